What follows belongs to an exercise in optimizing a design on an open flow for a short achievable clock period and few clock cycles; a production flow would make more cautious choices.
At most, simulation tests tie the RTL to the original design; equivalence was not proved.
Runs are listed by start time; runs that overlapped did not see each other's results, and the first one shown may already differ from the original design.
Some runs may be left out. An edit can pass the tests and still lose a function that they never use.
Function not checked in runs 1 to 8, 11 to 15, 18 to 20 and 25: the RTL went through the layout flow alone.
No activity file was given, so power comes from the tool's default toggle rates.

[flow/design.v]
module mult_harris (input  [15:0] A,
		    input  [15:0] B,
		    output [31:0] S,
		    output [31:0] C);
	wire [31:0] asx = {{16{A[15]}}, A};
	wire [16:0] bb  = {B, 1'b0};
	reg  [31:0] pp [0:8];
	reg  [2:0]  g;
	reg  [31:0] sel;
	integer i;
	always @(*) begin
		pp[8] = 32'b0;
		for (i = 0; i < 8; i = i + 1) begin
			g = bb[2*i +: 3];
			case (g)
				3'b001, 3'b010, 3'b101, 3'b110: sel = asx;
				3'b011, 3'b100:                 sel = asx << 1;
				default:                        sel = 32'b0;
			endcase
			if (g[2]) sel = ~sel;
			pp[i] = sel << (2*i);
			pp[8][2*i] = g[2];
		end
	end
	function [63:0] csa;
		input [31:0] x, y, z;
		reg [31:0] s, c;
		begin
			s = x ^ y ^ z;
			c = (x & y) | (x & z) | (y & z);
			csa = {s, c << 1};
		end
	endfunction
	wire [63:0] l1a = csa(pp[0], pp[1], pp[2]);
	wire [63:0] l1b = csa(pp[3], pp[4], pp[5]);
	wire [63:0] l1c = csa(pp[6], pp[7], pp[8]);
	wire [63:0] l2a = csa(l1a[63:32], l1a[31:0], l1b[63:32]);
	wire [63:0] l2b = csa(l1b[31:0], l1c[63:32], l1c[31:0]);
	wire [63:0] l3a = csa(l2a[63:32], l2a[31:0], l2b[63:32]);
	wire [63:0] l4a = csa(l3a[63:32], l3a[31:0], l2b[31:0]);
	assign S = l4a[63:32];
	assign C = l4a[31:0];
endmodule
module MIPS	(input		clk, reset_n,
		 output	[31:0]	imem_addr,
		 input	[31:0]	imem_data,
		 output	[31:0]	dmem_addr, dmem_wdata,
		 output		dmem_we,
		 input	[31:0]	dmem_rdata);
	reg  [31:0]	pc_f;
	reg		v_d;
	reg  [31:0]	ir_d, pcp1_d;
	reg  [31:0]	a_e, b_e, sd_e, tgt_e, pcp1_e;
	reg		fa_e, fb_e, fs_e;
	reg		wen_e, ld_e, st_e, mul_e, beq_e, bne_e, pred_e;
	reg  [4:0]	wdst_e;
	reg  [1:0]	sel_e;		 
	reg		sub_e;
	reg  [1:0]	lop_e;		 
	reg  [31:0]	res_m, sd_m, ms_m, mc_m;
	reg		wen_m, ld_m, st_m, mul_m;
	reg  [4:0]	wdst_m;
	reg  [31:0]	rf [1:31];
	wire [31:0]	mprod = ms_m + mc_m;
	wire [31:0]	wres  = ld_m ? dmem_rdata : (mul_m ? mprod : res_m);
	assign imem_addr  = pc_f;
	assign dmem_addr  = res_m;
	assign dmem_wdata = sd_m;
	assign dmem_we    = st_m;
	always @(posedge clk)
		if (wen_m)
			rf[wdst_m] <= wres;
	wire [5:0]	op    = ir_d[31:26];
	wire [5:0]	funct = ir_d[5:0];
	wire [4:0]	rs    = ir_d[25:21];
	wire [4:0]	rt    = ir_d[20:16];
	wire [4:0]	rd    = ir_d[15:11];
	wire [15:0]	imm   = ir_d[15:0];
	wire		is_r    = (op == 6'h00);
	wire		is_mul  = (op == 6'h3F);
	wire		is_addi = (op == 6'h08);
	wire		is_slti = (op == 6'h0A);
	wire		is_andi = (op == 6'h0C);
	wire		is_ori  = (op == 6'h0D);
	wire		is_xori = (op == 6'h0E);
	wire		is_lw   = (op == 6'h23);
	wire		is_sw   = (op == 6'h2B);
	wire		is_beq  = (op == 6'h04);
	wire		is_bne  = (op == 6'h05);
	wire		is_j    = (op == 6'h02);
	wire		sext    = is_addi | is_slti | is_lw | is_sw;
	wire		use_imm = sext | is_andi | is_ori | is_xori;
	wire		use_rs  = is_r | is_mul | use_imm | is_beq | is_bne;
	wire		use_rtb = is_r | is_mul | is_beq | is_bne;
	wire		wr      = is_r | is_mul | is_addi | is_slti | is_andi | is_ori | is_xori | is_lw;
	wire [4:0]	wdst    = (is_r | is_mul) ? rd : rt;
	wire		wen_d   = v_d & wr & (wdst != 5'd0);
	reg  [1:0]	sel_d, lop_d;
	reg		sub_d;
	always @(*) begin
		sel_d = 2'd0; sub_d = 1'b0; lop_d = 2'd0;
		if (is_r)
			case (funct)
				6'h22: sub_d = 1'b1;
				6'h24: begin sel_d = 2'd2; lop_d = 2'd0; end
				6'h25: begin sel_d = 2'd2; lop_d = 2'd1; end
				6'h27: begin sel_d = 2'd2; lop_d = 2'd2; end
				6'h26: begin sel_d = 2'd2; lop_d = 2'd3; end
				6'h2A: begin sel_d = 2'd1; sub_d = 1'b1; end
				default: ;
			endcase
		else if (is_slti) begin sel_d = 2'd1; sub_d = 1'b1; end
		else if (is_andi) begin sel_d = 2'd2; lop_d = 2'd0; end
		else if (is_ori)  begin sel_d = 2'd2; lop_d = 2'd1; end
		else if (is_xori) begin sel_d = 2'd2; lop_d = 2'd3; end
	end
	wire		fm_s = wen_m & (wdst_m == rs);
	wire		fm_t = wen_m & (wdst_m == rt);
	wire [31:0]	rs_val = (rs == 5'd0) ? 32'b0 : (fm_s ? wres : rf[rs]);
	wire [31:0]	rt_val = (rt == 5'd0) ? 32'b0 : (fm_t ? wres : rf[rt]);
	wire [31:0]	immx   = {(sext & imm[15]) ? 16'hFFFF : 16'h0000, imm};
	wire		fe_s = wen_e & (wdst_e == rs);
	wire		fe_t = wen_e & (wdst_e == rt);
	wire		stall = v_d & (ld_e | mul_e) & ((use_rs & fe_s) | (use_rtb & fe_t));
	wire [31:0]	btgt = pcp1_d + {{16{imm[15]}}, imm};
	wire [31:0]	jtgt = {pcp1_d[31:26], ir_d[25:0]};
	wire		same = (rs == rt);
	wire		pred = is_j | (is_beq & (same | imm[15])) | (is_bne & ~same);
	wire [31:0]	A = fa_e ? res_m : a_e;
	wire [31:0]	B = fb_e ? res_m : b_e;
	wire [31:0]	Bx = sub_e ? ~B : B;
	wire [32:0]	sum = {1'b0, A} + {1'b0, Bx} + {32'b0, sub_e};
	wire		slt = sum[31] ^ ~sum[32];
	reg  [31:0]	logic_r;
	always @(*)
		case (lop_e)
			2'd0: logic_r = A & B;
			2'd1: logic_r = A | B;
			2'd2: logic_r = ~(A | B);
			default: logic_r = A ^ B;
		endcase
	wire [31:0]	res_e = (sel_e == 2'd2) ? logic_r :
				(sel_e == 2'd1) ? {31'b0, slt} : sum[31:0];
	wire		eq    = (A == B);
	wire		taken = (beq_e & eq) | (bne_e & ~eq);
	wire		mispredict = (beq_e | bne_e) & (taken ^ pred_e);
	wire [31:0]	fix_pc = taken ? tgt_e : pcp1_e;
	wire [31:0]	ms_e, mc_e;
	mult_harris mult (.A(A[15:0]), .B(B[15:0]), .S(ms_e), .C(mc_e));
	wire		redirect_d = v_d & pred & ~stall;
	always @(posedge clk, negedge reset_n)
		if (!reset_n) begin
			pc_f   <= 32'b0;
			v_d    <= 1'b0;
			wen_e  <= 1'b0; ld_e <= 1'b0; st_e <= 1'b0; mul_e <= 1'b0;
			beq_e  <= 1'b0; bne_e <= 1'b0;
			wen_m  <= 1'b0; ld_m <= 1'b0; st_m <= 1'b0; mul_m <= 1'b0;
		end else begin
			if (mispredict)
				pc_f <= fix_pc;
			else if (stall)
				pc_f <= pc_f;
			else if (redirect_d)
				pc_f <= is_j ? jtgt : btgt;
			else
				pc_f <= pc_f + 32'd1;
			if (mispredict | redirect_d)
				v_d <= 1'b0;
			else if (!stall)
				v_d <= 1'b1;
			if (mispredict | stall | ~v_d) begin
				wen_e <= 1'b0; ld_e <= 1'b0; st_e <= 1'b0; mul_e <= 1'b0;
				beq_e <= 1'b0; bne_e <= 1'b0;
			end else begin
				wen_e <= wen_d; ld_e <= is_lw; st_e <= is_sw; mul_e <= is_mul;
				beq_e <= is_beq; bne_e <= is_bne;
			end
			wen_m <= wen_e; ld_m <= ld_e; st_m <= st_e; mul_m <= mul_e;
		end
	always @(posedge clk) begin
		if (!stall && !mispredict) begin
			ir_d   <= imem_data;
			pcp1_d <= pc_f + 32'd1;
		end
		a_e    <= rs_val;
		b_e    <= use_imm ? immx : rt_val;
		sd_e   <= rt_val;
		fa_e   <= fe_s;
		fb_e   <= fe_t & ~use_imm;
		fs_e   <= fe_t;
		wdst_e <= wdst;
		sel_e  <= sel_d;
		sub_e  <= sub_d;
		lop_e  <= lop_d;
		pred_e <= pred;
		tgt_e  <= btgt;
		pcp1_e <= pcp1_d;
		res_m  <= res_e;
		sd_m   <= fs_e ? wres : sd_e;
		ms_m   <= ms_e;
		mc_m   <= mc_e;
		wdst_m <= wdst_e;
	end
endmodule
[flow/run.sh]
#!/bin/bash
# synth_recipe.tcl (not shown) runs the flow's synth.tcl, then flattens the netlist and writes it again
# the make line also repeats each setting of config.mk as NAME=value (left out here)
make -C /OpenROAD-flow-scripts/flow DESIGN_CONFIG=/design/flow/config.mk WORK_HOME=/design/flow/orfs CLKGATE_MAP_FILE= SYNTH_SCRIPT=/design/flow/synth_recipe.tcl finish
[flow/config.mk]
export PLATFORM = sky130hd
export DESIGN_NAME = MIPS
export DESIGN_NICKNAME = MIPS
export VERILOG_FILES = /design/flow/design.v
export SDC_FILE = /design/flow/constraint.sdc
export NUM_CORES = 4
export LEC_CHECK = 0
export ABC_CLOCK_PERIOD_IN_PS = 3000
export CAP_MARGIN = 20
export CORE_MARGIN = 2
export CORE_UTILIZATION = 40
export SETUP_SLACK_MARGIN = 5
export SLEW_MARGIN = 20
[flow/constraint.sdc]
create_clock -name core_clock -period 11.5 [get_ports {clk}]
set_input_delay 2.3000 -clock core_clock [delete_from_list [all_inputs] [get_ports {clk}]]
set_output_delay 2.3000 -clock core_clock [all_outputs]
set_load 0.01 [all_outputs]
==> impl_results.md, run 1 <==
- Status: finished clean
- Measured slew at the worst slew-check pin: 1.15 ns
- Routed len/inst: 29.3 microns
- Via density: 6.03
- Io pins: 163
- Max reg flops: 992
- Reg2Reg Depth: 15
- Min Tclk post-route: 6.04 ns
- Placed Cells: 7762
- Filler cell count: 16400
- Synth top area share: 0.425
- Total setup buffers inserted after CTS: 0
- Hold buffers post-CTS: 0
- Relative slew margins: 0.230
- Final slew viol count: 0
- Post-Syn Area: 74500 sq um
- Clock Sinks: 1407
- Post-synthesis mux area share: 0.210
- Critical Path Stages: 15
- Largest net degree at the start of global routing: 95
- Worst Setup End Kind: register
- Tot Pwr: 19.8 mW
- Leak: 29.6 nW
- Post-DRT Antenna Nets: 0
- Drt drc: 0
- Max incr delay on CP: 0.58 ns
- Top Family by Delay on Critical Path: simple AND/OR/NAND/NOR gates
- Synth warn: 3
- Layout cell share with drive strength beyond 1: 0.195
- Total track usage: 0.244
- Root buffer cell: clkbuf_16
- Critical path destination: pc_f[31]$_DFFE_PN0P_
- Initial DRT Pass Iterations: 6
- Antenna violations before repair: 14
- Async set or reset register ratio after synthesis: 0.0306
- Grt total ovfl: 0
- First-pass GRT wire length: 340 mm
- Worst vdd ir: 241 uV
- Initial core utilization: 0.402
- H-Tree Depth: 4
- Post-synth EDFFs: 1056
- FMAX: 0.165 GHz
- Crit Reg-Reg Startpoint: fb_e$_DFF_P_
- Crit path top cell by count: buf_4
- Startpoint type of the worst setup path: register
- Cells resized by post-CTS repair: 1
- FP Rows: 158
- Finished Cell Area: 84100 sq um
- Fin crit share: 0.526
- Core Footprint: 185000 sq um
- Largest cells by area after synthesis: edfxtp_1 43%, mux4_2 15%, dfxtp_1 8.3%, mux2i_1 4.1%, ha_1 3.6%
- Kind of critical path: register to register
- Max clock buf depth: 3
- Vias: 48500
- Final Hold Viols: 0
- Seq/Total Area, Yosys: 0.523
- Non-Filler Instances: 8043
- Compound-cell area share of the yosys netlist: 0.0829
- Die height: 436 microns
- CP bufs+invs: 4
- Placed cell areas: 79200 sq um
- Setup Viol. Count Final: 0
- Post-Synth Simple-Gate Area: 0.0477
- RSZ-0062 raised after global routing: no
- DIE WIDTH: 436 microns
- Arr. time, crit path: 6.73 ns
- Routability cong.: 0.927
- Clock Latency Late Sink: 0.82 ns
- Vias in the first global route: 48300
- Worst Hold Class: register to register
- Post-synthesis adder-cell area fraction: 0.0652
- Slowest stage cell, crit path: buf_4
- CP Launch Point: fb_e$_DFF_P_
- Xor/xnor share of the synthesized area: 0.0365
- Clock transition at path regs: 0.07 ns
- Fin nets: 5823
- Area Overhead vs Synth: 12.8%
- CP cell instances: buf_4 > mux2i_1 > ha_1 > nor4_1 > nand4_1 > nor2_2 > o21ai_0 > a22o_2 > buf_4 > nand2b_1 > clkinv_2 > buf_6 > nand2_1 > a211oi_1 > nor3_1
- Port Buffers: 162
- Most common flop cell mapped by yosys: edfxtp_1
- Final HPWL DP: 151 mm
- CTS tree: done
- Total negative slack: 0 ns
- CTS buffer count: 152
- Synth cell types: 94
- Routed Wire Length: 236 mm
- CP max FO: 59
- Flops & latches, synth: 1407
- R2r endpoint: pc_f[31]$_DFFE_PN0P_
- Syn avg cell area: 13.9 sq um
- Max cap viols: 0
- Cells after Synth: 5361
- FF-to-FF setup slack: 5.46 ns
- Reg with most FFs: rf
- Initial DRC Count: 5689
- Clock skew: 0.0419 ns
- Largest area contributor in the netlist: edfxtp_1
- Die ar.: 190000 sq um
- Power Density: 236 nW/um^2
- Required time worst endpoint: 12.18 ns
- Combinational family with the most area after synthesis: multiplexers
worst min-delay path by stage:
| stage | cells past startpoint | startpoint | end |
|---|---|---|---|
| 6_report | 0 | mul_e$_DFF_PN0_ | mul_m$_DFF_PN0_ |
| 5_1_grt | 0 | pcp1_d[19]$_DFFE_PN_ | pcp1_e[19]$_DFF_P_ |
| 4_1_cts | 0 | pcp1_d[19]$_DFFE_PN_ | pcp1_e[19]$_DFF_P_ |
| 3_5_place_dp | 0 | mul_e$_DFF_PN0_ | mul_m$_DFF_PN0_ |
| 3_3_place_gp | 0 | ld_e$_DFF_PN0_ | ld_m$_DFF_PN0_ |
| 2_1_floorplan | 0 | st_e$_DFF_PN0_ | st_m$_DFF_PN0_ |
layout make-up:
type	instances	area (sq um)	area share
Antenna cell	7	17.5	0.000208
Clock buffer	198	4170	0.0496
Clock inverter	76	658	0.00783
Inverter	290	1090	0.0130
Multi-Input combinational cell	3297	33400	0.398
Sequential cell	1407	39000	0.464
Tap cell	2480	3100	0.0369
Timing Repair Buffer	288	2630	0.0313
cells by family after synthesis:
logic type | after synthesis
flops | 1407
compound gates | 960
mux | 918
simple gates | 783
buf+inv | 657
fa+ha+maj | 325
xor+xnor | 311
cells in the mapped netlist (all sizes together), types with 53 or more instances:
cell and number:
mux2 104, mux2i 308, a21o 60, nand2 221, clkbuf 234, o21ai 207
mux4 506, nor2 282, nand3 53, fa 107, inv 288, dfxtp 308
edfxtp 1056, a211oi 74, buf 133, nor3 73, a21oi 267, ha 214
a22oi 108, xor2 63, xnor2 248
per-stage QoR:
stage,util,hold WS (ns),worst slack (ns)
3_5_place_dp,0.428,0.361,4.99
2_1_floorplan,-,0.331,6.49
3_3_place_gp,0.428,0.357,5.06
6_report,0.454,0.375,5.46
5_1_grt,0.454,0.373,5.10
4_1_cts,0.454,0.374,5.19
per-layer routing:
metal | GRT usage | up-vias | share of wire
met5 | 0 | - | 0.000030
met1 | 0.324 | 25100 | 0.40
met4 | 0.0910 | 2 | 0.039
li1 | - | 20800 | -
met2 | 0.401 | 2251 | 0.48
met3 | 0.0429 | 430 | 0.079
power by group:
part	internal, mW	switching [mW]	total (mW)
Combinational	3.12	4.80	7.92
Clock	2.75	2.07	4.81
Sequential	6.68	0.414	7.09
Total	12.5	7.28	19.8
cells in the final DEF, fill, tap and decap left out, drive strengths merged, types with 11 or more instances in the layout:
master / instances
o21ai: 207
a21o: 60
inv: 295
a311oi: 11
and2: 13
nor4: 18
o21a: 18
nor2b: 20
a221oi: 34
a31oi: 38
and3: 27
buf: 127
clkinv: 61
mux2: 104
clkdlybuf4s50: 161
mux2i: 308
clkbuf: 198
nor3: 73
o211ai: 16
a21oi: 267
mux4: 506
xor2: 63
a22oi: 108
nor2: 282
ha: 214
dfxtp: 308
xnor2: 248
a211oi: 74
fa: 107
nand2: 221
nand3: 53
o22ai: 22
nand4: 16
dfrtp: 43
edfxtp: 1056
nand2b: 13
or3: 13
==> run 2: changes to the inputs <==
--- a/flow/design.v
+++ b/flow/design.v
@@ -50,5 +50,6 @@
 	reg  [31:0]	pc_f;
 	reg		v_d;
-	reg  [31:0]	ir_d, pcp1_d;
+	reg  [31:0]	ir_d, pcp1_d, tgt_d;
+	reg		pred_d;
 	reg  [31:0]	a_e, b_e, sd_e, tgt_e, pcp1_e;
 	reg		fa_e, fb_e, fs_e;
@@ -123,8 +124,13 @@
 	wire		fe_t = wen_e & (wdst_e == rt);
 	wire		stall = v_d & (ld_e | mul_e) & ((use_rs & fe_s) | (use_rtb & fe_t));
-	wire [31:0]	btgt = pcp1_d + {{16{imm[15]}}, imm};
-	wire [31:0]	jtgt = {pcp1_d[31:26], ir_d[25:0]};
-	wire		same = (rs == rt);
-	wire		pred = is_j | (is_beq & (same | imm[15])) | (is_bne & ~same);
+	wire [31:0]	pcp1_f = pc_f + 32'd1;
+	wire [5:0]	op_f   = imem_data[31:26];
+	wire		j_f    = (op_f == 6'h02);
+	wire		beq_f  = (op_f == 6'h04);
+	wire		bne_f  = (op_f == 6'h05);
+	wire		same_f = (imem_data[25:21] == imem_data[20:16]);
+	wire		pred_f = j_f | (beq_f & (same_f | imem_data[15])) | (bne_f & ~same_f);
+	wire [31:0]	btgt_f = pcp1_f + {{16{imem_data[15]}}, imem_data[15:0]};
+	wire [31:0]	tgt_f  = j_f ? {pcp1_f[31:26], imem_data[25:0]} : btgt_f;
 	wire [31:0]	A = fa_e ? res_m : a_e;
 	wire [31:0]	B = fb_e ? res_m : b_e;
@@ -148,5 +154,4 @@
 	wire [31:0]	ms_e, mc_e;
 	mult_harris mult (.A(A[15:0]), .B(B[15:0]), .S(ms_e), .C(mc_e));
-	wire		redirect_d = v_d & pred & ~stall;
 	always @(posedge clk, negedge reset_n)
 		if (!reset_n) begin
@@ -161,9 +166,9 @@
 			else if (stall)
 				pc_f <= pc_f;
-			else if (redirect_d)
-				pc_f <= is_j ? jtgt : btgt;
+			else if (pred_f)
+				pc_f <= tgt_f;
 			else
-				pc_f <= pc_f + 32'd1;
-			if (mispredict | redirect_d)
+				pc_f <= pcp1_f;
+			if (mispredict)
 				v_d <= 1'b0;
 			else if (!stall)
@@ -181,5 +186,7 @@
 		if (!stall && !mispredict) begin
 			ir_d   <= imem_data;
-			pcp1_d <= pc_f + 32'd1;
+			pcp1_d <= pcp1_f;
+			tgt_d  <= btgt_f;
+			pred_d <= pred_f;
 		end
 		a_e    <= rs_val;
@@ -193,6 +200,6 @@
 		sub_e  <= sub_d;
 		lop_e  <= lop_d;
-		pred_e <= pred;
-		tgt_e  <= btgt;
+		pred_e <= pred_d;
+		tgt_e  <= tgt_d;
 		pcp1_e <= pcp1_d;
 		res_m  <= res_e;
==> flow/flow/run.sh (new file) <==
#!/bin/bash
set -euo pipefail
bash standard.sh SETUP_SLACK_MARGIN=8 finish > standard_flow.log 2>&1
==> flow/standard.sh (new file) <==
#!/bin/bash
# synth_recipe.tcl (not shown) runs the flow's synth.tcl, then flattens the netlist and writes it again
# the make line also repeats each setting of config.mk as NAME=value (left out here)
make -C /OpenROAD-flow-scripts/flow DESIGN_CONFIG=/design/flow/config.mk WORK_HOME=/design/flow/orfs CLKGATE_MAP_FILE= SYNTH_SCRIPT=/design/flow/synth_recipe.tcl "${@:-finish}"
--- a/flow/config.mk
+++ b/flow/config.mk
@@ -10,4 +10,4 @@
 export CORE_MARGIN = 2
 export CORE_UTILIZATION = 40
-export SETUP_SLACK_MARGIN = 5
 export SLEW_MARGIN = 20
+export TNS_END_PERCENT = 10
removed: flow/run.sh
==> run 2 against run 1 <==
  * Non-clock buffer count increased by 221
  * Sequential share of layout area decreased by 2.1 points
  * Register-to-register slack improved by 1.9 ns
  * Wire length increased by 5.6%
  * Die area increased by 1.1%
  * Worst setup slack improved by 1.9 ns
  * Clock skew decreased by 0.012 ns
  * Sequential power increased by 4.2%
  * Critical path depth increased by 17
  * Global-route usage increased by 0.55 points
  * Combinational power increased by 15%
  * Largest power group unchanged
==> impl_results.md, run 2 <==
- Status: finished clean (unchanged)
- Startpoint type of the worst setup path: register (unchanged)
- Initial DRC Count: 5773 (was 5689)
- Grt total ovfl: 0 (unchanged)
- Seq/Total Area, Yosys: 0.530 (was 0.523)
- Most common cell after layout, fill and taps aside: edfxtp_1 (unchanged)
- Max reg flops: 992 (unchanged)
- Final Hold Viols: 0 (unchanged)
- Max cap viols: 0 (unchanged)
- Largest area contributor in the netlist: edfxtp_1 (unchanged)
- Synth top area share: 0.434 (was 0.425)
- Initial core utilization: 0.402 (about the same)
- Hold buffers post-CTS: 0 (unchanged)
- Via density: 6.11 (was 6.03)
- Slowest stage cell, crit path: dfxtp_4 (was buf_4)
- Power Density: 238 nW/um^2 (was 236 nW/um^2)
- Post-synth EDFFs: 1089 (was 1056)
- Antenna violations before repair: 4 (was 14)
- CP max FO: 5 (was 59)
- Async set or reset register ratio after synthesis: 0.0299 (was 0.0306)
- GR Layer Usage met2: 0.412 (was 0.401)
- Initial DRT Pass Iterations: 9 (was 6)
- Final slew viol count: 0 (unchanged)
- CTS tree: done (unchanged)
- Cells after Synth: 5326 (was 5361)
- Post-DRT Antenna Nets: 0 (unchanged)
- Final HPWL DP: 152 mm (was 151 mm)
- Relative slew margins: 0.244 (was 0.230)
- DIE WIDTH: 438 microns (was 436 microns)
- Worst Setup End Kind: register (unchanged)
- Kind of critical path: register to register (unchanged)
- FMAX: 0.239 GHz (was 0.165 GHz)
- Largest net degree at the start of global routing: 110 (was 95)
- Clock skew: 0.0303 ns (was 0.0419 ns)
- Worst Hold Class: register to register (unchanged)
- Layout cell share with drive strength beyond 1: 0.300 (was 0.195)
- Die height: 438 microns (was 436 microns)
- Utilization after layout: 0.483 (was 0.454)
- Setup Viol. Count Final: 0 (unchanged)
- Reg with most FFs: rf (unchanged)
- Routed Wire Length: 249 mm (was 236 mm)
- H-Tree Depth: 4 (unchanged)
- Total track usage: 0.250 (was 0.244)
- Most common flop cell mapped by yosys: edfxtp_1 (unchanged)
- Max incr delay on CP: 0.41 ns (was 0.58 ns)
- Synth cell types: 100 (was 94)
- Synth warn: 3 (unchanged)
- FP Rows: 159 (was 158)
- Clock Sinks: 1440 (was 1407)
- Required time worst endpoint: 12.18 ns (about the same)
- Total negative slack: 0 ns (unchanged)
- Max clock buf depth: 3 (unchanged)
- Post-Syn Area: 75400 sq um (was 74500 sq um)
- Met3 Use GR: 0.0396 (was 0.0429)
- Leak: 32.0 nW (was 29.6 nW)
- Routed len/inst: 30.1 microns (was 29.3 microns)
- RSZ-0062 raised after global routing: yes (was no)
- Most frequent cells after synthesis: 1089 x edfxtp_1, 503 x mux4_2, 308 x dfxtp_1 (was 1056 x edfxtp_1, 506 x mux4_2, 308 x dfxtp_1)
- Grt peak-use layer: met2 (unchanged)
- Area Overhead vs Synth: 20.0% (was 12.8%)
- Vias in the first global route: 49600 (was 48300)
- Die ar.: 192000 sq um (was 190000 sq um)
- Fin crit share: 0.365 (was 0.526)
- Fin nets: 6051 (was 5823)
- Core Footprint: 187000 sq um (was 185000 sq um)
- Vias: 50600 (was 48500)
- Root buffer cell: clkbuf_16 (unchanged)
- Routability cong.: 0.913 (was 0.927)
- Port Buffers: 162 (unchanged)
- Crit path top cell by count: buf_6 (was buf_4)
- Worst vdd ir: 287 uV (was 241 uV)
- Most common cell in the synthesized netlist: edfxtp_1 (unchanged)
- Min Tclk post-route: 4.19 ns (was 6.04 ns)
- Arr. time, crit path: 4.87 ns (was 6.73 ns)
- Grt met1 use: 0.327 (was 0.324)
- CTS buffer count: 154 (was 152)
- Drt drc: 0 (unchanged)
- Io pins: 163 (unchanged)
- WHS: 0.329 ns (was 0.375 ns)
- Measured slew at the worst slew-check pin: 1.13 ns (was 1.15 ns)
- Most frequent cells in the layout: 1089 x edfxtp_1, 503 x mux4_2, 265 x inv_1, 264 x dfxtp_1, 257 x mux2i_1 (was 1056 x edfxtp_1, 506 x mux4_2, 301 x mux2i_1, 296 x dfxtp_1, 281 x inv_1)
- Clock transition at path regs: 0.06 ns (was 0.07 ns)
- Clock Latency Late Sink: 0.82 ns (about the same)
- First-pass GRT wire length: 349 mm (was 340 mm)
- Syn avg cell area: 14.1 sq um (was 13.9 sq um)
- Flops & latches, synth: 1440 (was 1407)
- Largest cells by area after synthesis: edfxtp_1 43%, mux4_2 15%, dfxtp_1 8.2%, mux2i_1 3.9%, ha_1 3.7% (was edfxtp_1 43%, mux4_2 15%, dfxtp_1 8.3%, mux2i_1 4.1%, ha_1 3.6%)
- FF-to-FF setup slack: 7.31 ns (was 5.46 ns)
-- run 2: cell types whose count changed in the layout (fill, tap and decap cells not counted), sizes merged, moves of 19 or more --
cell | previous run | this run
clkbuf | 198 | 220
o22ai | 22 | 44
buf | 127 | 346
dlygate4sd2 | 0 | 35
a31oi | 38 | 14
clkdlybuf4s50 | 161 | 104
edfxtp | 1056 | 1089
o21ai | 207 | 226
nor2 | 282 | 238
-- run 2: logic make-up (layout without fill, tap and decap cells) --
family / after synthesis / count (layout) / synth area share
DFF: 1440 / 1440 / 0.530
AOI/OAI and AO/OA: 967 / 967 / 0.0824
muxes: 914 / 918 / 0.207
and+or+nand+nor: 713 / 713 / 0.0443
buffers and inverters: 641 / 1100 / 0.0332
adders and majority gates: 332 / 332 / 0.0657
xor gates and xnor gates: 319 / 319 / 0.0374
other: 0 / 2 / 0
-- run 2: area by class of cell --
type / instances / area [sq um]
timing repair buffer: 509 / 4960
clock inverter: 84 / 830
antenna: 2 / 5.00
timing repair inverter: 12 / 138
inverter: 291 / 1200
multi-input combinational: 3249 / 35900
sequential: 1440 / 40100
fill: 15900 / 97000
clock buffer: 204 / 4270
tap: 2495 / 3120
-- run 2: per-layer routing --
layer | wire [microns] | up-vias | part of all wire
met5 | 0 | - | 0
met4 | 11800 | 0 | 0.047
met3 | 19100 | 549 | 0.077
met2 | 120000 | 2572 | 0.48
met1 | 97700 | 26300 | 0.39
li1 | - | 21300 | -
-- run 2: worst max-delay path, delay by kind of cell, from the launching register on --
kind,cells,cell delay (ns)
buf+inv,25,2.71
flops,1,0.41
fa+ha+maj,1,0.15
mux,2,0.33
compound gates,3,0.30
simple gates,1,0.14
-- run 2: metrics by stage --
step | cell area, sq um | worst slack [ns] | total power [mW] | std cells
floorplan | 75600 | 6.77 | 12.7 | 5326
global placement | 80300 | 5.39 | 15.3 | 7761
detailed placement | 80300 | 5.32 | 15.5 | 7761
CTS | 87700 | 7.35 | 21.0 | 8169
global route | 90400 | 7.21 | 22.9 | 8285
finish | 90400 | 7.31 | 21.5 | 8286
-- run 2: power breakdown --
part | switching (mW) | internal (mW) | total (mW) | leakage, nW
clock | 2.16 | 2.89 | 5.05 | 2.50
combinational | 5.33 | 3.78 | 9.11 | 16.4
sequential | 0.463 | 6.93 | 7.39 | 13.1
total | 7.96 | 13.6 | 21.5 | 32.0
-- run 2: repair_timing --
action | CTS | global route
setup endpoints to repair | 783 | 816
pin swaps | 55 | 115
cloned | 14 | 14
resized for setup | 356 | 402
setup buffers | 106 | 101
-- run 2: final timing paths --
path,to,start,depth (start not counted)
min,pcp1_e[27]$_DFF_P_,pcp1_d[27]$_DFFE_PP_,0
max reg2reg,res_m[2]$_DFF_P_,fb_e$_DFF_P_,32
max,res_m[2]$_DFF_P_,fb_e$_DFF_P_,32
min in group asynchronous,pc_f[8]$_DFFE_PN0P_,reset_n,2
min reg2reg,pcp1_e[27]$_DFF_P_,pcp1_d[27]$_DFFE_PP_,0
max in group asynchronous,ld_m$_DFF_PN0_,reset_n,2
==> run 3: changes to the inputs <==
--- a/flow/design.v
+++ b/flow/design.v
@@ -53,5 +53,5 @@
 	reg		pred_d;
 	reg  [31:0]	a_e, b_e, sd_e, tgt_e, pcp1_e;
-	reg		fa_e, fb_e, fs_e;
+	reg		fs_e;
 	reg		wen_e, ld_e, st_e, mul_e, beq_e, bne_e, pred_e;
 	reg  [4:0]	wdst_e;
@@ -133,6 +133,6 @@
 	wire [31:0]	btgt_f = pcp1_f + {{16{imem_data[15]}}, imem_data[15:0]};
 	wire [31:0]	tgt_f  = j_f ? {pcp1_f[31:26], imem_data[25:0]} : btgt_f;
-	wire [31:0]	A = fa_e ? res_m : a_e;
-	wire [31:0]	B = fb_e ? res_m : b_e;
+	wire [31:0]	A = a_e;
+	wire [31:0]	B = b_e;
 	wire [31:0]	Bx = sub_e ? ~B : B;
 	wire [32:0]	sum = {1'b0, A} + {1'b0, Bx} + {32'b0, sub_e};
@@ -190,9 +190,7 @@
 			pred_d <= pred_f;
 		end
-		a_e    <= rs_val;
-		b_e    <= use_imm ? immx : rt_val;
+		a_e    <= fe_s ? res_e : rs_val;
+		b_e    <= (fe_t & ~use_imm) ? res_e : (use_imm ? immx : rt_val);
 		sd_e   <= rt_val;
-		fa_e   <= fe_s;
-		fb_e   <= fe_t & ~use_imm;
 		fs_e   <= fe_t;
 		wdst_e <= wdst;
==> flow/flow/run.sh (replaced) <==
#!/bin/bash
set -euo pipefail
bash standard.sh SETUP_SLACK_MARGIN=8 SETUP_MOVE_SEQUENCE=unbuffer,sizeup,swap,split finish > standard_flow.log 2>&1
==> run 3 against run 2 <==
  * Still clean on timing, DRC and antenna
  * Synthesized cell count rose by 3.4%
  * Register-to-register slack improved by 0.11 ns
  * Critical path depth shrank 19
  * Total power shrank 3.9%
  * Worst hold slack better by 0.010 ns
  * Wire length increased by 5.2%
  * Via count up 3.2%
  * Critical path type is now primary input to register
  * Highest routed layer is now met5
==> impl_results.md, run 3 <==
- WHS: 0.339 ns (was 0.329 ns)
- Total track usage: 0.255 (was 0.250)
- Hold Path Depth: 0 (unchanged)
- Tot Pwr: 20.7 mW (was 21.5 mW)
- Final slew viol count: 0 (unchanged)
- Power Density: 229 nW/um^2 (was 238 nW/um^2)
- Hold buffers post-CTS: 0 (unchanged)
- CTS tree: done (unchanged)
- Via density: 6.28 (was 6.11)
- Placed cell areas: 80800 sq um (was 80300 sq um)
- Clock Sinks: 1443 (was 1440)
- Core Footprint: 190000 sq um (was 187000 sq um)
- Post-Syn Area: 76000 sq um (was 75400 sq um)
- Seq/Total Area, Yosys: 0.526 (was 0.530)
- Non-Filler Instances: 8322 (was 8286)
- Die ar.: 194000 sq um (was 192000 sq um)
- Layout cell share with drive strength beyond 1: 0.270 (was 0.300)
- Arr. time, crit path: 4.84 ns (was 4.87 ns)
- Worst vdd ir: 203 uV (was 287 uV)
- Port Buffers: 162 (unchanged)
- FMAX: 0.243 GHz (was 0.239 GHz)
- CP max FO: 3 (was 5)
- H-Tree Depth: 4 (unchanged)
- Max incr delay on CP: 0.37 ns (was 0.41 ns)
- Area Overhead vs Synth: 19.0% (was 20.0%)
- Post-Synth Simple-Gate Area: 0.0531 (was 0.0443)
- Slowest stage cell, crit path: a2111oi_4 (was dfxtp_4)
- FP Rows: 160 (was 159)
- Initial DRT Pass Iterations: 6 (was 9)
- CTS buffer count: 157 (was 154)
- Measured slew at the worst slew-check pin: 1.22 ns (was 1.13 ns)
- Worst Setup End Kind: register (unchanged)
- Initial DRC Count: 6763 (was 5773)
- Final Hold Viols: 0 (unchanged)
- Final worst setup slack: 7.39 ns (was 7.31 ns)
- Reg with most FFs: rf (unchanged)
- Total negative slack: 0 ns (unchanged)
- Hold Startpoint: tgt_d[20]$_DFFE_PP_ (was pcp1_d[27]$_DFFE_PP_)
- Post-DRT Antenna Nets: 0 (unchanged)
- Largest cells by area after synthesis: edfxtp_1 43%, mux4_2 17%, dfxtp_1 8.2%, ha_1 3.5%, mux2i_1 3.3% (was edfxtp_1 43%, mux4_2 15%, dfxtp_1 8.2%, mux2i_1 3.9%, ha_1 3.7%)
- Async set or reset register ratio after synthesis: 0.0298 (was 0.0299)
- Relative slew margins: 0.185 (was 0.244)
- Synth warn: 3 (unchanged)
- Clock Latency Late Sink: 0.84 ns (was 0.82 ns)
- Post-synthesis adder-cell area fraction: 0.0638 (was 0.0657)
- Area of the multi-input gates: 35900 sq um (about the same)
- Crit Reg-Reg Startpoint: b_e[1]$_DFF_P_ (was fb_e$_DFF_P_)
- R2r endpoint: ms_m[25]$_DFF_P_ (was res_m[2]$_DFF_P_)
- Routed len/inst: 31.5 microns (was 30.1 microns)
- Root buffer cell: clkbuf_16 (unchanged)
- Syn avg cell area: 13.8 sq um (was 14.1 sq um)
- Min Tclk post-route: 4.11 ns (was 4.19 ns)
- Die height: 440 microns (was 438 microns)
- Combinational family with the most area after synthesis: multiplexers (unchanged)
- Clock skew: 0.0497 ns (was 0.0303 ns)
- Cells after Synth: 5508 (was 5326)
- Flops & latches, synth: 1443 (was 1440)
- Drt drc: 0 (unchanged)
- Placed Cells: 7916 (was 7761)
- Grt total ovfl: 0 (unchanged)
- Status: finished clean (unchanged)
- Vias: 52300 (was 50600)
- Io pins: 163 (unchanged)
- Synth top area share: 0.430 (was 0.434)
- Finished Cell Area: 90400 sq um (about the same)
- Post-synthesis mux area share: 0.206 (was 0.207)
- Routability cong.: 0.903 (was 0.913)
- Leak: 32.0 nW (about the same)
- Worst Hold Class: register to register (unchanged)
- Max reg flops: 992 (unchanged)
- Post-synth EDFFs: 1089 (unchanged)
- Initial core utilization: 0.401 (was 0.402)
- Fin nets: 6068 (was 6051)
- Largest area contributor in the netlist: edfxtp_1 (unchanged)
- Routed Wire Length: 262 mm (was 249 mm)
- FF-to-FF setup slack: 7.42 ns (was 7.31 ns)
- Clock transition at path regs: 0.06 ns (about the same)
- Crit path top cell by count: a21o_1 (was buf_6)
- Compound-cell area share of the yosys netlist: 0.0907 (was 0.0824)
- Worst hold path endpoint: tgt_e[20]$_DFF_P_ (was pcp1_e[27]$_DFF_P_)
- Synth cell types: 90 (was 100)
- Antenna violations before repair: 10 (was 4)
- Most common cell in the synthesized netlist: edfxtp_1 (unchanged)
- RSZ-0062 raised after global routing: yes (unchanged)
- CP cell instances: buf_8 > ha_4 > fa_2 > a21o_1 > a21oi_2 > nand3b_1 > a21o_1 > a21oi_4 > a2111oi_4 > o31ai_2 > xor2_1 > a21oi_1 > a211oi_1
- First-pass GRT wire length: 357 mm (was 349 mm)
- DIE WIDTH: 440 microns (was 438 microns)
- Most common cell after layout, fill and taps aside: edfxtp_1 (unchanged)
- Utilization after layout: 0.477 (was 0.483)
- Max clock buf depth: 3 (unchanged)
- Largest net degree at the start of global routing: 126 (was 110)
- Setup Viol. Count Final: 0 (unchanged)
- Most frequent cells in the layout: 1089 x edfxtp_1, 563 x mux4_2, 363 x nor2_1, 273 x a21oi_1, 260 x inv_1 (was 1089 x edfxtp_1, 503 x mux4_2, 265 x inv_1, 264 x dfxtp_1, 257 x mux2i_1)
- Required time worst endpoint: 12.23 ns (was 12.18 ns)
- Startpoint type of the worst setup path: primary input (was register)
- Vias in the first global route: 50000 (was 49600)
- Fin crit share: 0.357 (was 0.365)
- Register area: 40100 sq um (about the same)
- Xor/xnor share of the synthesized area: 0.0253 (was 0.0374)
- Pre-CTS setup slack: 5.14 ns (was 5.32 ns)
- Kind of critical path: primary input to register (was register to register)
- Max cap viols: 0 (unchanged)
- Most frequent cells after synthesis: 1089 x edfxtp_1, 563 x mux4_2, 407 x nor2_1 (was 1089 x edfxtp_1, 503 x mux4_2, 308 x dfxtp_1)
- Most common flop cell mapped by yosys: edfxtp_1 (unchanged)
- Final HPWL DP: 151 mm (was 152 mm)
- Reg2Reg Depth: 14 (was 32)
- Filler cell count: 16200 (was 15900)
run 3: layout make-up:
| class | instances | area share |
|---|---|---|
| Timing Repair Buffer | 423 | 0.0557 |
| Antenna cell | 4 | 0.000111 |
| Inverter | 277 | 0.0122 |
| Clock inverter | 77 | 0.00852 |
| Tap cell | 2511 | 0.0347 |
| Multi-Input combinational cell | 3378 | 0.397 |
| Sequential cell | 1443 | 0.444 |
| Clock buffer | 209 | 0.0477 |
run 3: worst max-delay path by stage:
stage                   start                    to  depth (start not counted)
2_1_floorplan    imem_data[0]  pc_f[24]$_DFFE_PN0P_                         12
3_3_place_gp   b_e[5]$_DFF_P_        st_e$_DFF_PN0_                         19
3_5_place_dp   b_e[5]$_DFF_P_        st_e$_DFF_PN0_                         19
4_1_cts          imem_data[0]  pc_f[24]$_DFFE_PN0P_                         13
5_1_grt          imem_data[0]  pc_f[24]$_DFFE_PN0P_                         13
6_report         imem_data[0]  pc_f[24]$_DFFE_PN0P_                         13
run 3: report_power, final:
group	internal, mW	switching (mW)	leakage [nW]
clock	2.83	2.21	2.48
sequential	6.87	0.418	13.1
combinational	3.30	5.07	16.4
total	13.0	7.70	32.0
run 3: what timing repair did:
| action | in CTS | in global routing |
|---|---|---|
| endpoints found under the setup margin | 719 | 839 |
| setup buffers | 60 | 56 |
| resized for setup | 495 | 366 |
| pin swaps | 58 | 142 |
run 3: per-layer routing:
layer	vias to the layer above	GRT usage	share of wire
li1	21700	-	-
met1	27000	0.348	0.39
met2	3065	0.402	0.46
met3	558	0.0485	0.10
met4	2	0.105	0.046
met5	-	0	0.00073
run 3: critical path, delay by kind of cell:
kind	cells	cell delay (ns)
AO/OA/AOI/OAI	8	1.49
buffers and inverters	1	0.11
adder cells (fa/ha/maj)	2	0.52
AND/OR/NAND/NOR	1	0.19
XOR/XNOR	1	0.21
run 3: logic make-up after synthesis:
group           Yosys count
mux                     854
buf+inv                 687
flops                  1443
xor+xnor                220
fa+ha+maj               322
simple gates            911
compound gates         1071
==> run 4: changes to the inputs <==
--- a/flow/config.mk
+++ b/flow/config.mk
@@ -9,5 +9,5 @@
 export CAP_MARGIN = 20
 export CORE_MARGIN = 2
-export CORE_UTILIZATION = 40
+export CORE_UTILIZATION = 65
 export SLEW_MARGIN = 20
 export TNS_END_PERCENT = 10
==> run 4 against run 3 <==
  * First-iteration DRC count up 28%
  * Core utilization up 28 points
  * Non-clock buffer count down 21
  * Design area down 2.7%
  * Flip-flop and latch count unchanged
  * Clock skew down 0.0049 ns
  * Sequential power about the same
  * Global-route usage up 14 points
  * Die area down 38%
  * Via count up 2.1%
  * Area after synthesis unchanged
  * Fmax down 1.5%
  * Critical endpoint is now b_e[4]$_DFF_P_
  * Highest routed layer unchanged
==> impl_results.md, run 4 <==
- Status: finished clean (unchanged)
- CTS buffer count: 148 (was 157)
- Clock transition at path regs: 0.06 ns (about the same)
- Clk pwr share: 0.234 (was 0.243)
- Drt drc: 0 (unchanged)
- Utilization after layout: 0.759 (was 0.477)
- CP max FO: 34 (was 3)
- Die ar.: 120000 sq um (was 194000 sq um)
- Port Buffers: 162 (unchanged)
- Largest area contributor in the netlist: edfxtp_1 (unchanged)
- Antenna violations before repair: 8 (was 10)
- Clock Latency Late Sink: 0.79 ns (was 0.84 ns)
- Measured slew at the worst slew-check pin: 1.23 ns (was 1.22 ns)
- Post-synth EDFFs: 1089 (unchanged)
- Power Density: 232 nW/um^2 (was 229 nW/um^2)
- Worst Setup End Kind: register (unchanged)
- Io pins: 163 (unchanged)
- Most common flop cell mapped by yosys: edfxtp_1 (unchanged)
- DIE WIDTH: 346 microns (was 440 microns)
- Most common cell after layout, fill and taps aside: edfxtp_1 (unchanged)
- H-Tree Depth: 4 (unchanged)
- Max incr delay on CP: 0.80 ns (was 0.37 ns)
- Final slew viol count: 0 (unchanged)
- Placed Cells: 6918 (was 7916)
- CP cell instances: clkdlybuf4s50_1 > nand2_1 > o21ai_2 > buf_4 > nor2_1 > a211oi_1 > mux2i_1 > o21ai_0 (was buf_8 > ha_4 > fa_2 > a21o_1 > a21oi_2 > nand3b_1 > a21o_1 > a21oi_4 > a2111oi_4 > o31ai_2 > xor2_1 > a21oi_1 > a211oi_1)
- Largest net degree at the start of global routing: 139 (was 126)
- Synth warn: 3 (unchanged)
- CTS tree: done (unchanged)
- Worst vdd ir: 193 uV (was 203 uV)
- Vias in the first global route: 50700 (was 50000)
- Post-Syn Area: 76000 sq um (unchanged)
- Fin crit share: 0.363 (was 0.357)
- FP Rows: 125 (was 160)
- Reg with most FFs: rf (unchanged)
- Cell-internal power: 12.9 mW (was 13.0 mW)
- Filler cell count: 6995 (was 16200)
- Switching share of power: 0.368 (was 0.372)
- Clock skew: 0.0448 ns (was 0.0497 ns)
- First-pass GRT wire length: 345 mm (was 357 mm)
- Grt total ovfl: 0 (unchanged)
- Synth cell types: 90 (unchanged)
- Startpoint type of the worst setup path: primary input (unchanged)
- Root buffer cell: clkbuf_16 (unchanged)
- Net Switching: 7.53 mW (was 7.70 mW)
- Total track usage: 0.399 (was 0.255)
- Die height: 346 microns (was 440 microns)
- Tot Pwr: 20.4 mW (was 20.7 mW)
- Synth top area share: 0.430 (unchanged)
- Initial DRC Count: 8677 (was 6763)
- Total negative slack: 0 ns (unchanged)
- Largest cells by area after synthesis: edfxtp_1 43%, mux4_2 17%, dfxtp_1 8.2%, ha_1 3.5%, mux2i_1 3.3% (unchanged)
- Layout cell share with drive strength beyond 1: 0.252 (was 0.270)
- Leak: 31.5 nW (was 32.0 nW)
- Vias: 53400 (was 52300)
- Routability cong.: 0.976 (was 0.903)
- Routed Wire Length: 252 mm (was 262 mm)
- Initial core utilization: 0.655 (was 0.401)
- Flops & latches, synth: 1443 (unchanged)
- Final HPWL DP: 142 mm (was 151 mm)
- Max reg flops: 992 (unchanged)
- Most common cell in the synthesized netlist: edfxtp_1 (unchanged)
- Slowest stage cell, crit path: a211oi_1 (was a2111oi_4)
- Clock Sinks: 1443 (unchanged)
- Seq/Total Area, Yosys: 0.526 (unchanged)
- Arr. time, crit path: 4.80 ns (was 4.84 ns)
- Non-Filler Instances: 7298 (was 8322)
- Sequential Power Share: 0.357 (was 0.352)
- Required time worst endpoint: 12.13 ns (was 12.23 ns)
- Worst Hold Class: register to register (unchanged)
- Via density: 7.32 (was 6.28)
- Async set or reset register ratio after synthesis: 0.0298 (unchanged)
- RSZ-0062 raised after global routing: yes (unchanged)
- Setup Viol. Count Final: 0 (unchanged)
- Max cap viols: 0 (unchanged)
- Relative slew margins: 0.181 (was 0.185)
- FMAX: 0.240 GHz (was 0.243 GHz)
- Min Tclk post-route: 4.17 ns (was 4.11 ns)
- Fin nets: 6038 (was 6068)
- Routed len/inst: 34.6 microns (was 31.5 microns)
- Post-DRT Antenna Nets: 0 (unchanged)
- Most frequent cells in the layout: 1089 x edfxtp_1, 563 x mux4_2, 363 x nor2_1, 284 x a21oi_1, 263 x dfxtp_1 (was 1089 x edfxtp_1, 563 x mux4_2, 363 x nor2_1, 273 x a21oi_1, 260 x inv_1)
- Comb pwr share: 0.409 (was 0.405)
- Area Overhead vs Synth: 15.8% (was 19.0%)
- Max clock buf depth: 3 (unchanged)
- Initial DRT Pass Iterations: 9 (was 6)
- Final Hold Viols: 0 (unchanged)
- Kind of critical path: primary input to register (unchanged)
- Core Footprint: 116000 sq um (was 190000 sq um)
- Cells after Synth: 5508 (unchanged)
- Most frequent cells after synthesis: 1089 x edfxtp_1, 563 x mux4_2, 407 x nor2_1 (unchanged)
- Syn avg cell area: 13.8 sq um (unchanged)
## run 4: cell counts after synthesis
No cell type changed its count.
## run 4: layout make-up
| cell class | count | area [sq um] | area share |
|---|---|---|---|
| Sequential cell | 1443 | 40100 | 0.456 |
| Multi-Input combinational cell | 3378 | 35400 | 0.403 |
| Timing Repair Buffer | 402 | 4670 | 0.0530 |
| Clock buffer | 203 | 4160 | 0.0472 |
| Tap cell | 1524 | 1910 | 0.0217 |
| Inverter | 277 | 1110 | 0.0126 |
| Clock inverter | 69 | 611 | 0.00694 |
| Antenna cell | 2 | 5.00 | 0.0000568 |
## run 4: kinds of logic (layout without fill, tap and decap cells)
kind of cell / after synthesis / in the layout / synth area share
fa+ha+maj: 322 / 322 / 0.0638
xor+xnor: 220 / 220 / 0.0253
flops: 1443 / 1443 / 0.526
compound gates: 1071 / 1071 / 0.0907
simple gates: 911 / 911 / 0.0531
buf+inv: 687 / 951 / 0.0350
mux: 854 / 854 / 0.206
other cells: 0 / 2 / 0
## run 4: metal layers
| metal | up-vias | routed length (microns) | global-route usage |
|---|---|---|---|
| li1 | 21600 | - | - |
| met1 | 26800 | 89500 | 0.552 |
| met2 | 4261 | 114000 | 0.603 |
| met3 | 735 | 35500 | 0.106 |
| met4 | 6 | 14000 | 0.175 |
| met5 | - | 45 | 0 |
## run 4: power groups by stage
stage	registers, mW	logic [mW]	clock network [mW]
after floorplan	7.25	4.68	0
after global placement	7.35	7.02	0
after detailed placement	7.36	7.21	0
after CTS	7.26	7.56	4.79
after global routing	7.34	9.13	4.99
final	7.30	8.35	4.79
## run 4: what timing repair did
| action | 4_1_cts | 5_1_grt |
|---|---|---|
| hold endpoints to repair | 0 | 0 |
| resized for setup | 334 | 326 |
| hold buffers | 0 | 0 |
| buffers inserted | 47 | 58 |
| setup endpoints to repair | 695 | 804 |
| pin swaps | 47 | 96 |
## run 4: metrics by stage
| step | setup WS, ns | hold WS, ns | cell area [sq um] |
|---|---|---|---|
| after floorplan | 6.99 | 0.323 | 76100 |
| after global placement | 5.46 | 0.324 | 79400 |
| after detailed placement | 5.36 | 0.327 | 79500 |
| after CTS | 7.38 | 0.335 | 85800 |
| after global routing | 7.29 | 0.335 | 88000 |
| final | 7.33 | 0.333 | 88000 |
## run 4: path summary, 6_finish.rpt
check                               startpoint              endpoint  slack (ns)  depth (start not counted)
setup / recovery                 dmem_rdata[4]        b_e[4]$_DFF_P_        7.33                          8
hold / removal             tgt_d[13]$_DFFE_PP_     tgt_e[13]$_DFF_P_        0.33                          0
setup reg to reg               mul_m$_DFF_PN0_        b_e[4]$_DFF_P_        7.40                         10
hold reg to reg            tgt_d[13]$_DFFE_PP_     tgt_e[13]$_DFF_P_        0.33                          0
max in group asynchronous              reset_n  pc_f[24]$_DFFE_PN0P_        9.33                          2
min in group asynchronous              reset_n   pc_f[7]$_DFFE_PN0P_        1.66                          2
## run 4: worst max-delay path, delay by kind of cell
| family | cells | cell delay [ns] |
|---|---|---|
| buf+inv | 2 | 0.81 |
| simple gates | 2 | 0.15 |
| mux | 1 | 0.22 |
| compound gates | 3 | 1.31 |
==> run 5: changes to the inputs <==
--- a/flow/design.v
+++ b/flow/design.v
@@ -49,8 +49,9 @@
 		 input	[31:0]	dmem_rdata);
 	reg  [31:0]	pc_f;
+	reg  [31:0]	ia_f;		 
 	reg		v_d;
-	reg  [31:0]	ir_d, pcp1_d, tgt_d;
+	reg  [31:0]	ir_d, alt_d;	 
 	reg		pred_d;
-	reg  [31:0]	a_e, b_e, sd_e, tgt_e, pcp1_e;
+	reg  [31:0]	a_e, b_e, sd_e, alt_e;
 	reg		fs_e;
 	reg		wen_e, ld_e, st_e, mul_e, beq_e, bne_e, pred_e;
@@ -65,5 +66,5 @@
 	wire [31:0]	mprod = ms_m + mc_m;
 	wire [31:0]	wres  = ld_m ? dmem_rdata : (mul_m ? mprod : res_m);
-	assign imem_addr  = pc_f;
+	assign imem_addr  = ia_f;
 	assign dmem_addr  = res_m;
 	assign dmem_wdata = sd_m;
@@ -131,5 +132,10 @@
 	wire		same_f = (imem_data[25:21] == imem_data[20:16]);
 	wire		pred_f = j_f | (beq_f & (same_f | imem_data[15])) | (bne_f & ~same_f);
-	wire [31:0]	btgt_f = pcp1_f + {{16{imem_data[15]}}, imem_data[15:0]};
+	wire [15:0]	imm_f  = imem_data[15:0];
+	wire [16:0]	lo_f   = {1'b0, pcp1_f[15:0]} + {1'b0, imm_f};
+	wire [15:0]	hip_f  = pcp1_f[31:16] + 16'd1;
+	wire [15:0]	him_f  = pcp1_f[31:16] - 16'd1;
+	wire [15:0]	hi_f   = (lo_f[16] == imm_f[15]) ? pcp1_f[31:16] : (lo_f[16] ? hip_f : him_f);
+	wire [31:0]	btgt_f = {hi_f, lo_f[15:0]};
 	wire [31:0]	tgt_f  = j_f ? {pcp1_f[31:26], imem_data[25:0]} : btgt_f;
 	wire [31:0]	A = a_e;
@@ -151,7 +157,11 @@
 	wire		taken = (beq_e & eq) | (bne_e & ~eq);
 	wire		mispredict = (beq_e | bne_e) & (taken ^ pred_e);
-	wire [31:0]	fix_pc = taken ? tgt_e : pcp1_e;
 	wire [31:0]	ms_e, mc_e;
 	mult_harris mult (.A(A[15:0]), .B(B[15:0]), .S(ms_e), .C(mc_e));
+	wire		take_tgt = pred_f & ~mispredict & ~stall;
+	wire [31:0]	pc_other = mispredict ? alt_e : (stall ? pc_f : pcp1_f);
+	wire [31:0]	pc_next  = take_tgt ? tgt_f : pc_other;
+	always @(posedge clk)
+		ia_f <= reset_n ? pc_next : 32'b0;
 	always @(posedge clk, negedge reset_n)
 		if (!reset_n) begin
@@ -162,12 +172,5 @@
 			wen_m  <= 1'b0; ld_m <= 1'b0; st_m <= 1'b0; mul_m <= 1'b0;
 		end else begin
-			if (mispredict)
-				pc_f <= fix_pc;
-			else if (stall)
-				pc_f <= pc_f;
-			else if (pred_f)
-				pc_f <= tgt_f;
-			else
-				pc_f <= pcp1_f;
+			pc_f <= pc_next;
 			if (mispredict)
 				v_d <= 1'b0;
@@ -186,6 +189,5 @@
 		if (!stall && !mispredict) begin
 			ir_d   <= imem_data;
-			pcp1_d <= pcp1_f;
-			tgt_d  <= btgt_f;
+			alt_d  <= pred_f ? pcp1_f : btgt_f;
 			pred_d <= pred_f;
 		end
@@ -199,6 +201,5 @@
 		lop_e  <= lop_d;
 		pred_e <= pred_d;
-		tgt_e  <= tgt_d;
-		pcp1_e <= pcp1_d;
+		alt_e  <= alt_d;
 		res_m  <= res_e;
 		sd_m   <= fs_e ? wres : sd_e;
==> flow/flow/run.sh (replaced) <==
#!/bin/bash
# Layout of the design: the standard flow (standard.sh) with different
# effort settings; the constraints (clock period, I/O delays, loads) are
# the standard flow's, unchanged.
#  - ports are buffered with buf_4 instead of the weakest buffer.
set -euo pipefail
bash standard.sh \
  SETUP_SLACK_MARGIN=8.3 \
  SETUP_MOVE_SEQUENCE=unbuffer,sizeup,swap,buffer,split \
  "BUFFER_PORTS_ARGS=-buffer_cell sky130_fd_sc_hd__buf_4" \
  finish > standard_flow.log 2>&1
--- a/flow/config.mk
+++ b/flow/config.mk
@@ -9,5 +9,5 @@
 export CAP_MARGIN = 20
 export CORE_MARGIN = 2
-export CORE_UTILIZATION = 65
+export CORE_UTILIZATION = 50
 export SLEW_MARGIN = 20
-export TNS_END_PERCENT = 10
+export TNS_END_PERCENT = 100
==> run 5 against run 4 <==
  * Wire length up 7.2%
  * Final cell count up 13%
  * Area after synthesis down 0.32%
  * Synthesized cell count up 2.2%
  * Worst hold slack worse by 0.0025 ns
  * Critical path depth up 12
==> impl_results.md, run 5 <==
- Seq/Total Area, Yosys: 0.515 (was 0.526)
- Max incr delay on CP: 0.40 ns (was 0.80 ns)
- Routed Wire Length: 271 mm (was 252 mm)
- Required time worst endpoint: 12.19 ns (was 12.13 ns)
- Most common flop cell mapped by yosys: edfxtp_1 (unchanged)
- Final HPWL DP: 149 mm (was 142 mm)
- Final worst setup slack: 6.30 ns (was 7.33 ns)
- Setup Viol. Count Final: 0 (unchanged)
- Initial core utilization: 0.505 (was 0.655)
- Io pins: 163 (unchanged)
- CTS tree: done (unchanged)
- Most frequent cells in the layout: 1057 x edfxtp_1, 572 x mux4_2, 415 x nor2_1, 349 x buf_4, 260 x a21oi_1 (was 1089 x edfxtp_1, 563 x mux4_2, 363 x nor2_1, 284 x a21oi_1, 263 x dfxtp_1)
- Drt drc: 0 (unchanged)
- Clock skew: 0.0645 ns (was 0.0448 ns)
- FP Rows: 142 (was 125)
- Initial DRT Pass Iterations: 6 (was 9)
- Async set or reset register ratio after synthesis: 0.0305 (was 0.0298)
- H-Tree Depth: 4 (unchanged)
- Routability cong.: 0.901 (was 0.976)
- Relative slew margins: 0.0841 (was 0.181)
- Max clock buf depth: 3 (unchanged)
- Grt total ovfl: 0 (unchanged)
- Final slew viol count: 0 (unchanged)
- Total track usage: 0.344 (was 0.399)
- Most frequent cells after synthesis: 1057 x edfxtp_1, 572 x mux4_2, 476 x nor2_1 (was 1089 x edfxtp_1, 563 x mux4_2, 407 x nor2_1)
- Post-Syn Area: 75800 sq um (was 76000 sq um)
- Synth warn: 3 (unchanged)
- Final Hold Viols: 0 (unchanged)
- Most common cell in the synthesized netlist: edfxtp_1 (unchanged)
- Initial DRC Count: 7377 (was 8677)
- Port Buffers: 162 (unchanged)
- Core Footprint: 150000 sq um (was 116000 sq um)
- Root buffer cell: clkbuf_16 (unchanged)
- Slowest stage cell, crit path: o41a_1 (was a211oi_1)
- CP cell instances: buf_8 > ha_4 > inv_2 > fa_2 > nand2b_4 > a21oi_4 > o41a_1 > a211oi_4 > o21ai_4 > inv_8 > ha_4 > a21o_1 > a21oi_2 > nand2_1 > a31oi_2 > a21oi_2 > a2111oi_4 > mux2i_1 > mux2i_1 > a21oi_1 (was clkdlybuf4s50_1 > nand2_1 > o21ai_2 > buf_4 > nor2_1 > a211oi_1 > mux2i_1 > o21ai_0)
- Largest net degree at the start of global routing: 65 (was 139)
- Fin nets: 6463 (was 6038)
- Metal2 WL: 123 mm (was 114 mm)
- Kind of critical path: primary input to register (unchanged)
- First-pass GRT wire length: 378 mm (was 345 mm)
- CP max FO: 8 (was 34)
- Worst Hold Class: register to register (unchanged)
- Status: finished clean (unchanged)
- Fin crit share: 0.452 (was 0.363)
- WHS: 0.331 ns (was 0.333 ns)
- Die height: 393 microns (was 346 microns)
- Hold Path Depth: 0 (unchanged)
- RSZ-0062 raised after global routing: yes (unchanged)
- Worst vdd ir: 173 uV (was 193 uV)
- Placed Cells: 7516 (was 6918)
- Layout cell share with drive strength beyond 1: 0.381 (was 0.252)
- Max layer used: met5 (unchanged)
- CTS buffer count: 152 (was 148)
- Clock Sinks: 1411 (was 1443)
- Power Density: 247 nW/um^2 (was 232 nW/um^2)
- Reg with most FFs: rf (unchanged)
- Flops & latches, synth: 1411 (was 1443)
- Leak: 33.8 nW (was 31.5 nW)
- Synth top area share: 0.419 (was 0.430)
- Clock Latency Late Sink: 0.81 ns (was 0.79 ns)
- Routed len/inst: 32.9 microns (was 34.6 microns)
- Via density: 6.69 (was 7.32)
- Max cap viols: 0 (unchanged)
- Wl on met1: 105 mm (was 89.5 mm)
- Vias in the first global route: 52800 (was 50700)
- Largest area contributor in the netlist: edfxtp_1 (unchanged)
- Arr. time, crit path: 5.89 ns (was 4.80 ns)
- Min Tclk post-route: 5.20 ns (was 4.17 ns)
- FMAX: 0.192 GHz (was 0.240 GHz)
- Non-Filler Instances: 8226 (was 7298)
- Cells after Synth: 5630 (was 5508)
- DIE WIDTH: 393 microns (was 346 microns)
- Post-synth EDFFs: 1057 (was 1089)
- Most common cell after layout, fill and taps aside: edfxtp_1 (unchanged)
- Total negative slack: 0 ns (unchanged)
- Antenna violations before repair: 7 (was 8)
- Hold buffers post-CTS: 0 (unchanged)
- Area Overhead vs Synth: 24.7% (was 15.8%)
- Synth cell types: 91 (was 90)
- Die ar.: 155000 sq um (was 120000 sq um)
- Measured slew at the worst slew-check pin: 1.37 ns (was 1.23 ns)
- Met3 wire length: 30.1 mm (was 35.5 mm)
- Reg2Reg Depth: 22 (was 10)
- Pre-CTS setup slack: 5.02 ns (was 5.36 ns)
- Post-DRT Antenna Nets: 0 (unchanged)
- Startpoint type of the worst setup path: primary input (unchanged)
- Largest cells by area after synthesis: edfxtp_1 42%, mux4_2 17%, dfxtp_1 8.2%, ha_1 3.2%, fa_1 3.1% (was edfxtp_1 43%, mux4_2 17%, dfxtp_1 8.2%, ha_1 3.5%, mux2i_1 3.3%)
- Syn avg cell area: 13.5 sq um (was 13.8 sq um)
- Clock transition at path regs: 0.06 ns (about the same)
- Vias: 55000 (was 53400)
- Max reg flops: 992 (unchanged)
- Worst Setup End Kind: register (unchanged)
run 5: stage by stage:
step / power (mW) / utilization / cell area, sq um
CTS: 22.2 / 0.613 / 92000
global placement: 15.5 / 0.535 / 80300
detailed placement: 15.6 / 0.535 / 80300
global route: 24.5 / 0.629 / 94500
floorplan: 12.8 / - / 77200
finish: 23.3 / 0.630 / 94500
run 5: cells by family (layout without fill, tap and decap cells):
family | after synthesis | in the layout | share of synthesized area
compound gates | 1082 | 1082 | 0.0898
xor+xnor | 233 | 233 | 0.0270
simple gates | 1042 | 1042 | 0.0615
mux | 860 | 860 | 0.209
other cells | 0 | 2 | 0
buf+inv | 690 | 1268 | 0.0343
fa+ha+maj | 312 | 312 | 0.0632
flops | 1411 | 1411 | 0.515
run 5: cell type report:
| class | instances | area, sq um |
|---|---|---|
| tap | 2016 | 2520 |
| timing repair buffer | 720 | 8440 |
| clock inverter | 77 | 832 |
| antenna | 2 | 5.00 |
| clock buffer | 200 | 4120 |
| sequential | 1411 | 39300 |
| inverter | 271 | 1110 |
| fill | 11000 | 55600 |
| multi-input combinational | 3529 | 38100 |
run 5: critical path: cells and delay by family:
family / cells / cell delay [ns]
muxes: 2 / 0.51
and+or+nand+nor: 2 / 0.23
adders and majority gates: 3 / 0.55
buffers and inverters: 3 / 0.27
AOI/OAI and AO/OA: 10 / 2.04
run 5: repair_timing:
action / in CTS / in global routing
buffers inserted: 312 / 119
pin swaps: 202 / 213
endpoints found under the hold margin: 0 / 0
resized for setup: 805 / 340
endpoints found under the setup margin: 1027 / 813
run 5: path summary, 6_finish.rpt:
path | start | end | slack (ns)
max in group asynchronous | reset_n | ld_m$_DFF_PN0_ | 9.07
worst min register to register | alt_d[17]$_DFFE_PP_ | alt_e[17]$_DFF_P_ | 0.33
min in group asynchronous | reset_n | pc_f[15]$_DFF_PN0_ | 1.41
worst max-delay path | imem_data[0] | ia_f[29]$_SDFF_PN0_ | 6.30
worst max register to register | pc_f[0]$_DFF_PN0_ | ia_f[29]$_SDFF_PN0_ | 6.45
worst min-delay path | alt_d[17]$_DFFE_PP_ | alt_e[17]$_DFF_P_ | 0.33
run 5: routing by layer:
metal  track usage  vias to the layer above
met5       0.00319                        -
met2         0.523                     3492
met3        0.0697                      631
met1         0.488                    28300
li1              -                    22600
met4         0.133                        8
run 5: power by group:
part           switching [mW]  internal [mW]  leakage (nW)  total [mW]
Combinational            6.38           4.95          18.6        11.3
Sequential              0.418           6.70          12.8        7.12
Clock                    2.17           2.70          2.40        4.88
==> run 6: changes to the inputs <==
--- a/flow/flow/run.sh
+++ b/flow/flow/run.sh
@@ -7,5 +7,5 @@
 bash standard.sh \
   SETUP_SLACK_MARGIN=8.3 \
-  SETUP_MOVE_SEQUENCE=unbuffer,sizeup,swap,buffer,split \
+  SETUP_MOVE_SEQUENCE=unbuffer,sizeup,swap,split \
   "BUFFER_PORTS_ARGS=-buffer_cell sky130_fd_sc_hd__buf_4" \
   finish > standard_flow.log 2>&1
==> run 6 against run 5 <==
  * Fmax fell by 3.1%
  * Register-to-register slack got worse by 0.17 ns
  * Synthesized cell count stayed put
  * Design area decreased by 2.5%
  * Count of clock-buffer cells in the layout unchanged
  * Total power decreased by 2.9%
  * Clock power barely moved
  * Critical path depth is the same
  * Core utilization fell by 1.6 points
  * Largest power group unchanged
  * Worst hold slack worse by 0.00066 ns
  * Still clean
  * Clock skew increased by 0.0026 ns
  * First-iteration DRC count up 1.7%
==> impl_results.md, run 6 <==
- Measured slew at the worst slew-check pin: 1.33 ns (was 1.37 ns)
- CP max FO: 7 (was 8)
- CTS buffer count: 152 (unchanged)
- Most frequent cells in the layout: 1057 x edfxtp_1, 572 x mux4_2, 417 x nor2_1, 274 x a21oi_1, 246 x inv_1 (was 1057 x edfxtp_1, 572 x mux4_2, 415 x nor2_1, 349 x buf_4, 260 x a21oi_1)
- Core Footprint: 150000 sq um (unchanged)
- Routability cong.: 0.901 (unchanged)
- H-Tree Depth: 4 (unchanged)
- Seq/Total Area, Yosys: 0.515 (unchanged)
- Max clock buf depth: 3 (unchanged)
- CTS tree: done (unchanged)
- Via density: 6.77 (was 6.69)
- Die ar.: 155000 sq um (unchanged)
- Synth cell types: 91 (unchanged)
- Kind of critical path: primary input to register (unchanged)
- WHS: 0.330 ns (was 0.331 ns)
- Antenna violations before repair: 6 (was 7)
- Worst Setup End Kind: register (unchanged)
- Layout cell share with drive strength beyond 1: 0.343 (was 0.381)
- Initial DRC Count: 7505 (was 7377)
- Routed Wire Length: 277 mm (was 271 mm)
- Most common cell after layout, fill and taps aside: edfxtp_1 (unchanged)
- Startpoint type of the worst setup path: primary input (unchanged)
- Vias: 54000 (was 55000)
- Final slew viol count: 0 (unchanged)
- Syn avg cell area: 13.5 sq um (unchanged)
- Io pins: 163 (unchanged)
- Clock Latency Late Sink: 0.82 ns (was 0.81 ns)
- Total negative slack: 0 ns (unchanged)
- Leak: 32.5 nW (was 33.8 nW)
- Largest area contributor in the netlist: edfxtp_1 (unchanged)
- Area Overhead vs Synth: 21.6% (was 24.7%)
- Vias in the first global route: 51900 (was 52800)
- Worst vdd ir: 184 uV (was 173 uV)
- Grt total ovfl: 0 (unchanged)
- Final HPWL DP: 149 mm (unchanged)
- Clock transition at path regs: 0.06 ns (about the same)
- Synth top area share: 0.419 (unchanged)
- Async set or reset register ratio after synthesis: 0.0305 (unchanged)
- Relative slew margins: 0.111 (was 0.0841)
- R2r endpoint: ia_f[29]$_SDFF_PN0_ (unchanged)
- Total track usage: 0.352 (was 0.344)
- Post-DRT Antenna Nets: 0 (unchanged)
- Initial core utilization: 0.505 (unchanged)
- Most frequent cells after synthesis: 1057 x edfxtp_1, 572 x mux4_2, 476 x nor2_1 (unchanged)
- Cells after Synth: 5630 (unchanged)
- Max reg flops: 992 (unchanged)
- Fin nets: 6213 (was 6463)
- Die height: 393 microns (unchanged)
- Final Hold Viols: 0 (unchanged)
- Fin crit share: 0.467 (was 0.452)
- Largest cells by area after synthesis: edfxtp_1 42%, mux4_2 17%, dfxtp_1 8.2%, ha_1 3.2%, fa_1 3.1% (unchanged)
- Root buffer cell: clkbuf_16 (unchanged)
- Status: finished clean (unchanged)
- Setup Viol. Count Final: 0 (unchanged)
- Flops & latches, synth: 1411 (unchanged)
- Worst Hold Class: register to register (unchanged)
- FMAX: 0.186 GHz (was 0.192 GHz)
- FP Rows: 142 (unchanged)
- Synth warn: 3 (unchanged)
- Hold buffers post-CTS: 0 (unchanged)
- First-pass GRT wire length: 383 mm (was 378 mm)
- RSZ-0062 raised after global routing: yes (unchanged)
- Power Density: 246 nW/um^2 (was 247 nW/um^2)
- Hold Startpoint: alt_d[17]$_DFFE_PP_ (unchanged)
- Crit Reg-Reg Startpoint: pc_f[0]$_DFF_PN0_ (unchanged)
- Clock Sinks: 1411 (unchanged)
- Largest net degree at the start of global routing: 65 (unchanged)
- FF-to-FF setup slack: 6.28 ns (was 6.45 ns)
- Initial DRT Pass Iterations: 6 (unchanged)
- Most common flop cell mapped by yosys: edfxtp_1 (unchanged)
- Min Tclk post-route: 5.37 ns (was 5.20 ns)
- Post-Syn Area: 75800 sq um (unchanged)
- Most common cell in the synthesized netlist: edfxtp_1 (unchanged)
- Routed len/inst: 34.7 microns (was 32.9 microns)
- Reg with most FFs: rf (unchanged)
- Port Buffers: 162 (unchanged)
- Worst hold path endpoint: alt_e[17]$_DFF_P_ (unchanged)
- Arr. time, crit path: 6.06 ns (was 5.89 ns)
- Max cap viols: 0 (unchanged)
- Required time worst endpoint: 12.19 ns (about the same)
- DIE WIDTH: 393 microns (unchanged)
- Clock skew: 0.0671 ns (was 0.0645 ns)
- Reg2Reg Depth: 21 (was 22)
- Hold Path Depth: 0 (unchanged)
- Drt drc: 0 (unchanged)
- Post-synth EDFFs: 1057 (unchanged)
-- run 6: cell counts after synthesis --
Identical to the previous run, type by type.
-- run 6: stage by stage --
| stage | setup WS (ns) | instance area (sq um) | utilization | cells | total power [mW] |
|---|---|---|---|---|---|
| after global routing | 6.00 | 92100 | 0.614 | 7975 | 23.8 |
| final | 6.13 | 92100 | 0.614 | 7975 | 22.7 |
| after CTS | 6.14 | 90500 | 0.603 | 7951 | 22.1 |
| after global placement | 5.01 | 80300 | 0.535 | 7516 | 15.5 |
| after detailed placement | 5.02 | 80300 | 0.535 | 7516 | 15.6 |
| after floorplan | 5.68 | 77200 | - | 5630 | 12.8 |
-- run 6: cells by family (layout without fill, tap and decap cells) --
kind of cell | after synthesis | in the layout | synth area share
muxes | 860 | 860 | 0.209
buffers and inverters | 690 | 1018 | 0.0343
other | 0 | 1 | 0
adders and majority gates | 312 | 312 | 0.0632
DFF | 1411 | 1411 | 0.515
and+or+nand+nor | 1042 | 1042 | 0.0615
AOI/OAI and AO/OA | 1082 | 1082 | 0.0898
xor gates and xnor gates | 233 | 233 | 0.0270
-- run 6: final cells by class --
type	count	area, sq um
diodes	1	2.50
clock buffers	200	4120
clock inverters	77	832
fillers	11300	58000
inverters	271	1120
multi-input cells	3529	38100
flip-flops and latches	1411	39300
well taps	2016	2520
repair buffers	470	6140
-- run 6: routing by layer --
metal / track usage / routed length [microns] / up-vias
met1: 0.497 / 107000 / 27900
met5: 0.00319 / 94 / -
met4: 0.153 / 14300 / 8
met3: 0.0747 / 30800 / 617
li1: - / - / 22100
met2: 0.529 / 124000 / 3475
-- run 6: worst max-delay path by stage --
stage                  from  cells after the start             endpoint  slack, ns
2_1_floorplan  imem_data[0]                     20  alt_d[31]$_DFFE_PP_       5.68
3_3_place_gp   imem_data[0]                     20  ia_f[29]$_SDFF_PN0_       5.01
3_5_place_dp   imem_data[0]                     19  ia_f[30]$_SDFF_PN0_       5.02
4_1_cts        imem_data[0]                     20  ia_f[29]$_SDFF_PN0_       6.14
5_1_grt        imem_data[0]                     20  ia_f[29]$_SDFF_PN0_       6.00
6_report       imem_data[0]                     20  ia_f[29]$_SDFF_PN0_       6.13
-- run 6: critical path, cell delays in order --
cell	delay, ns
buf_8	0.08
ha_4	0.12
inv_2	0.03
fa_2	0.35
nand2b_4	0.17
a21oi_4	0.14
o41a_1	0.32
a211oi_4	0.14
o21ai_4	0.35
inv_8	0.12
ha_4	0.26
a21o_1	0.17
a21oi_2	0.18
nand2_1	0.08
a31oi_2	0.23
a21oi_2	0.09
a2111oi_4	0.32
mux2i_1	0.26
mux2i_1	0.24
a21oi_1	0.09
-- run 6: timing repair --
| action | 4_1_cts | 5_1_grt |
|---|---|---|
| resized for setup | 782 | 260 |
| pin swaps | 168 | 143 |
| hold endpoints to repair | 0 | 0 |
| setup buffers | 158 | 23 |
| endpoints found under the setup margin | 1027 | 663 |
-- run 6: power breakdown --
part	internal [mW]	total, mW	switching, mW
registers	6.70	7.13	0.432
clock network	2.70	4.89	2.19
logic	4.37	10.6	6.26
==> run 7: changes to the inputs <==
--- a/flow/design.v
+++ b/flow/design.v
@@ -1,10 +1,51 @@
+module ks_add #(parameter W = 32)
+	(input  [W-1:0] a, b,
+	 input          cin,
+	 output [W-1:0] s,
+	 output         cout);
+	localparam L = $clog2(W + 1);	 
+	wire [W-1:0] p = a ^ b;
+	wire [W:0]   g0 = {a & b, 1'b0} | {{W{1'b0}}, cin};	 
+	wire [W:0]   p0 = {p, 1'b0};
+	wire [W:0] G [0:L];
+	wire [W:0] P [0:L];
+	assign G[0] = g0;
+	assign P[0] = p0;
+	genvar k, i;
+	generate
+		for (k = 0; k < L; k = k + 1) begin : lv
+			for (i = 0; i <= W; i = i + 1) begin : bt
+				if (i >= (1 << k)) begin : op
+					assign G[k+1][i] = G[k][i] | (P[k][i] & G[k][i - (1 << k)]);
+					assign P[k+1][i] = P[k][i] & P[k][i - (1 << k)];
+				end else begin : pass
+					assign G[k+1][i] = G[k][i];
+					assign P[k+1][i] = P[k][i];
+				end
+			end
+		end
+	endgenerate
+	assign s    = p ^ G[L][W-1:0];
+	assign cout = G[L][W];
+endmodule
+module booth_enc (input  [15:0] B,
+		  output [7:0]  neg, one, two);
+	wire [16:0] bb = {B, 1'b0};
+	genvar i;
+	generate
+		for (i = 0; i < 8; i = i + 1) begin : g
+			wire [2:0] d = bb[2*i +: 3];
+			assign neg[i] = d[2];
+			assign one[i] = d[1] ^ d[0];
+			assign two[i] = (d == 3'b011) | (d == 3'b100);
+		end
+	endgenerate
+endmodule
 module mult_harris (input  [15:0] A,
-		    input  [15:0] B,
+		    input  [7:0]  neg, one, two,
 		    output [31:0] S,
 		    output [31:0] C);
 	wire [31:0] asx = {{16{A[15]}}, A};
-	wire [16:0] bb  = {B, 1'b0};
 	reg  [31:0] pp [0:8];
-	reg  [2:0]  g;
 	reg  [31:0] sel;
 	integer i;
@@ -12,13 +53,8 @@
 		pp[8] = 32'b0;
 		for (i = 0; i < 8; i = i + 1) begin
-			g = bb[2*i +: 3];
-			case (g)
-				3'b001, 3'b010, 3'b101, 3'b110: sel = asx;
-				3'b011, 3'b100:                 sel = asx << 1;
-				default:                        sel = 32'b0;
-			endcase
-			if (g[2]) sel = ~sel;
+			sel = ({32{one[i]}} & asx) | ({32{two[i]}} & (asx << 1));
+			if (neg[i]) sel = ~sel;
 			pp[i] = sel << (2*i);
-			pp[8][2*i] = g[2];
+			pp[8][2*i] = neg[i];
 		end
 	end
@@ -55,4 +91,5 @@
 	reg  [31:0]	a_e, b_e, sd_e, alt_e;
 	reg		fs_e;
+	reg  [7:0]	bneg_e, bone_e, btwo_e;	 
 	reg		wen_e, ld_e, st_e, mul_e, beq_e, bne_e, pred_e;
 	reg  [4:0]	wdst_e;
@@ -64,5 +101,7 @@
 	reg  [4:0]	wdst_m;
 	reg  [31:0]	rf [1:31];
-	wire [31:0]	mprod = ms_m + mc_m;
+	wire [31:0]	mprod;
+	wire		mprod_co;
+	ks_add #(32) madd (.a(ms_m), .b(mc_m), .cin(1'b0), .s(mprod), .cout(mprod_co));
 	wire [31:0]	wres  = ld_m ? dmem_rdata : (mul_m ? mprod : res_m);
 	assign imem_addr  = ia_f;
@@ -124,4 +163,7 @@
 	wire		fe_s = wen_e & (wdst_e == rs);
 	wire		fe_t = wen_e & (wdst_e == rt);
+	wire [15:0]	bm_d = fe_t ? res_e[15:0] : rt_val[15:0];
+	wire [7:0]	bneg_d, bone_d, btwo_d;
+	booth_enc benc (.B(bm_d), .neg(bneg_d), .one(bone_d), .two(btwo_d));
 	wire		stall = v_d & (ld_e | mul_e) & ((use_rs & fe_s) | (use_rtb & fe_t));
 	wire [31:0]	pcp1_f = pc_f + 32'd1;
@@ -132,15 +174,13 @@
 	wire		same_f = (imem_data[25:21] == imem_data[20:16]);
 	wire		pred_f = j_f | (beq_f & (same_f | imem_data[15])) | (bne_f & ~same_f);
-	wire [15:0]	imm_f  = imem_data[15:0];
-	wire [16:0]	lo_f   = {1'b0, pcp1_f[15:0]} + {1'b0, imm_f};
-	wire [15:0]	hip_f  = pcp1_f[31:16] + 16'd1;
-	wire [15:0]	him_f  = pcp1_f[31:16] - 16'd1;
-	wire [15:0]	hi_f   = (lo_f[16] == imm_f[15]) ? pcp1_f[31:16] : (lo_f[16] ? hip_f : him_f);
-	wire [31:0]	btgt_f = {hi_f, lo_f[15:0]};
+	wire [31:0]	btgt_f;
+	wire		btgt_co;
+	ks_add #(32) tadd (.a(pc_f), .b({{16{imem_data[15]}}, imem_data[15:0]}), .cin(1'b1), .s(btgt_f), .cout(btgt_co));
 	wire [31:0]	tgt_f  = j_f ? {pcp1_f[31:26], imem_data[25:0]} : btgt_f;
 	wire [31:0]	A = a_e;
 	wire [31:0]	B = b_e;
 	wire [31:0]	Bx = sub_e ? ~B : B;
-	wire [32:0]	sum = {1'b0, A} + {1'b0, Bx} + {32'b0, sub_e};
+	wire [32:0]	sum;
+	ks_add #(32) aadd (.a(A), .b(Bx), .cin(sub_e), .s(sum[31:0]), .cout(sum[32]));
 	wire		slt = sum[31] ^ ~sum[32];
 	reg  [31:0]	logic_r;
@@ -158,5 +198,5 @@
 	wire		mispredict = (beq_e | bne_e) & (taken ^ pred_e);
 	wire [31:0]	ms_e, mc_e;
-	mult_harris mult (.A(A[15:0]), .B(B[15:0]), .S(ms_e), .C(mc_e));
+	mult_harris mult (.A(A[15:0]), .neg(bneg_e), .one(bone_e), .two(btwo_e), .S(ms_e), .C(mc_e));
 	wire		take_tgt = pred_f & ~mispredict & ~stall;
 	wire [31:0]	pc_other = mispredict ? alt_e : (stall ? pc_f : pcp1_f);
@@ -196,4 +236,7 @@
 		sd_e   <= rt_val;
 		fs_e   <= fe_t;
+		bneg_e <= bneg_d;
+		bone_e <= bone_d;
+		btwo_e <= btwo_d;
 		wdst_e <= wdst;
 		sel_e  <= sel_d;
==> run 7 against run 6 <==
  * Worst setup slack improved by 1.2 ns
  * Area after synthesis about the same
  * Sequential power increased by 3.2%
  * Fmax increased by 30%
  * Sequential share of layout area about the same
  * Combinational power decreased by 5%
  * Still clean
  * Clock power increased by 3%
  * Final cell count decreased by 1.6%
  * Worst hold slack got worse by 0.0051 ns
  * Global-route usage decreased by 0.12 points
  * Core utilization increased by 0.90 points
==> impl_results.md, run 7 <==
- Die height: 393 microns (about the same)
- Synth top area share: 0.419 (about the same)
- Vias: 53000 (was 54000)
- Max reg flops: 992 (unchanged)
- Initial DRC Count: 7259 (was 7505)
- Grt peak-use layer: met2 (unchanged)
- Routed Wire Length: 280 mm (was 277 mm)
- Filler cell count: 11100 (was 11300)
- Most frequent cells after synthesis: 1057 x edfxtp_1, 567 x mux4_2, 385 x nor2_1 (was 1057 x edfxtp_1, 572 x mux4_2, 476 x nor2_1)
- CP max FO: 8 (was 7)
- DIE WIDTH: 393 microns (about the same)
- Max incr delay on CP: 0.58 ns (was 0.35 ns)
- Routed len/inst: 35.7 microns (was 34.7 microns)
- Routability cong.: 0.916 (was 0.901)
- WHS: 0.325 ns (was 0.330 ns)
- Leak: 33.2 nW (was 32.5 nW)
- Core Footprint: 150000 sq um (unchanged)
- Seq/Total Area, Yosys: 0.522 (was 0.515)
- Most frequent cells in the layout: 1057 x edfxtp_1, 567 x mux4_2, 326 x nor2_1, 282 x inv_1, 181 x a21oi_1 (was 1057 x edfxtp_1, 572 x mux4_2, 417 x nor2_1, 274 x a21oi_1, 246 x inv_1)
- Largest area contributor in the netlist: edfxtp_1 (unchanged)
- Critical path destination: ia_f[31]$_SDFF_PN0_ (was ia_f[29]$_SDFF_PN0_)
- Synth warn: 4 (was 3)
- Setup Viol. Count Final: 0 (unchanged)
- Reg with most FFs: rf (unchanged)
- Post-synth EDFFs: 1057 (unchanged)
- RSZ-0062 raised after global routing: yes (unchanged)
- Fin nets: 6107 (was 6213)
- Fin crit share: 0.359 (was 0.467)
- FF-to-FF setup slack: 7.85 ns (was 6.28 ns)
- Met3 Use GR: 0.0754 (was 0.0747)
- Clock transition at path regs: 0.06 ns (about the same)
- Largest cells by area after synthesis: edfxtp_1 42%, mux4_2 17%, dfxtp_1 8.9%, ha_1 3.5%, fa_1 3.1% (was edfxtp_1 42%, mux4_2 17%, dfxtp_1 8.2%, ha_1 3.2%, fa_1 3.1%)
- Die ar.: 155000 sq um (about the same)
- Kind of critical path: primary input to register (unchanged)
- Total track usage: 0.351 (was 0.352)
- Most common cell in the synthesized netlist: edfxtp_1 (unchanged)
- Reg2Reg Depth: 15 (was 21)
- Measured slew at the worst slew-check pin: 1.13 ns (was 1.33 ns)
- Antenna violations before repair: 8 (was 6)
- Max cap viols: 0 (unchanged)
- Clock Latency Late Sink: 0.84 ns (was 0.82 ns)
- Min Tclk post-route: 4.13 ns (was 5.37 ns)
- CP Launch Point: imem_data[17] (was imem_data[0])
- Syn avg cell area: 13.9 sq um (was 13.5 sq um)
- Area of the multi-input gates: 38100 sq um (about the same)
- Grt total ovfl: 0 (unchanged)
- Vias in the first global route: 51300 (was 51900)
- Most common flop cell mapped by yosys: edfxtp_1 (unchanged)
- Io pins: 163 (unchanged)
- Root buffer cell: clkbuf_16 (unchanged)
- FMAX: 0.242 GHz (was 0.186 GHz)
- Grt met1 use: 0.485 (was 0.497)
- Initial DRT Pass Iterations: 6 (unchanged)
- Worst vdd ir: 180 uV (was 184 uV)
- Status: finished clean (unchanged)
- Port Buffers: 162 (unchanged)
- Clock Sinks: 1435 (was 1411)
- Arr. time, crit path: 4.82 ns (was 6.06 ns)
- Max clock buf depth: 3 (unchanged)
- Final slew viol count: 0 (unchanged)
- First-pass GRT wire length: 380 mm (was 383 mm)
- CP cell instances: buf_8 > xnor2_4 > a21oi_2 > a311o_1 > o21ai_4 > clkinv_8 > or3_4 > a31oi_4 > nor4bb_4 > nor4_2 (was buf_8 > ha_4 > inv_2 > fa_2 > nand2b_4 > a21oi_4 > o41a_1 > a211oi_4 > o21ai_4 > inv_8 > ha_4 > a21o_1 > a21oi_2 > nand2_1 > a31oi_2 > a21oi_2 > a2111oi_4 > mux2i_1 > mux2i_1 > a21oi_1)
- Startpoint type of the worst setup path: primary input (unchanged)
- Via density: 6.76 (was 6.77)
- Relative slew margins: 0.249 (was 0.111)
- Placed cell areas: 80300 sq um (about the same)
- Synth cell types: 106 (was 91)
- R2r endpoint: btwo_e[6]$_DFF_P_ (was ia_f[29]$_SDFF_PN0_)
- CTS tree: done (unchanged)
- Layout cell share with drive strength beyond 1: 0.375 (was 0.343)
- Total negative slack: 0 ns (unchanged)
- Required time worst endpoint: 12.20 ns (was 12.19 ns)
- Final Hold Viols: 0 (unchanged)
- Post-DRT Antenna Nets: 0 (unchanged)
- Final HPWL DP: 147 mm (was 149 mm)
- Worst Setup End Kind: register (unchanged)
- Initial core utilization: 0.505 (about the same)
- Async set or reset register ratio after synthesis: 0.0300 (was 0.0305)
- GR Layer Usage met2: 0.537 (was 0.529)
- Hold buffers post-CTS: 0 (unchanged)
- H-Tree Depth: 4 (unchanged)
- Area Overhead vs Synth: 23.4% (was 21.6%)
- Most common cell after layout, fill and taps aside: edfxtp_1 (unchanged)
- Power Density: 240 nW/um^2 (was 246 nW/um^2)
- Cells after Synth: 5431 (was 5630)
- Finished Cell Area: 93500 sq um (was 92100 sq um)
- Largest net degree at the start of global routing: 71 (was 65)
- Diodes inserted: 0 (was 1)
- Register area: 39900 sq um (was 39300 sq um)
- Flops & latches, synth: 1435 (was 1411)
- Worst Hold Class: register to register (unchanged)
- Drt drc: 0 (unchanged)
- FP Rows: 142 (unchanged)
- Clock skew: 0.0488 ns (was 0.0671 ns)
- Hold Path Depth: 0 (unchanged)
- Crit Reg-Reg Startpoint: sub_e$_DFF_P_ (was pc_f[0]$_DFF_PN0_)
- Post-Syn Area: 75700 sq um (was 75800 sq um)
- CTS buffer count: 155 (was 152)
- Slowest stage cell, crit path: o21ai_4 (was fa_2)
==> run 7: worst min-delay path by stage <==
stage / slack, ns / startpoint / endpoint
6_report: 0.32 / alt_d[13]$_DFFE_PP_ / alt_e[13]$_DFF_P_
5_1_grt: 0.34 / alt_d[3]$_DFFE_PP_ / alt_e[3]$_DFF_P_
4_1_cts: 0.33 / alt_d[15]$_DFFE_PP_ / alt_e[15]$_DFF_P_
3_5_place_dp: 0.33 / alt_d[15]$_DFFE_PP_ / alt_e[15]$_DFF_P_
3_3_place_gp: 0.32 / alt_d[8]$_DFFE_PP_ / alt_e[8]$_DFF_P_
2_1_floorplan: 0.32 / alt_d[0]$_DFFE_PP_ / alt_e[0]$_DFF_P_
==> run 7: through the flow <==
stage,setup WS (ns),cells,power [mW],utilization
CTS,7.42,7809,21.8,0.608
global placement,5.86,7350,15.3,0.535
finish,7.37,7851,22.5,0.623
detailed placement,5.83,7350,15.4,0.535
floorplan,6.96,5431,12.8,-
global route,7.29,7851,23.7,0.623
==> run 7: final cells by class <==
| cell class | count | share of cell area |
|---|---|---|
| sequential | 1435 | 0.426 |
| multi-input combinational | 3310 | 0.408 |
| timing repair buffer | 495 | 0.0712 |
| clock buffer | 200 | 0.0442 |
| tap | 2016 | 0.0270 |
| inverter | 315 | 0.0135 |
| clock inverter | 80 | 0.0100 |
==> run 7: critical path: cells and delay by family <==
| kind | cells | cell delay, ns |
|---|---|---|
| AO/OA/AOI/OAI | 4 | 1.20 |
| XOR/XNOR | 1 | 0.18 |
| buffers and inverters | 2 | 0.35 |
| AND/OR/NAND/NOR | 3 | 0.78 |
==> run 7: repair_timing <==
| item | 4_1_cts | 5_1_grt |
|---|---|---|
| gates resized for setup | 875 | 370 |
| pin swaps | 199 | 192 |
| buffers inserted | 179 | 42 |
| setup endpoints to repair | 923 | 697 |
==> run 7: power by group <==
group | switching [mW] | internal, mW | total, mW
registers | 0.529 | 6.83 | 7.36
clock network | 2.24 | 2.78 | 5.03
logic | 5.85 | 4.24 | 10.1
==> run 7: layer usage <==
layer	vias to the layer above	routed length [microns]
li1	21500	-
met1	27600	107000
met2	3387	125000
met3	616	31900
met4	6	15900
met5	-	35
==> run 7: kinds of logic (layout without fill, tap and decap cells) <==
kind of cell,count (synthesis),in the layout,share of synthesized area
flip-flops,1435,1435,0.522
XOR/XNOR,299,299,0.0346
adder cells (fa/ha/maj),329,329,0.0658
buffers and inverters,686,1090,0.0372
AND/OR/NAND/NOR,906,906,0.0548
multiplexers,804,804,0.201
AO/OA/AOI/OAI,972,972,0.0845
==> run 8: changes to the inputs <==
--- a/flow/design.v
+++ b/flow/design.v
@@ -87,5 +87,5 @@
 	reg  [31:0]	ia_f;		 
 	reg		v_d;
-	reg  [31:0]	ir_d, alt_d;	 
+	reg  [31:0]	ir_d, pcp1_d;
 	reg		pred_d;
 	reg  [31:0]	a_e, b_e, sd_e, alt_e;
@@ -166,6 +166,12 @@
 	wire [7:0]	bneg_d, bone_d, btwo_d;
 	booth_enc benc (.B(bm_d), .neg(bneg_d), .one(bone_d), .two(btwo_d));
+	wire [31:0]	btgt_d;
+	wire		btgt_co;
+	ks_add #(32) dadd (.a(pcp1_d), .b({{16{imm[15]}}, imm}), .cin(1'b0), .s(btgt_d), .cout(btgt_co));
+	wire [31:0]	alt_d = pred_d ? pcp1_d : btgt_d;
 	wire		stall = v_d & (ld_e | mul_e) & ((use_rs & fe_s) | (use_rtb & fe_t));
-	wire [31:0]	pcp1_f = pc_f + 32'd1;
+	wire [31:0]	pcp1_f;
+	wire		pcp1_co;
+	ks_add #(32) inc (.a(pc_f), .b(32'b0), .cin(1'b1), .s(pcp1_f), .cout(pcp1_co));
 	wire [5:0]	op_f   = imem_data[31:26];
 	wire		j_f    = (op_f == 6'h02);
@@ -174,7 +180,15 @@
 	wire		same_f = (imem_data[25:21] == imem_data[20:16]);
 	wire		pred_f = j_f | (beq_f & (same_f | imem_data[15])) | (bne_f & ~same_f);
-	wire [31:0]	btgt_f;
-	wire		btgt_co;
-	ks_add #(32) tadd (.a(pc_f), .b({{16{imem_data[15]}}, imem_data[15:0]}), .cin(1'b1), .s(btgt_f), .cout(btgt_co));
+	wire [15:0]	imm_f = imem_data[15:0];
+	wire [15:0]	lo_f;
+	wire		lo_co;
+	ks_add #(16) tadd (.a(pc_f[15:0]), .b(imm_f), .cin(1'b1), .s(lo_f), .cout(lo_co));
+	wire [15:0]	hi0_f = pc_f[31:16];
+	wire [15:0]	hip_f, him_f;
+	wire		hip_co, him_co;
+	ks_add #(16) hinc (.a(pc_f[31:16]), .b(16'h0000), .cin(1'b1), .s(hip_f), .cout(hip_co));
+	ks_add #(16) hdec (.a(pc_f[31:16]), .b(16'hFFFF), .cin(1'b0), .s(him_f), .cout(him_co));
+	wire [15:0]	hi_f  = (lo_co ^ imm_f[15]) ? (lo_co ? hip_f : him_f) : hi0_f;
+	wire [31:0]	btgt_f = {hi_f, lo_f};
 	wire [31:0]	tgt_f  = j_f ? {pcp1_f[31:26], imem_data[25:0]} : btgt_f;
 	wire [31:0]	A = a_e;
@@ -202,6 +216,8 @@
 	wire [31:0]	pc_other = mispredict ? alt_e : (stall ? pc_f : pcp1_f);
 	wire [31:0]	pc_next  = take_tgt ? tgt_f : pc_other;
+	wire		take_tgt_r = take_tgt & reset_n;
+	wire [31:0]	pc_other_r = reset_n ? pc_other : 32'b0;
 	always @(posedge clk)
-		ia_f <= reset_n ? pc_next : 32'b0;
+		ia_f <= take_tgt_r ? tgt_f : pc_other_r;
 	always @(posedge clk, negedge reset_n)
 		if (!reset_n) begin
@@ -227,7 +243,7 @@
 		end
 	always @(posedge clk) begin
-		if (!stall && !mispredict) begin
+		if (!stall) begin
 			ir_d   <= imem_data;
-			alt_d  <= pred_f ? pcp1_f : btgt_f;
+			pcp1_d <= pcp1_f;
 			pred_d <= pred_f;
 		end
--- a/flow/config.mk
+++ b/flow/config.mk
@@ -6,5 +6,5 @@
 export NUM_CORES = 4
 export LEC_CHECK = 0
-export ABC_CLOCK_PERIOD_IN_PS = 3000
+export ABC_CLOCK_PERIOD_IN_PS = 1000
 export CAP_MARGIN = 20
 export CORE_MARGIN = 2
==> run 8 against run 7 <==
  * Global-route usage decreased by 1.3 points
  * Critical path type unchanged
  * Critical endpoint is now ia_f[31]$_DFF_P_
  * Sequential share of layout area increased by 0.47 points
  * Worst setup slack got worse by 0.075 ns
  * Critical path depth increased by 3
  * Fmax decreased by 1.8%
  * Highest routed layer unchanged
  * First-iteration DRC count decreased by 4.9%
  * Still clean
  * Final cell count increased by 1.7%
  * Total power decreased by 4.9%
  * Synthesized cell count increased by 3.5%
  * Sequential power about the same
==> impl_results.md, run 8 <==
- Status: finished clean (unchanged)
- Die height: 397 microns (was 393 microns)
- Most frequent cells in the layout: 1057 x edfxtp_1, 564 x mux4_2, 305 x nor2_1, 251 x inv_1, 249 x a21oi_1 (was 1057 x edfxtp_1, 567 x mux4_2, 326 x nor2_1, 282 x inv_1, 181 x a21oi_1)
- Clock skew: 0.0454 ns (was 0.0488 ns)
- Port Buffers: 162 (unchanged)
- Flops & latches, synth: 1435 (unchanged)
- Largest area contributor in the netlist: edfxtp_1 (unchanged)
- Root buffer cell: clkbuf_16 (unchanged)
- Setup Viol. Count Final: 0 (unchanged)
- Via density: 6.74 (was 6.76)
- Leak: 32.7 nW (was 33.2 nW)
- RSZ-0062 raised after global routing: yes (unchanged)
- Placed Cells: 7569 (was 7350)
- Hold buffers post-CTS: 0 (unchanged)
- CP Launch Point: imem_data[0] (was imem_data[17])
- Most common cell after layout, fill and taps aside: edfxtp_1 (unchanged)
- CTS buffer count: 158 (was 155)
- First-pass GRT wire length: 379 mm (was 380 mm)
- Clock Sinks: 1435 (unchanged)
- Synth cell types: 95 (was 106)
- CP bufs+invs: 3 (was 2)
- Initial core utilization: 0.502 (was 0.505)
- Max cap viols: 0 (unchanged)
- Async set or reset register ratio after synthesis: 0.0300 (unchanged)
- Routability cong.: 0.927 (was 0.916)
- Clock transition at path regs: 0.06 ns (about the same)
- Crit Reg-Reg Startpoint: b_e[29]$_DFF_P_ (was sub_e$_DFF_P_)
- Routed len/inst: 34.3 microns (was 35.7 microns)
- CP cell instances: buf_12 > inv_8 > ha_4 > o211ai_1 > a21o_1 > a311oi_2 > o31a_1 > o21ai_4 > buf_6 > nand2_1 > a31oi_1 > xnor2_1 > a211oi_1 (was buf_8 > xnor2_4 > a21oi_2 > a311o_1 > o21ai_4 > clkinv_8 > or3_4 > a31oi_4 > nor4bb_4 > nor4_2)
- Combinational family with the most area after synthesis: multiplexers (unchanged)
- Max clock buf depth: 3 (unchanged)
- Antenna violations before repair: 11 (was 8)
- Layout cell share with drive strength beyond 1: 0.315 (was 0.375)
- Measured slew at the worst slew-check pin: 1.08 ns (was 1.13 ns)
- Vias in the first global route: 52500 (was 51300)
- Required time worst endpoint: 12.20 ns (about the same)
- Most common flop cell mapped by yosys: edfxtp_1 (unchanged)
- Core Footprint: 154000 sq um (was 150000 sq um)
- H-Tree Depth: 4 (unchanged)
- Post-DRT Antenna Nets: 0 (unchanged)
- Synth warn: 5 (was 4)
- Post-synthesis mux area share: 0.198 (was 0.201)
- Pre-CTS setup slack: 6.17 ns (was 5.83 ns)
- Syn avg cell area: 13.7 sq um (was 13.9 sq um)
- Io pins: 163 (unchanged)
- Slowest stage cell, crit path: o31a_1 (was o21ai_4)
- Synth top area share: 0.411 (was 0.419)
- Final slew viol count: 0 (unchanged)
- Reg with most FFs: rf (unchanged)
- Fin nets: 6227 (was 6107)
- Initial DRC Count: 6905 (was 7259)
- Total track usage: 0.338 (was 0.351)
- Max incr delay on CP: 0.43 ns (was 0.58 ns)
- Total negative slack: 0 ns (unchanged)
- Compound-cell area share of the yosys netlist: 0.0920 (was 0.0845)
- Worst Setup End Kind: register (unchanged)
- Area of the multi-input gates: 38200 sq um (was 38100 sq um)
- Non-Filler Instances: 7987 (was 7851)
- Largest cells by area after synthesis: edfxtp_1 41%, mux4_2 16%, dfxtp_1 8.7%, ha_1 3.7%, fa_1 3.0% (was edfxtp_1 42%, mux4_2 17%, dfxtp_1 8.9%, ha_1 3.5%, fa_1 3.1%)
- Post-synthesis adder-cell area fraction: 0.0678 (was 0.0658)
- Fin crit share: 0.365 (was 0.359)
- CP max FO: 6 (was 8)
- Post-synth EDFFs: 1057 (unchanged)
- Routed Wire Length: 274 mm (was 280 mm)
- Xor/xnor share of the synthesized area: 0.0346 (about the same)
- Arr. time, crit path: 4.90 ns (was 4.82 ns)
- FP Rows: 144 (was 142)
- Min Tclk post-route: 4.20 ns (was 4.13 ns)
- Largest net degree at the start of global routing: 73 (was 71)
- Final HPWL DP: 151 mm (was 147 mm)
- Seq/Total Area, Yosys: 0.512 (was 0.522)
- FMAX: 0.238 GHz (was 0.242 GHz)
- Most common cell in the synthesized netlist: edfxtp_1 (unchanged)
- Worst Hold Class: register to register (unchanged)
- Drt drc: 0 (unchanged)
- Post-Synth Simple-Gate Area: 0.0592 (was 0.0548)
- Vias: 53800 (was 53000)
- Top Family by Delay on Critical Path: compound AO/OA/AOI/OAI gates (unchanged)
- Worst vdd ir: 202 uV (was 180 uV)
- Startpoint type of the worst setup path: primary input (unchanged)
- Die ar.: 157000 sq um (was 155000 sq um)
- Area Overhead vs Synth: 19.7% (was 23.4%)
- Filler cell count: 11700 (was 11100)
- Kind of critical path: primary input to register (unchanged)
- Most frequent cells after synthesis: 1057 x edfxtp_1, 564 x mux4_2, 351 x nor2_1 (was 1057 x edfxtp_1, 567 x mux4_2, 385 x nor2_1)
- Final Hold Viols: 0 (unchanged)
- Cells after Synth: 5621 (was 5431)
- Post-Syn Area: 77200 sq um (was 75700 sq um)
- Final worst setup slack: 7.30 ns (was 7.37 ns)
- Initial DRT Pass Iterations: 6 (unchanged)
- Max reg flops: 992 (unchanged)
- Grt total ovfl: 0 (unchanged)
- Register area: 39800 sq um (was 39900 sq um)
- Hold Startpoint: st_e$_DFF_PN0_ (was alt_d[13]$_DFFE_PP_)
- Clock Latency Late Sink: 0.82 ns (was 0.84 ns)
- DIE WIDTH: 397 microns (was 393 microns)
- CTS tree: done (unchanged)
- Power Density: 231 nW/um^2 (was 240 nW/um^2)
- Relative slew margins: 0.275 (was 0.249)
==> run 8: changes by cell type in the layout (fill, tap and decap cells not counted), sizes merged, moves of 18 or more <==
cell	previous run	this run
ha	213	231
nor2	388	351
nand2	206	263
a21oi	270	290
inv	317	275
a211oi	79	108
xnor2	182	148
xor2	117	157
buf	492	416
==> run 8: through the flow <==
step | power, mW | util | hold WS, ns | cell area [sq um]
floorplan | 12.4 | - | 0.331 | 78100
finish | 21.4 | 0.601 | 0.344 | 92300
global route | 22.6 | 0.601 | 0.342 | 92300
global placement | 14.9 | 0.530 | 0.333 | 81400
detailed placement | 15.0 | 0.530 | 0.345 | 81400
CTS | 20.9 | 0.592 | 0.344 | 90900
==> run 8: path summary, 6_finish.rpt <==
| path | to | slack (ns) | cells after the start |
|---|---|---|---|
| worst min register to register | st_m$_DFF_PN0_ | 0.34 | 0 |
| worst max register to register | ia_f[23]$_DFF_P_ | 7.68 | 12 |
| worst max-delay path | ia_f[31]$_DFF_P_ | 7.30 | 13 |
| max in group asynchronous | ld_m$_DFF_PN0_ | 9.24 | 1 |
| worst min-delay path | st_m$_DFF_PN0_ | 0.34 | 0 |
| min in group asynchronous | pc_f[30]$_DFF_PN0_ | 1.59 | 1 |
==> run 8: worst register-to-register path, stage by stage (launching register included) <==
cell     delay [ns]
dfxtp_1        0.41
inv_1          0.07
ha_1           0.34
nor4_4         0.56
nand4_1        0.26
nor2_4         0.23
mux2i_1        0.10
a22o_1         0.29
buf_8          0.21
nor3_4         0.49
nand2_1        0.28
o221a_2        0.33
and2_1         0.15
==> run 8: logic make-up (layout without fill, tap and decap cells) <==
family / Yosys count / after routing
and+or+nand+nor: 983 / 983
other: 0 / 3
adders and majority gates: 348 / 348
xor gates and xnor gates: 305 / 305
buffers and inverters: 665 / 984
muxes: 813 / 813
DFF: 1435 / 1435
AOI/OAI and AO/OA: 1072 / 1072
==> run 8: cell type report <==
| class | count | area share |
|---|---|---|
| timing repair buffer | 421 | 0.0609 |
| sequential | 1435 | 0.431 |
| clock inverter | 81 | 0.00810 |
| multi-input combinational | 3521 | 0.414 |
| clock buffer | 206 | 0.0462 |
| tap | 2044 | 0.0277 |
| antenna | 3 | 0.0000813 |
| inverter | 276 | 0.0121 |
==> run 8: power breakdown <==
group | internal, mW | switching, mW
logic | 3.76 | 5.30
registers | 6.77 | 0.554
clock network | 2.83 | 2.15
==> run 8: metal layers <==
metal  global-route usage  wire length [microns]  share of wire
met5                    0                     41        0.00015
met2                0.527                 127000           0.46
met3               0.0649                  28100           0.10
met1                0.464                 105000           0.38
met4                0.147                  13500          0.049
==> run 8: repair_timing <==
item	4_1_cts	5_1_grt
gates resized for setup	718	218
setup buffers	99	29
endpoints found under the setup margin	866	442
pin swaps	132	136
==> run 9: changes to the inputs <==
--- a/flow/design.v
+++ b/flow/design.v
@@ -4,5 +4,5 @@
 	 output [W-1:0] s,
 	 output         cout);
-	localparam L = $clog2(W + 1);	 
+	localparam L = (W >= 64) ? 7 : (W >= 32) ? 6 : (W >= 16) ? 5 : (W >= 8) ? 4 : (W >= 4) ? 3 : 2;	 
 	wire [W-1:0] p = a ^ b;
 	wire [W:0]   g0 = {a & b, 1'b0} | {{W{1'b0}}, cin};	 
@@ -87,5 +87,5 @@
 	reg  [31:0]	ia_f;		 
 	reg		v_d;
-	reg  [31:0]	ir_d, pcp1_d;
+	reg  [31:0]	ir_d, alt_d;	 
 	reg		pred_d;
 	reg  [31:0]	a_e, b_e, sd_e, alt_e;
@@ -166,12 +166,6 @@
 	wire [7:0]	bneg_d, bone_d, btwo_d;
 	booth_enc benc (.B(bm_d), .neg(bneg_d), .one(bone_d), .two(btwo_d));
-	wire [31:0]	btgt_d;
-	wire		btgt_co;
-	ks_add #(32) dadd (.a(pcp1_d), .b({{16{imm[15]}}, imm}), .cin(1'b0), .s(btgt_d), .cout(btgt_co));
-	wire [31:0]	alt_d = pred_d ? pcp1_d : btgt_d;
 	wire		stall = v_d & (ld_e | mul_e) & ((use_rs & fe_s) | (use_rtb & fe_t));
-	wire [31:0]	pcp1_f;
-	wire		pcp1_co;
-	ks_add #(32) inc (.a(pc_f), .b(32'b0), .cin(1'b1), .s(pcp1_f), .cout(pcp1_co));
+	wire [31:0]	pcp1_f = pc_f + 32'd1;
 	wire [5:0]	op_f   = imem_data[31:26];
 	wire		j_f    = (op_f == 6'h02);
@@ -180,15 +174,7 @@
 	wire		same_f = (imem_data[25:21] == imem_data[20:16]);
 	wire		pred_f = j_f | (beq_f & (same_f | imem_data[15])) | (bne_f & ~same_f);
-	wire [15:0]	imm_f = imem_data[15:0];
-	wire [15:0]	lo_f;
-	wire		lo_co;
-	ks_add #(16) tadd (.a(pc_f[15:0]), .b(imm_f), .cin(1'b1), .s(lo_f), .cout(lo_co));
-	wire [15:0]	hi0_f = pc_f[31:16];
-	wire [15:0]	hip_f, him_f;
-	wire		hip_co, him_co;
-	ks_add #(16) hinc (.a(pc_f[31:16]), .b(16'h0000), .cin(1'b1), .s(hip_f), .cout(hip_co));
-	ks_add #(16) hdec (.a(pc_f[31:16]), .b(16'hFFFF), .cin(1'b0), .s(him_f), .cout(him_co));
-	wire [15:0]	hi_f  = (lo_co ^ imm_f[15]) ? (lo_co ? hip_f : him_f) : hi0_f;
-	wire [31:0]	btgt_f = {hi_f, lo_f};
+	wire [31:0]	btgt_f;
+	wire		btgt_co;
+	ks_add #(32) tadd (.a(pc_f), .b({{16{imem_data[15]}}, imem_data[15:0]}), .cin(1'b1), .s(btgt_f), .cout(btgt_co));
 	wire [31:0]	tgt_f  = j_f ? {pcp1_f[31:26], imem_data[25:0]} : btgt_f;
 	wire [31:0]	A = a_e;
@@ -216,8 +202,6 @@
 	wire [31:0]	pc_other = mispredict ? alt_e : (stall ? pc_f : pcp1_f);
 	wire [31:0]	pc_next  = take_tgt ? tgt_f : pc_other;
-	wire		take_tgt_r = take_tgt & reset_n;
-	wire [31:0]	pc_other_r = reset_n ? pc_other : 32'b0;
 	always @(posedge clk)
-		ia_f <= take_tgt_r ? tgt_f : pc_other_r;
+		ia_f <= reset_n ? pc_next : 32'b0;
 	always @(posedge clk, negedge reset_n)
 		if (!reset_n) begin
@@ -243,7 +227,7 @@
 		end
 	always @(posedge clk) begin
-		if (!stall) begin
+		if (!stall && !mispredict) begin
 			ir_d   <= imem_data;
-			pcp1_d <= pcp1_f;
+			alt_d  <= pred_f ? pcp1_f : btgt_f;
 			pred_d <= pred_f;
 		end
--- a/flow/config.mk
+++ b/flow/config.mk
@@ -6,5 +6,5 @@
 export NUM_CORES = 4
 export LEC_CHECK = 0
-export ABC_CLOCK_PERIOD_IN_PS = 1000
+export ABC_CLOCK_PERIOD_IN_PS = 3000
 export CAP_MARGIN = 20
 export CORE_MARGIN = 2
==> run 9 against run 8 <==
  * Still clean
  * Non-clock buffer count is 74 higher
  * Combinational power is 11% higher
  * Sequential power hardly changed
  * Fmax is 1.8% higher
  * Die area is 1.8% lower
  * Count of clock-buffer cells in the layout is 6 lower
  * Clock power is 1% higher
  * Flip-flop and latch count stayed put
  * Largest cell class unchanged
==> impl_results.md, run 9 <==
- Most common cell in the synthesized netlist: edfxtp_1 (unchanged)
- Synth warn: 4 (was 5)
- Most frequent cells after synthesis: 1057 x edfxtp_1, 567 x mux4_2, 385 x nor2_1 (was 1057 x edfxtp_1, 564 x mux4_2, 351 x nor2_1)
- Setup Viol. Count Final: 0 (unchanged)
- Arr. time, crit path: 4.82 ns (was 4.90 ns)
- Hold buffers post-CTS: 0 (unchanged)
- Total negative slack: 0 ns (unchanged)
- Status: finished clean (unchanged)
- Initial core utilization: 0.505 (was 0.502)
- Most common cell after layout, fill and taps aside: edfxtp_1 (unchanged)
- Post-synth EDFFs: 1057 (unchanged)
- CTS buffer count: 155 (was 158)
- Layout cell share with drive strength beyond 1: 0.375 (was 0.315)
- Final worst setup slack: 7.37 ns (was 7.30 ns)
- Utilization after layout: 0.623 (was 0.601)
- Leak: 33.2 nW (was 32.7 nW)
- FF-to-FF setup slack: 7.85 ns (was 7.68 ns)
- Worst Setup End Kind: register (unchanged)
- Worst hold path endpoint: alt_e[13]$_DFF_P_ (was st_m$_DFF_PN0_)
- Cells after Synth: 5431 (was 5621)
- Final HPWL DP: 147 mm (was 151 mm)
- Largest net degree at the start of global routing: 71 (was 73)
- Drt drc: 0 (unchanged)
- FMAX: 0.242 GHz (was 0.238 GHz)
- Seq/Total Area, Yosys: 0.522 (was 0.512)
- Area Overhead vs Synth: 23.4% (was 19.7%)
- Die height: 393 microns (was 397 microns)
- Hold Startpoint: alt_d[13]$_DFFE_PP_ (was st_e$_DFF_PN0_)
- H-Tree Depth: 4 (unchanged)
- Reg2Reg Depth: 15 (was 12)
- CTS tree: done (unchanged)
- Flops & latches, synth: 1435 (unchanged)
- Required time worst endpoint: 12.20 ns (about the same)
- WHS: 0.325 ns (was 0.344 ns)
- Largest cells by area after synthesis: edfxtp_1 42%, mux4_2 17%, dfxtp_1 8.9%, ha_1 3.5%, fa_1 3.1% (was edfxtp_1 41%, mux4_2 16%, dfxtp_1 8.7%, ha_1 3.7%, fa_1 3.0%)
- Max cap viols: 0 (unchanged)
- Root buffer cell: clkbuf_16 (unchanged)
- Routed Wire Length: 280 mm (was 274 mm)
- FP Rows: 142 (was 144)
- Fin nets: 6107 (was 6227)
- Routed len/inst: 35.7 microns (was 34.3 microns)
- Kind of critical path: primary input to register (unchanged)
- Reg with most FFs: rf (unchanged)
- Io pins: 163 (unchanged)
- Startpoint type of the worst setup path: primary input (unchanged)
- Relative slew margins: 0.249 (was 0.275)
- Most frequent cells in the layout: 1057 x edfxtp_1, 567 x mux4_2, 326 x nor2_1, 282 x inv_1, 181 x a21oi_1 (was 1057 x edfxtp_1, 564 x mux4_2, 305 x nor2_1, 251 x inv_1, 249 x a21oi_1)
- Total track usage: 0.351 (was 0.338)
- Most common flop cell mapped by yosys: edfxtp_1 (unchanged)
- Core Footprint: 150000 sq um (was 154000 sq um)
- Clock Latency Late Sink: 0.84 ns (was 0.82 ns)
- Initial DRC Count: 7259 (was 6905)
- Max reg flops: 992 (unchanged)
- Post-Syn Area: 75700 sq um (was 77200 sq um)
- DIE WIDTH: 393 microns (was 397 microns)
- RSZ-0062 raised after global routing: yes (unchanged)
- Syn avg cell area: 13.9 sq um (was 13.7 sq um)
- First-pass GRT wire length: 380 mm (was 379 mm)
- Min Tclk post-route: 4.13 ns (was 4.20 ns)
- Tot Pwr: 22.5 mW (was 21.4 mW)
- Routability cong.: 0.916 (was 0.927)
- Largest area contributor in the netlist: edfxtp_1 (unchanged)
- CP max FO: 8 (was 6)
- Max clock buf depth: 3 (unchanged)
- Synth cell types: 106 (was 95)
- Antenna violations before repair: 8 (was 11)
- Vias: 53000 (was 53800)
- Async set or reset register ratio after synthesis: 0.0300 (unchanged)
- Clock skew: 0.0488 ns (was 0.0454 ns)
- Port Buffers: 162 (unchanged)
- Initial DRT Pass Iterations: 6 (unchanged)
- Measured slew at the worst slew-check pin: 1.13 ns (was 1.08 ns)
- R2r endpoint: btwo_e[6]$_DFF_P_ (was ia_f[23]$_DFF_P_)
- Via density: 6.76 (was 6.74)
- Vias in the first global route: 51300 (was 52500)
- Power Density: 240 nW/um^2 (was 231 nW/um^2)
- Clock transition at path regs: 0.06 ns (about the same)
- Hold Path Depth: 0 (unchanged)
- Die ar.: 155000 sq um (was 157000 sq um)
- Crit Reg-Reg Startpoint: sub_e$_DFF_P_ (was b_e[29]$_DFF_P_)
- Worst vdd ir: 180 uV (was 202 uV)
- Final Hold Viols: 0 (unchanged)
- Pre-CTS setup slack: 5.83 ns (was 6.17 ns)
- Synth top area share: 0.419 (was 0.411)
- Worst Hold Class: register to register (unchanged)
- Post-DRT Antenna Nets: 0 (unchanged)
- Diodes inserted: 0 (was 3)
- Grt total ovfl: 0 (unchanged)
- Clock Sinks: 1435 (unchanged)
- Fin crit share: 0.359 (was 0.365)
- Final slew viol count: 0 (unchanged)
run 9: cell count changes in the layout (fill, tap and decap cells not counted), sizes merged, moves of 14 or more:
cell | previous run | this run
a211oi | 108 | 79
a21o | 54 | 38
a21oi | 290 | 270
a221oi | 14 | 29
buf | 416 | 492
ha | 231 | 213
inv | 275 | 317
mux2i | 186 | 170
nand2 | 263 | 206
nor2 | 351 | 388
o211ai | 29 | 15
xnor2 | 148 | 182
xor2 | 157 | 117
run 9: layout make-up:
cell class / instances / area (sq um)
fill: 11100 / 56700
sequential: 1435 / 39900
multi-input combinational: 3310 / 38100
timing repair buffer: 495 / 6660
clock buffer: 200 / 4130
tap: 2016 / 2520
inverter: 315 / 1270
clock inverter: 80 / 938
run 9: metrics by stage:
step	cell area (sq um)	instances
2_1_floorplan	77200	5431
3_3_place_gp	80300	7350
3_5_place_dp	80300	7350
4_1_cts	91300	7809
5_1_grt	93500	7851
6_report	93500	7851
run 9: critical path, stage by stage:
cell and delay (ns):
buf_8 0.11, xnor2_4 0.18, a21oi_2 0.07, a311o_1 0.31, o21ai_4 0.58, clkinv_8 0.24
or3_4 0.40, a31oi_4 0.24, nor4bb_4 0.09, nor4_2 0.29
run 9: cell families (layout without fill, tap and decap cells):
logic type | Yosys count | in the layout | share of synthesized area
multiplexers | 804 | 804 | 0.201
buffers and inverters | 686 | 1090 | 0.0372
AND/OR/NAND/NOR | 906 | 906 | 0.0548
adder cells (fa/ha/maj) | 329 | 329 | 0.0658
flip-flops | 1435 | 1435 | 0.522
AO/OA/AOI/OAI | 972 | 972 | 0.0845
XOR/XNOR | 299 | 299 | 0.0346
run 9: where the power goes:
part	leakage, nW	switching, mW	internal [mW]
Clock	2.47	2.24	2.78
Combinational	17.8	5.85	4.24
Sequential	13.0	0.529	6.83
Total	33.2	8.62	13.8
run 9: layer usage:
metal	up-vias	routed length [microns]	GRT usage
li1	21500	-	-
met1	27600	107000	0.485
met2	3387	125000	0.537
met3	616	31900	0.0754
met4	6	15900	0.154
met5	-	35	0
run 9: timing repair:
action	in CTS	in global routing
pin swaps	199	192
gates resized for setup	875	370
buffers inserted	179	42
setup endpoints to repair	923	697
run 9: worst max-delay path by stage:
stage,endpoint,startpoint,slack (ns),depth (start not counted)
4_1_cts,ia_f[28]$_SDFF_PN0_,imem_data[4],7.42,12
3_3_place_gp,ia_f[6]$_SDFF_PN0_,imem_data[24],5.86,11
5_1_grt,ia_f[31]$_SDFF_PN0_,imem_data[1],7.29,11
6_report,ia_f[31]$_SDFF_PN0_,imem_data[17],7.37,10
2_1_floorplan,ia_f[28]$_SDFF_PN0_,imem_data[4],6.96,11
3_5_place_dp,ia_f[6]$_SDFF_PN0_,imem_data[19],5.83,11
Testbench counts for the RTL of run 9, summed over its fixed seeds: cycles 28,736.
==> run 10: changes to the inputs <==
--- a/flow/design.v
+++ b/flow/design.v
@@ -87,6 +87,16 @@
 	reg  [31:0]	ia_f;		 
 	reg		v_d;
-	reg  [31:0]	ir_d, alt_d;	 
-	reg		pred_d;
+	reg  [31:0]	ir_d, pc_d, pcp1_d;
+	reg		bt_d;		 
+	reg  [31:0]	bw_d;		 
+	reg  [2:0]	bi_d;		 
+	reg  [31:0]	bt_tag [0:7];
+	reg  [31:0]	bt_tgt [0:7];
+	reg  [31:0]	bt_word [0:7];
+	reg  [7:0]	bt_v;
+	reg  [2:0]	bt_rr;		 
+	reg		wq_v, kq_v;	 
+	reg  [31:0]	wq_pc, wq_tgt, wq_word;
+	reg  [2:0]	kq_idx;
 	reg  [31:0]	a_e, b_e, sd_e, alt_e;
 	reg		fs_e;
@@ -163,19 +173,37 @@
 	wire		fe_s = wen_e & (wdst_e == rs);
 	wire		fe_t = wen_e & (wdst_e == rt);
-	wire [15:0]	bm_d = fe_t ? res_e[15:0] : rt_val[15:0];
 	wire [7:0]	bneg_d, bone_d, btwo_d;
-	booth_enc benc (.B(bm_d), .neg(bneg_d), .one(bone_d), .two(btwo_d));
-	wire		stall = v_d & (ld_e | mul_e) & ((use_rs & fe_s) | (use_rtb & fe_t));
-	wire [31:0]	pcp1_f = pc_f + 32'd1;
-	wire [5:0]	op_f   = imem_data[31:26];
-	wire		j_f    = (op_f == 6'h02);
-	wire		beq_f  = (op_f == 6'h04);
-	wire		bne_f  = (op_f == 6'h05);
-	wire		same_f = (imem_data[25:21] == imem_data[20:16]);
-	wire		pred_f = j_f | (beq_f & (same_f | imem_data[15])) | (bne_f & ~same_f);
-	wire [31:0]	btgt_f;
+	booth_enc benc (.B(rt_val[15:0]), .neg(bneg_d), .one(bone_d), .two(btwo_d));
+	wire		stall = v_d & (((ld_e | mul_e) & ((use_rs & fe_s) | (use_rtb & fe_t))) | (is_mul & fe_t));
+	wire [31:0]	pcp1_f;
+	wire		pcp1_co;
+	ks_add #(32) inc (.a(pc_f), .b(32'b0), .cin(1'b1), .s(pcp1_f), .cout(pcp1_co));
+	wire		j_f    = (imem_data[31:26] == 6'h02);
+	wire [31:0]	jtgt_f = {pcp1_f[31:26], imem_data[25:0]};
+	reg  [7:0]	hitv;
+	reg  [31:0]	hit_tgt, hit_word;
+	reg  [2:0]	hit_idx;
+	integer		bi;
+	always @(*) begin
+		hit_tgt = 32'b0; hit_word = 32'b0; hit_idx = 3'd0;
+		for (bi = 0; bi < 8; bi = bi + 1) begin
+			hitv[bi] = bt_v[bi] & (bt_tag[bi] == pc_f);
+			hit_tgt  = hit_tgt  | ({32{hitv[bi]}} & bt_tgt[bi]);
+			hit_word = hit_word | ({32{hitv[bi]}} & bt_word[bi]);
+			hit_idx  = hit_idx  | ({3{hitv[bi]}} & bi[2:0]);
+		end
+	end
+	wire		bhit = |hitv;
+	wire		same   = (rs == rt);
+	wire		pred_s = (is_beq & (same | imm[15])) | (is_bne & ~same);
+	wire [31:0]	btgt_d;
 	wire		btgt_co;
-	ks_add #(32) tadd (.a(pc_f), .b({{16{imem_data[15]}}, imem_data[15:0]}), .cin(1'b1), .s(btgt_f), .cout(btgt_co));
-	wire [31:0]	tgt_f  = j_f ? {pcp1_f[31:26], imem_data[25:0]} : btgt_f;
+	ks_add #(32) dadd (.a(pcp1_d), .b({{16{imm[15]}}, imm}), .cin(1'b0), .s(btgt_d), .cout(btgt_co));
+	wire		word_ok = (bw_d == ir_d);
+	wire		redirect_d = v_d & ~stall & ~is_j & (bt_d ? ~word_ok : pred_s);
+	wire [31:0]	rtgt_d = pred_s ? btgt_d : pcp1_d;
+	wire [31:0]	alt_d  = pred_s ? pcp1_d : btgt_d;
+	wire		bt_ins = v_d & ~stall & ~is_j & pred_s & ~(bt_d & word_ok);
+	wire		bt_kill = v_d & ~stall & bt_d & ~word_ok;
 	wire [31:0]	A = a_e;
 	wire [31:0]	B = b_e;
@@ -199,9 +227,37 @@
 	wire [31:0]	ms_e, mc_e;
 	mult_harris mult (.A(A[15:0]), .neg(bneg_e), .one(bone_e), .two(btwo_e), .S(ms_e), .C(mc_e));
-	wire		take_tgt = pred_f & ~mispredict & ~stall;
-	wire [31:0]	pc_other = mispredict ? alt_e : (stall ? pc_f : pcp1_f);
-	wire [31:0]	pc_next  = take_tgt ? tgt_f : pc_other;
+	wire		take_j  = j_f & ~mispredict & ~redirect_d & ~stall;
+	wire [31:0]	pc_rest = mispredict ? alt_e : (redirect_d ? rtgt_d :
+				  (stall ? pc_f : (bhit ? hit_tgt : pcp1_f)));
+	wire [31:0]	pc_next = take_j ? jtgt_f : pc_rest;
 	always @(posedge clk)
 		ia_f <= reset_n ? pc_next : 32'b0;
+	always @(posedge clk, negedge reset_n)
+		if (!reset_n) begin
+			bt_v  <= 8'b0;
+			bt_rr <= 3'd0;
+			wq_v  <= 1'b0;
+			kq_v  <= 1'b0;
+		end else begin
+			wq_v <= bt_ins;
+			kq_v <= bt_kill;
+			if (kq_v)
+				bt_v[kq_idx] <= 1'b0;
+			if (wq_v) begin
+				bt_v[bt_rr] <= 1'b1;
+				bt_rr <= bt_rr + 3'd1;
+			end
+		end
+	always @(posedge clk) begin
+		wq_pc   <= pc_d;
+		wq_tgt  <= btgt_d;
+		wq_word <= ir_d;
+		kq_idx  <= bi_d;
+		if (wq_v) begin
+			bt_tag[bt_rr]  <= wq_pc;
+			bt_tgt[bt_rr]  <= wq_tgt;
+			bt_word[bt_rr] <= wq_word;
+		end
+	end
 	always @(posedge clk, negedge reset_n)
 		if (!reset_n) begin
@@ -213,5 +269,5 @@
 		end else begin
 			pc_f <= pc_next;
-			if (mispredict)
+			if (mispredict | redirect_d)
 				v_d <= 1'b0;
 			else if (!stall)
@@ -227,8 +283,11 @@
 		end
 	always @(posedge clk) begin
-		if (!stall && !mispredict) begin
+		if (!stall) begin
 			ir_d   <= imem_data;
-			alt_d  <= pred_f ? pcp1_f : btgt_f;
-			pred_d <= pred_f;
+			pc_d   <= pc_f;
+			pcp1_d <= pcp1_f;
+			bt_d   <= bhit & ~j_f;
+			bw_d   <= hit_word;
+			bi_d   <= hit_idx;
 		end
 		a_e    <= fe_s ? res_e : rs_val;
@@ -243,5 +302,5 @@
 		sub_e  <= sub_d;
 		lop_e  <= lop_d;
-		pred_e <= pred_d;
+		pred_e <= pred_s;
 		alt_e  <= alt_d;
 		res_m  <= res_e;
==> run 10 against run 9 <==
  * Critical path depth is the same
  * Flip-flop and latch count grew 938
  * Clock skew grew 0.041 ns
  * Global-route usage shrank 1.1 points
  * Worst hold slack gained 0.012 ns
  * Fmax grew 7.2%
  * Area after synthesis grew 45%
  * Total power grew 33%
  * Count of clock-buffer cells in the layout grew 127
  * Critical endpoint is now ia_f[27]$_SDFF_PN0_
==> impl_results.md, run 10 <==
- Status: finished clean (unchanged)
- Total track usage: 0.340 (was 0.351)
- Seq/Total Area, Yosys: 0.609 (was 0.522)
- Initial DRC Count: 10600 (was 7259)
- Startpoint type of the worst setup path: primary input (unchanged)
- Leak: 45.4 nW (was 33.2 nW)
- Cell-internal power: 19.4 mW (was 13.8 mW)
- Kind of critical path: primary input to register (unchanged)
- Min Tclk post-route: 3.85 ns (was 4.13 ns)
- Worst Setup End Kind: register (unchanged)
- Fin nets: 7963 (was 6107)
- Final slew viol count: 0 (unchanged)
- Synth top area share: 0.519 (was 0.419)
- Largest net degree at the start of global routing: 80 (was 71)
- H-Tree Depth: 4 (unchanged)
- Area Overhead vs Synth: 19.5% (was 23.4%)
- Comb pwr share: 0.337 (was 0.449)
- Largest area contributor in the netlist: edfxtp_1 (unchanged)
- Tot Pwr: 30.0 mW (was 22.5 mW)
- Hold Path Depth: 0 (unchanged)
- Setup Viol. Count Final: 0 (unchanged)
- First-pass GRT wire length: 531 mm (was 380 mm)
- Final HPWL DP: 210 mm (was 147 mm)
- Routed Wire Length: 390 mm (was 280 mm)
- Post-synth EDFFs: 1892 (was 1057)
- Syn avg cell area: 15.0 sq um (was 13.9 sq um)
- Worst hold path endpoint: wq_pc[1]$_DFF_P_ (was alt_e[13]$_DFF_P_)
- Flops & latches, synth: 2373 (was 1435)
- Largest cells by area after synthesis: edfxtp_1 52%, mux4_2 12%, dfxtp_1 7.8%, xor2_1 2.7%, ha_1 2.5% (was edfxtp_1 42%, mux4_2 17%, dfxtp_1 8.9%, ha_1 3.5%, fa_1 3.1%)
- Clock transition at path regs: 0.06 ns (about the same)
- Initial core utilization: 0.504 (was 0.505)
- Reg with most FFs: rf (unchanged)
- Die height: 472 microns (was 393 microns)
- Placed cell areas: 115000 sq um (was 80300 sq um)
- Grt total ovfl: 0 (unchanged)
- Max clock buf depth: 3 (unchanged)
- Most common cell after layout, fill and taps aside: edfxtp_1 (unchanged)
- Relative slew margins: 0.235 (was 0.249)
- Power Density: 229 nW/um^2 (was 240 nW/um^2)
- Port Buffers: 162 (unchanged)
- RSZ-0062 raised after global routing: yes (unchanged)
- Via density: 6.71 (was 6.76)
- Clock skew: 0.0900 ns (was 0.0488 ns)
- Reg2Reg Depth: 12 (was 15)
- Most common flop cell mapped by yosys: edfxtp_1 (unchanged)
- Most frequent cells in the layout: 1892 x edfxtp_1, 570 x mux4_2, 317 x xor2_1, 316 x nand2_1, 279 x dfxtp_1 (was 1057 x edfxtp_1, 567 x mux4_2, 326 x nor2_1, 282 x inv_1, 181 x a21oi_1)
- CP max FO: 6 (was 8)
- CTS tree: done (unchanged)
- CTS buffer count: 240 (was 155)
- Layout cell share with drive strength beyond 1: 0.293 (was 0.375)
- Crit Reg-Reg Startpoint: ms_m[2]$_DFF_P_ (was sub_e$_DFF_P_)
- Initial DRT Pass Iterations: 8 (was 6)
- Max cap viols: 0 (unchanged)
- Drt drc: 0 (unchanged)
- FP Rows: 171 (was 142)
- Die ar.: 223000 sq um (was 155000 sq um)
- Clk pwr share: 0.263 (was 0.224)
- Post-DRT Antenna Nets: 0 (unchanged)
- Post-Syn Area: 110000 sq um (was 75700 sq um)
- Finished Cell Area: 131000 sq um (was 93500 sq um)
- Clock Sinks: 2373 (was 1435)
- Most common cell in the synthesized netlist: edfxtp_1 (unchanged)
- Max reg flops: 992 (unchanged)
- Cells after Synth: 7286 (was 5431)
- Fin crit share: 0.335 (was 0.359)
- R2r endpoint: rf[2][28]$_DFFE_PP_ (was btwo_e[6]$_DFF_P_)
- Sequential Power Share: 0.400 (was 0.328)
- Routability cong.: 0.956 (was 0.916)
- Arr. time, crit path: 4.64 ns (was 4.82 ns)
- Synth warn: 4 (unchanged)
- Core Footprint: 217000 sq um (was 150000 sq um)
- Antenna violations before repair: 27 (was 8)
- Clock Latency Late Sink: 0.92 ns (was 0.84 ns)
- Root buffer cell: clkbuf_16 (unchanged)
- Worst vdd ir: 183 uV (was 180 uV)
- Async set or reset register ratio after synthesis: 0.0236 (was 0.0300)
- Io pins: 163 (unchanged)
- Worst Hold Class: register to register (unchanged)
- FMAX: 0.260 GHz (was 0.242 GHz)
- Hold buffers post-CTS: 0 (unchanged)
- Routed len/inst: 36.6 microns (was 35.7 microns)
- Required time worst endpoint: 12.29 ns (was 12.20 ns)
- FF-to-FF setup slack: 7.71 ns (was 7.85 ns)
- Measured slew at the worst slew-check pin: 1.15 ns (was 1.13 ns)
- Vias: 71400 (was 53000)
- Most frequent cells after synthesis: 1892 x edfxtp_1, 570 x mux4_2, 425 x dfxtp_1 (was 1057 x edfxtp_1, 567 x mux4_2, 385 x nor2_1)
- DIE WIDTH: 472 microns (was 393 microns)
- Synth cell types: 90 (was 106)
- Net Switching: 10.6 mW (was 8.62 mW)
- Hold Startpoint: pc_d[1]$_DFFE_PN_ (was alt_d[13]$_DFFE_PP_)
- Vias in the first global route: 68400 (was 51300)
- Final Hold Viols: 0 (unchanged)
- Switching share of power: 0.354 (was 0.384)
- Total negative slack: 0 ns (unchanged)
==> run 10: changes by cell type in the layout (fill, tap and decap cells not counted), moves of 38 or more <==
cell / before / now
dfxtp_1: 166 / 279
nor2_1: 326 / 273
clkbuf_16: 155 / 245
nand2_1: 170 / 316
mux2i_1: 125 / 171
a22oi_1: 105 / 243
a221oi_1: 20 / 69
xnor2_1: 163 / 235
xor2_1: 102 / 317
dfxtp_2: 120 / 82
nand3_1: 46 / 100
edfxtp_1: 1057 / 1892
a22o_1: 6 / 73
==> run 10: through the flow <==
stage	setup slack [ns]	util	hold slack [ns]	std cells
after detailed placement	6.13	0.528	0.327	10000
final	7.65	0.602	0.337	10600
after CTS	7.60	0.592	0.339	10600
after global placement	6.18	0.528	0.323	10000
after floorplan	7.47	-	0.323	7286
after global routing	7.62	0.602	0.344	10600
==> run 10: power groups by stage <==
stage | logic [mW] | clock network, mW | registers [mW]
2_1_floorplan | 5.50 | 0 | 11.5
3_3_place_gp | 7.95 | 0 | 12.0
3_5_place_dp | 8.07 | 0 | 12.0
4_1_cts | 9.40 | 7.94 | 11.9
5_1_grt | 10.9 | 8.28 | 12.0
6_report | 10.1 | 7.89 | 12.0
==> run 10: cells by family after synthesis <==
family                   count (synthesis)  synth area share
flip-flops                            2373             0.609
AO/OA/AOI/OAI                         1237            0.0781
AND/OR/NAND/NOR                       1142            0.0489
multiplexers                           831             0.142
buffers and inverters                  777            0.0286
XOR/XNOR                               590            0.0472
adder cells (fa/ha/maj)                336            0.0464
==> run 10: worst max-delay path by stage <==
| stage | from | end | slack (ns) | depth (start not counted) |
|---|---|---|---|---|
| after CTS | st_m$_DFF_PN0_ | dmem_we | 7.60 | 1 |
| final | imem_data[29] | ia_f[27]$_SDFF_PN0_ | 7.65 | 10 |
| after global placement | imem_data[29] | ia_f[2]$_SDFF_PN0_ | 6.18 | 10 |
| after detailed placement | imem_data[29] | ia_f[2]$_SDFF_PN0_ | 6.13 | 10 |
| after global routing | imem_data[29] | ia_f[27]$_SDFF_PN0_ | 7.62 | 10 |
| after floorplan | imem_data[29] | ia_f[27]$_SDFF_PN0_ | 7.47 | 10 |
==> run 10: layer usage <==
layer  vias to the layer above  GRT usage  wire (microns)
li1                      28800          -               -
met1                     37300      0.471          149000
met2                      4496      0.518          175000
met3                       862     0.0829           46500
met4                        16      0.142           19400
met5                         -          0              98
==> run 10: cell type report <==
class | instances | area (sq um)
Clock buffer | 327 | 6620
Antenna cell | 9 | 22.5
Tap cell | 2854 | 3570
Timing Repair Buffer | 515 | 6950
Fill cell | 16100 | 86500
Clock inverter | 131 | 1340
Sequential cell | 2373 | 67100
Multi-Input combinational cell | 4136 | 44100
Inverter | 295 | 1190
==> run 10: critical path, cell delays in order <==
cell	delay (ns)
buf_8	0.10
nor4_4	0.24
nand3b_1	0.38
o21bai_4	0.33
o22ai_4	0.27
or3_4	0.30
a2bb2oi_2	0.17
o21ai_1	0.07
a221o_1	0.31
and2_1	0.16
==> run 10: timing repair <==
action | CTS | global route
setup endpoints to repair | 1053 | 593
resized for setup | 904 | 363
pin swaps | 145 | 177
endpoints found under the hold margin | 0 | 0
buffers inserted | 139 | 32
Testbench counts for the RTL of run 10, summed over its fixed seeds: cycles 29,524.
==> run 11: changes to the inputs <==
--- a/flow/design.v
+++ b/flow/design.v
@@ -78,4 +78,18 @@
 	assign C = l4a[31:0];
 endmodule
+module next_pc	(input	[5:0]	op,		 
+		 input	[25:0]	target,		 
+		 input	[5:0]	pcp1_hi,	 
+		 input		hold,		 
+		 input	[31:0]	pc_rest,
+		 input		reset_n,
+		 output		take_j,
+		 output	[31:0]	pc_next, ia_next);
+	assign take_j = (op == 6'h02) & ~hold;
+	wire   take_r = take_j & reset_n;
+	wire [31:0] jtgt = {pcp1_hi, target};
+	assign pc_next = take_j ? jtgt : pc_rest;
+	assign ia_next = take_r ? jtgt : (reset_n ? pc_rest : 32'b0);
+endmodule
 module MIPS	(input		clk, reset_n,
 		 output	[31:0]	imem_addr,
@@ -180,5 +194,4 @@
 	ks_add #(32) inc (.a(pc_f), .b(32'b0), .cin(1'b1), .s(pcp1_f), .cout(pcp1_co));
 	wire		j_f    = (imem_data[31:26] == 6'h02);
-	wire [31:0]	jtgt_f = {pcp1_f[31:26], imem_data[25:0]};
 	reg  [7:0]	hitv;
 	reg  [31:0]	hit_tgt, hit_word;
@@ -227,10 +240,13 @@
 	wire [31:0]	ms_e, mc_e;
 	mult_harris mult (.A(A[15:0]), .neg(bneg_e), .one(bone_e), .two(btwo_e), .S(ms_e), .C(mc_e));
-	wire		take_j  = j_f & ~mispredict & ~redirect_d & ~stall;
 	wire [31:0]	pc_rest = mispredict ? alt_e : (redirect_d ? rtgt_d :
 				  (stall ? pc_f : (bhit ? hit_tgt : pcp1_f)));
-	wire [31:0]	pc_next = take_j ? jtgt_f : pc_rest;
+	wire		take_j;
+	wire [31:0]	pc_next, ia_next;
+	next_pc npc (.op(imem_data[31:26]), .target(imem_data[25:0]), .pcp1_hi(pcp1_f[31:26]),
+		     .hold(mispredict | redirect_d | stall), .pc_rest(pc_rest), .reset_n(reset_n),
+		     .take_j(take_j), .pc_next(pc_next), .ia_next(ia_next));
 	always @(posedge clk)
-		ia_f <= reset_n ? pc_next : 32'b0;
+		ia_f <= ia_next;
 	always @(posedge clk, negedge reset_n)
 		if (!reset_n) begin
--- a/flow/config.mk
+++ b/flow/config.mk
@@ -11,3 +11,5 @@
 export CORE_UTILIZATION = 50
 export SLEW_MARGIN = 20
+export SYNTH_HIERARCHICAL = 1
+export SYNTH_MINIMUM_KEEP_SIZE = 0
 export TNS_END_PERCENT = 100
==> run 11 against run 10 <==
  * Still clean
  * Non-clock buffer count rose by 107
  * Sequential power barely moved
  * Critical path depth rose by 8
  * Total power rose by 13%
  * Area after synthesis rose by 3.0%
  * Largest cell class unchanged
  * Global-route usage rose by 0.53 points
==> impl_results.md, run 11 <==
- FP Rows: 174 (was 171)
- Finished Cell Area: 137000 sq um (was 131000 sq um)
- Measured slew at the worst slew-check pin: 1.19 ns (was 1.15 ns)
- Relative slew margins: 0.206 (was 0.235)
- Power Density: 248 nW/um^2 (was 229 nW/um^2)
- Routed len/inst: 36.9 microns (was 36.6 microns)
- Worst Hold Class: register to register (unchanged)
- Largest net degree at the start of global routing: 68 (was 80)
- Placed Cells: 10400 (was 10000)
- Die height: 479 microns (was 472 microns)
- First-pass GRT wire length: 557 mm (was 531 mm)
- Setup Viol. Count Final: 0 (unchanged)
- Syn avg cell area: 14.9 sq um (was 15.0 sq um)
- Grt total ovfl: 0 (unchanged)
- Filler cell count: 16400 (was 16100)
- Status: finished clean (unchanged)
- Post-Syn Area: 113000 sq um (was 110000 sq um)
- Final HPWL DP: 218 mm (was 210 mm)
- DIE WIDTH: 479 microns (was 472 microns)
- Max incr delay on CP: 0.49 ns (was 0.38 ns)
- Required time worst endpoint: 12.29 ns (about the same)
- Hold buffers post-CTS: 0 (unchanged)
- Area Overhead vs Synth: 21.5% (was 19.5%)
- Utilization after layout: 0.610 (was 0.602)
- Via density: 6.68 (was 6.71)
- Kind of critical path: register to register (was primary input to register)
- Non-Filler Instances: 11200 (was 10600)
- RSZ-0062 raised after global routing: yes (unchanged)
- Max clock buf depth: 4 (was 3)
- Io pins: 163 (unchanged)
- Initial DRC Count: 10900 (was 10600)
- Max reg flops: 992 (unchanged)
- Hold Path Depth: 0 (unchanged)
- Synth warn: 10 (was 4)
- Antenna violations before repair: 33 (was 27)
- Fin crit share: 0.369 (was 0.335)
- Reg with most FFs: rf (unchanged)
- FMAX: 0.236 GHz (was 0.260 GHz)
- Initial core utilization: 0.502 (was 0.504)
- CTS tree: done (unchanged)
- Clock skew: 0.0891 ns (was 0.0900 ns)
- Initial DRT Pass Iterations: 6 (was 8)
- Final Hold Viols: 0 (unchanged)
- Clock transition at path regs: 0.06 ns (about the same)
- Top Family by Delay on Critical Path: simple AND/OR/NAND/NOR gates (was compound AO/OA/AOI/OAI gates)
- Layout cell share with drive strength beyond 1: 0.321 (was 0.293)
- Fin nets: 8383 (was 7963)
- CTS buffer count: 276 (was 240)
- Cells after Synth: 7559 (was 7286)
- Min Tclk post-route: 4.24 ns (was 3.85 ns)
- Worst Setup End Kind: register (unchanged)
- Final slew viol count: 0 (unchanged)
- Clock Sinks: 2386 (was 2373)
- Worst vdd ir: 190 uV (was 183 uV)
- Max cap viols: 0 (unchanged)
- Leak: 48.2 nW (was 45.4 nW)
- Most common cell after layout, fill and taps aside: edfxtp_1 (unchanged)
- Critical Path Stages: 18 (was 10)
- FF-to-FF setup slack: 7.26 ns (was 7.71 ns)
- CP max FO: 7 (was 6)
- Vias in the first global route: 71100 (was 68400)
- Routability cong.: 0.925 (was 0.956)
- Total track usage: 0.346 (was 0.340)
- Drt drc: 0 (unchanged)
- Routed Wire Length: 412 mm (was 390 mm)
- Clock Latency Late Sink: 0.95 ns (was 0.92 ns)
- Reg2Reg Depth: 18 (was 12)
- CP bufs+invs: 7 (was 1)
- Core Footprint: 224000 sq um (was 217000 sq um)
- Post-DRT Antenna Nets: 0 (unchanged)
- Most frequent cells in the layout: 1892 x edfxtp_1, 546 x mux4_2, 320 x inv_1, 308 x xor2_1, 286 x dfxtp_1 (was 1892 x edfxtp_1, 570 x mux4_2, 317 x xor2_1, 316 x nand2_1, 279 x dfxtp_1)
- Root buffer cell: clkbuf_16 (unchanged)
- Die ar.: 229000 sq um (was 223000 sq um)
- Port Buffers: 162 (unchanged)
- Slowest stage cell, crit path: or4b_4 (was nand3b_1)
- Placed cell areas: 118000 sq um (was 115000 sq um)
- Vias: 74500 (was 71400)
- CP cell instances: inv_1 > ha_1 > nor4_1 > nand4_1 > nor2_4 > mux2i_1 > a22o_1 > buf_12 > nand2b_4 > buf_12 > clkinv_4 > nand2_2 > or4b_4 > nor4_4 > buf_12 > buf_12 > buf_12 > mux2_4 (was buf_8 > nor4_4 > nand3b_1 > o21bai_4 > o22ai_4 > or3_4 > a2bb2oi_2 > o21ai_1 > a221o_1 > and2_1)
- Arr. time, crit path: 5.03 ns (was 4.64 ns)
- H-Tree Depth: 5 (was 4)
- Startpoint type of the worst setup path: register (was primary input)
- Crit path top cell by count: buf_12
- Total negative slack: 0 ns (unchanged)
[run 11: changes by cell type in the layout (fill, tap and decap cells not counted), sizes merged, moves of 33 or more]
cell / change
nor2: -38
nand2: -44
a211oi: +77
mux2: +122
ha: +39
buf: +96
clkbuf: +45
conb: +43
inv: +45
o31ai: +33
[run 11: layer usage]
metal,track usage,up-vias,share of wire
met3,0.0825,946,0.13
met5,0,-,0.00022
met1,0.497,38600,0.39
met4,0.135,16,0.049
li1,-,30000,-
met2,0.510,4897,0.44
[run 11: what timing repair did]
action / CTS / global route
pin swaps: 173 / 154
gates resized for setup: 1194 / 402
gates cloned: 0 / 0
buffers inserted: 220 / 56
setup endpoints to repair: 1324 / 1144
[run 11: power by group]
part | switching (mW) | internal (mW)
sequential | 1.04 | 11.1
combinational | 7.88 | 5.43
clock | 3.52 | 5.03
total | 12.4 | 21.6
[run 11: final timing paths]
| kind | start | end |
|---|---|---|
| setup / recovery | a_e[6]$_DFF_P_ | pc_f[13]$_DFF_PN0_ |
| max in group asynchronous | reset_n | ld_m$_DFF_PN0_ |
| hold / removal | pc_d[6]$_DFFE_PN_ | wq_pc[6]$_DFF_P_ |
| hold reg to reg | pc_d[6]$_DFFE_PN_ | wq_pc[6]$_DFF_P_ |
| setup reg to reg | a_e[6]$_DFF_P_ | pc_f[13]$_DFF_PN0_ |
| min in group asynchronous | reset_n | pc_f[29]$_DFF_PN0_ |
[run 11: final cells by class]
class / count / area (sq um) / area share
well taps: 2992 / 3740 / 0.0273
flip-flops and latches: 2386 / 67400 / 0.492
diodes: 8 / 20.0 / 0.000146
clock buffers: 363 / 7460 / 0.0544
repair buffers: 622 / 8270 / 0.0604
multi-input cells: 4325 / 47700 / 0.348
inverters: 338 / 1300 / 0.00948
clock inverters: 118 / 1130 / 0.00828
[run 11: worst reg2reg max path: cells and delay by family, from the launching register on]
family          cells  cell delay [ns]
compound gates      1             0.25
fa+ha+maj           1             0.30
buf+inv             7             0.95
flops               1             0.41
mux                 2             0.41
simple gates        7             1.85
[run 11: stage by stage]
stage / setup WS [ns] / hold slack [ns] / power [mW]
6_report: 7.26 / 0.311 / 34.0
5_1_grt: 7.21 / 0.322 / 35.4
4_1_cts: 7.15 / 0.300 / 33.0
3_5_place_dp: 5.61 / 0.327 / 22.0
3_3_place_gp: 5.65 / 0.323 / 21.8
2_1_floorplan: 7.68 / 0.323 / 18.2
==> run 12: changes to the inputs <==
--- a/flow/design.v
+++ b/flow/design.v
@@ -78,17 +78,28 @@
 	assign C = l4a[31:0];
 endmodule
-module next_pc	(input	[5:0]	op,		 
-		 input	[25:0]	target,		 
-		 input	[5:0]	pcp1_hi,	 
+module next_pc	(input	[31:0]	word,		 
+		 input	[31:0]	pcp1,		 
+		 input	[23:0]	up, dn,		 
 		 input		hold,		 
 		 input	[31:0]	pc_rest,
 		 input		reset_n,
-		 output		take_j,
+		 output		short_br,	 
 		 output	[31:0]	pc_next, ia_next);
-	assign take_j = (op == 6'h02) & ~hold;
-	wire   take_r = take_j & reset_n;
-	wire [31:0] jtgt = {pcp1_hi, target};
-	assign pc_next = take_j ? jtgt : pc_rest;
-	assign ia_next = take_r ? jtgt : (reset_n ? pc_rest : 32'b0);
+	wire [5:0]  op   = word[31:26];
+	wire        same = (word[25:21] == word[20:16]);
+	wire [15:0] imm  = word[15:0];
+	wire        is_j = (op == 6'h02);
+	wire        pred = ((op == 6'h04) & (same | imm[15])) | ((op == 6'h05) & ~same);
+	wire        short = (imm[15:7] == {9{imm[7]}});
+	assign short_br = pred & short;
+	wire [7:0]  lo;
+	wire        lo_co;
+	ks_add #(8) badd (.a(pcp1[7:0]), .b(imm[7:0]), .cin(1'b0), .s(lo), .cout(lo_co));
+	wire [23:0] hi = (lo_co == imm[7]) ? pcp1[31:8] : (lo_co ? up : dn);
+	wire [31:0] btgt = {hi, lo};
+	wire        take = (is_j | short_br) & ~hold;
+	wire [31:0] tgt  = is_j ? {pcp1[31:26], word[25:0]} : btgt;
+	assign pc_next = take ? tgt : pc_rest;
+	assign ia_next = (take & reset_n) ? tgt : (reset_n ? pc_rest : 32'b0);
 endmodule
 module MIPS	(input		clk, reset_n,
@@ -101,16 +112,5 @@
 	reg  [31:0]	ia_f;		 
 	reg		v_d;
-	reg  [31:0]	ir_d, pc_d, pcp1_d;
-	reg		bt_d;		 
-	reg  [31:0]	bw_d;		 
-	reg  [2:0]	bi_d;		 
-	reg  [31:0]	bt_tag [0:7];
-	reg  [31:0]	bt_tgt [0:7];
-	reg  [31:0]	bt_word [0:7];
-	reg  [7:0]	bt_v;
-	reg  [2:0]	bt_rr;		 
-	reg		wq_v, kq_v;	 
-	reg  [31:0]	wq_pc, wq_tgt, wq_word;
-	reg  [2:0]	kq_idx;
+	reg  [31:0]	ir_d, pcp1_d;
 	reg  [31:0]	a_e, b_e, sd_e, alt_e;
 	reg		fs_e;
@@ -193,30 +193,16 @@
 	wire		pcp1_co;
 	ks_add #(32) inc (.a(pc_f), .b(32'b0), .cin(1'b1), .s(pcp1_f), .cout(pcp1_co));
-	wire		j_f    = (imem_data[31:26] == 6'h02);
-	reg  [7:0]	hitv;
-	reg  [31:0]	hit_tgt, hit_word;
-	reg  [2:0]	hit_idx;
-	integer		bi;
-	always @(*) begin
-		hit_tgt = 32'b0; hit_word = 32'b0; hit_idx = 3'd0;
-		for (bi = 0; bi < 8; bi = bi + 1) begin
-			hitv[bi] = bt_v[bi] & (bt_tag[bi] == pc_f);
-			hit_tgt  = hit_tgt  | ({32{hitv[bi]}} & bt_tgt[bi]);
-			hit_word = hit_word | ({32{hitv[bi]}} & bt_word[bi]);
-			hit_idx  = hit_idx  | ({3{hitv[bi]}} & bi[2:0]);
-		end
-	end
-	wire		bhit = |hitv;
+	wire [23:0]	up_f, dn_f;
+	wire		up_co, dn_co;
+	ks_add #(24) hinc (.a(pcp1_f[31:8]), .b(24'h000000), .cin(1'b1), .s(up_f), .cout(up_co));
+	ks_add #(24) hdec (.a(pcp1_f[31:8]), .b(24'hFFFFFF), .cin(1'b0), .s(dn_f), .cout(dn_co));
 	wire		same   = (rs == rt);
 	wire		pred_s = (is_beq & (same | imm[15])) | (is_bne & ~same);
+	wire		short_d = (imm[15:7] == {9{imm[7]}});
 	wire [31:0]	btgt_d;
 	wire		btgt_co;
 	ks_add #(32) dadd (.a(pcp1_d), .b({{16{imm[15]}}, imm}), .cin(1'b0), .s(btgt_d), .cout(btgt_co));
-	wire		word_ok = (bw_d == ir_d);
-	wire		redirect_d = v_d & ~stall & ~is_j & (bt_d ? ~word_ok : pred_s);
-	wire [31:0]	rtgt_d = pred_s ? btgt_d : pcp1_d;
+	wire		redirect_d = v_d & ~stall & pred_s & ~short_d;
 	wire [31:0]	alt_d  = pred_s ? pcp1_d : btgt_d;
-	wire		bt_ins = v_d & ~stall & ~is_j & pred_s & ~(bt_d & word_ok);
-	wire		bt_kill = v_d & ~stall & bt_d & ~word_ok;
 	wire [31:0]	A = a_e;
 	wire [31:0]	B = b_e;
@@ -240,42 +226,14 @@
 	wire [31:0]	ms_e, mc_e;
 	mult_harris mult (.A(A[15:0]), .neg(bneg_e), .one(bone_e), .two(btwo_e), .S(ms_e), .C(mc_e));
-	wire [31:0]	pc_rest = mispredict ? alt_e : (redirect_d ? rtgt_d :
-				  (stall ? pc_f : (bhit ? hit_tgt : pcp1_f)));
-	wire		take_j;
+	wire [31:0]	pc_rest = mispredict ? alt_e : (redirect_d ? btgt_d : (stall ? pc_f : pcp1_f));
+	wire		short_br;
 	wire [31:0]	pc_next, ia_next;
-	next_pc npc (.op(imem_data[31:26]), .target(imem_data[25:0]), .pcp1_hi(pcp1_f[31:26]),
+	next_pc npc (.word(imem_data), .pcp1(pcp1_f), .up(up_f), .dn(dn_f),
 		     .hold(mispredict | redirect_d | stall), .pc_rest(pc_rest), .reset_n(reset_n),
-		     .take_j(take_j), .pc_next(pc_next), .ia_next(ia_next));
+		     .short_br(short_br), .pc_next(pc_next), .ia_next(ia_next));
 	always @(posedge clk)
 		ia_f <= ia_next;
 	always @(posedge clk, negedge reset_n)
 		if (!reset_n) begin
-			bt_v  <= 8'b0;
-			bt_rr <= 3'd0;
-			wq_v  <= 1'b0;
-			kq_v  <= 1'b0;
-		end else begin
-			wq_v <= bt_ins;
-			kq_v <= bt_kill;
-			if (kq_v)
-				bt_v[kq_idx] <= 1'b0;
-			if (wq_v) begin
-				bt_v[bt_rr] <= 1'b1;
-				bt_rr <= bt_rr + 3'd1;
-			end
-		end
-	always @(posedge clk) begin
-		wq_pc   <= pc_d;
-		wq_tgt  <= btgt_d;
-		wq_word <= ir_d;
-		kq_idx  <= bi_d;
-		if (wq_v) begin
-			bt_tag[bt_rr]  <= wq_pc;
-			bt_tgt[bt_rr]  <= wq_tgt;
-			bt_word[bt_rr] <= wq_word;
-		end
-	end
-	always @(posedge clk, negedge reset_n)
-		if (!reset_n) begin
 			pc_f   <= 32'b0;
 			v_d    <= 1'b0;
@@ -301,9 +259,5 @@
 		if (!stall) begin
 			ir_d   <= imem_data;
-			pc_d   <= pc_f;
 			pcp1_d <= pcp1_f;
-			bt_d   <= bhit & ~j_f;
-			bw_d   <= hit_word;
-			bi_d   <= hit_idx;
 		end
 		a_e    <= fe_s ? res_e : rs_val;
--- a/flow/config.mk
+++ b/flow/config.mk
@@ -11,5 +11,3 @@
 export CORE_UTILIZATION = 50
 export SLEW_MARGIN = 20
-export SYNTH_HIERARCHICAL = 1
-export SYNTH_MINIMUM_KEEP_SIZE = 0
 export TNS_END_PERCENT = 100
==> run 12 against run 11 <==
  * Combinational power is 26% lower
  * Largest power group unchanged
  * Die area down 32%
  * Total power down 35%
  * Sequential share of layout area fell by 6.8 points
  * Clock skew fell by 0.048 ns
  * Design area down 32%
  * Largest cell class unchanged
  * Clock power fell by 41%
  * Global-route usage down 0.69 points
  * Worst setup slack worse by 0.35 ns
  * Fmax is 7.7% lower
  * Sequential power decreased by about 40%
  * Critical endpoint is now ia_f[25]$_DFF_P_
  * Final cell count down 28%
==> impl_results.md, run 12 <==
- Via density: 6.73 (was 6.68)
- Cells after Synth: 5589 (was 7559)
- Fin nets: 6242 (was 8383)
- Total track usage: 0.339 (was 0.346)
- Max cap viols: 0 (unchanged)
- Largest cells by area after synthesis: edfxtp_1 41%, mux4_2 17%, dfxtp_1 8.5%, ha_1 3.6%, mux2i_1 3.2%
- Comb pwr share: 0.442 (was 0.391)
- Max incr delay on CP: 0.39 ns (was 0.49 ns)
- Initial core utilization: 0.505 (was 0.502)
- Leak: 33.2 nW (was 48.2 nW)
- First-pass GRT wire length: 378 mm (was 557 mm)
- CP max FO: 7 (unchanged)
- Initial DRT Pass Iterations: 8 (was 6)
- Measured slew at the worst slew-check pin: 1.18 ns (was 1.19 ns)
- Utilization after layout: 0.613 (was 0.610)
- Clock Sinks: 1425 (was 2386)
- Port Buffers: 162 (unchanged)
- Most frequent cells in the layout: 1056 x edfxtp_1, 571 x mux4_2, 279 x nor2_1, 270 x inv_1, 242 x nand2_1 (was 1892 x edfxtp_1, 546 x mux4_2, 320 x inv_1, 308 x xor2_1, 286 x dfxtp_1)
- Final Hold Viols: 0 (unchanged)
- Startpoint type of the worst setup path: primary input (was register)
- Slowest stage cell, crit path: or3b_4 (was or4b_4)
- Seq/Total Area, Yosys: 0.511
- Arr. time, crit path: 5.30 ns (was 5.03 ns)
- Antenna violations before repair: 2 (was 33)
- Grt total ovfl: 0 (unchanged)
- Clk pwr share: 0.228 (was 0.251)
- Worst vdd ir: 185 uV (was 190 uV)
- Reg with most FFs: rf (unchanged)
- Kind of critical path: primary input to register (was register to register)
- FMAX: 0.218 GHz (was 0.236 GHz)
- Worst Hold Class: register to register (unchanged)
- Syn avg cell area: 13.8 sq um (was 14.9 sq um)
- Power Density: 237 nW/um^2 (was 248 nW/um^2)
- Synth warn: 6 (was 10)
- Largest area contributor in the netlist: edfxtp_1
- Core Footprint: 152000 sq um (was 224000 sq um)
- Die height: 396 microns (was 479 microns)
- Sequential Power Share: 0.331 (was 0.358)
- Post-synth EDFFs: 1056
- Drt drc: 0 (unchanged)
- Async set or reset register ratio after synthesis: 0.0302
- Synth cell types: 90
- DIE WIDTH: 396 microns (was 479 microns)
- Final HPWL DP: 155 mm (was 218 mm)
- Layout cell share with drive strength beyond 1: 0.343 (was 0.321)
- Io pins: 163 (unchanged)
- Net Switching: 8.49 mW (was 12.4 mW)
- Largest net degree at the start of global routing: 65 (was 68)
- Top Family by Delay on Critical Path: simple AND/OR/NAND/NOR gates (unchanged)
- Min Tclk post-route: 4.60 ns (was 4.24 ns)
- Routed Wire Length: 281 mm (was 412 mm)
- Fin crit share: 0.400 (was 0.369)
- Vias: 53800 (was 74500)
- Cell-internal power: 13.7 mW (was 21.6 mW)
- Switching share of power: 0.383 (was 0.366)
- Worst Setup End Kind: register (unchanged)
- FP Rows: 143 (was 174)
- Routability cong.: 0.913 (was 0.925)
- Max clock buf depth: 3 (was 4)
- Setup Viol. Count Final: 0 (unchanged)
- Post-DRT Antenna Nets: 0 (unchanged)
- Total negative slack: 0 ns (unchanged)
- Status: finished clean (unchanged)
- Flops & latches, synth: 1425
- Routed len/inst: 35.2 microns (was 36.9 microns)
- H-Tree Depth: 4 (was 5)
- Clock Latency Late Sink: 0.82 ns (was 0.95 ns)
- Most common cell after layout, fill and taps aside: edfxtp_1 (unchanged)
- Max reg flops: 992 (unchanged)
- CTS tree: done (unchanged)
- Most frequent cells after synthesis: 1056 x edfxtp_1, 571 x mux4_2, 335 x nor2_1
- Post-Syn Area: 76900 sq um (was 113000 sq um)
- CP cell instances: buf_8 > ha_4 > fa_2 > a21o_1 > a41oi_2 > nand3_4 > nand2_8 > nand4_1 > nor4_4 > a31oi_1 > xor2_1 > nor2_1 > or3b_4 > and2_1 (was inv_1 > ha_1 > nor4_1 > nand4_1 > nor2_4 > mux2i_1 > a22o_1 > buf_12 > nand2b_4 > buf_12 > clkinv_4 > nand2_2 > or4b_4 > nor4_4 > buf_12 > buf_12 > buf_12 > mux2_4)
- Relative slew margins: 0.212 (was 0.206)
- Vias in the first global route: 52200 (was 71100)
- Clock transition at path regs: 0.06 ns (about the same)
- CTS buffer count: 157 (was 276)
- CP bufs+invs: 1 (was 7)
- RSZ-0062 raised after global routing: yes (unchanged)
- Die ar.: 157000 sq um (was 229000 sq um)
- Required time worst endpoint: 12.20 ns (was 12.29 ns)
- Most common cell in the synthesized netlist: edfxtp_1
- Root buffer cell: clkbuf_16 (unchanged)
- Hold buffers post-CTS: 0 (unchanged)
- Clock skew: 0.0411 ns (was 0.0891 ns)
- Final slew viol count: 0 (unchanged)
- Synth top area share: 0.412
- Area Overhead vs Synth: 21.5% (about the same)
- Initial DRC Count: 7391 (was 10900)
- Most common flop cell mapped by yosys: edfxtp_1
-- run 12: changes by cell type in the layout (fill, tap and decap cells not counted), sizes merged, moves of 46 or more --
| cell | delta |
|---|---|
| edfxtp | -836 |
| mux2 | -97 |
| a22oi | -118 |
| buf | -139 |
| inv | -46 |
| xor2 | -192 |
| dfxtp | -112 |
| nor4 | -51 |
| nand4 | -60 |
| a22o | -55 |
| clkbuf | -161 |
| xnor2 | -52 |
| a211oi | -85 |
-- run 12: per-layer routing --
metal / track usage / wire length [microns] / vias to the layer above
met5: 0 / 0 / -
met4: 0.163 / 17900 / 0
met3: 0.0642 / 30400 / 667
met2: 0.525 / 127000 / 3340
met1: 0.463 / 106000 / 27900
li1: - / - / 21900
-- run 12: final cells by class --
cell class	count	area [sq um]
flip-flops and latches	1425	39700
repair buffers	476	6240
clock inverters	81	847
diodes	4	10.0
well taps	2030	2540
multi-input cells	3478	38700
fillers	11500	59000
inverters	297	1160
clock buffers	207	4260
-- run 12: logic make-up after synthesis --
group | after synthesis | share of synthesized area
flip-flops | 1425 | 0.511
AO/OA/AOI/OAI | 948 | 0.0788
AND/OR/NAND/NOR | 932 | 0.0569
multiplexers | 886 | 0.209
buffers and inverters | 686 | 0.0348
XOR/XNOR | 371 | 0.0422
adder cells (fa/ha/maj) | 341 | 0.0670
-- run 12: worst paths after layout --
check / startpoint / to / slack, ns / cells past startpoint
max in group asynchronous: reset_n / ld_m$_DFF_PN0_ / 9.15 / 2
max reg2reg: pc_f[0]$_DFF_PN0_ / ia_f[26]$_DFF_P_ / 7.13 / 12
min reg2reg: ld_e$_DFF_PN0_ / ld_m$_DFF_PN0_ / 0.36 / 0
min: ld_e$_DFF_PN0_ / ld_m$_DFF_PN0_ / 0.36 / 0
max: imem_data[0] / ia_f[25]$_DFF_P_ / 6.90 / 14
min in group asynchronous: reset_n / pc_f[27]$_DFF_PN0_ / 1.41 / 1
-- run 12: power by group through the flow --
stage	logic [mW]	registers (mW)	clock network, mW
after global placement	7.75	7.37	0
after CTS	9.00	7.33	5.08
after global routing	10.7	7.37	5.29
after floorplan	5.59	7.06	0
final	9.79	7.33	5.05
after detailed placement	7.85	7.36	0
-- run 12: metrics by stage --
stage | cells | hold slack (ns) | setup slack (ns) | power (mW) | cell area (sq um)
5_1_grt | 7994 | 0.366 | 6.77 | 23.4 | 93400
3_3_place_gp | 7516 | 0.343 | 5.90 | 15.1 | 81300
3_5_place_dp | 7516 | 0.344 | 5.88 | 15.2 | 81300
2_1_floorplan | 5589 | 0.331 | 6.57 | 12.6 | 78000
6_report | 7998 | 0.360 | 6.90 | 22.2 | 93500
4_1_cts | 7917 | 0.361 | 6.99 | 21.4 | 90900
-- run 12: timing repair --
action	CTS	global route
gates resized for setup	736	374
endpoints found under the hold margin	0	0
setup buffers	113	77
pin swaps	167	208
endpoints found under the setup margin	1046	718
==> run 13: changes to the inputs <==
--- a/flow/config.mk
+++ b/flow/config.mk
@@ -11,3 +11,5 @@
 export CORE_UTILIZATION = 50
 export SLEW_MARGIN = 20
+export SYNTH_HIERARCHICAL = 1
+export SYNTH_MINIMUM_KEEP_SIZE = 0
 export TNS_END_PERCENT = 100
==> run 13 against run 12 <==
  * Still clean
  * Synthesized cell count is 17% higher
  * Non-clock buffer count is 57 higher
  * Final cell count is 14% higher
  * Worst setup slack worse by 0.33 ns
  * Flip-flop and latch count is 13 higher
  * Fmax is 6.8% lower
  * Worst hold slack worse by 0.0098 ns
  * Sequential share of layout area is 3.6 points lower
  * Total power is 36% higher
  * Design area is 10% higher
  * First-iteration DRC count is 29% higher
  * Largest power group unchanged
  * Highest routed layer is now met5
==> impl_results.md, run 13 <==
- CP max FO: 6 (was 7)
- Initial DRT Pass Iterations: 8 (unchanged)
- FF-to-FF setup slack: 6.57 ns (was 7.13 ns)
- Cells after Synth: 6513 (was 5589)
- Clock skew: 0.0620 ns (was 0.0411 ns)
- WHS: 0.350 ns (was 0.360 ns)
- Clock transition at path regs: 0.05 ns (was 0.06 ns)
- Routed Wire Length: 333 mm (was 281 mm)
- Die ar.: 170000 sq um (was 157000 sq um)
- Relative slew margins: 0.179 (was 0.212)
- Status: finished clean (unchanged)
- Max cap viols: 0 (unchanged)
- Total track usage: 0.369 (was 0.339)
- Initial DRC Count: 9504 (was 7391)
- FMAX: 0.203 GHz (was 0.218 GHz)
- Min Tclk post-route: 4.93 ns (was 4.60 ns)
- Grt total ovfl: 0 (unchanged)
- Largest net degree at the start of global routing: 84 (was 65)
- Port Buffers: 162 (unchanged)
- Routability cong.: 0.970 (was 0.913)
- Kind of critical path: register to register (was primary input to register)
- Area Overhead vs Synth: 23.3% (was 21.5%)
- Syn avg cell area: 12.8 sq um (was 13.8 sq um)
- Reg with most FFs: rf (unchanged)
- Required time worst endpoint: 12.21 ns (was 12.20 ns)
- Max incr delay on CP: 0.50 ns (was 0.39 ns)
- Routed len/inst: 36.4 microns (was 35.2 microns)
- Setup Viol. Count Final: 0 (unchanged)
- FP Rows: 149 (was 143)
- Hold Path Depth: 0 (unchanged)
- Hold Startpoint: st_e$_DFF_PN0_ (was ld_e$_DFF_PN0_)
- R2r endpoint: pc_f[26]$_DFF_PN0_ (was ia_f[26]$_DFF_P_)
- CP bufs+invs: 0 (was 1)
- CP cell instances: fa_2 > a21o_1 > a221oi_4 > o21ai_4 > a31oi_4 > o21ai_4 > xor2_4 > ha_4 > a211o_1 > o211ai_2 > a21oi_2 > a311o_2 > a2111o_1 > o211a_1 > nand3b_1 > a22o_1 > nand3_2 > a22o_1 (was buf_8 > ha_4 > fa_2 > a21o_1 > a41oi_2 > nand3_4 > nand2_8 > nand4_1 > nor4_4 > a31oi_1 > xor2_1 > nor2_1 > or3b_4 > and2_1)
- Synth warn: 12 (was 6)
- Startpoint type of the worst setup path: register (was primary input)
- Max reg flops: 992 (unchanged)
- Io pins: 163 (unchanged)
- CTS tree: done (unchanged)
- Measured slew at the worst slew-check pin: 1.23 ns (was 1.18 ns)
- Root buffer cell: clkbuf_16 (unchanged)
- Drt drc: 0 (unchanged)
- Vias: 62900 (was 53800)
- Crit Reg-Reg Startpoint: pc_f[0]$_DFF_PN0_ (unchanged)
- DIE WIDTH: 412 microns (was 396 microns)
- Most frequent cells in the layout: 1056 x edfxtp_1, 492 x mux4_2, 327 x inv_1, 275 x nor2_1, 257 x nand2_1 (was 1056 x edfxtp_1, 571 x mux4_2, 279 x nor2_1, 270 x inv_1, 242 x nand2_1)
- Post-Syn Area: 83400 sq um (was 76900 sq um)
- Layout cell share with drive strength beyond 1: 0.346 (was 0.343)
- Die height: 412 microns (was 396 microns)
- First-pass GRT wire length: 443 mm (was 378 mm)
- Fin crit share: 0.429 (was 0.400)
- Reg2Reg Depth: 18 (was 12)
- Final Hold Viols: 0 (unchanged)
- Power Density: 293 nW/um^2 (was 237 nW/um^2)
- Clock Latency Late Sink: 0.86 ns (was 0.82 ns)
- Leak: 37.3 nW (was 33.2 nW)
- Worst Hold Class: register to register (unchanged)
- Worst vdd ir: 256 uV (was 185 uV)
- Worst hold path endpoint: st_m$_DFF_PN0_ (was ld_m$_DFF_PN0_)
- Post-DRT Antenna Nets: 0 (unchanged)
- Core Footprint: 165000 sq um (was 152000 sq um)
- Worst Setup End Kind: register (unchanged)
- CTS buffer count: 161 (was 157)
- Total negative slack: 0 ns (unchanged)
- Fin nets: 7290 (was 6242)
- H-Tree Depth: 4 (unchanged)
- RSZ-0062 raised after global routing: yes (unchanged)
- Final slew viol count: 0 (unchanged)
- Antenna violations before repair: 27 (was 2)
- Initial core utilization: 0.504 (was 0.505)
- Slowest stage cell, crit path: a31oi_4 (was or3b_4)
- Clock Sinks: 1438 (was 1425)
- Top Family by Delay on Critical Path: compound AO/OA/AOI/OAI gates (was simple AND/OR/NAND/NOR gates)
- Most common cell after layout, fill and taps aside: edfxtp_1 (unchanged)
- Vias in the first global route: 59600 (was 52200)
- Max clock buf depth: 3 (unchanged)
- Via density: 6.88 (was 6.73)
- Final HPWL DP: 177 mm (was 155 mm)
- Arr. time, crit path: 5.64 ns (was 5.30 ns)
[run 13: worst register-to-register path: stages, from the launching register on]
cell,delay (ns)
dfrtp_1,0.40
fa_2,0.37
a21o_1,0.21
a221oi_4,0.33
o21ai_4,0.12
a31oi_4,0.50
o21ai_4,0.12
xor2_4,0.45
ha_4,0.31
a211o_1,0.27
o211ai_2,0.08
a21oi_2,0.08
a311o_2,0.43
a2111o_1,0.39
o211a_1,0.14
nand3b_1,0.13
a22o_1,0.21
nand3_2,0.10
a22o_1,0.19
[run 13: what timing repair did]
action | in CTS | in global routing
resized for setup | 1003 | 436
pin swaps | 200 | 216
setup endpoints to repair | 1199 | 802
hold buffers | 0 | 0
hold endpoints to repair | 0 | 0
setup buffers | 167 | 56
[run 13: cell type report]
type                       count  area, sq um
antenna                       25         62.6
clock buffer                 205         4400
clock inverter                93         1130
fill                       12300        62500
inverter                     346         1310
multi-input combinational   4324        46000
sequential                  1438        39900
tap                         2189         2740
timing repair buffer         533         7280
[run 13: metal layers]
layer / vias to the layer above / part of all wire / global-route usage
met1: 32200 / 0.37 / 0.496
met4: 12 / 0.050 / 0.146
met3: 854 / 0.15 / 0.131
met5: - / 0.0016 / 0
met2: 4293 / 0.43 / 0.547
li1: 25600 / - / -
[run 13: through the flow]
stage	total power [mW]	worst slack [ns]	instance area, sq um	instances	utilization
finish	30.2	6.57	103000	9153	0.622
global route	31.5	6.44	103000	9129	0.622
CTS	28.4	6.73	100000	9068	0.605
global placement	20.2	6.07	87800	8603	0.531
detailed placement	20.3	6.08	87800	8603	0.531
floorplan	16.2	7.37	84800	6608	-
[run 13: worst max path at each step]
stage / start / to / slack [ns] / cells after the start
finish: pc_f[0]$_DFF_PN0_ / pc_f[26]$_DFF_PN0_ / 6.57 / 18
global route: pc_f[0]$_DFF_PN0_ / ia_f[25]$_DFF_P_ / 6.44 / 17
CTS: pc_f[0]$_DFF_PN0_ / pc_f[26]$_DFF_PN0_ / 6.73 / 18
detailed placement: imem_data[7] / pc_f[28]$_DFF_PN0_ / 6.08 / 6
global placement: imem_data[7] / pc_f[29]$_DFF_PN0_ / 6.07 / 6
floorplan: imem_data[2] / ia_f[16]$_DFF_P_ / 7.37 / 13
[run 13: report_power, final]
group | total [mW] | internal [mW] | switching (mW) | leakage (nW)
Sequential | 7.40 | 6.86 | 0.541 | 13.0
Clock | 5.40 | 3.13 | 2.27 | 2.70
Combinational | 17.4 | 7.11 | 10.3 | 21.6
==> run 14: changes to the inputs <==
--- a/flow/design.v
+++ b/flow/design.v
@@ -79,8 +79,11 @@
 endmodule
 module next_pc	(input	[31:0]	word,		 
+		 input	[31:0]	pc,		 
 		 input	[31:0]	pcp1,		 
 		 input	[23:0]	up, dn,		 
 		 input		hold,		 
 		 input	[31:0]	pc_rest,
+		 input		mispredict,	 
+		 input	[31:0]	alt,		 
 		 input		reset_n,
 		 output		short_br,	 
@@ -95,11 +98,12 @@
 	wire [7:0]  lo;
 	wire        lo_co;
-	ks_add #(8) badd (.a(pcp1[7:0]), .b(imm[7:0]), .cin(1'b0), .s(lo), .cout(lo_co));
-	wire [23:0] hi = (lo_co == imm[7]) ? pcp1[31:8] : (lo_co ? up : dn);
+	ks_add #(8) badd (.a(pc[7:0]), .b(imm[7:0]), .cin(1'b1), .s(lo), .cout(lo_co));
+	wire [23:0] hi = (lo_co == imm[7]) ? pc[31:8] : (lo_co ? up : dn);
 	wire [31:0] btgt = {hi, lo};
 	wire        take = (is_j | short_br) & ~hold;
 	wire [31:0] tgt  = is_j ? {pcp1[31:26], word[25:0]} : btgt;
-	assign pc_next = take ? tgt : pc_rest;
-	assign ia_next = (take & reset_n) ? tgt : (reset_n ? pc_rest : 32'b0);
+	wire [31:0] pc_f_next = take ? tgt : pc_rest;
+	assign pc_next = mispredict ? alt : pc_f_next;
+	assign ia_next = ~reset_n ? 32'b0 : pc_next;
 endmodule
 module MIPS	(input		clk, reset_n,
@@ -195,6 +199,6 @@
 	wire [23:0]	up_f, dn_f;
 	wire		up_co, dn_co;
-	ks_add #(24) hinc (.a(pcp1_f[31:8]), .b(24'h000000), .cin(1'b1), .s(up_f), .cout(up_co));
-	ks_add #(24) hdec (.a(pcp1_f[31:8]), .b(24'hFFFFFF), .cin(1'b0), .s(dn_f), .cout(dn_co));
+	ks_add #(24) hinc (.a(pc_f[31:8]), .b(24'h000000), .cin(1'b1), .s(up_f), .cout(up_co));
+	ks_add #(24) hdec (.a(pc_f[31:8]), .b(24'hFFFFFF), .cin(1'b0), .s(dn_f), .cout(dn_co));
 	wire		same   = (rs == rt);
 	wire		pred_s = (is_beq & (same | imm[15])) | (is_bne & ~same);
@@ -226,9 +230,9 @@
 	wire [31:0]	ms_e, mc_e;
 	mult_harris mult (.A(A[15:0]), .neg(bneg_e), .one(bone_e), .two(btwo_e), .S(ms_e), .C(mc_e));
-	wire [31:0]	pc_rest = mispredict ? alt_e : (redirect_d ? btgt_d : (stall ? pc_f : pcp1_f));
+	wire [31:0]	pc_rest = redirect_d ? btgt_d : (stall ? pc_f : pcp1_f);
 	wire		short_br;
 	wire [31:0]	pc_next, ia_next;
-	next_pc npc (.word(imem_data), .pcp1(pcp1_f), .up(up_f), .dn(dn_f),
-		     .hold(mispredict | redirect_d | stall), .pc_rest(pc_rest), .reset_n(reset_n),
+	next_pc npc (.word(imem_data), .pc(pc_f), .pcp1(pcp1_f), .up(up_f), .dn(dn_f),
+		     .hold(redirect_d | stall), .pc_rest(pc_rest), .mispredict(mispredict), .alt(alt_e), .reset_n(reset_n),
 		     .short_br(short_br), .pc_next(pc_next), .ia_next(ia_next));
 	always @(posedge clk)
==> run 14 against run 13 <==
  * Largest power group unchanged
  * Global-route usage is 0.50 points lower
  * Core utilization shrank 1.3 points
  * Wire length is 3.9% lower
  * Area after synthesis fell by 0.52%
  * Count of clock-buffer cells in the layout up 5
  * Still clean
  * Design area down 2.4%
  * Sequential share of layout area increased by 0.88 points
  * Highest routed layer unchanged
==> impl_results.md, run 14 <==
- Area Overhead vs Synth: 21.0% (was 23.3%)
- Sequential Power Share: 0.295 (was 0.245)
- Largest net degree at the start of global routing: 73 (was 84)
- Arr. time, crit path: 4.74 ns (was 5.64 ns)
- Synth warn: 12 (unchanged)
- CP max FO: 12 (was 6)
- FP Rows: 149 (unchanged)
- Clock skew: 0.0448 ns (was 0.0620 ns)
- Vias in the first global route: 61000 (was 59600)
- Total track usage: 0.364 (was 0.369)
- Via density: 6.76 (was 6.88)
- Tot Pwr: 25.3 mW (was 30.2 mW)
- Max reg flops: 992 (unchanged)
- Final slew viol count: 0 (unchanged)
- Initial DRC Count: 7953 (was 9504)
- CTS tree: done (unchanged)
- Placed Cells: 8745 (was 8603)
- Most common cell after layout, fill and taps aside: edfxtp_1 (unchanged)
- Most frequent cells in the layout: 1056 x edfxtp_1, 425 x mux4_2, 376 x nand2_1, 319 x inv_1, 290 x mux2i_1 (was 1056 x edfxtp_1, 492 x mux4_2, 327 x inv_1, 275 x nor2_1, 257 x nand2_1)
- Comb pwr share: 0.500 (was 0.576)
- Max cap viols: 0 (unchanged)
- Grt total ovfl: 0 (unchanged)
- Clock Latency Late Sink: 0.83 ns (was 0.86 ns)
- Clock Sinks: 1438 (unchanged)
- Final HPWL DP: 181 mm (was 177 mm)
- Measured slew at the worst slew-check pin: 1.25 ns (was 1.23 ns)
- Final worst setup slack: 7.45 ns (was 6.57 ns)
- Fin nets: 7376 (was 7290)
- Post-DRT Antenna Nets: 0 (unchanged)
- Reg with most FFs: rf (unchanged)
- Routability cong.: 0.928 (was 0.970)
- Root buffer cell: clkbuf_16 (unchanged)
- Worst Setup End Kind: register (unchanged)
- DIE WIDTH: 411 microns (was 412 microns)
- Clock transition at path regs: 0.06 ns (was 0.05 ns)
- WHS: 0.362 ns (was 0.350 ns)
- Kind of critical path: primary input to register (was register to register)
- Initial core utilization: 0.504 (about the same)
- RSZ-0062 raised after global routing: yes (unchanged)
- Finished Cell Area: 100000 sq um (was 103000 sq um)
- Required time worst endpoint: 12.19 ns (was 12.21 ns)
- Cell-internal power: 15.0 mW (was 17.1 mW)
- Non-Filler Instances: 9214 (was 9153)
- Relative slew margins: 0.164 (was 0.179)
- Io pins: 163 (unchanged)
- Worst Hold Class: register to register (unchanged)
- Pre-CTS setup slack: 6.36 ns (was 6.08 ns)
- Min Tclk post-route: 4.05 ns (was 4.93 ns)
- Switching share of power: 0.406 (was 0.433)
- FMAX: 0.247 GHz (was 0.203 GHz)
- Leak: 36.4 nW (was 37.3 nW)
- Utilization after layout: 0.609 (was 0.622)
- Routed Wire Length: 320 mm (was 333 mm)
- Die ar.: 169000 sq um (was 170000 sq um)
- First-pass GRT wire length: 441 mm (was 443 mm)
- Drt drc: 0 (unchanged)
- H-Tree Depth: 4 (unchanged)
- Core Footprint: 165000 sq um (about the same)
- Power Density: 252 nW/um^2 (was 293 nW/um^2)
- Cells after Synth: 6657 (was 6513)
- CTS buffer count: 156 (was 161)
- Net Switching: 10.3 mW (was 13.1 mW)
- Worst vdd ir: 320 uV (was 256 uV)
- Layout cell share with drive strength beyond 1: 0.307 (was 0.346)
- Post-Syn Area: 83000 sq um (was 83400 sq um)
- Die height: 411 microns (was 412 microns)
- Final Hold Viols: 0 (unchanged)
- Vias: 62300 (was 62900)
- Initial DRT Pass Iterations: 12 (was 8)
- Syn avg cell area: 12.5 sq um (was 12.8 sq um)
- Antenna violations before repair: 8 (was 27)
- Setup Viol. Count Final: 0 (unchanged)
- Max clock buf depth: 3 (unchanged)
- Clk pwr share: 0.204 (was 0.179)
- Fin crit share: 0.352 (was 0.429)
- Startpoint type of the worst setup path: primary input (was register)
- Placed cell areas: 87300 sq um (was 87800 sq um)
- Status: finished clean (unchanged)
- Total negative slack: 0 ns (unchanged)
- Routed len/inst: 34.7 microns (was 36.4 microns)
- Port Buffers: 162 (unchanged)
- FF-to-FF setup slack: 7.52 ns (was 6.57 ns)
-- run 14: changes by cell type in the layout (fill, tap and decap cells not counted), moves of 34 or more --
cell	before	now
nand3_1	83	122
o21ai_0	145	181
buf_12	132	87
a21oi_1	176	221
mux2i_1	170	290
nor2_1	275	233
a22o_1	57	0
a22oi_1	119	162
mux4_2	492	425
a211oi_2	46	4
a211oi_1	168	101
and3_1	54	20
nand2_1	257	376
-- run 14: power groups by stage --
| stage | logic [mW] | clock network (mW) | registers (mW) |
|---|---|---|---|
| floorplan | 6.89 | 0 | 7.19 |
| detailed placement | 9.79 | 0 | 7.46 |
| global placement | 9.69 | 0 | 7.45 |
| CTS | 11.7 | 5.19 | 7.42 |
| global route | 13.6 | 5.39 | 7.50 |
| finish | 12.7 | 5.17 | 7.47 |
-- run 14: area by class of cell --
| cell class | instances | area, sq um |
|---|---|---|
| Inverter | 339 | 1290 |
| Timing Repair Buffer | 498 | 6410 |
| Clock buffer | 210 | 4280 |
| Clock inverter | 78 | 948 |
| Tap cell | 2189 | 2740 |
| Sequential cell | 1438 | 39900 |
| Multi-Input combinational cell | 4457 | 44800 |
| Fill cell | 12700 | 64400 |
| Antenna cell | 5 | 12.5 |
-- run 14: final timing paths --
check | startpoint | to | cells past startpoint
worst min register to register | st_e$_DFF_PN0_ | st_m$_DFF_PN0_ | 0
worst max-delay path | imem_data[0] | pc_f[9]$_DFF_PN0_ | 15
max in group asynchronous | reset_n | ld_m$_DFF_PN0_ | 1
min in group asynchronous | reset_n | pc_f[17]$_DFF_PN0_ | 1
worst min-delay path | st_e$_DFF_PN0_ | st_m$_DFF_PN0_ | 0
worst max register to register | sub_e$_DFF_P_ | b_e[0]$_DFF_P_ | 14
-- run 14: critical path, stage by stage --
cell and delay [ns]:
buf_8 0.11, ha_4 0.25, a21o_1 0.12, nand4_1 0.14, nand2_2 0.14, a21oi_4 0.07
o21ai_4 0.16, buf_12 0.19, buf_16 0.17, buf_16 0.19, mux2i_1 0.21, mux2_2 0.17
o211ai_1 0.09, o31ai_2 0.28, o31ai_1 0.12
-- run 14: per-layer routing --
layer  routed length, microns  global-route usage  up-vias
met3                    31500              0.0789      878
met1                   117000               0.459    31700
li1                         -                   -    26000
met2                   143000               0.556     3713
met4                    28400               0.265       10
met5                       61                   0        -
-- run 14: what timing repair did --
action / CTS / global route
gates resized for setup: 907 / 365
setup buffers: 144 / 32
hold endpoints to repair: 0 / 0
hold buffers: 0 / 0
endpoints found under the setup margin: 1088 / 608
pin swaps: 166 / 158
==> run 15: changes to the inputs <==
--- a/flow/design.v
+++ b/flow/design.v
@@ -78,8 +78,7 @@
 	assign C = l4a[31:0];
 endmodule
-module next_pc	(input	[31:0]	word,		 
-		 input	[31:0]	pc,		 
-		 input	[31:0]	pcp1,		 
-		 input	[23:0]	up, dn,		 
+module next_pc	(input	[5:0]	op,		 
+		 input	[25:0]	target,		 
+		 input	[5:0]	pcp1_hi,	 
 		 input		hold,		 
 		 input	[31:0]	pc_rest,
@@ -87,21 +86,9 @@
 		 input	[31:0]	alt,		 
 		 input		reset_n,
-		 output		short_br,	 
+		 output		take_j,
 		 output	[31:0]	pc_next, ia_next);
-	wire [5:0]  op   = word[31:26];
-	wire        same = (word[25:21] == word[20:16]);
-	wire [15:0] imm  = word[15:0];
-	wire        is_j = (op == 6'h02);
-	wire        pred = ((op == 6'h04) & (same | imm[15])) | ((op == 6'h05) & ~same);
-	wire        short = (imm[15:7] == {9{imm[7]}});
-	assign short_br = pred & short;
-	wire [7:0]  lo;
-	wire        lo_co;
-	ks_add #(8) badd (.a(pc[7:0]), .b(imm[7:0]), .cin(1'b1), .s(lo), .cout(lo_co));
-	wire [23:0] hi = (lo_co == imm[7]) ? pc[31:8] : (lo_co ? up : dn);
-	wire [31:0] btgt = {hi, lo};
-	wire        take = (is_j | short_br) & ~hold;
-	wire [31:0] tgt  = is_j ? {pcp1[31:26], word[25:0]} : btgt;
-	wire [31:0] pc_f_next = take ? tgt : pc_rest;
+	assign take_j = (op == 6'h02) & ~hold;
+	wire [31:0] jtgt = {pcp1_hi, target};
+	wire [31:0] pc_f_next = take_j ? jtgt : pc_rest;
 	assign pc_next = mispredict ? alt : pc_f_next;
 	assign ia_next = ~reset_n ? 32'b0 : pc_next;
@@ -116,5 +103,16 @@
 	reg  [31:0]	ia_f;		 
 	reg		v_d;
-	reg  [31:0]	ir_d, pcp1_d;
+	reg  [31:0]	ir_d, pc_d, pcp1_d;
+	reg		bt_d;		 
+	reg  [31:0]	bw_d;		 
+	reg  [2:0]	bi_d;		 
+	reg  [31:0]	bt_tag [0:7];
+	reg  [31:0]	bt_tgt [0:7];
+	reg  [31:0]	bt_word [0:7];
+	reg  [7:0]	bt_v;
+	reg  [2:0]	bt_rr;		 
+	reg		wq_v, kq_v;	 
+	reg  [31:0]	wq_pc, wq_tgt, wq_word;
+	reg  [2:0]	kq_idx;
 	reg  [31:0]	a_e, b_e, sd_e, alt_e;
 	reg		fs_e;
@@ -197,16 +195,30 @@
 	wire		pcp1_co;
 	ks_add #(32) inc (.a(pc_f), .b(32'b0), .cin(1'b1), .s(pcp1_f), .cout(pcp1_co));
-	wire [23:0]	up_f, dn_f;
-	wire		up_co, dn_co;
-	ks_add #(24) hinc (.a(pc_f[31:8]), .b(24'h000000), .cin(1'b1), .s(up_f), .cout(up_co));
-	ks_add #(24) hdec (.a(pc_f[31:8]), .b(24'hFFFFFF), .cin(1'b0), .s(dn_f), .cout(dn_co));
+	wire		j_f    = (imem_data[31:26] == 6'h02);
+	reg  [7:0]	hitv;
+	reg  [31:0]	hit_tgt, hit_word;
+	reg  [2:0]	hit_idx;
+	integer		bi;
+	always @(*) begin
+		hit_tgt = 32'b0; hit_word = 32'b0; hit_idx = 3'd0;
+		for (bi = 0; bi < 8; bi = bi + 1) begin
+			hitv[bi] = bt_v[bi] & (bt_tag[bi] == pc_f);
+			hit_tgt  = hit_tgt  | ({32{hitv[bi]}} & bt_tgt[bi]);
+			hit_word = hit_word | ({32{hitv[bi]}} & bt_word[bi]);
+			hit_idx  = hit_idx  | ({3{hitv[bi]}} & bi[2:0]);
+		end
+	end
+	wire		bhit = |hitv;
 	wire		same   = (rs == rt);
 	wire		pred_s = (is_beq & (same | imm[15])) | (is_bne & ~same);
-	wire		short_d = (imm[15:7] == {9{imm[7]}});
 	wire [31:0]	btgt_d;
 	wire		btgt_co;
 	ks_add #(32) dadd (.a(pcp1_d), .b({{16{imm[15]}}, imm}), .cin(1'b0), .s(btgt_d), .cout(btgt_co));
-	wire		redirect_d = v_d & ~stall & pred_s & ~short_d;
+	wire		word_ok = (bw_d == ir_d);
+	wire		redirect_d = v_d & ~stall & ~is_j & (bt_d ? ~word_ok : pred_s);
+	wire [31:0]	rtgt_d = pred_s ? btgt_d : pcp1_d;
 	wire [31:0]	alt_d  = pred_s ? pcp1_d : btgt_d;
+	wire		bt_ins = v_d & ~stall & ~is_j & pred_s & ~(bt_d & word_ok);
+	wire		bt_kill = v_d & ~stall & bt_d & ~word_ok;
 	wire [31:0]	A = a_e;
 	wire [31:0]	B = b_e;
@@ -230,14 +242,41 @@
 	wire [31:0]	ms_e, mc_e;
 	mult_harris mult (.A(A[15:0]), .neg(bneg_e), .one(bone_e), .two(btwo_e), .S(ms_e), .C(mc_e));
-	wire [31:0]	pc_rest = redirect_d ? btgt_d : (stall ? pc_f : pcp1_f);
-	wire		short_br;
+	wire [31:0]	pc_rest = redirect_d ? rtgt_d : (stall ? pc_f : (bhit ? hit_tgt : pcp1_f));
+	wire		take_j;
 	wire [31:0]	pc_next, ia_next;
-	next_pc npc (.word(imem_data), .pc(pc_f), .pcp1(pcp1_f), .up(up_f), .dn(dn_f),
+	next_pc npc (.op(imem_data[31:26]), .target(imem_data[25:0]), .pcp1_hi(pcp1_f[31:26]),
 		     .hold(redirect_d | stall), .pc_rest(pc_rest), .mispredict(mispredict), .alt(alt_e), .reset_n(reset_n),
-		     .short_br(short_br), .pc_next(pc_next), .ia_next(ia_next));
+		     .take_j(take_j), .pc_next(pc_next), .ia_next(ia_next));
 	always @(posedge clk)
 		ia_f <= ia_next;
 	always @(posedge clk, negedge reset_n)
 		if (!reset_n) begin
+			bt_v  <= 8'b0;
+			bt_rr <= 3'd0;
+			wq_v  <= 1'b0;
+			kq_v  <= 1'b0;
+		end else begin
+			wq_v <= bt_ins;
+			kq_v <= bt_kill;
+			if (kq_v)
+				bt_v[kq_idx] <= 1'b0;
+			if (wq_v) begin
+				bt_v[bt_rr] <= 1'b1;
+				bt_rr <= bt_rr + 3'd1;
+			end
+		end
+	always @(posedge clk) begin
+		wq_pc   <= pc_d;
+		wq_tgt  <= btgt_d;
+		wq_word <= ir_d;
+		kq_idx  <= bi_d;
+		if (wq_v) begin
+			bt_tag[bt_rr]  <= wq_pc;
+			bt_tgt[bt_rr]  <= wq_tgt;
+			bt_word[bt_rr] <= wq_word;
+		end
+	end
+	always @(posedge clk, negedge reset_n)
+		if (!reset_n) begin
 			pc_f   <= 32'b0;
 			v_d    <= 1'b0;
@@ -263,5 +302,9 @@
 		if (!stall) begin
 			ir_d   <= imem_data;
+			pc_d   <= pc_f;
 			pcp1_d <= pcp1_f;
+			bt_d   <= bhit & ~j_f;
+			bw_d   <= hit_word;
+			bi_d   <= hit_idx;
 		end
 		a_e    <= fe_s ? res_e : rs_val;
==> run 15 against run 14 <==
  * Synthesized cell count rose by 21%
  * Highest routed layer unchanged
  * Wire length increased by 37%
  * Critical path depth grew 1
  * Total power grew 36%
  * Via count rose by 29%
  * Largest cell class is now sequential cells
  * Final cell count increased by 26%
  * Still clean
  * Combinational power increased by 6%
  * Sequential share of layout area increased by 8.4 points
  * Core utilization about the same
  * Area after synthesis grew 39%
==> impl_results.md, run 15 <==
- Status: finished clean (unchanged)
- Post-Syn Area: 116000 sq um (was 83000 sq um)
- Met3 wire length: 59.3 mm (was 31.5 mm)
- Routed Wire Length: 438 mm (was 320 mm)
- Max layer used: met5 (unchanged)
- Syn avg cell area: 14.3 sq um (was 12.5 sq um)
- CP max FO: 6 (was 12)
- Placed cell areas: 121000 sq um (was 87300 sq um)
- Kind of critical path: register to register (was primary input to register)
- Die ar.: 235000 sq um (was 169000 sq um)
- Clock skew: 0.0645 ns (was 0.0448 ns)
- Metal2 WL: 185 mm (was 143 mm)
- CTS tree: done (unchanged)
- Vias in the first global route: 76600 (was 61000)
- RSZ-0062 raised after global routing: yes (unchanged)
- Io pins: 163 (unchanged)
- Grt total ovfl: 0 (unchanged)
- Die height: 485 microns (was 411 microns)
- Post-DRT Antenna Nets: 0 (unchanged)
- Final HPWL DP: 242 mm (was 181 mm)
- Total track usage: 0.353 (was 0.364)
- Vias: 80200 (was 62300)
- Core Footprint: 230000 sq um (was 165000 sq um)
- Initial core utilization: 0.503 (was 0.504)
- Routability cong.: 0.952 (was 0.928)
- Clock transition at path regs: 0.07 ns (was 0.06 ns)
- FP Rows: 176 (was 149)
- Cells after Synth: 8067 (was 6657)
- Worst Setup End Kind: register (unchanged)
- Power Density: 245 nW/um^2 (was 252 nW/um^2)
- Final slew viol count: 0 (unchanged)
- Via density: 6.90 (was 6.76)
- Total negative slack: 0 ns (unchanged)
- Largest net degree at the start of global routing: 100 (was 73)
- Max clock buf depth: 4 (was 3)
- Antenna violations before repair: 33 (was 8)
- Root buffer cell: clkbuf_16 (unchanged)
- Most frequent cells in the layout: 1892 x edfxtp_1, 506 x mux4_2, 370 x xnor2_1, 341 x inv_1, 311 x nand4_1 (was 1056 x edfxtp_1, 425 x mux4_2, 376 x nand2_1, 319 x inv_1, 290 x mux2i_1)
- Area Overhead vs Synth: 21.2% (was 21.0%)
- Finished Cell Area: 140000 sq um (was 100000 sq um)
- Wl on met1: 170 mm (was 117 mm)
- Most common cell after layout, fill and taps aside: edfxtp_1 (unchanged)
- Fin crit share: 0.338 (was 0.352)
- Relative slew margins: 0.219 (was 0.164)
- Worst Hold Class: register to register (unchanged)
- Min Tclk post-route: 3.89 ns (was 4.05 ns)
- Max reg flops: 992 (unchanged)
- Routed len/inst: 37.6 microns (was 34.7 microns)
- Final Hold Viols: 0 (unchanged)
- Arr. time, crit path: 4.70 ns (was 4.74 ns)
- Setup Viol. Count Final: 0 (unchanged)
- Drt drc: 0 (unchanged)
- CTS buffer count: 276 (was 156)
- Worst vdd ir: 183 uV (was 320 uV)
- Layout cell share with drive strength beyond 1: 0.311 (was 0.307)
- Initial DRC Count: 11700 (was 7953)
- DIE WIDTH: 485 microns (was 411 microns)
- FMAX: 0.257 GHz (was 0.247 GHz)
- Required time worst endpoint: 12.32 ns (was 12.19 ns)
- Startpoint type of the worst setup path: register (was primary input)
- Max cap viols: 0 (unchanged)
- Leak: 48.6 nW (was 36.4 nW)
- Initial DRT Pass Iterations: 6 (was 12)
- Clock Sinks: 2386 (was 1438)
- Clock Latency Late Sink: 0.95 ns (was 0.83 ns)
- Synth warn: 10 (was 12)
- First-pass GRT wire length: 587 mm (was 441 mm)
- H-Tree Depth: 5 (was 4)
- Fin nets: 8820 (was 7376)
- Reg with most FFs: rf (unchanged)
- Measured slew at the worst slew-check pin: 1.17 ns (was 1.25 ns)
- Filler cell count: 17000 (was 12700)
- Port Buffers: 162 (unchanged)
## run 15: through the flow
stage               cells  setup WS [ns]  utilization  hold WS [ns]  total power, mW
CTS                 11500           7.58        0.594         0.331             33.0
global route        11600           7.52        0.609         0.346             35.7
floorplan            8107           7.88            -         0.323             18.4
global placement    10900           6.45        0.526         0.324             22.4
finish              11600           7.61        0.609         0.328             34.4
detailed placement  10900           6.34        0.526         0.327             22.4
## run 15: power by group
group	internal, mW	switching, mW
sequential	11.1	1.20
clock	5.05	3.57
combinational	5.37	8.08
## run 15: worst paths after layout
check                                   from  slack, ns  cells after the start            endpoint
min                        pc_d[4]$_DFFE_PN_       0.33                      0    wq_pc[4]$_DFF_P_
max                            sub_e$_DFF_P_       7.61                     16      b_e[0]$_DFF_P_
max in group asynchronous            reset_n       9.11                      2   pc_f[3]$_DFF_PN0_
min reg2reg                pc_d[4]$_DFFE_PN_       0.33                      0    wq_pc[4]$_DFF_P_
min in group asynchronous            reset_n       1.23                      1  pc_f[24]$_DFF_PN0_
max reg2reg                    sub_e$_DFF_P_       7.61                     16      b_e[0]$_DFF_P_
## run 15: what timing repair did
action	4_1_cts	5_1_grt
pin swaps	251	217
hold buffers	0	0
setup endpoints to repair	1495	810
buffers inserted	173	68
resized for setup	1079	476
## run 15: layout make-up
| cell class | count | area (sq um) | share of cell area |
|---|---|---|---|
| Timing Repair Buffer | 618 | 8060 | 0.0575 |
| Clock inverter | 113 | 1050 | 0.00751 |
| Tap cell | 3026 | 3790 | 0.0270 |
| Antenna cell | 13 | 32.5 | 0.000232 |
| Inverter | 362 | 1370 | 0.00976 |
| Clock buffer | 365 | 7610 | 0.0543 |
| Sequential cell | 2386 | 67400 | 0.481 |
| Multi-Input combinational cell | 4742 | 50800 | 0.362 |
## run 15: metal layers
metal	global-route usage	up-vias
met5	0	-
met4	0.153	14
met3	0.0956	1019
met2	0.507	5543
met1	0.505	41500
li1	-	32100
## run 15: critical path, stage by stage (launching register included)
cell      delay, ns
dfxtp_2        0.33
buf_12         0.14
buf_12         0.15
xor2_4         0.16
fa_2           0.39
a21o_1         0.21
a221oi_4       0.31
o21ai_4        0.14
a31oi_4        0.34
o41a_4         0.29
o31ai_4        0.08
xor2_2         0.21
xnor2_2        0.31
a211oi_2       0.13
a21oi_2        0.29
a21oi_2        0.10
a21oi_2        0.15
==> run 16: changes to the inputs <==
--- a/flow/design.v
+++ b/flow/design.v
@@ -3,4 +3,5 @@
 	 input          cin,
 	 output [W-1:0] s,
+	 output [W-1:0] c,	 
 	 output         cout);
 	localparam L = (W >= 64) ? 7 : (W >= 32) ? 6 : (W >= 16) ? 5 : (W >= 8) ? 4 : (W >= 4) ? 3 : 2;	 
@@ -26,5 +27,6 @@
 		end
 	endgenerate
-	assign s    = p ^ G[L][W-1:0];
+	assign c    = G[L][W-1:0];
+	assign s    = p ^ c;
 	assign cout = G[L][W];
 endmodule
@@ -106,13 +108,13 @@
 	reg		bt_d;		 
 	reg  [31:0]	bw_d;		 
-	reg  [2:0]	bi_d;		 
-	reg  [31:0]	bt_tag [0:7];
-	reg  [31:0]	bt_tgt [0:7];
-	reg  [31:0]	bt_word [0:7];
-	reg  [7:0]	bt_v;
-	reg  [2:0]	bt_rr;		 
+	reg  [1:0]	bi_d;		 
+	reg  [31:0]	bt_tag [0:3];
+	reg  [31:0]	bt_tgt [0:3];
+	reg  [31:0]	bt_word [0:3];
+	reg  [3:0]	bt_v;
+	reg  [1:0]	bt_rr;		 
 	reg		wq_v, kq_v;	 
 	reg  [31:0]	wq_pc, wq_tgt, wq_word;
-	reg  [2:0]	kq_idx;
+	reg  [1:0]	kq_idx;
 	reg  [31:0]	a_e, b_e, sd_e, alt_e;
 	reg		fs_e;
@@ -196,15 +198,15 @@
 	ks_add #(32) inc (.a(pc_f), .b(32'b0), .cin(1'b1), .s(pcp1_f), .cout(pcp1_co));
 	wire		j_f    = (imem_data[31:26] == 6'h02);
-	reg  [7:0]	hitv;
+	reg  [3:0]	hitv;
 	reg  [31:0]	hit_tgt, hit_word;
-	reg  [2:0]	hit_idx;
+	reg  [1:0]	hit_idx;
 	integer		bi;
 	always @(*) begin
-		hit_tgt = 32'b0; hit_word = 32'b0; hit_idx = 3'd0;
-		for (bi = 0; bi < 8; bi = bi + 1) begin
+		hit_tgt = 32'b0; hit_word = 32'b0; hit_idx = 2'd0;
+		for (bi = 0; bi < 4; bi = bi + 1) begin
 			hitv[bi] = bt_v[bi] & (bt_tag[bi] == pc_f);
 			hit_tgt  = hit_tgt  | ({32{hitv[bi]}} & bt_tgt[bi]);
 			hit_word = hit_word | ({32{hitv[bi]}} & bt_word[bi]);
-			hit_idx  = hit_idx  | ({3{hitv[bi]}} & bi[2:0]);
+			hit_idx  = hit_idx  | ({2{hitv[bi]}} & bi[1:0]);
 		end
 	end
@@ -225,6 +227,9 @@
 	wire [31:0]	Bx = sub_e ? ~B : B;
 	wire [32:0]	sum;
-	ks_add #(32) aadd (.a(A), .b(Bx), .cin(sub_e), .s(sum[31:0]), .cout(sum[32]));
-	wire		slt = sum[31] ^ ~sum[32];
+	wire [31:0]	carry;
+	ks_add #(32) aadd (.a(A), .b(Bx), .cin(sub_e), .s(sum[31:0]), .c(carry), .cout(sum[32]));
+	wire		p31 = A[31] ^ Bx[31];
+	wire		g31 = A[31] & Bx[31];
+	wire		slt = carry[31] ? (p31 ^ (g31 | p31)) : (p31 ^ ~g31);
 	reg  [31:0]	logic_r;
 	always @(*)
@@ -252,6 +257,6 @@
 	always @(posedge clk, negedge reset_n)
 		if (!reset_n) begin
-			bt_v  <= 8'b0;
-			bt_rr <= 3'd0;
+			bt_v  <= 4'b0;
+			bt_rr <= 2'd0;
 			wq_v  <= 1'b0;
 			kq_v  <= 1'b0;
@@ -263,5 +268,5 @@
 			if (wq_v) begin
 				bt_v[bt_rr] <= 1'b1;
-				bt_rr <= bt_rr + 3'd1;
+				bt_rr <= bt_rr + 2'd1;
 			end
 		end
--- a/flow/config.mk
+++ b/flow/config.mk
@@ -9,5 +9,5 @@
 export CAP_MARGIN = 20
 export CORE_MARGIN = 2
-export CORE_UTILIZATION = 50
+export CORE_UTILIZATION = 62
 export SLEW_MARGIN = 20
 export SYNTH_HIERARCHICAL = 1
==> run 16 against run 15 <==
  * Largest cell class unchanged
  * Clock power decreased by 21%
  * Highest routed layer unchanged
  * Still clean on timing, DRC and antenna
  * Die area decreased by 31%
  * Count of clock-buffer cells in the layout decreased by 95
==> impl_results.md, run 16 <==
- Status: finished clean (unchanged)
- Max clock buf depth: 3 (was 4)
- CTS buffer count: 200 (was 276)
- Worst vdd ir: 288 uV (was 183 uV)
- CTS tree: done (unchanged)
- Final Hold Viols: 0 (unchanged)
- Max cap viols: 0 (unchanged)
- Initial core utilization: 0.622 (was 0.503)
- Cell-internal power: 18.5 mW (was 21.5 mW)
- Antenna violations before repair: 9 (was 33)
- Non-Filler Instances: 9268 (was 11600)
- Worst Setup End Kind: register (unchanged)
- Max reg flops: 992 (unchanged)
- Placed Cells: 8685 (was 10900)
- Comb pwr share: 0.422 (was 0.391)
- CP max FO: 27 (was 6)
- H-Tree Depth: 4 (was 5)
- Placed cell areas: 102000 sq um (was 121000 sq um)
- Grt total ovfl: 0 (unchanged)
- CP cell instances: xor2_1 > nor4_1 > nand4_1 > o21ai_1 > a221oi_2 > a21o_1 > buf_12 > or4_4 > nor2_4 > buf_12 > buf_16 > a211oi_2 (was buf_12 > buf_12 > xor2_4 > fa_2 > a21o_1 > a221oi_4 > o21ai_4 > a31oi_4 > o41a_4 > o31ai_4 > xor2_2 > xnor2_2 > a211oi_2 > a21oi_2 > a21oi_2 > a21oi_2)
- Required time worst endpoint: 12.19 ns (was 12.32 ns)
- Total track usage: 0.406 (was 0.353)
- Clock Latency Late Sink: 0.87 ns (was 0.95 ns)
- Total negative slack: 0 ns (unchanged)
- Root buffer cell: clkbuf_16 (unchanged)
- Die ar.: 162000 sq um (was 235000 sq um)
- Relative slew margins: 0.169 (was 0.219)
- FP Rows: 146 (was 176)
- Synth warn: 10 (unchanged)
- Finished Cell Area: 117000 sq um (was 140000 sq um)
- Hold buffers post-CTS: 0 (unchanged)
- Routed len/inst: 37.1 microns (was 37.6 microns)
- Setup Viol. Count Final: 0 (unchanged)
- Initial DRC Count: 9516 (was 11700)
- RSZ-0062 raised after global routing: yes (unchanged)
- Kind of critical path: register to register (unchanged)
- Drt drc: 0 (unchanged)
- Area of the multi-input gates: 43700 sq um (was 50800 sq um)
- Largest net degree at the start of global routing: 97 (was 100)
- Final slew viol count: 0 (unchanged)
- Power Density: 254 nW/um^2 (was 245 nW/um^2)
- First-pass GRT wire length: 464 mm (was 587 mm)
- Measured slew at the worst slew-check pin: 1.21 ns (was 1.17 ns)
- Grt met1 use: 0.554 (was 0.505)
- GR Layer Usage met2: 0.601 (was 0.507)
- Startpoint type of the worst setup path: register (unchanged)
- Die height: 402 microns (was 485 microns)
- Port Buffers: 162 (unchanged)
- Vias in the first global route: 63800 (was 76600)
- Post-DRT Antenna Nets: 0 (unchanged)
- Reg with most FFs: rf (unchanged)
- Tot Pwr: 29.6 mW (was 34.4 mW)
- Grt peak-use layer: met2 (unchanged)
- Max incr delay on CP: 0.65 ns (was 0.39 ns)
- Syn avg cell area: 14.5 sq um (was 14.3 sq um)
- Clk pwr share: 0.229 (was 0.251)
- Min Tclk post-route: 3.88 ns (was 3.89 ns)
- Register area: 55600 sq um (was 67400 sq um)
- DIE WIDTH: 402 microns (was 485 microns)
- Io pins: 163 (unchanged)
- Net Switching: 11.1 mW (was 12.8 mW)
- Via density: 7.14 (was 6.90)
- Filler cell count: 9708 (was 17000)
- Core Footprint: 158000 sq um (was 230000 sq um)
- Leak: 41.8 nW (was 48.6 nW)
- Initial DRT Pass Iterations: 6 (unchanged)
- Area Overhead vs Synth: 18.7% (was 21.2%)
- Vias: 66100 (was 80200)
- Cells after Synth: 6763 (was 8067)
- Layout cell share with drive strength beyond 1: 0.320 (was 0.311)
- Clock skew: 0.0708 ns (was 0.0645 ns)
- Sequential Power Share: 0.349 (was 0.358)
- Crit path top cell by count: buf_12 (was a21oi_2)
- Most common cell after layout, fill and taps aside: edfxtp_1 (unchanged)
- Post-Syn Area: 98300 sq um (was 116000 sq um)
- Most frequent cells in the layout: 1507 x edfxtp_1, 543 x mux4_2, 296 x inv_1, 293 x dfxtp_1, 268 x nand2_1 (was 1892 x edfxtp_1, 506 x mux4_2, 370 x xnor2_1, 341 x inv_1, 311 x nand4_1)
- Utilization after layout: 0.738 (was 0.609)
- Fin crit share: 0.337 (was 0.338)
- Worst Hold Class: register to register (unchanged)
- Clock Sinks: 1995 (was 2386)
- Fin nets: 7456 (was 8820)
- Switching share of power: 0.375 (was 0.374)
- Routability cong.: 0.945 (was 0.952)
- Routed Wire Length: 344 mm (was 438 mm)
- Final HPWL DP: 184 mm (was 242 mm)
- Met3 Use GR: 0.108 (was 0.0956)
- FMAX: 0.258 GHz (was 0.257 GHz)
- Slowest stage cell, crit path: edfxtp_1 (was fa_2)
- Arr. time, crit path: 4.57 ns (was 4.70 ns)
- Clock transition at path regs: 0.06 ns (was 0.07 ns)
run 16: power by group through the flow:
| stage | clock network (mW) | registers (mW) | logic (mW) |
|---|---|---|---|
| 2_1_floorplan | 0 | 9.87 | 6.34 |
| 3_3_place_gp | 0 | 10.3 | 9.35 |
| 3_5_place_dp | 0 | 10.3 | 9.30 |
| 4_1_cts | 6.78 | 10.3 | 11.1 |
| 5_1_grt | 7.06 | 10.4 | 13.4 |
| 6_report | 6.77 | 10.3 | 12.5 |
run 16: critical path, delay by kind of cell (launching register included):
kind	cells	cell delay (ns)
and+or+nand+nor	4	1.50
buffers and inverters	3	0.58
DFF	1	0.65
AOI/OAI and AO/OA	4	0.71
xor gates and xnor gates	1	0.26
run 16: cell type report:
class                      count  share of cell area
sequential                  1995               0.477
multi-input combinational   3973               0.374
timing repair buffer         514              0.0574
clock buffer                 270              0.0473
tap                         2072              0.0222
inverter                     335              0.0112
clock inverter               107              0.0108
antenna                        2           0.0000429
run 16: metrics by stage:
step | hold WS [ns] | worst slack, ns
after detailed placement | 0.327 | 6.33
after floorplan | 0.323 | 7.96
after CTS | 0.340 | 7.67
after global placement | 0.324 | 6.38
final | 0.340 | 7.62
after global routing | 0.346 | 7.51
run 16: final timing paths:
path | cells past startpoint | to | slack [ns] | start
setup / recovery | 12 | ia_f[7]$_DFF_P_ | 7.62 | ir_d[14]$_DFFE_PN_
hold / removal | 0 | wq_pc[23]$_DFF_P_ | 0.34 | pc_d[23]$_DFFE_PN_
setup reg to reg | 12 | ia_f[7]$_DFF_P_ | 7.62 | ir_d[14]$_DFFE_PN_
hold reg to reg | 0 | wq_pc[23]$_DFF_P_ | 0.34 | pc_d[23]$_DFFE_PN_
max in group asynchronous | 1 | ld_m$_DFF_PN0_ | 9.14 | reset_n
min in group asynchronous | 1 | kq_v$_DFF_PN0_ | 1.57 | reset_n
run 16: metal layers:
metal  vias up  share of wire
met1     33500           0.36
li1      26600              -
met2      4940           0.43
met3      1137           0.14
met5         -        0.00093
met4        10          0.071
run 16: timing repair:
action	4_1_cts	5_1_grt
endpoints found under the setup margin	1240	836
pin swaps	159	199
buffers inserted	140	63
gates resized for setup	860	365
Testbench counts for the RTL of run 16, summed over its fixed seeds: cycles 29,524.
==> run 17: changes to the inputs <==
--- a/flow/config.mk
+++ b/flow/config.mk
@@ -9,5 +9,5 @@
 export CAP_MARGIN = 20
 export CORE_MARGIN = 2
-export CORE_UTILIZATION = 62
+export CORE_UTILIZATION = 50
 export SLEW_MARGIN = 20
 export SYNTH_HIERARCHICAL = 1
==> run 17 against run 16 <==
  * Design area rose by 1.7%
  * Wire length rose by 5.6%
  * First-iteration DRC count fell by 11%
  * Critical endpoint is now pc_f[16]$_DFF_PN0_
==> impl_results.md, run 17 <==
- Total track usage: 0.349 (was 0.406)
- Crit Reg-Reg Startpoint: ir_d[26]$_DFFE_PN_ (was ir_d[14]$_DFFE_PN_)
- Die height: 447 microns (was 402 microns)
- Register area: 55600 sq um (about the same)
- Die ar.: 200000 sq um (was 162000 sq um)
- Layout cell share with drive strength beyond 1: 0.331 (was 0.320)
- Total negative slack: 0 ns (unchanged)
- CP Launch Point: ir_d[26]$_DFFE_PN_ (was ir_d[14]$_DFFE_PN_)
- Filler cell count: 14400 (was 9708)
- Measured slew at the worst slew-check pin: 1.12 ns (was 1.21 ns)
- Initial DRC Count: 8499 (was 9516)
- Reg with most FFs: rf (unchanged)
- Relative slew margins: 0.254 (was 0.169)
- CTS tree: done (unchanged)
- Clock Latency Late Sink: 0.86 ns (was 0.87 ns)
- Root buffer cell: clkbuf_16 (unchanged)
- Final HPWL DP: 196 mm (was 184 mm)
- Most common cell after layout, fill and taps aside: edfxtp_1 (unchanged)
- Reg2Reg Depth: 15 (was 12)
- Max cap viols: 0 (unchanged)
- Post-DRT Antenna Nets: 0 (unchanged)
- Fin crit share: 0.326 (was 0.337)
- Hold buffers post-CTS: 0 (unchanged)
- Syn avg cell area: 14.5 sq um (unchanged)
- Placed Cells: 9242 (was 8685)
- Antenna violations before repair: 23 (was 9)
- Post-Syn Area: 98300 sq um (unchanged)
- Setup Viol. Count Final: 0 (unchanged)
- Final worst setup slack: 7.75 ns (was 7.62 ns)
- Initial DRT Pass Iterations: 5 (was 6)
- Kind of critical path: register to register (unchanged)
- Grt total ovfl: 0 (unchanged)
- Critical path destination: pc_f[16]$_DFF_PN0_ (was ia_f[7]$_DFF_P_)
- Final Hold Viols: 0 (unchanged)
- Routability cong.: 0.923 (was 0.945)
- Required time worst endpoint: 12.20 ns (was 12.19 ns)
- Via density: 6.68 (was 7.14)
- Status: finished clean (unchanged)
- Min Tclk post-route: 3.75 ns (was 3.88 ns)
- Max reg flops: 992 (unchanged)
- Tot Pwr: 30.0 mW (was 29.6 mW)
- Startpoint type of the worst setup path: register (unchanged)
- Routed Wire Length: 363 mm (was 344 mm)
- Non-Filler Instances: 9845 (was 9268)
- FP Rows: 162 (was 146)
- CTS buffer count: 210 (was 200)
- Vias in the first global route: 63700 (was 63800)
- Core Footprint: 195000 sq um (was 158000 sq um)
- Clock transition at path regs: 0.06 ns (about the same)
- Port Buffers: 162 (unchanged)
- Placed cell areas: 103000 sq um (was 102000 sq um)
- Pre-CTS setup slack: 6.61 ns (was 6.33 ns)
- Initial core utilization: 0.504 (was 0.622)
- Worst Setup End Kind: register (unchanged)
- Finished Cell Area: 119000 sq um (was 117000 sq um)
- RSZ-0062 raised after global routing: yes (unchanged)
- Arr. time, crit path: 4.45 ns (was 4.57 ns)
- Max clock buf depth: 3 (unchanged)
- Clock skew: 0.0349 ns (was 0.0708 ns)
- DIE WIDTH: 447 microns (was 402 microns)
- H-Tree Depth: 4 (unchanged)
- Leak: 42.2 nW (was 41.8 nW)
- Area of the multi-input gates: 44300 sq um (was 43700 sq um)
- Fin nets: 7466 (was 7456)
- Drt drc: 0 (unchanged)
- FMAX: 0.267 GHz (was 0.258 GHz)
- Worst vdd ir: 249 uV (was 288 uV)
- Most frequent cells in the layout: 1507 x edfxtp_1, 543 x mux4_2, 308 x inv_1, 281 x dfxtp_1, 276 x nand2_1 (was 1507 x edfxtp_1, 543 x mux4_2, 296 x inv_1, 293 x dfxtp_1, 268 x nand2_1)
- Power Density: 252 nW/um^2 (was 254 nW/um^2)
- First-pass GRT wire length: 489 mm (was 464 mm)
- Area Overhead vs Synth: 20.7% (was 18.7%)
- Synth warn: 10 (unchanged)
- R2r endpoint: pc_f[16]$_DFF_PN0_ (was ia_f[7]$_DFF_P_)
- Cells after Synth: 6763 (unchanged)
- CP max FO: 18 (was 27)
- Routed len/inst: 36.9 microns (was 37.1 microns)
- Worst Hold Class: register to register (unchanged)
- Final slew viol count: 0 (unchanged)
- FF-to-FF setup slack: 7.75 ns (was 7.62 ns)
- Vias: 65800 (was 66100)
- Clock Sinks: 1995 (unchanged)
- Largest net degree at the start of global routing: 90 (was 97)
- Io pins: 163 (unchanged)
==> run 17: final cells by class <==
type / instances / share of cell area
Clock inverter: 120 / 0.0105
Multi-Input combinational cell: 3973 / 0.373
Tap cell: 2624 / 0.0277
Timing Repair Buffer: 514 / 0.0594
Clock buffer: 273 / 0.0490
Inverter: 335 / 0.0109
Sequential cell: 1995 / 0.469
Antenna cell: 11 / 0.000232
==> run 17: metrics by stage <==
| step | util | hold WS, ns |
|---|---|---|
| 5_1_grt | 0.608 | 0.343 |
| 6_report | 0.608 | 0.338 |
| 2_1_floorplan | - | 0.323 |
| 4_1_cts | 0.597 | 0.340 |
| 3_3_place_gp | 0.527 | 0.324 |
| 3_5_place_dp | 0.527 | 0.327 |
==> run 17: how the worst min path moves through the flow <==
stage	startpoint	end	slack, ns	depth (start not counted)
final	pc_d[12]$_DFFE_PN_	wq_pc[12]$_DFF_P_	0.34	0
after global routing	bi_d[0]$_DFFE_PN_	kq_idx[0]$_DFF_P_	0.34	0
after CTS	pc_d[9]$_DFFE_PN_	wq_pc[9]$_DFF_P_	0.34	0
after detailed placement	pc_d[23]$_DFFE_PN_	wq_pc[23]$_DFF_P_	0.33	0
after global placement	pc_d[27]$_DFFE_PN_	wq_pc[27]$_DFF_P_	0.32	0
after floorplan	bi_d[0]$_DFFE_PN_	kq_idx[0]$_DFF_P_	0.32	0
==> run 17: critical path, cell delays in order, from the launching register on <==
cell and delay, ns:
edfxtp_1 0.54, nand3_2 0.23, nor2_1 0.10, o21bai_4 0.35
buf_6 0.24, or2_1 0.18, a21oi_4 0.08, buf_12 0.18
a21o_1 0.19, buf_12 0.16, or4_4 0.56, nor2_4 0.15
buf_12 0.17, buf_16 0.16, buf_16 0.19, a21oi_1 0.10
==> run 17: metal layers <==
layer / global-route usage / part of all wire
met2: 0.534 / 0.45
met4: 0.183 / 0.064
met5: 0 / 0.00023
met1: 0.468 / 0.38
met3: 0.0800 / 0.11
==> run 17: repair_timing <==
item / in CTS / in global routing
pin swaps: 172 / 177
gates resized for setup: 965 / 301
setup buffers: 151 / 48
setup endpoints to repair: 1169 / 714
==> run 17: power breakdown <==
| part | switching, mW | internal (mW) |
|---|---|---|
| Sequential | 0.928 | 9.41 |
| Combinational | 7.40 | 5.22 |
| Clock | 2.95 | 4.04 |
==> run 18: changes to the inputs <==
--- a/flow/design.v
+++ b/flow/design.v
@@ -106,4 +106,5 @@
 	reg		v_d;
 	reg  [31:0]	ir_d, pc_d, pcp1_d;
+	reg  [31:0]	btgt_d;		 
 	reg		bt_d;		 
 	reg  [31:0]	bw_d;		 
@@ -198,4 +199,7 @@
 	ks_add #(32) inc (.a(pc_f), .b(32'b0), .cin(1'b1), .s(pcp1_f), .cout(pcp1_co));
 	wire		j_f    = (imem_data[31:26] == 6'h02);
+	wire [31:0]	btgt_f;
+	wire		btgt_co;
+	ks_add #(32) tadd (.a(pcp1_f), .b({{16{imem_data[15]}}, imem_data[15:0]}), .cin(1'b0), .s(btgt_f), .cout(btgt_co));
 	reg  [3:0]	hitv;
 	reg  [31:0]	hit_tgt, hit_word;
@@ -214,7 +218,4 @@
 	wire		same   = (rs == rt);
 	wire		pred_s = (is_beq & (same | imm[15])) | (is_bne & ~same);
-	wire [31:0]	btgt_d;
-	wire		btgt_co;
-	ks_add #(32) dadd (.a(pcp1_d), .b({{16{imm[15]}}, imm}), .cin(1'b0), .s(btgt_d), .cout(btgt_co));
 	wire		word_ok = (bw_d == ir_d);
 	wire		redirect_d = v_d & ~stall & ~is_j & (bt_d ? ~word_ok : pred_s);
@@ -309,4 +310,5 @@
 			pc_d   <= pc_f;
 			pcp1_d <= pcp1_f;
+			btgt_d <= btgt_f;
 			bt_d   <= bhit & ~j_f;
 			bw_d   <= hit_word;
==> run 18 against run 17 <==
  * Still clean
  * Wire length rose by 2.3%
  * Non-clock buffer count up 43
  * Global-route usage decreased by 0.45 points
==> impl_results.md, run 18 <==
- Max reg flops: 992 (unchanged)
- Arr. time, crit path: 4.87 ns (was 4.45 ns)
- Pre-CTS setup slack: 5.98 ns (was 6.61 ns)
- Vias in the first global route: 64500 (was 63700)
- Initial DRC Count: 9904 (was 8499)
- Metal2 WL: 166 mm (was 162 mm)
- Utilization after layout: 0.614 (was 0.608)
- CTS buffer count: 210 (unchanged)
- Synth warn: 10 (unchanged)
- Fin nets: 7541 (was 7466)
- Final worst setup slack: 7.25 ns (was 7.75 ns)
- Tot Pwr: 32.1 mW (was 30.0 mW)
- Max cap viols: 0 (unchanged)
- Min Tclk post-route: 4.25 ns (was 3.75 ns)
- Clock Latency Late Sink: 0.90 ns (was 0.86 ns)
- Port Buffers: 162 (unchanged)
- FMAX: 0.235 GHz (was 0.267 GHz)
- Measured slew at the worst slew-check pin: 1.19 ns (was 1.12 ns)
- Final slew viol count: 0 (unchanged)
- Kind of critical path: register to register (unchanged)
- Hold buffers post-CTS: 0 (unchanged)
- Filler cell count: 14500 (was 14400)
- Grt total ovfl: 0 (unchanged)
- DIE WIDTH: 450 microns (was 447 microns)
- Initial DRT Pass Iterations: 7 (was 5)
- Startpoint type of the worst setup path: register (unchanged)
- Clock skew: 0.0698 ns (was 0.0349 ns)
- Final HPWL DP: 195 mm (was 196 mm)
- Drt drc: 0 (unchanged)
- Fin crit share: 0.370 (was 0.326)
- Non-Filler Instances: 9941 (was 9845)
- Cells after Synth: 6795 (was 6763)
- Total negative slack: 0 ns (unchanged)
- Via density: 6.71 (was 6.68)
- Final Hold Viols: 0 (unchanged)
- Core Footprint: 197000 sq um (was 195000 sq um)
- Post-Syn Area: 99300 sq um (was 98300 sq um)
- Relative slew margins: 0.205 (was 0.254)
- Die height: 450 microns (was 447 microns)
- Antenna violations before repair: 18 (was 23)
- Power Density: 265 nW/um^2 (was 252 nW/um^2)
- Max clock buf depth: 3 (unchanged)
- Vias: 66700 (was 65800)
- Syn avg cell area: 14.6 sq um (was 14.5 sq um)
- FP Rows: 163 (was 162)
- Die ar.: 202000 sq um (was 200000 sq um)
- Most common cell after layout, fill and taps aside: edfxtp_1 (unchanged)
- CTS tree: done (unchanged)
- CP Launch Point: pc_f[3]$_DFF_PN0_ (was ir_d[26]$_DFFE_PN_)
- First-pass GRT wire length: 494 mm (was 489 mm)
- Leak: 43.0 nW (was 42.2 nW)
- Worst Setup End Kind: register (unchanged)
- Hold Startpoint: pc_d[20]$_DFFE_PN_ (was pc_d[12]$_DFFE_PN_)
- Register area: 56600 sq um (was 55600 sq um)
- Clock Sinks: 2027 (was 1995)
- Placed Cells: 9289 (was 9242)
- Root buffer cell: clkbuf_16 (unchanged)
- Met3 wire length: 41.6 mm (was 41.0 mm)
- Area Overhead vs Synth: 22.1% (was 20.7%)
- Routability cong.: 0.912 (was 0.923)
- Most frequent cells in the layout: 1539 x edfxtp_1, 543 x mux4_2, 306 x inv_1, 292 x dfxtp_1, 261 x nand2_1 (was 1507 x edfxtp_1, 543 x mux4_2, 308 x inv_1, 281 x dfxtp_1, 276 x nand2_1)
- RSZ-0062 raised after global routing: yes (unchanged)
- Placed cell areas: 104000 sq um (was 103000 sq um)
- Largest net degree at the start of global routing: 109 (was 90)
- WHS: 0.335 ns (was 0.338 ns)
- Finished Cell Area: 121000 sq um (was 119000 sq um)
- Initial core utilization: 0.503 (was 0.504)
- Reg with most FFs: rf (unchanged)
- Layout cell share with drive strength beyond 1: 0.343 (was 0.331)
- Area of the multi-input gates: 45100 sq um (was 44300 sq um)
- Io pins: 163 (unchanged)
- CP max FO: 7 (was 18)
- Routed Wire Length: 371 mm (was 363 mm)
- Status: finished clean (unchanged)
- Post-DRT Antenna Nets: 0 (unchanged)
- Setup Viol. Count Final: 0 (unchanged)
- Wl on met1: 138 mm (was 137 mm)
- Crit Reg-Reg Startpoint: pc_f[3]$_DFF_PN0_ (was ir_d[26]$_DFFE_PN_)
- Total track usage: 0.345 (was 0.349)
- Clock transition at path regs: 0.06 ns (about the same)
- H-Tree Depth: 4 (unchanged)
- Routed len/inst: 37.4 microns (was 36.9 microns)
- Worst Hold Class: register to register (unchanged)
- Required time worst endpoint: 12.11 ns (was 12.20 ns)
- Worst vdd ir: 219 uV (was 249 uV)
- Max layer used: met5 (unchanged)
==> run 18: per-layer routing <==
metal | track usage | up-vias
met4 | 0.184 | 10
met1 | 0.456 | 34700
met2 | 0.531 | 4127
met3 | 0.0809 | 979
met5 | 0 | -
li1 | - | 26900
==> run 18: path summary, 6_finish.rpt <==
path	endpoint	slack [ns]	depth (start not counted)
worst max-delay path	btgt_d[24]$_DFFE_PN_	7.25	16
worst min-delay path	wq_pc[20]$_DFF_P_	0.33	0
worst max register to register	btgt_d[24]$_DFFE_PN_	7.25	16
worst min register to register	wq_pc[20]$_DFF_P_	0.33	0
max in group asynchronous	ld_m$_DFF_PN0_	9.27	2
min in group asynchronous	pc_f[30]$_DFF_PN0_	1.36	1
==> run 18: area by class of cell <==
class                   instances  area share
well taps                    2640      0.0273
flip-flops and latches       2027       0.467
clock inverters               126      0.0109
multi-input cells            3973       0.372
repair buffers                557      0.0650
clock buffers                 265      0.0467
inverters                     335      0.0108
diodes                         18    0.000372
==> run 18: what timing repair did <==
action                     in CTS  in global routing
setup endpoints to repair    1301                974
buffers inserted              166                 77
pin swaps                     227                183
gates cloned                    0                  0
resized for setup            1005                393
==> run 18: report_power, final <==
| group | internal (mW) | switching (mW) | leakage [nW] | total, mW |
|---|---|---|---|---|
| Clock | 3.94 | 3.03 | 3.41 | 6.97 |
| Combinational | 6.07 | 8.34 | 21.1 | 14.4 |
| Sequential | 9.69 | 0.999 | 18.5 | 10.7 |
| Total | 19.7 | 12.4 | 43.0 | 32.1 |
==> run 18: worst max-delay path: stages, from the launching register on <==
cell and delay [ns]:
dfrtp_4 0.59, ha_4 0.31, nand3_2 0.11, nor2_4 0.06, o21ai_2 0.18, o211ai_1 0.24, a31o_2 0.37, a31o_4 0.27
xor2_4 0.22, ha_4 0.27, a21o_4 0.23, a21oi_2 0.14, o21ai_1 0.08, a21o_1 0.15, a221o_1 0.39, or2_4 0.24
xor2_1 0.14
==> run 19: changes to the inputs <==
--- a/flow/design.v
+++ b/flow/design.v
@@ -201,5 +201,5 @@
 	wire [31:0]	btgt_f;
 	wire		btgt_co;
-	ks_add #(32) tadd (.a(pcp1_f), .b({{16{imem_data[15]}}, imem_data[15:0]}), .cin(1'b0), .s(btgt_f), .cout(btgt_co));
+	ks_add #(32) tadd (.a(pc_f), .b({{16{imem_data[15]}}, imem_data[15:0]}), .cin(1'b1), .s(btgt_f), .cout(btgt_co));
 	reg  [3:0]	hitv;
 	reg  [31:0]	hit_tgt, hit_word;
==> run 19 against run 18 <==
  * Worst hold slack got worse by 0.0073 ns
  * Largest cell class unchanged
  * Still clean
  * Count of clock-buffer cells in the layout up 7
  * Clock power barely moved
  * Critical path type unchanged
==> impl_results.md, run 19 <==
- Routability cong.: 0.895 (was 0.912)
- RSZ-0062 raised after global routing: yes (unchanged)
- H-Tree Depth: 4 (unchanged)
- Worst hold path endpoint: wq_pc[17]$_DFF_P_ (was wq_pc[20]$_DFF_P_)
- Cell-internal power: 19.0 mW (was 19.7 mW)
- Net Switching: 11.7 mW (was 12.4 mW)
- Routed Wire Length: 371 mm (about the same)
- Total negative slack: 0 ns (unchanged)
- Measured slew at the worst slew-check pin: 1.19 ns (about the same)
- Routed len/inst: 37.3 microns (was 37.4 microns)
- Required time worst endpoint: 12.25 ns (was 12.11 ns)
- Most frequent cells in the layout: 1539 x edfxtp_1, 543 x mux4_2, 304 x inv_1, 291 x dfxtp_1 (was 1539 x edfxtp_1, 543 x mux4_2, 306 x inv_1, 292 x dfxtp_1, 261 x nand2_1)
- CP bufs+invs: 4 (was 0)
- Comb pwr share: 0.428 (was 0.449)
- Hold buffers post-CTS: 0 (unchanged)
- Via density: 6.64 (was 6.71)
- Status: finished clean (unchanged)
- Worst Hold Class: register to register (unchanged)
- Vias in the first global route: 64300 (was 64500)
- Antenna violations before repair: 22 (was 18)
- Port Buffers: 162 (unchanged)
- Setup Viol. Count Final: 0 (unchanged)
- Slowest stage cell, crit path: or4_4 (was dfrtp_4)
- Synth warn: 10 (unchanged)
- CP cell instances: xor2_1 > nor4_2 > nand4_1 > o21ai_2 > a221oi_2 > a21o_1 > buf_12 > or4_4 > nor2_4 > buf_12 > buf_16 > buf_16 > a21oi_2 (was ha_4 > nand3_2 > nor2_4 > o21ai_2 > o211ai_1 > a31o_2 > a31o_4 > xor2_4 > ha_4 > a21o_4 > a21oi_2 > o21ai_1 > a21o_1 > a221o_1 > or2_4 > xor2_1)
- Met3 wire length: 42.5 mm (was 41.6 mm)
- Layout cell share with drive strength beyond 1: 0.333 (was 0.343)
- Leak: 42.9 nW (was 43.0 nW)
- Startpoint type of the worst setup path: register (unchanged)
- CP Launch Point: ir_d[21]$_DFFE_PN_ (was pc_f[3]$_DFF_PN0_)
- Max cap viols: 0 (unchanged)
- Hold Path Depth: 0 (unchanged)
- Clock skew: 0.0448 ns (was 0.0698 ns)
- FF-to-FF setup slack: 7.57 ns (was 7.25 ns)
- Power Density: 255 nW/um^2 (was 265 nW/um^2)
- Clock Latency Late Sink: 0.89 ns (was 0.90 ns)
- Max layer used: met5 (unchanged)
- Initial core utilization: 0.503 (unchanged)
- Largest net degree at the start of global routing: 97 (was 109)
- Vias: 65900 (was 66700)
- Final Hold Viols: 0 (unchanged)
- Tot Pwr: 30.7 mW (was 32.1 mW)
- Io pins: 163 (unchanged)
- Most common cell after layout, fill and taps aside: edfxtp_1 (unchanged)
- Worst Setup End Kind: register (unchanged)
- Reg2Reg Depth: 13 (was 16)
- Max clock buf depth: 3 (unchanged)
- Clock transition at path regs: 0.06 ns (about the same)
- Switching share of power: 0.381 (was 0.386)
- Initial DRT Pass Iterations: 6 (was 7)
- First-pass GRT wire length: 500 mm (was 494 mm)
- Clock Sinks: 2027 (unchanged)
- FMAX: 0.254 GHz (was 0.235 GHz)
- Die ar.: 202000 sq um (unchanged)
- Sequential Power Share: 0.344 (was 0.333)
- Core Footprint: 197000 sq um (unchanged)
- Final HPWL DP: 195 mm (about the same)
- Initial DRC Count: 8623 (was 9904)
- Fin nets: 7528 (was 7541)
- CTS tree: done (unchanged)
- Arr. time, crit path: 4.68 ns (was 4.87 ns)
- Die height: 450 microns (unchanged)
- R2r endpoint: pc_f[10]$_DFF_PN0_ (was btgt_d[24]$_DFFE_PN_)
- Fin crit share: 0.342 (was 0.370)
- Grt total ovfl: 0 (unchanged)
- DIE WIDTH: 450 microns (unchanged)
- Area Overhead vs Synth: 21.3% (was 22.1%)
- Crit Reg-Reg Startpoint: ir_d[21]$_DFFE_PN_ (was pc_f[3]$_DFF_PN0_)
- Syn avg cell area: 14.6 sq um (unchanged)
- Root buffer cell: clkbuf_16 (unchanged)
- CTS buffer count: 209 (was 210)
- Post-Syn Area: 99300 sq um (unchanged)
- Metal2 WL: 164 mm (was 166 mm)
- Worst vdd ir: 295 uV (was 219 uV)
- Post-DRT Antenna Nets: 0 (unchanged)
- CP max FO: 14 (was 7)
- Total track usage: 0.353 (was 0.345)
- FP Rows: 163 (unchanged)
- Top Family by Delay on Critical Path: simple AND/OR/NAND/NOR gates (was compound AO/OA/AOI/OAI gates)
- Hold Startpoint: pc_d[17]$_DFFE_PN_ (was pc_d[20]$_DFFE_PN_)
- Cells after Synth: 6795 (unchanged)
- Drt drc: 0 (unchanged)
- Reg with most FFs: rf (unchanged)
- Min Tclk post-route: 3.93 ns (was 4.25 ns)
- Relative slew margins: 0.204 (was 0.205)
- Wl on met1: 137 mm (was 138 mm)
- Clk pwr share: 0.227 (was 0.217)
- Final slew viol count: 0 (unchanged)
- Max reg flops: 992 (unchanged)
- Max incr delay on CP: 0.66 ns (was 0.59 ns)
- Kind of critical path: register to register (unchanged)
-- run 19: changes by cell type in the layout (fill, tap and decap cells not counted), moves of 9 or more --
cell	before	now
ha_4	69	53
xnor2_1	253	262
mux2i_2	19	8
buf_12	140	115
mux2i_1	250	263
inv_6	2	12
buf_6	148	158
ha_1	175	190
-- run 19: repair_timing --
item	CTS	global route
setup buffers	167	60
gates resized for setup	945	337
hold endpoints to repair	0	0
pin swaps	196	183
gates cloned	0	0
endpoints found under the setup margin	1372	904
-- run 19: area by class of cell --
class / instances / area (sq um)
timing repair buffer: 545 / 7640
clock inverter: 124 / 1310
sequential: 2027 / 56600
clock buffer: 272 / 5710
inverter: 335 / 1310
multi-input combinational: 3973 / 44500
tap: 2640 / 3300
antenna: 12 / 30.0
fill: 14700 / 77000
-- run 19: worst reg2reg max path: stages, from the launching register on --
cell and delay, ns:
edfxtp_1 0.65, xor2_1 0.29, nor4_2 0.27, nand4_1 0.19, o21ai_2 0.25, a221oi_2 0.13, a21o_1 0.23, buf_12 0.16
or4_4 0.67, nor2_4 0.30, buf_12 0.23, buf_16 0.18, buf_16 0.19, a21oi_2 0.09
-- run 19: stage by stage --
stage / utilization / setup slack, ns / cells / hold WS [ns] / cell area [sq um]
after floorplan: - / 7.26 / 6835 / 0.323 / 100000
final: 0.610 / 7.57 / 9928 / 0.328 / 120000
after detailed placement: 0.528 / 6.26 / 9293 / 0.328 / 104000
after CTS: 0.598 / 7.60 / 9856 / 0.325 / 118000
after global routing: 0.610 / 7.49 / 9920 / 0.338 / 120000
after global placement: 0.528 / 6.41 / 9293 / 0.324 / 104000
-- run 19: worst max-delay path by stage --
stage,slack [ns],depth (start not counted),end
after floorplan,7.26,7,btgt_d[27]$_DFFE_PN_
after global placement,6.41,12,ia_f[18]$_DFF_P_
after detailed placement,6.26,12,ia_f[17]$_DFF_P_
after CTS,7.60,13,pc_f[27]$_DFF_PN0_
after global routing,7.49,13,pc_f[29]$_DFF_PN0_
final,7.57,13,pc_f[10]$_DFF_PN0_
-- run 19: routing by layer --
layer,GRT usage,vias up
li1,-,26800
met1,0.463,34000
met2,0.533,4163
met3,0.0871,935
met4,0.210,8
met5,0,-
-- run 19: power by group through the flow --
stage	Sequential, mW	Combinational [mW]	Clock [mW]
global route	10.6	14.1	7.32
detailed placement	10.6	9.53	0
CTS	10.5	12.1	7.02
finish	10.6	13.2	6.97
global placement	10.6	9.51	0
floorplan	10.1	6.35	0
==> run 20: changes to the inputs <==
--- a/flow/flow/run.sh
+++ b/flow/flow/run.sh
@@ -6,6 +6,6 @@
 set -euo pipefail
 bash standard.sh \
-  SETUP_SLACK_MARGIN=8.3 \
-  SETUP_MOVE_SEQUENCE=unbuffer,sizeup,swap,split \
+  SETUP_SLACK_MARGIN=8.6 \
+  SETUP_MOVE_SEQUENCE=unbuffer,sizeup,swap,buffer,split \
   "BUFFER_PORTS_ARGS=-buffer_cell sky130_fd_sc_hd__buf_4" \
   finish > standard_flow.log 2>&1
==> run 20 against run 19 <==
  * Still clean on timing, DRC and antenna
  * Worst setup slack better by 0.11 ns
  * Wire length grew 4.9%
  * Worst hold slack better by 0.0070 ns
  * Critical endpoint is now dmem_addr[27]
  * Highest routed layer unchanged
==> impl_results.md, run 20 <==
- Status: finished clean (unchanged)
- WHS: 0.335 ns (was 0.328 ns)
- Clock transition at path regs: 0.07 ns (was 0.06 ns)
- Top Family by Delay on Critical Path: flip-flops (was simple AND/OR/NAND/NOR gates)
- Min Tclk post-route: 3.82 ns (was 3.93 ns)
- Initial core utilization: 0.503 (unchanged)
- Startpoint type of the worst setup path: register (unchanged)
- Met3 Use GR: 0.0745 (was 0.0871)
- Antenna violations before repair: 17 (was 22)
- Total negative slack: 0 ns (unchanged)
- Drt drc: 0 (unchanged)
- FP Rows: 163 (unchanged)
- Area Overhead vs Synth: 33.2% (was 21.3%)
- Post-DRT Antenna Nets: 0 (unchanged)
- Fin nets: 8308 (was 7528)
- H-Tree Depth: 4 (unchanged)
- Clock Latency Late Sink: 0.92 ns (was 0.89 ns)
- Reg with most FFs: rf (unchanged)
- Die ar.: 202000 sq um (unchanged)
- Tot Pwr: 33.4 mW (was 30.7 mW)
- Slowest stage cell, crit path: dfxtp_4 (was or4_4)
- Area of the multi-input gates: 47100 sq um (was 44500 sq um)
- Fin crit share: 0.332 (was 0.342)
- Most frequent cells in the layout: 1539 x edfxtp_1, 597 x buf_4, 543 x mux4_2, 307 x buf_6, 292 x buf_12 (was 1539 x edfxtp_1, 543 x mux4_2, 304 x inv_1, 291 x dfxtp_1)
- Grt total ovfl: 0 (unchanged)
- Worst Hold Class: register to register (unchanged)
- CTS tree: done (unchanged)
- Vias in the first global route: 67200 (was 64300)
- Io pins: 163 (unchanged)
- Initial DRT Pass Iterations: 8 (was 6)
- Max clock buf depth: 3 (unchanged)
- Routability cong.: 0.885 (was 0.895)
- Port Buffers: 162 (unchanged)
- FMAX: 0.262 GHz (was 0.254 GHz)
- Layout cell share with drive strength beyond 1: 0.442 (was 0.333)
- Final HPWL DP: 194 mm (was 195 mm)
- Grt peak-use layer: met2 (unchanged)
- CP cell instances: buf_6 (was xor2_1 > nor4_2 > nand4_1 > o21ai_2 > a221oi_2 > a21o_1 > buf_12 > or4_4 > nor2_4 > buf_12 > buf_16 > buf_16 > a21oi_2)
- Syn avg cell area: 14.6 sq um (unchanged)
- Power Density: 253 nW/um^2 (was 255 nW/um^2)
- Post-Syn Area: 99300 sq um (unchanged)
- Routed Wire Length: 389 mm (was 371 mm)
- Relative slew margins: 0.181 (was 0.204)
- Clock skew: 0.0613 ns (was 0.0448 ns)
- Most common cell after layout, fill and taps aside: edfxtp_1 (unchanged)
- CTS buffer count: 210 (was 209)
- Root buffer cell: clkbuf_16 (unchanged)
- Cells after Synth: 6795 (unchanged)
- Filler cell count: 13200 (was 14700)
- Arr. time, crit path: 1.52 ns (was 4.68 ns)
- Worst Setup End Kind: output port (was register)
- Worst vdd ir: 230 uV (was 295 uV)
- Vias: 71000 (was 65900)
- Measured slew at the worst slew-check pin: 1.23 ns (was 1.19 ns)
- Synth warn: 10 (unchanged)
- GR Layer Usage met2: 0.546 (was 0.533)
- Final slew viol count: 0 (unchanged)
- Setup Viol. Count Final: 0 (unchanged)
- First-pass GRT wire length: 505 mm (was 500 mm)
- Max incr delay on CP: 0.48 ns (was 0.66 ns)
- Required time worst endpoint: 9.20 ns (was 12.25 ns)
- Leak: 48.5 nW (was 42.9 nW)
- Routed len/inst: 36.3 microns (was 37.3 microns)
- Kind of critical path: register to output port (was register to register)
- CP bufs+invs: 1 (was 4)
- Core Footprint: 197000 sq um (unchanged)
- DIE WIDTH: 450 microns (unchanged)
- Die height: 450 microns (unchanged)
- Total track usage: 0.352 (was 0.353)
- RSZ-0062 raised after global routing: yes (unchanged)
- Max cap viols: 0 (unchanged)
- Final Hold Viols: 0 (unchanged)
- Final worst setup slack: 7.68 ns (was 7.57 ns)
- Hold buffers post-CTS: 0 (unchanged)
- CP max FO: 2 (was 14)
- Pre-CTS setup slack: 6.28 ns (was 6.26 ns)
- Utilization after layout: 0.670 (was 0.610)
- Register area: 56700 sq um (was 56600 sq um)
- Via density: 6.63 (was 6.64)
- Max reg flops: 992 (unchanged)
- Largest net degree at the start of global routing: 65 (was 97)
- Initial DRC Count: 9841 (was 8623)
- Clock Sinks: 2027 (unchanged)
- Grt met1 use: 0.464 (was 0.463)
run 20: final timing paths:
kind / start / end / slack (ns) / cells past startpoint
max: res_m[27]$_DFF_P_ / dmem_addr[27] / 7.68 / 1
min: pc_d[31]$_DFFE_PN_ / wq_pc[31]$_DFF_P_ / 0.33 / 0
max reg2reg: sub_e$_DFF_P_ / b_e[0]$_DFF_P_ / 7.68 / 17
min reg2reg: pc_d[31]$_DFFE_PN_ / wq_pc[31]$_DFF_P_ / 0.33 / 0
max in group asynchronous: reset_n / ld_m$_DFF_PN0_ / 9.27 / 1
min in group asynchronous: reset_n / pc_f[10]$_DFF_PN0_ / 1.53 / 1
run 20: routing by layer:
| layer | routed length, microns | vias up |
|---|---|---|
| li1 | - | 28400 |
| met1 | 142000 | 36600 |
| met2 | 174000 | 4684 |
| met3 | 43100 | 1259 |
| met4 | 29800 | 16 |
| met5 | 101 | - |
run 20: area by class of cell:
cell class,count,share of cell area
repair buffers,1324,0.126
multi-input cells,3973,0.356
clock buffers,259,0.0427
inverters,335,0.0101
flip-flops and latches,2027,0.429
clock inverters,139,0.0111
diodes,7,0.000132
well taps,2640,0.0250
run 20: where the power goes:
group          internal, mW  leakage [nW]  switching [mW]
Clock                  3.99          3.50            3.08
Sequential             9.64          18.5            1.01
Combinational          7.29          26.5            8.41
Total                  20.9          48.5            12.5
run 20: metrics by stage:
stage / std cells / instance area (sq um)
final: 10700 / 132000
after global routing: 10700 / 132000
after CTS: 10300 / 125000
after detailed placement: 9278 / 105000
after global placement: 9278 / 105000
after floorplan: 6835 / 102000
run 20: what timing repair did:
item                                    4_1_cts  5_1_grt
gates resized for setup                    1282      685
pin swaps                                   261      311
endpoints found under the setup margin     1869     1321
endpoints found under the hold margin         0        0
buffers inserted                            630      390
gates cloned                                  0        0
==> run 21: changes to the inputs <==
--- a/flow/design.v
+++ b/flow/design.v
@@ -106,5 +106,4 @@
 	reg		v_d;
 	reg  [31:0]	ir_d, pc_d, pcp1_d;
-	reg  [31:0]	btgt_d;		 
 	reg		bt_d;		 
 	reg  [31:0]	bw_d;		 
@@ -122,4 +121,6 @@
 	reg  [7:0]	bneg_e, bone_e, btwo_e;	 
 	reg		wen_e, ld_e, st_e, mul_e, beq_e, bne_e, pred_e;
+	reg		addi_e;		 
+	reg  [31:0]	nimm_e;		 
 	reg  [4:0]	wdst_e;
 	reg  [1:0]	sel_e;		 
@@ -199,7 +200,4 @@
 	ks_add #(32) inc (.a(pc_f), .b(32'b0), .cin(1'b1), .s(pcp1_f), .cout(pcp1_co));
 	wire		j_f    = (imem_data[31:26] == 6'h02);
-	wire [31:0]	btgt_f;
-	wire		btgt_co;
-	ks_add #(32) tadd (.a(pc_f), .b({{16{imem_data[15]}}, imem_data[15:0]}), .cin(1'b1), .s(btgt_f), .cout(btgt_co));
 	reg  [3:0]	hitv;
 	reg  [31:0]	hit_tgt, hit_word;
@@ -218,8 +216,16 @@
 	wire		same   = (rs == rt);
 	wire		pred_s = (is_beq & (same | imm[15])) | (is_bne & ~same);
+	wire [31:0]	btgt_d;
+	wire		btgt_co;
+	ks_add #(32) dadd (.a(pcp1_d), .b({{16{imm[15]}}, imm}), .cin(1'b0), .s(btgt_d), .cout(btgt_co));
 	wire		word_ok = (bw_d == ir_d);
-	wire		redirect_d = v_d & ~stall & ~is_j & (bt_d ? ~word_ok : pred_s);
-	wire [31:0]	rtgt_d = pred_s ? btgt_d : pcp1_d;
-	wire [31:0]	alt_d  = pred_s ? pcp1_d : btgt_d;
+	wire		fuse   = (is_beq | is_bne) & addi_e &
+				 (((rt == 5'd0) & fe_s) | ((rs == 5'd0) & fe_t));
+	wire		zero_e = (a_e == nimm_e);
+	wire		pred_d = fuse ? (is_beq ? zero_e : ~zero_e) : pred_s;
+	wire		f_took = bt_d & word_ok;
+	wire		redirect_d = v_d & ~stall & ~is_j & ((bt_d & ~word_ok) | (f_took ^ pred_d));
+	wire [31:0]	rtgt_d = pred_d ? btgt_d : pcp1_d;
+	wire [31:0]	alt_d  = pred_d ? pcp1_d : btgt_d;
 	wire		bt_ins = v_d & ~stall & ~is_j & pred_s & ~(bt_d & word_ok);
 	wire		bt_kill = v_d & ~stall & bt_d & ~word_ok;
@@ -287,5 +293,5 @@
 			pc_f   <= 32'b0;
 			v_d    <= 1'b0;
-			wen_e  <= 1'b0; ld_e <= 1'b0; st_e <= 1'b0; mul_e <= 1'b0;
+			wen_e  <= 1'b0; ld_e <= 1'b0; st_e <= 1'b0; mul_e <= 1'b0; addi_e <= 1'b0;
 			beq_e  <= 1'b0; bne_e <= 1'b0;
 			wen_m  <= 1'b0; ld_m <= 1'b0; st_m <= 1'b0; mul_m <= 1'b0;
@@ -297,8 +303,8 @@
 				v_d <= 1'b1;
 			if (mispredict | stall | ~v_d) begin
-				wen_e <= 1'b0; ld_e <= 1'b0; st_e <= 1'b0; mul_e <= 1'b0;
+				wen_e <= 1'b0; ld_e <= 1'b0; st_e <= 1'b0; mul_e <= 1'b0; addi_e <= 1'b0;
 				beq_e <= 1'b0; bne_e <= 1'b0;
 			end else begin
-				wen_e <= wen_d; ld_e <= is_lw; st_e <= is_sw; mul_e <= is_mul;
+				wen_e <= wen_d; ld_e <= is_lw; st_e <= is_sw; mul_e <= is_mul; addi_e <= is_addi & wen_d;
 				beq_e <= is_beq; bne_e <= is_bne;
 			end
@@ -310,5 +316,4 @@
 			pc_d   <= pc_f;
 			pcp1_d <= pcp1_f;
-			btgt_d <= btgt_f;
 			bt_d   <= bhit & ~j_f;
 			bw_d   <= hit_word;
@@ -326,5 +331,6 @@
 		sub_e  <= sub_d;
 		lop_e  <= lop_d;
-		pred_e <= pred_s;
+		pred_e <= pred_d;
+		nimm_e <= ~immx + 32'd1;
 		alt_e  <= alt_d;
 		res_m  <= res_e;
==> run 21 against run 20 <==
  * Wire length decreased by 4.2%
  * Fmax increased by 3.0%
  * Clock skew rose by 0.014 ns
  * Die area hardly changed
  * Largest power group unchanged
  * Register-to-register slack better by 0.11 ns
  * Design area is 2.5% lower
  * Area after synthesis hardly changed
  * Combinational power is 8% lower
  * Non-clock buffer count decreased by 201
  * Synthesized cell count is 0.66% higher
  * Still clean on timing, DRC and antenna
==> impl_results.md, run 21 <==
- Most common cell after layout, fill and taps aside: edfxtp_1 (unchanged)
- H-Tree Depth: 4 (unchanged)
- Reg2Reg Depth: 19 (was 17)
- Initial DRT Pass Iterations: 6 (was 8)
- Final HPWL DP: 195 mm (was 194 mm)
- Die ar.: 202000 sq um (about the same)
- Max reg flops: 992 (unchanged)
- CP cell instances: buf_6 (unchanged)
- FMAX: 0.270 GHz (was 0.262 GHz)
- Top Family by Delay on Critical Path: flip-flops (unchanged)
- Cells after Synth: 6840 (was 6795)
- Grt total ovfl: 0 (unchanged)
- Initial DRC Count: 8574 (was 9841)
- Max incr delay on CP: 0.41 ns (was 0.48 ns)
- Power Density: 250 nW/um^2 (was 253 nW/um^2)
- First-pass GRT wire length: 507 mm (was 505 mm)
- Hold buffers post-CTS: 0 (unchanged)
- Arr. time, crit path: 1.41 ns (was 1.52 ns)
- Min Tclk post-route: 3.71 ns (was 3.82 ns)
- Drt drc: 0 (unchanged)
- Worst vdd ir: 228 uV (was 230 uV)
- Clock Sinks: 2027 (unchanged)
- Critical Path Stages: 1 (unchanged)
- Initial core utilization: 0.503 (about the same)
- Relative slew margins: 0.180 (was 0.181)
- Total negative slack: 0 ns (unchanged)
- Port Buffers: 162 (unchanged)
- Required time worst endpoint: 9.20 ns (about the same)
- Root buffer cell: clkbuf_16 (unchanged)
- Via density: 6.54 (was 6.63)
- Leak: 47.0 nW (was 48.5 nW)
- Core Footprint: 197000 sq um (unchanged)
- Routed len/inst: 35.3 microns (was 36.3 microns)
- Largest net degree at the start of global routing: 71 (was 65)
- Post-DRT Antenna Nets: 0 (unchanged)
- Routability cong.: 0.904 (was 0.885)
- Worst Setup End Kind: output port (unchanged)
- Status: finished clean (unchanged)
- Post-Syn Area: 99400 sq um (was 99300 sq um)
- Clock skew: 0.0754 ns (was 0.0613 ns)
- Fin crit share: 0.323 (was 0.332)
- CTS tree: done (unchanged)
- Clock Latency Late Sink: 0.89 ns (was 0.92 ns)
- Vias: 69100 (was 71000)
- Vias in the first global route: 67500 (was 67200)
- DIE WIDTH: 450 microns (about the same)
- Final Hold Viols: 0 (unchanged)
- Total track usage: 0.354 (was 0.352)
- Register area: 56400 sq um (was 56700 sq um)
- CP max FO: 2 (unchanged)
- Io pins: 163 (unchanged)
- Most frequent cells in the layout: 1507 x edfxtp_1, 547 x mux4_2, 476 x buf_4, 313 x buf_6, 297 x dfxtp_1 (was 1539 x edfxtp_1, 597 x buf_4, 543 x mux4_2, 307 x buf_6, 292 x buf_12)
- Area of the multi-input gates: 46600 sq um (was 47100 sq um)
- Antenna violations before repair: 10 (was 17)
- Kind of critical path: register to output port (unchanged)
- WHS: 0.340 ns (was 0.335 ns)
- Syn avg cell area: 14.5 sq um (was 14.6 sq um)
- CP bufs+invs: 1 (unchanged)
- Synth warn: 10 (unchanged)
- Die height: 450 microns (about the same)
- FP Rows: 163 (unchanged)
- Reg with most FFs: rf (unchanged)
- Clock transition at path regs: 0.07 ns (about the same)
- Routed Wire Length: 373 mm (was 389 mm)
- Fin nets: 8164 (was 8308)
- Max clock buf depth: 3 (unchanged)
- Worst Hold Class: register to register (unchanged)
- Measured slew at the worst slew-check pin: 1.23 ns (about the same)
- Slowest stage cell, crit path: dfxtp_4 (unchanged)
- Area Overhead vs Synth: 29.7% (was 33.2%)
- Startpoint type of the worst setup path: register (unchanged)
- Final slew viol count: 0 (unchanged)
- RSZ-0062 raised after global routing: yes (unchanged)
- CTS buffer count: 212 (was 210)
- Max cap viols: 0 (unchanged)
- Filler cell count: 13800 (was 13200)
- Layout cell share with drive strength beyond 1: 0.413 (was 0.442)
- Tot Pwr: 32.2 mW (was 33.4 mW)
- Setup Viol. Count Final: 0 (unchanged)
- Hold Path Depth: 0 (unchanged)
[run 21: area by class of cell]
| class | count | share of cell area |
|---|---|---|
| Tap cell | 2640 | 0.0256 |
| Clock buffer | 277 | 0.0454 |
| Clock inverter | 126 | 0.0114 |
| Inverter | 304 | 0.00895 |
| Multi-Input combinational cell | 4055 | 0.362 |
| Timing Repair Buffer | 1123 | 0.110 |
| Sequential cell | 2027 | 0.437 |
| Antenna cell | 3 | 0.0000582 |
[run 21: through the flow]
step	util	cell area, sq um	setup slack, ns	cells
CTS	0.633	125000	7.75	10400
global route	0.653	129000	7.77	10600
finish	0.653	129000	7.79	10600
floorplan	-	102000	7.96	6880
detailed placement	0.530	105000	6.55	9305
global placement	0.530	105000	6.68	9305
[run 21: repair_timing]
action                                  4_1_cts  5_1_grt
gates resized for setup                    1316      481
pin swaps                                   269      306
buffers inserted                            650      194
endpoints found under the setup margin     1898     1217
[run 21: per-layer routing]
metal | global-route usage | share of wire | vias up
met2 | 0.555 | 0.46 | 4298
met1 | 0.465 | 0.37 | 35800
met3 | 0.0689 | 0.096 | 949
li1 | - | - | 28000
met5 | 0 | 0.000083 | -
met4 | 0.201 | 0.075 | 4
[run 21: path summary, 6_finish.rpt]
kind	from	endpoint	slack (ns)
min reg2reg	pc_d[6]$_DFFE_PN_	wq_pc[6]$_DFF_P_	0.34
max	res_m[23]$_DFF_P_	dmem_addr[23]	7.79
max in group asynchronous	reset_n	ld_m$_DFF_PN0_	9.15
min in group asynchronous	reset_n	pc_f[6]$_DFF_PN0_	1.56
max reg2reg	sub_e$_DFF_P_	b_e[0]$_DFF_P_	7.79
min	pc_d[6]$_DFFE_PN_	wq_pc[6]$_DFF_P_	0.34
[run 21: report_power, final]
group,total (mW),internal (mW),leakage (nW),switching [mW]
Clock,7.24,4.22,3.58,3.03
Combinational,14.5,6.65,25.0,7.89
Sequential,10.5,9.53,18.4,0.926
Testbench counts for the RTL of run 21, summed over its fixed seeds: cycles 28,914.
==> run 22: changes to the inputs <==
--- a/flow/flow/run.sh
+++ b/flow/flow/run.sh
@@ -6,6 +6,6 @@
 set -euo pipefail
 bash standard.sh \
-  SETUP_SLACK_MARGIN=8.6 \
-  SETUP_MOVE_SEQUENCE=unbuffer,sizeup,swap,buffer,split \
+  SETUP_SLACK_MARGIN=8.3 \
+  SETUP_MOVE_SEQUENCE=unbuffer,sizeup,swap,split \
   "BUFFER_PORTS_ARGS=-buffer_cell sky130_fd_sc_hd__buf_4" \
   finish > standard_flow.log 2>&1
==> run 22 against run 21 <==
  * Wire length down 1.2%
  * Count of clock-buffer cells in the layout down 1
  * Via count down 5.2%
  * Flip-flop and latch count unchanged
  * Sequential power about the same
  * Core utilization down 4.3 points
  * Die area unchanged
  * Sequential share of layout area up 3.0 points
  * Worst setup slack worse by 0.22 ns
  * Design area down 6.5%
  * First-iteration DRC count up 1.4%
==> impl_results.md, run 22 <==
- Slowest stage cell, crit path: or4_4 (was dfxtp_4)
- Drt drc: 0 (unchanged)
- Synth warn: 10 (unchanged)
- Total track usage: 0.349 (was 0.354)
- Leak: 43.1 nW (was 47.0 nW)
- Status: finished clean (unchanged)
- Worst Setup End Kind: register (was output port)
- Worst vdd ir: 262 uV (was 228 uV)
- CTS tree: done (unchanged)
- Clock skew: 0.0404 ns (was 0.0754 ns)
- Fin nets: 7575 (was 8164)
- Root buffer cell: clkbuf_16 (unchanged)
- Die height: 450 microns (unchanged)
- Arr. time, crit path: 4.69 ns (was 1.41 ns)
- First-pass GRT wire length: 495 mm (was 507 mm)
- Max reg flops: 992 (unchanged)
- CP max FO: 18 (was 2)
- Core Footprint: 197000 sq um (unchanged)
- Routed Wire Length: 368 mm (was 373 mm)
- Layout cell share with drive strength beyond 1: 0.327 (was 0.413)
- Port Buffers: 162 (unchanged)
- Power Density: 252 nW/um^2 (was 250 nW/um^2)
- Max clock buf depth: 3 (unchanged)
- Required time worst endpoint: 12.25 ns (was 9.20 ns)
- Kind of critical path: register to register (was register to output port)
- Post-Syn Area: 99400 sq um (unchanged)
- Total negative slack: 0 ns (unchanged)
- Clock Sinks: 2027 (unchanged)
- RSZ-0062 raised after global routing: yes (unchanged)
- Initial DRT Pass Iterations: 6 (unchanged)
- Initial core utilization: 0.503 (unchanged)
- Io pins: 163 (unchanged)
- CP cell instances: xor2_1 > nor4_2 > nand4_1 > or4_4 > nand3_4 > and3b_2 > o31ai_4 > or4_4 > nor2_4 > buf_12 > buf_16 > a21oi_1 (was buf_6)
- Grt total ovfl: 0 (unchanged)
- Most common cell after layout, fill and taps aside: edfxtp_1 (unchanged)
- Startpoint type of the worst setup path: register (unchanged)
- Via density: 6.56 (was 6.54)
- Setup Viol. Count Final: 0 (unchanged)
- Met3 Use GR: 0.0776 (was 0.0689)
- Routability cong.: 0.911 (was 0.904)
- Grt met1 use: 0.448 (was 0.465)
- Die ar.: 202000 sq um (unchanged)
- Cells after Synth: 6840 (unchanged)
- Clock transition at path regs: 0.06 ns (was 0.07 ns)
- Post-DRT Antenna Nets: 0 (unchanged)
- Worst Hold Class: register to register (unchanged)
- H-Tree Depth: 4 (unchanged)
- Measured slew at the worst slew-check pin: 1.22 ns (was 1.23 ns)
- Area Overhead vs Synth: 21.3% (was 29.7%)
- Final Hold Viols: 0 (unchanged)
- Reg with most FFs: rf (unchanged)
- DIE WIDTH: 450 microns (unchanged)
- Most frequent cells in the layout: 1507 x edfxtp_1, 547 x mux4_2, 330 x dfxtp_1, 288 x xor2_1, 278 x inv_1 (was 1507 x edfxtp_1, 547 x mux4_2, 476 x buf_4, 313 x buf_6, 297 x dfxtp_1)
- Antenna violations before repair: 30 (was 10)
- FP Rows: 163 (unchanged)
- Vias in the first global route: 63900 (was 67500)
- Initial DRC Count: 8692 (was 8574)
- Max incr delay on CP: 0.60 ns (was 0.41 ns)
- Max cap viols: 0 (unchanged)
- Min Tclk post-route: 3.93 ns (was 3.71 ns)
- Fin crit share: 0.342 (was 0.323)
- Final slew viol count: 0 (unchanged)
- Largest net degree at the start of global routing: 68 (was 71)
- Routed len/inst: 36.9 microns (was 35.3 microns)
- Vias: 65500 (was 69100)
- FMAX: 0.254 GHz (was 0.270 GHz)
- CTS buffer count: 211 (was 212)
- GR Layer Usage met2: 0.543 (was 0.555)
- Relative slew margins: 0.185 (was 0.180)
- Crit path top cell by count: or4_4
- Grt peak-use layer: met2 (unchanged)
- Clock Latency Late Sink: 0.89 ns (about the same)
- Syn avg cell area: 14.5 sq um (unchanged)
- Final HPWL DP: 193 mm (was 195 mm)
- Tot Pwr: 30.4 mW (was 32.2 mW)
-- run 22: what timing repair did --
item / in CTS / in global routing
setup buffers: 167 / 42
gates resized for setup: 979 / 414
hold buffers: 0 / 0
pin swaps: 168 / 191
endpoints found under the setup margin: 1238 / 846
-- run 22: report_power, final --
group / internal [mW] / switching (mW) / total, mW
clock: 4.10 / 3.01 / 7.11
combinational: 5.27 / 7.59 / 12.9
sequential: 9.53 / 0.884 / 10.4
total: 18.9 / 11.5 / 30.4
-- run 22: layout make-up --
cell class | count | area, sq um
flip-flops and latches | 2027 | 56300
clock inverters | 125 | 1470
well taps | 2640 | 3300
clock buffers | 276 | 5710
inverters | 304 | 1160
fillers | 14700 | 76900
repair buffers | 535 | 7760
multi-input cells | 4055 | 44800
diodes | 28 | 70.1
-- run 22: critical path, delay by kind of cell, from the launching register on --
kind	cells	cell delay, ns
compound gates	2	0.19
xor+xnor	1	0.16
buf+inv	2	0.42
flops	1	0.59
simple gates	7	2.39
-- run 22: final timing paths --
kind | startpoint | to | slack (ns) | cells after the start
worst max-delay path | a_e[27]$_DFF_P_ | pc_f[7]$_DFF_PN0_ | 7.57 | 12
worst min-delay path | pc_d[12]$_DFFE_PN_ | wq_pc[12]$_DFF_P_ | 0.34 | 0
worst max register to register | a_e[27]$_DFF_P_ | pc_f[7]$_DFF_PN0_ | 7.57 | 12
worst min register to register | pc_d[12]$_DFFE_PN_ | wq_pc[12]$_DFF_P_ | 0.34 | 0
max in group asynchronous | reset_n | ld_m$_DFF_PN0_ | 9.05 | 1
min in group asynchronous | reset_n | pc_f[6]$_DFF_PN0_ | 1.57 | 1
-- run 22: routing by layer --
metal	vias up	part of all wire
met3	870	0.11
met1	34000	0.36
met5	-	0.00047
met4	10	0.077
li1	26900	-
met2	3773	0.45
-- run 22: stage by stage --
step / cells / worst slack, ns / utilization / cell area (sq um) / hold slack [ns]
floorplan: 6880 / 7.96 / - / 100000 / 0.323
global placement: 9352 / 6.13 / 0.527 / 104000 / 0.324
detailed placement: 9352 / 6.12 / 0.527 / 104000 / 0.327
CTS: 9920 / 7.68 / 0.598 / 118000 / 0.317
global route: 9972 / 7.51 / 0.610 / 120000 / 0.336
finish: 9990 / 7.57 / 0.610 / 121000 / 0.338
==> run 23: changes to the inputs <==
--- a/flow/flow/run.sh
+++ b/flow/flow/run.sh
@@ -6,6 +6,6 @@
 set -euo pipefail
 bash standard.sh \
-  SETUP_SLACK_MARGIN=8.3 \
-  SETUP_MOVE_SEQUENCE=unbuffer,sizeup,swap,split \
+  SETUP_SLACK_MARGIN=8.6 \
+  SETUP_MOVE_SEQUENCE=unbuffer,sizeup,swap,buffer,split \
   "BUFFER_PORTS_ARGS=-buffer_cell sky130_fd_sc_hd__buf_4" \
   finish > standard_flow.log 2>&1
==> run 23 against run 22 <==
  * Still clean
  * Area after synthesis is the same
  * Largest power group unchanged
  * Critical path type is now register to output port
  * Register-to-register slack gained 0.22 ns
  * Core utilization grew 4.3 points
  * Combinational power grew 12%
  * Worst hold slack gained 0.0021 ns
  * Critical endpoint is now dmem_addr[23]
==> impl_results.md, run 23 <==
- Root buffer cell: clkbuf_16 (unchanged)
- CP bufs+invs: 1 (was 2)
- Worst vdd ir: 228 uV (was 262 uV)
- Hold Startpoint: pc_d[6]$_DFFE_PN_ (was pc_d[12]$_DFFE_PN_)
- Max reg flops: 992 (unchanged)
- Reg with most FFs: rf (unchanged)
- Max cap viols: 0 (unchanged)
- Initial DRT Pass Iterations: 6 (unchanged)
- Clock Sinks: 2027 (unchanged)
- Initial core utilization: 0.503 (unchanged)
- Startpoint type of the worst setup path: register (unchanged)
- Port Buffers: 162 (unchanged)
- Measured slew at the worst slew-check pin: 1.23 ns (was 1.22 ns)
- Setup Viol. Count Final: 0 (unchanged)
- Synth warn: 10 (unchanged)
- Post-DRT Antenna Nets: 0 (unchanged)
- CP Launch Point: res_m[23]$_DFF_P_ (was a_e[27]$_DFF_P_)
- Final HPWL DP: 195 mm (was 193 mm)
- H-Tree Depth: 4 (unchanged)
- Leak: 47.0 nW (was 43.1 nW)
- Max incr delay on CP: 0.41 ns (was 0.60 ns)
- Pre-CTS setup slack: 6.55 ns (was 6.12 ns)
- Core Footprint: 197000 sq um (unchanged)
- Clock transition at path regs: 0.07 ns (was 0.06 ns)
- Routed Wire Length: 373 mm (was 368 mm)
- Syn avg cell area: 14.5 sq um (unchanged)
- CTS tree: done (unchanged)
- Fin nets: 8164 (was 7575)
- Crit Reg-Reg Startpoint: sub_e$_DFF_P_ (was a_e[27]$_DFF_P_)
- Slowest stage cell, crit path: dfxtp_4 (was or4_4)
- Worst Setup End Kind: output port (was register)
- Most common cell after layout, fill and taps aside: edfxtp_1 (unchanged)
- Total track usage: 0.354 (was 0.349)
- Antenna violations before repair: 10 (was 30)
- CP cell instances: buf_6 (was xor2_1 > nor4_2 > nand4_1 > or4_4 > nand3_4 > and3b_2 > o31ai_4 > or4_4 > nor2_4 > buf_12 > buf_16 > a21oi_1)
- Cells after Synth: 6840 (unchanged)
- Routability cong.: 0.904 (was 0.911)
- Die ar.: 202000 sq um (unchanged)
- RSZ-0062 raised after global routing: yes (unchanged)
- WHS: 0.340 ns (was 0.338 ns)
- Status: finished clean (unchanged)
- Fin crit share: 0.323 (was 0.342)
- First-pass GRT wire length: 507 mm (was 495 mm)
- Largest net degree at the start of global routing: 71 (was 68)
- Vias: 69100 (was 65500)
- Min Tclk post-route: 3.71 ns (was 3.93 ns)
- DIE WIDTH: 450 microns (unchanged)
- Top Family by Delay on Critical Path: flip-flops (was simple AND/OR/NAND/NOR gates)
- CP max FO: 2 (was 18)
- Layout cell share with drive strength beyond 1: 0.413 (was 0.327)
- Clock skew: 0.0754 ns (was 0.0404 ns)
- Routed len/inst: 35.3 microns (was 36.9 microns)
- Total negative slack: 0 ns (unchanged)
- Drt drc: 0 (unchanged)
- Clock Latency Late Sink: 0.89 ns (about the same)
- Most frequent cells in the layout: 1507 x edfxtp_1, 547 x mux4_2, 476 x buf_4, 313 x buf_6, 297 x dfxtp_1 (was 1507 x edfxtp_1, 547 x mux4_2, 330 x dfxtp_1, 288 x xor2_1, 278 x inv_1)
- Area Overhead vs Synth: 29.7% (was 21.3%)
- Initial DRC Count: 8574 (was 8692)
- Kind of critical path: register to output port (was register to register)
- Final Hold Viols: 0 (unchanged)
- Final slew viol count: 0 (unchanged)
- Grt total ovfl: 0 (unchanged)
- Utilization after layout: 0.653 (was 0.610)
- Relative slew margins: 0.180 (was 0.185)
- Power Density: 250 nW/um^2 (was 252 nW/um^2)
- Die height: 450 microns (unchanged)
- Vias in the first global route: 67500 (was 63900)
- Arr. time, crit path: 1.41 ns (was 4.69 ns)
- Post-Syn Area: 99400 sq um (unchanged)
- Max clock buf depth: 3 (unchanged)
- CTS buffer count: 212 (was 211)
- Via density: 6.54 (was 6.56)
- Required time worst endpoint: 9.20 ns (was 12.25 ns)
- FP Rows: 163 (unchanged)
- Final worst setup slack: 7.79 ns (was 7.57 ns)
- FMAX: 0.270 GHz (was 0.254 GHz)
- Hold buffers post-CTS: 0 (unchanged)
- Io pins: 163 (unchanged)
- Worst Hold Class: register to register (unchanged)
run 23: routing by layer:
metal,global-route usage,share of wire,vias to the layer above
met3,0.0689,0.096,949
li1,-,-,28000
met5,0,0.000083,-
met4,0.201,0.075,4
met1,0.465,0.37,35800
met2,0.555,0.46,4298
run 23: path summary, 6_finish.rpt:
check | endpoint | cells after the start | slack [ns]
min in group asynchronous | pc_f[6]$_DFF_PN0_ | 1 | 1.56
hold / removal | wq_pc[6]$_DFF_P_ | 0 | 0.34
setup reg to reg | b_e[0]$_DFF_P_ | 19 | 7.79
max in group asynchronous | ld_m$_DFF_PN0_ | 1 | 9.15
hold reg to reg | wq_pc[6]$_DFF_P_ | 0 | 0.34
setup / recovery | dmem_addr[23] | 1 | 7.79
run 23: what timing repair did:
item,CTS,global route
pin swaps,269,306
endpoints found under the setup margin,1898,1217
buffers inserted,650,194
hold endpoints to repair,0,0
resized for setup,1316,481
run 23: cell type report:
type / instances / area, sq um
fill: 13800 / 68500
sequential: 2027 / 56400
multi-input combinational: 4055 / 46600
timing repair buffer: 1123 / 14200
clock buffer: 277 / 5850
tap: 2640 / 3300
clock inverter: 126 / 1470
inverter: 304 / 1150
antenna: 3 / 7.51
run 23: stage by stage:
step                std cells  instance area [sq um]  power [mW]
floorplan                6880                 102000        16.5
global placement         9305                 105000        19.6
detailed placement       9305                 105000        19.7
CTS                     10400                 125000        30.5
global route            10600                 129000        33.6
finish                  10600                 129000        32.2
run 23: power breakdown:
part	total (mW)	leakage [nW]	switching (mW)	internal (mW)
clock network	7.24	3.58	3.03	4.22
logic	14.5	25.0	7.89	6.65
registers	10.5	18.4	0.926	9.53
total	32.2	47.0	11.8	20.4
==> run 24: changes to the inputs <==
--- a/flow/flow/run.sh
+++ b/flow/flow/run.sh
@@ -6,5 +6,5 @@
 set -euo pipefail
 bash standard.sh \
-  SETUP_SLACK_MARGIN=8.6 \
+  SETUP_SLACK_MARGIN=9.0 \
   SETUP_MOVE_SEQUENCE=unbuffer,sizeup,swap,buffer,split \
   "BUFFER_PORTS_ARGS=-buffer_cell sky130_fd_sc_hd__buf_4" \
==> run 24 against run 23 <==
  * Sequential power hardly changed
  * Largest power group unchanged
  * Core utilization rose by 2.1 points
  * Combinational power grew 9.7%
  * Count of clock-buffer cells in the layout shrank 9
  * Critical path depth grew 16
==> impl_results.md, run 24 <==
- Port Buffers: 162 (unchanged)
- Routability cong.: 0.901 (was 0.904)
- Worst Hold Class: register to register (unchanged)
- CP cell instances: ha_4 > a21o_1 > o21bai_4 > a221oi_4 > o211ai_1 > buf_4 > a21bo_4 > buf_6 > a21o_4 > xor2_4 > mux2i_4 > o21ai_4 > buf_12 > buf_12 > o21ai_4 > a21oi_4 > o221a_1 (was buf_6)
- Hold buffers post-CTS: 0 (unchanged)
- Area Overhead vs Synth: 33.9% (was 29.7%)
- Worst vdd ir: 276 uV (was 228 uV)
- Placed cell areas: 105000 sq um (about the same)
- Min Tclk post-route: 3.77 ns (was 3.71 ns)
- Io pins: 163 (unchanged)
- Via density: 6.59 (was 6.54)
- Initial DRC Count: 8897 (was 8574)
- Max clock buf depth: 3 (unchanged)
- Slowest stage cell, crit path: a221oi_4 (was dfxtp_4)
- Setup Viol. Count Final: 0 (unchanged)
- FMAX: 0.265 GHz (was 0.270 GHz)
- Most common cell after layout, fill and taps aside: edfxtp_1 (unchanged)
- Root buffer cell: clkbuf_16 (unchanged)
- Routed Wire Length: 388 mm (was 373 mm)
- Filler cell count: 13200 (was 13800)
- Post-DRT Antenna Nets: 0 (unchanged)
- Max incr delay on CP: 0.35 ns (was 0.41 ns)
- Die ar.: 202000 sq um (unchanged)
- Clock Latency Late Sink: 0.89 ns (about the same)
- Layout cell share with drive strength beyond 1: 0.438 (was 0.413)
- RSZ-0062 raised after global routing: yes (unchanged)
- Arr. time, crit path: 4.57 ns (was 1.41 ns)
- Final HPWL DP: 193 mm (was 195 mm)
- Reg with most FFs: rf (unchanged)
- Vias: 71000 (was 69100)
- Fin nets: 8372 (was 8164)
- H-Tree Depth: 4 (unchanged)
- Required time worst endpoint: 12.30 ns (was 9.20 ns)
- Routed len/inst: 36.0 microns (was 35.3 microns)
- Tot Pwr: 33.5 mW (was 32.2 mW)
- Max reg flops: 992 (unchanged)
- Core Footprint: 197000 sq um (unchanged)
- Relative slew margins: 0.252 (was 0.180)
- Cells after Synth: 6840 (unchanged)
- Synth warn: 10 (unchanged)
- CP bufs+invs: 4 (was 1)
- Finished Cell Area: 133000 sq um (was 129000 sq um)
- Total negative slack: 0 ns (unchanged)
- CTS buffer count: 214 (was 212)
- Max cap viols: 0 (unchanged)
- Post-Syn Area: 99400 sq um (unchanged)
- Syn avg cell area: 14.5 sq um (unchanged)
- Worst Setup End Kind: register (was output port)
- Final Hold Viols: 0 (unchanged)
- Measured slew at the worst slew-check pin: 1.09 ns (was 1.23 ns)
- Non-Filler Instances: 10800 (was 10600)
- WHS: 0.335 ns (was 0.340 ns)
- Clock skew: 0.0535 ns (was 0.0754 ns)
- Leak: 48.9 nW (was 47.0 nW)
- Fin crit share: 0.328 (was 0.323)
- Top Family by Delay on Critical Path: compound AO/OA/AOI/OAI gates (was flip-flops)
- First-pass GRT wire length: 518 mm (was 507 mm)
- CTS tree: done (unchanged)
- Antenna violations before repair: 9 (was 10)
- Final slew viol count: 0 (unchanged)
- Clock transition at path regs: 0.06 ns (was 0.07 ns)
- Most frequent cells in the layout: 1507 x edfxtp_1, 547 x mux4_2, 532 x buf_4, 358 x buf_6, 302 x buf_12 (was 1507 x edfxtp_1, 547 x mux4_2, 476 x buf_4, 313 x buf_6, 297 x dfxtp_1)
- Power Density: 252 nW/um^2 (was 250 nW/um^2)
- Die height: 450 microns (unchanged)
- Kind of critical path: register to register (was register to output port)
- Largest net degree at the start of global routing: 69 (was 71)
- Placed Cells: 9331 (was 9305)
- Clock Sinks: 2027 (unchanged)
- CP max FO: 3 (was 2)
- Initial DRT Pass Iterations: 12 (was 6)
- Status: finished clean (unchanged)
- Total track usage: 0.362 (was 0.354)
- Vias in the first global route: 68600 (was 67500)
- Grt total ovfl: 0 (unchanged)
- Initial core utilization: 0.503 (unchanged)
- FP Rows: 163 (unchanged)
- DIE WIDTH: 450 microns (unchanged)
- Drt drc: 0 (unchanged)
- Startpoint type of the worst setup path: register (unchanged)
run 24: path summary, 6_finish.rpt:
check	slack, ns	cells after the start	start	to
hold / removal	0.34	0	pc_d[27]$_DFFE_PN_	wq_pc[27]$_DFF_P_
min in group asynchronous	1.31	1	reset_n	pc_f[15]$_DFF_PN0_
hold reg to reg	0.34	0	pc_d[27]$_DFFE_PN_	wq_pc[27]$_DFF_P_
setup reg to reg	7.73	17	ms_m[7]$_DFF_P_	b_e[22]$_DFF_P_
setup / recovery	7.73	17	ms_m[7]$_DFF_P_	b_e[22]$_DFF_P_
max in group asynchronous	9.22	2	reset_n	ld_m$_DFF_PN0_
run 24: stage by stage:
| step | setup slack (ns) | util |
|---|---|---|
| floorplan | 7.96 | - |
| global placement | 6.56 | 0.533 |
| detailed placement | 6.47 | 0.533 |
| CTS | 7.73 | 0.646 |
| global route | 7.70 | 0.674 |
| finish | 7.73 | 0.674 |
run 24: layout make-up:
class,count,area (sq um),area share
repair buffers,1329,17200,0.129
well taps,2640,3300,0.0248
clock inverters,136,1420,0.0107
clock buffers,268,5790,0.0435
inverters,304,1160,0.00869
flip-flops and latches,2027,56300,0.423
multi-input cells,4055,47800,0.359
diodes,17,42.5,0.000320
run 24: where the power goes:
| part | leakage (nW) | switching (mW) | internal [mW] |
|---|---|---|---|
| Sequential | 18.4 | 0.895 | 9.53 |
| Combinational | 26.9 | 8.43 | 7.47 |
| Clock | 3.52 | 3.07 | 4.11 |
run 24: routing by layer:
layer,global-route usage,vias up,routed length (microns),part of all wire
li1,-,28400,-,-
met3,0.0698,1066,39700,0.10
met2,0.558,4557,176000,0.45
met4,0.221,2,30400,0.078
met5,0,-,13,0.000034
met1,0.475,37000,141000,0.36
run 24: what timing repair did:
action,4_1_cts,5_1_grt
buffers inserted,737,287
gates resized for setup,1469,539
pin swaps,307,282
endpoints found under the hold margin,0,0
gates cloned,0,0
endpoints found under the setup margin,2765,1730
==> run 25: changes to the inputs <==
--- a/flow/design.v
+++ b/flow/design.v
@@ -232,5 +232,5 @@
 	wire [31:0]	A = a_e;
 	wire [31:0]	B = b_e;
-	wire [31:0]	Bx = sub_e ? ~B : B;
+	wire [31:0]	Bx = B;		 
 	wire [32:0]	sum;
 	wire [31:0]	carry;
@@ -321,5 +321,5 @@
 		end
 		a_e    <= fe_s ? res_e : rs_val;
-		b_e    <= (fe_t & ~use_imm) ? res_e : (use_imm ? immx : rt_val);
+		b_e    <= {32{sub_d}} ^ ((fe_t & ~use_imm) ? res_e : (use_imm ? immx : rt_val));
 		sd_e   <= rt_val;
 		fs_e   <= fe_t;
--- a/flow/flow/run.sh
+++ b/flow/flow/run.sh
@@ -6,5 +6,5 @@
 set -euo pipefail
 bash standard.sh \
-  SETUP_SLACK_MARGIN=9.0 \
+  SETUP_SLACK_MARGIN=8.6 \
   SETUP_MOVE_SEQUENCE=unbuffer,sizeup,swap,buffer,split \
   "BUFFER_PORTS_ARGS=-buffer_cell sky130_fd_sc_hd__buf_4" \
==> run 25 against run 24 <==
  * Wire length is 5.6% higher
  * Design area fell by 0.21%
  * Combinational power increased by 6%
  * The layout now fails its checks (capacitance limit, slew limit)
  * Non-clock buffer count down 13
  * Largest power group unchanged
  * Area after synthesis about the same
  * Synthesized cell count about the same
==> impl_results.md, run 25 <==
- Status: complete, but fails checks (was finished clean)
- SO Viols: capacitance limit, slew limit
- Synth warn: 10 (unchanged)
- Vias in the first global route: 69000 (was 68600)
- R2r endpoint: b_e[30]$_DFF_P_ (was b_e[22]$_DFF_P_)
- CP cell instances: ha_4 > a21o_1 > buf_4 > a221oi_2 > o21ai_1 > a211o_1 > o21bai_1 > a31oi_1 > xor2_1 > inv_1 > a21oi_1 > a22o_2 > o22ai_1 > a211oi_2 > xor2_1 (was ha_4 > a21o_1 > o21bai_4 > a221oi_4 > o211ai_1 > buf_4 > a21bo_4 > buf_6 > a21o_4 > xor2_4 > mux2i_4 > o21ai_4 > buf_12 > buf_12 > o21ai_4 > a21oi_4 > o221a_1)
- CP max FO: 6 (was 3)
- Root buffer cell: clkbuf_16 (unchanged)
- H-Tree Depth: 4 (unchanged)
- Final Hold Viols: 0 (unchanged)
- Routed Wire Length: 410 mm (was 388 mm)
- Non-Filler Instances: 10700 (was 10800)
- Startpoint type of the worst setup path: register (unchanged)
- Worst Hold Class: register to register (unchanged)
- Crit path top cell by count: xor2_1
- Most frequent cells in the layout: 1507 x edfxtp_1, 540 x mux4_2, 506 x buf_4, 341 x buf_6, 335 x buf_12 (was 1507 x edfxtp_1, 547 x mux4_2, 532 x buf_4, 358 x buf_6, 302 x buf_12)
- Measured slew at the worst slew-check pin: 1.59 ns (was 1.09 ns)
- Reg2Reg Depth: 15 (was 17)
- Initial DRT Pass Iterations: 13 (was 12)
- Crit Reg-Reg Startpoint: a_e[17]$_DFF_P_ (was ms_m[7]$_DFF_P_)
- Core Footprint: 197000 sq um (unchanged)
- Hold Path Depth: 0 (unchanged)
- Leak: 48.5 nW (was 48.9 nW)
- Die height: 450 microns (about the same)
- Worst Setup End Kind: register (unchanged)
- Power Density: 258 nW/um^2 (was 252 nW/um^2)
- Setup Viol. Count Final: 0 (unchanged)
- Routed len/inst: 38.1 microns (was 36.0 microns)
- Kind of critical path: register to register (unchanged)
- Fin crit share: 0.395 (was 0.328)
- Initial DRC Count: 10100 (was 8897)
- Cells after Synth: 6836 (was 6840)
- Post-Syn Area: 99400 sq um (about the same)
- DIE WIDTH: 450 microns (about the same)
- Hold Startpoint: pc_d[26]$_DFFE_PN_ (was pc_d[27]$_DFFE_PN_)
- Max cap viols: 1 (was 0)
- Clock skew: 0.0688 ns (was 0.0535 ns)
- Fin nets: 8346 (was 8372)
- Worst hold path endpoint: wq_pc[26]$_DFF_P_ (was wq_pc[27]$_DFF_P_)
- Arr. time, crit path: 5.28 ns (was 4.57 ns)
- Die ar.: 202000 sq um (about the same)
- Post-DRT Antenna Nets: 0 (unchanged)
- Slowest stage cell, crit path: o22ai_1 (was a221oi_4)
- Reg with most FFs: rf (unchanged)
- Vias: 72300 (was 71000)
- Via density: 6.73 (was 6.59)
- FP Rows: 163 (unchanged)
- First-pass GRT wire length: 526 mm (was 518 mm)
- Layout cell share with drive strength beyond 1: 0.445 (was 0.438)
- Most common cell after layout, fill and taps aside: edfxtp_1 (unchanged)
- Max reg flops: 992 (unchanged)
- Clock Latency Late Sink: 0.90 ns (was 0.89 ns)
- Drt drc: 0 (unchanged)
- CTS tree: done (unchanged)
- Placed Cells: 9315 (was 9331)
- Max clock buf depth: 3 (unchanged)
- RSZ-0062 raised after global routing: yes (unchanged)
- Min Tclk post-route: 4.54 ns (was 3.77 ns)
- Routability cong.: 0.923 (was 0.901)
- Grt total ovfl: 0 (unchanged)
- Io pins: 163 (unchanged)
- Hold buffers post-CTS: 0 (unchanged)
- CTS buffer count: 212 (was 214)
- Final HPWL DP: 188 mm (was 193 mm)
- Total negative slack: 0 ns (unchanged)
- FMAX: 0.220 GHz (was 0.265 GHz)
- Total track usage: 0.370 (was 0.362)
- Worst vdd ir: 227 uV (was 276 uV)
- Required time worst endpoint: 12.24 ns (was 12.30 ns)
- Syn avg cell area: 14.5 sq um (about the same)
- Initial core utilization: 0.504 (was 0.503)
- Max incr delay on CP: 1.19 ns (was 0.35 ns)
- Final slew viol count: 2 (was 0)
- Antenna violations before repair: 25 (was 9)
- FF-to-FF setup slack: 6.96 ns (was 7.73 ns)
- Clock transition at path regs: 0.08 ns (was 0.06 ns)
- Relative slew margins: -0.0612 (was 0.252)
- Largest net degree at the start of global routing: 94 (was 69)
- Tot Pwr: 34.2 mW (was 33.5 mW)
- Port Buffers: 162 (unchanged)
- Area Overhead vs Synth: 33.5% (was 33.9%)
- Clock Sinks: 2027 (unchanged)
==> run 25: cell types whose count changed in the layout (fill, tap and decap cells not counted), moves of 29 or more <==
cell       delta
buf_12       +33
a21oi_2      -32
a22o_1       +35
o21ai_1      -29
nand2_1      -54
a21oi_1      +32
a2bb2oi_1    -31
a2bb2oi_2    +31
mux2_2       +31
a21oi_4      -38
==> run 25: area by class of cell <==
| type | count | area (sq um) |
|---|---|---|
| sequential | 2027 | 56400 |
| fill | 13100 | 64600 |
| clock inverter | 124 | 1170 |
| timing repair buffer | 1316 | 17300 |
| inverter | 284 | 1090 |
| antenna | 10 | 25.0 |
| clock buffer | 278 | 5870 |
| multi-input combinational | 4066 | 47600 |
| tap | 2640 | 3300 |
==> run 25: how the worst max path moves through the flow <==
stage / from / end / slack [ns]
2_1_floorplan: dmem_rdata[13] / btwo_e[7]$_DFF_P_ / 7.96
3_3_place_gp: ir_d[20]$_DFFE_PN_ / pc_f[0]$_DFF_PN0_ / 5.99
3_5_place_dp: ir_d[20]$_DFFE_PN_ / ia_f[0]$_DFF_P_ / 5.90
4_1_cts: res_m[8]$_DFF_P_ / dmem_addr[8] / 7.71
5_1_grt: mc_m[7]$_DFF_P_ / b_e[30]$_DFF_P_ / 6.96
6_report: a_e[17]$_DFF_P_ / b_e[30]$_DFF_P_ / 6.96
==> run 25: critical path: cells and delay by family, from the launching register on <==
kind	cells	cell delay, ns
adder cells (fa/ha/maj)	1	0.24
AO/OA/AOI/OAI	10	3.00
XOR/XNOR	2	0.44
buffers and inverters	2	0.26
flip-flops	1	0.43
==> run 25: layer usage <==
layer / wire, microns / vias up / GRT usage
li1: - / 28500 / -
met1: 142000 / 37100 / 0.472
met2: 179000 / 5192 / 0.573
met3: 53100 / 1528 / 0.0934
met4: 35200 / 22 / 0.217
met5: 300 / - / 0
==> run 25: what timing repair did <==
| item | 4_1_cts | 5_1_grt |
|---|---|---|
| resized for setup | 1578 | 635 |
| pin swaps | 354 | 308 |
| setup buffers | 769 | 248 |
| setup endpoints to repair | 1417 | 1364 |
==> run 25: report_power, final <==
part,internal (mW),leakage [nW],switching (mW)
registers,9.54,18.4,0.911
clock network,3.96,3.44,3.05
logic,7.61,26.6,9.17
==> run 25: per-stage QoR <==
stage               hold slack, ns  utilization  cell area, sq um  worst slack (ns)
CTS                          0.336        0.644            127000              7.71
finish                       0.337        0.673            133000              6.96
global placement             0.323        0.530            105000              5.99
detailed placement           0.327        0.530            105000              5.90
floorplan                    0.323            -            101000              7.96
global route                 0.344        0.672            133000              6.96

## port drivers added, routing unchanged
How much do the figures lean on ideal ports? The routed layouts below were timed once more, with nothing changed but the port constraints.
Step 1 (the two cells are an assumption about what drives the block):
set clk [get_ports {clk}]
set_driving_cell -lib_cell sky130_fd_sc_hd__clkbuf_16 $clk
set_driving_cell -lib_cell sky130_fd_sc_hd__buf_2 [delete_from_list [all_inputs] $clk]
Step 2 adds t to the input delays and takes it off the output delays; t is the mean of the earliest and latest rising clock arrival at the registers after step 1. Input paths then give back, and output paths get back, about the clock's delay inside the block.
Slacks: no drivers / after step 1 / after step 2; pairs: no drivers / after step 1.
run | t, ns | setup WS [ns] | worst setup path after step 2
run 1 | 0.877 | 5.455 / 5.455 / 5.455 | register to register
run 2 | 0.893 | 7.308 / 7.260 / 6.569 | input to register
run 3 | 0.905 | 7.391 / 7.357 / 6.541 | input to register
run 4 | 0.855 | 7.328 / 7.270 / 6.481 | input to register
run 5 | 0.869 | 6.298 / 6.344 / 5.474 | input to register
run 6 | 0.878 | 6.133 / 6.170 / 5.292 | input to register
run 7 | 0.893 | 7.375 / 7.419 / 6.526 | input to register
run 8 | 0.891 | 7.300 / 7.311 / 6.420 | input to register
run 9 | 0.893 | 7.375 / 7.419 / 6.526 | input to register
run 10 | 0.967 | 7.653 / 7.568 / 6.738 | input to register
run 11 | 1.003 | 7.256 / 7.256 / 7.238 | input to register
run 12 | 0.885 | 6.904 / 6.951 / 6.066 | input to register
run 13 | 0.913 | 6.570 / 6.570 / 6.570 | register to register
run 14 | 0.905 | 7.454 / 7.511 / 6.606 | input to register
run 15 | 1.015 | 7.615 / 7.542 / 7.098 | input to register
run 16 | 0.927 | 7.620 / 7.613 / 7.322 | input to register
run 17 | 0.926 | 7.753 / 7.674 / 7.313 | input to register
run 18 | 0.971 | 7.245 / 7.245 / 6.724 | input to register
run 19 | 0.960 | 7.571 / 7.571 / 6.863 | input to register
run 20 | 0.977 | 7.679 / 7.587 / 6.915 | input to register
run 21 | 0.941 | 7.789 / 7.699 / 7.447 | input to register
run 22 | 0.962 | 7.567 / 7.567 / 7.227 | input to register
run 23 | 0.941 | 7.789 / 7.699 / 7.447 | input to register
run 24 | 0.952 | 7.730 / 7.688 / 7.309 | input to register
run 25 | 0.966 | 6.962 / 6.962 / 6.962 | register to register
The setup slack of run 10, which loses most, moves by -0.085 ns with the drivers and by -0.915 ns with both steps.
